From an optimization exercise on the open Yosys and OpenROAD flow, aimed at small area, a short achievable clock period and few clock cycles; shortcuts taken in it are not production practice.
RTL that was checked went through simulation tests only; none was proved equivalent to the original.
The runs stand in the order in which they began. Some may have run side by side, so a run need not build on the results above it, and the first need not be the original design.
The series may have gaps, and a smaller design here may also do less where the tests do not look.
For runs 3, 4 and 7 to 12, only the layout was checked, not whether the RTL still works.

$ cat flow/run.sh
#!/bin/bash
# synth_recipe.tcl (not shown) runs the flow's synth.tcl, then flattens the netlist and writes it again
# the make line also repeats each setting of config.mk as NAME=value (left out here)
make -C /OpenROAD-flow-scripts/flow DESIGN_CONFIG=/design/flow/config.mk WORK_HOME=/design/flow/orfs CLKGATE_MAP_FILE= SYNTH_SCRIPT=/design/flow/synth_recipe.tcl finish
$ cat flow/config.mk
export PLATFORM = sky130hd
export DESIGN_NAME = SimpleCPU
export DESIGN_NICKNAME = SimpleCPU
export VERILOG_FILES = /design/flow/design.v
export SDC_FILE = /design/flow/constraint.sdc
export NUM_CORES = 4
export LEC_CHECK = 0
export CAP_MARGIN = 20
export CORE_MARGIN = 2
export CORE_UTILIZATION = 40
export PLACE_DENSITY = 0.6
export SLEW_MARGIN = 20
$ cat flow/constraint.sdc
create_clock -name core_clock -period 10.0 [get_ports {clk}]
set_input_delay 2.0000 -clock core_clock [delete_from_list [all_inputs] [get_ports {clk}]]
set_output_delay 2.0000 -clock core_clock [all_outputs]
set_load 0.01 [all_outputs]
$ cat flow/design.v
module SimpleCPU(clk,rst,wrEn,data_fromRAM,addr_toRAM,data_toRAM,pCounter);
parameter SIZE = 13;
input clk,rst;
input wire [15:0] data_fromRAM;
output reg wrEn;
output reg [15:0] data_toRAM;
output reg [SIZE-1:0] addr_toRAM;
output reg [SIZE-1:0] pCounter;
reg [1:0] state,stateNxt;
reg [2:0] opcode,opcodeNxt;
reg [12:0] arg,argNxt;
reg [15:0] starArg,starArgNxt;
reg [SIZE-1:0] pCounterNxt;
reg [15:0] W,WNxt;
always @(posedge clk) begin
    state <= stateNxt;
    pCounter <= pCounterNxt;
    opcode <= opcodeNxt;
    arg <= argNxt;
    starArg <= starArgNxt;
    W <= WNxt;
end
always @(*) begin
    stateNxt = state+1;
    pCounterNxt = pCounter;
    opcodeNxt = opcode;
    argNxt = arg;
    starArgNxt = starArg;
    WNxt = W;
    wrEn = 0;
    addr_toRAM = 13'bx;
    data_toRAM = 16'bx;
    if(rst)begin
        stateNxt = 0;
        opcodeNxt = 0;
        argNxt = 0;
        starArgNxt = 0;
        WNxt = 0;
        data_toRAM = 0;
        pCounterNxt = 0;
        addr_toRAM = 0;
        wrEn = 0;
    end else begin
        case(state)
            0:begin
                {opcodeNxt,argNxt} = data_fromRAM;
                if(argNxt == 0)
                    addr_toRAM = 4;
                else
                    addr_toRAM = argNxt;
            end
            1:begin
                starArgNxt = data_fromRAM;  
					 addr_toRAM = arg;
                if(arg == 0)
                    addr_toRAM = starArgNxt;  
            end
            2:begin
						  starArgNxt = data_fromRAM;
                wrEn = (opcode == 3'b110) ? 1 : 0;
                addr_toRAM = (arg == 0) ? starArg : arg;  
                pCounterNxt = pCounter +1;
                case(opcode)
                    3'b000: WNxt = W + starArgNxt;
                    3'b001: WNxt = ~(W & starArgNxt);
                    3'b010: WNxt = (starArgNxt <= 16) ? (W >> starArgNxt) : (W << (starArgNxt - 16));
                    3'b011: WNxt = (W < starArgNxt);
                    3'b101: WNxt = starArgNxt;
                    3'b110: data_toRAM = W;
                    3'b111: WNxt = starArgNxt * W;
                    3'b100: pCounterNxt = (W == 0) ? starArgNxt : pCounter+1;
                endcase
            end
            3:begin addr_toRAM = pCounter;stateNxt = 0;end
            default:begin 
                  stateNxt = 0;
                  opcodeNxt = 0;
                  argNxt = 0;
                  starArgNxt = 0;
                  WNxt = 0;
                  data_toRAM = 0;
                  pCounterNxt = 0;
                  addr_toRAM = 0;
                  wrEn = 0;
                end
        endcase
    end
end
endmodule
==> results of run 1 <==
==> final timing paths <==
path / startpoint / slack, ps / depth (start not counted) / endpoint
max: data_fromRAM[5] / 2180 / 19 / W[14]
min: state[0] / 490 / 1 / state[0]
max reg2reg: W[1] / 3840 / 20 / W[15]
min reg2reg: state[0] / 490 / 1 / state[0]
==> flip-flops by register name, indices dropped and copies added (netlist names) <==
name / count
W: 16
pCounter: 13
starArg: 13
state: 2
arg: 13
opcode: 3
==> through the flow <==
step | hold WS (ps) | util (%)
after floorplan | 448 | -
after global placement | 470 | 43.8
after detailed placement | 477 | 43.8
after CTS | 484 | 45.1
after global routing | 500 | 45.1
final | 486 | 45.1
==> per-layer routing <==
| layer | track usage (%) | vias to the layer above | routed length (um) |
|---|---|---|---|
| met5 | 0 | - | 0 |
| met4 | 9.37 | 0 | 1230 |
| met3 | 3.36 | 79 | 2630 |
| met2 | 46.9 | 448 | 17100 |
| met1 | 36.6 | 4727 | 15400 |
| li1 | - | 4507 | - |
==> area by class of cell <==
cell class                 count  area (sq um)
inverter                     158           593
multi-input combinational   1027          7880
clock inverter                 4          47.5
sequential                    60          1200
timing repair buffer          93           828
clock buffer                  12           256
fill                        2552         13700
tap                          330           413
==> cells by family after synthesis <==
kind of cell	share of synthesized area, %
compound gates	17.8
simple gates	21.1
xor+xnor	4.45
fa+ha+maj	27.3
flops	12.0
mux	7.66
buf+inv	9.64
==> worst max-delay path, stage by stage <==
cell and delay, ps:
clkdlybuf4s50_1 810, ha_1 490, fa_1 510, inv_1 50
fa_1 390, fa_1 520, fa_1 540, inv_1 50
fa_1 470, inv_1 60, fa_1 480, inv_1 40
ha_1 340, and3_1 170, a211oi_1 370, a21oi_1 140
xor2_1 170, a221o_1 350, o21a_1 110
==> cell usage in the layout (no fill, tap or decap), types with 10 or more instances in the layout <==
cell and n:
a211oi_1 11, a21oi_1 78, a22oi_1 16, a31oi_1 11
and2_1 49, buf_4 33, clkdlybuf4s50_1 56, dfxtp_1 60
fa_1 81, ha_1 90, inv_1 157, mux2i_1 51
mux4_2 10, nand2_1 153, nand2b_1 18, nand3_1 15
nor2_1 123, nor2b_1 20, nor3_1 23, o21ai_0 90
o22ai_1 16, xnor2_1 38, xor2_1 13
==> impl_metrics.tcl, run 1 <==
set metrics [dict create \
    avgSynthCellArea_sq_um 7.49 \
    cts.sinks 60 \
    vias_per_cell 5.80 \
    clk_path_buf_depth 2 \
    start_util_pct 40.4 \
    yosysMostFrequentCell "inv_1" \
    post_cts_resized 0 \
    fin_tns_setup_ps 0 \
    finalNonFillerCells 1684 \
    cts_made_buffers 9 \
    clk_pin_slew_worst_paths_ps 50 \
    synth_top_cells_by_count "inv_1 (157), nand2_1 (153), nor2_1 (123)" \
    ant_nets 0 \
    max_freq_ghz 0.128 \
    hold_buffers 0 \
    yosysSeqAreaShare_pct 12.0 \
    wire_per_inst_um 21.6 \
    h-tree-depth 3 \
    wl_mm 36.4 \
    drtPass1Iterations 5 \
    period_minus_slack_ps 7820 \
    place_congestion 0.999 \
    yosysTopAreaCell "fa_1" \
    antenna_found_initial 0 \
    portBuffers 60 \
    drive_above_1_share_pct 5.24 \
    synth_top_cell_area_share_pct 16.1 \
    dp_hpwl_mm 26.7 \
    grt_first_pass_wirelength_mm 55.9 \
    rows 58 \
    outcome "no timing/DRC/antenna violations" \
    vias 9761 \
    clock-root-buffer "clkbuf_16" \
    dp.cells 1668 \
    synth-seq-cells 60 \
    synthToLayoutAreaGrowth_pct 11.6 \
    drv_cap 0 \
    diodes 0 \
    cp_data_arrival_time_ps 8060 \
    route.detailed.drc 0 \
    setup_viol 0 \
    post_cts_buffers 0 \
    holdCritPathClass "reg2reg" \
    dieArea_sq_um 26400 \
    synth_area_leaders "fa_1 (16%), dfxtp_1 (12%), ha_1 (11%)" \
    worst_pin_slew_ps 1070 \
    period_share_pct 78.2 \
    clk_latency_ps 350 \
    synth_flop_cell "dfxtp_1" \
    grt_start_max_net_pins 56 \
    worst_slack_ps 2180 \
    die_w_um 162 \
    core_sq_um 24900 \
    slew_violations 0 \
    synthArstFlopShare_pct 0 \
    grt-ovfl-total 0 \
    rsz0062_at_grt "false" \
    placed_area_sq_um 10900 \
    design_area_sq_um 11200 \
    yosys_warnings 1 \
    synth_cell_type_count 63 \
    dp_slack_ps 1880 \
    dr.first_iter.drc_count 889 \
    crit_path_end_kind "register" \
    start_kind "primary input" \
    io_pins 61 \
    synth_cells 1342 \
    crit_required_ps 10240 \
    slew_headroom_pct 28.7 \
    grt.total_usage_pct 27.7 \
    final_nets 1538 \
    finalHoldViolCount 0 \
    fin_skew_ps 8.36 \
    chipHeight_um 162 \
    synth_nets 1531 \
    critPathKind "in2reg" \
    cts_tree "done" \
    grt_pass1_vias 9600 \
    synth_edf_count 0 \
    syn_area_sq_um 10000 \
    worstPathMaxFanout 17 \
]
Testbench counts, summed over its fixed seeds: cycles 942,824.
Power of run 1 is not shown: the default activity estimate is doubtful for this run.
==> inputs of run 2 (changes only) <==
==> flow/design.v (replaced) <==
module SimpleCPU(clk,rst,wrEn,data_fromRAM,addr_toRAM,data_toRAM,pCounter);
parameter SIZE = 13;
input clk,rst;
input wire [15:0] data_fromRAM;
output reg wrEn;
output reg [15:0] data_toRAM;
output reg [SIZE-1:0] addr_toRAM;
output reg [SIZE-1:0] pCounter;
localparam OP_ADD = 3'd0, OP_NAND = 3'd1, OP_SRL = 3'd2, OP_LT = 3'd3,
           OP_BZ = 3'd4, OP_CP2W = 3'd5, OP_CPFW = 3'd6, OP_MUL = 3'd7;
localparam S_F = 3'd0, S_I = 3'd1, S_E = 3'd2, S_D = 3'd3, S_M = 3'd4;
reg [2:0] state, stateNxt;
reg [2:0] op, opNxt;
reg [15:0] W, WNxt;
reg [15:0] opnd;
reg [12:0] pcNxt;
wire [15:0] d = data_fromRAM;
wire [2:0] dOp = d[15:13];
wire dZero = ~|d[12:0];
wire wNZ = |W;
wire [12:0] pcInc = pCounter + 13'd1;
wire isLT = (op == OP_LT);
wire [16:0] sum = {1'b0, W} + {1'b0, d ^ {16{isLT}}} + {16'd0, isLT};
wire [3:0] sh = d[3:0];
wire shLeft = d[4];
wire shZero = (|d[15:5]) | (shLeft & ~|sh);
wire [15:0] shIn, shOut, shRes;
genvar k;
generate for (k = 0; k < 16; k = k + 1) begin : rev
    assign shIn[k] = shLeft ? W[15-k] : W[k];
    assign shRes[k] = shLeft ? shOut[15-k] : shOut[k];
end endgenerate
assign shOut = shIn >> sh;
reg [15:0] alu;
always @(*) begin
    case (op)
        OP_ADD:  alu = sum[15:0];
        OP_NAND: alu = ~(W & d);
        OP_SRL:  alu = shZero ? 16'd0 : shRes;
        OP_LT:   alu = {15'd0, ~sum[16]};
        default: alu = d;
    endcase
end
always @(*) begin
    stateNxt = state;
    opNxt = op;
    WNxt = W;
    pcNxt = pCounter;
    wrEn = 1'b0;
    data_toRAM = W;
    addr_toRAM = pcInc;
    if (rst) begin
        stateNxt = S_F;
        WNxt = 16'd0;
        pcNxt = 13'd0;
        addr_toRAM = 13'd0;
    end else begin
        case (state)
            S_F: begin
                opNxt = dOp;
                if (dOp == OP_BZ && wNZ) begin
                    pcNxt = pcInc;
                end else begin
                    addr_toRAM = {d[12:3], d[2] | dZero, d[1:0]};
                    if (dZero)
                        stateNxt = S_I;
                    else if (dOp == OP_CPFW) begin
                        wrEn = 1'b1;
                        stateNxt = S_D;
                    end else
                        stateNxt = S_E;
                end
            end
            S_I: begin
                addr_toRAM = d[12:0];
                if (op == OP_CPFW) begin
                    wrEn = 1'b1;
                    stateNxt = S_D;
                end else
                    stateNxt = S_E;
            end
            S_E: begin
                if (op == OP_BZ) begin
                    addr_toRAM = d[12:0];
                    pcNxt = d[12:0];
                    stateNxt = S_F;
                end else if (op == OP_MUL) begin
                    addr_toRAM = pCounter;
                    stateNxt = S_M;
                end else begin
                    WNxt = alu;
                    pcNxt = pcInc;
                    stateNxt = S_F;
                end
            end
            S_M: begin
                WNxt = W * opnd;
                pcNxt = pcInc;
                stateNxt = S_F;
            end
            default: begin  
                pcNxt = pcInc;
                stateNxt = S_F;
            end
        endcase
    end
end
always @(posedge clk) begin
    state <= stateNxt;
    op <= opNxt;
    W <= WNxt;
    pCounter <= pcNxt;
    opnd <= d;
end
endmodule
==> run 2 against run 1 <==
Still clean on timing, DRC and antenna. Setup slack improved by 1100 ps. Register-to-register slack worse by 50 ps. Core utilization is 0.43 points lower. Synthesized cell count down 13%.
==> impl_metrics.tcl, run 2 <==
set metrics [dict create \
    finalHoldViolCount 0 \
    setup_viol 0 \
    synth_cells 1173 \
    slew_headroom_pct 34.2 \
    holdCritPathClass "reg2reg" \
    yosys_warnings 1 \
    max_freq_ghz 0.149 \
    vias_per_cell 5.83 \
    synth_flop_cell "dfxtp_1" \
    dr.first_iter.drc_count 709 \
    final_nets 1341 \
    dp_hpwl_mm 22.0 \
    portBuffers 60 \
    final_common_cell "nand2_1" \
    fin_skew_ps 12.5 \
    grt.total_usage_pct 25.4 \
    min_from "pCounter[1]" \
    cts_tree "done" \
    synth_top_cells_by_count "nand2_1 (133), inv_1 (118), fa_1 (81)" \
    reg2reg_from "W[3]" \
    fin_tns_setup_ps 0 \
    synth-seq-cells 51 \
    wl_mm 30.3 \
    clock-root-buffer "clkbuf_16" \
    place_congestion 0.965 \
    start_util_pct 40.4 \
    final_cell_mix "nand2_1 (133), inv_1 (118), fa_1 (81), and2_1 (76), nor2_1 (75)" \
    grt_first_pass_wirelength_mm 48.8 \
    clk_path_buf_depth 2 \
    h-tree-depth 2 \
    crit_path_end_kind "output pin" \
    cp-startpoint "data_fromRAM[14]" \
    io_pins 61 \
    die_w_um 157 \
    synth_top_cell_area_share_pct 17.2 \
    clk_pin_slew_worst_paths_ps 80 \
    dieArea_sq_um 24700 \
    synthArstFlopShare_pct 0 \
    post_cts_buffers 0 \
    core_sq_um 23300 \
    diodes 0 \
    synth_nets 1338 \
    cp_data_arrival_time_ps 4720 \
    antenna_found_initial 0 \
    hold_depth 2 \
    ant_nets 0 \
    clk_latency_ps 310 \
    synth_edf_count 3 \
    post_cts_resized 0 \
    rows 56 \
    fillCellCount 2344 \
    final-seq-area_sq_um 1050 \
    cts_made_buffers 5 \
    worst_pin_slew_ps 984 \
    start_kind "primary input" \
    yosysTopAreaCell "fa_1" \
    vias 8726 \
    rr_worst_depth 20 \
    drv_cap 0 \
    yosysMostFrequentCell "nand2_1" \
    slew_violations 0 \
    crit_required_ps 8000 \
    grt_pass1_vias 8691 \
    synth_cell_type_count 71 \
    hold_buffers 0 \
    multi_input_area_sq_um 7510 \
    synth_area_leaders "fa_1 (17%), dfxtp_1 (10%), ha_1 (8.8%)" \
    wire_per_inst_um 20.3 \
    dp.cells 1488 \
    worstPathMaxFanout 23 \
    chipHeight_um 157 \
    avgSynthCellArea_sq_um 8.01 \
    outcome "no timing/DRC/antenna violations" \
    yosysSeqAreaShare_pct 11.2 \
    critPathKind "in2out" \
    synthToLayoutAreaGrowth_pct 10.4 \
    period_minus_slack_ps 6720 \
    period_share_pct 67.2 \
    drive_above_1_share_pct 6.54 \
    rsz0062_at_grt "false" \
    finalNonFillerCells 1496 \
    drtPass1Iterations 6 \
    route.detailed.drc 0 \
    top_regs "W x16, opnd x16, pCounter x13" \
    grt_start_max_net_pins 45 \
    syn_area_sq_um 9400 \
    grt-ovfl-total 0 \
    cts.sinks 51 \
    rrSetupSlack_ps 3790 \
]
[run 2: cell types whose count changed after synthesis, moves of 20 or more]
cell     before  now
nor2_1      123   75
o21ai_0      90   45
inv_1       157  118
mux2i_1      51   21
and2_1       49   76
ha_1         90   66
xnor2_1      38   59
nand2_1     153  133
[run 2: metal layers]
layer | vias to the layer above | routed length (um) | GRT usage (%)
met5 | - | 0 | 0
met4 | 0 | 753 | 7.23
met3 | 66 | 2720 | 4.63
met2 | 432 | 13600 | 39.8
met1 | 4222 | 13300 | 35.8
li1 | 4006 | - | -
[run 2: kinds of logic after synthesis]
family | Yosys count | synth area share, %
muxes | 52 | 8.42
AOI/OAI and AO/OA | 240 | 17.2
DFF | 51 | 11.2
buffers and inverters | 210 | 9.01
xor gates and xnor gates | 86 | 8.16
and+or+nand+nor | 387 | 20.0
adders and majority gates | 147 | 26.0
[run 2: metrics by stage]
step                      instance area, sq um  util [%]  worst slack [ps]  hold WS [ps]
after floorplan                           9400         -              4300           516
after global placement                   10200      43.8              3360           510
after detailed placement                 10200      43.8              3330           518
after CTS                                10400      44.6              3310           532
after global routing                     10400      44.6              3060           565
final                                    10400      44.6              3280           536
[run 2: final cells by class]
cell class | count | share of cell area (%)
Multi-Input combinational cell | 912 | 72.3
Clock inverter | 2 | 0.578
Tap cell | 319 | 3.84
Inverter | 119 | 4.30
Clock buffer | 6 | 1.24
Sequential cell | 51 | 10.1
Timing Repair Buffer | 87 | 7.59
[run 2: worst paths after layout]
| path | end |
|---|---|
| min | pCounter[1] |
| max reg2reg | W[14] |
| min reg2reg | pCounter[1] |
| max | addr_toRAM[2] |
[run 2: critical path, stage by stage]
cell and delay (ps):
clkdlybuf4s50_1 700, nand3b_1 230, o21a_1 690, o21ai_0 230, a31oi_1 280, clkdlybuf4s50_1 580
Testbench counts for the RTL of run 2, summed over its fixed seeds: cycles 477,662.
Power of run 2 is not shown: the default activity estimate is doubtful for this run.
==> inputs of run 3 (changes only) <==
--- a/flow/design.v
+++ b/flow/design.v
@@ -12,7 +12,8 @@
 reg [2:0] state, stateNxt;
 reg [2:0] op, opNxt;
 reg [15:0] W, WNxt;
-reg [15:0] opnd;
+reg [15:0] opnd, acc;
+localparam MR = 2;
 reg [12:0] pcNxt;
 wire [15:0] d = data_fromRAM;
 wire [2:0] dOp = d[15:13];
@@ -31,6 +32,19 @@
     assign shRes[k] = shLeft ? shOut[15-k] : shOut[k];
 end endgenerate
 assign shOut = shIn >> sh;
+wire inE = (state == S_E);
+wire [15:0] mB = inE ? d : opnd;
+wire [15:0] mAcc = inE ? 16'd0 : acc;
+reg [15:0] mSum;
+integer j;
+always @(*) begin
+    mSum = mAcc;
+    for (j = 0; j < MR; j = j + 1)
+        mSum = mSum + ((W << j) & {16{mB[j]}});
+end
+wire [15:0] mBRest = mB >> MR;
+wire [15:0] mWRest = W << MR;
+wire mDone = ~|mBRest | ~|mWRest;
 reg [15:0] alu;
 always @(*) begin
     case (op)
@@ -38,6 +52,7 @@
         OP_NAND: alu = ~(W & d);
         OP_SRL:  alu = shZero ? 16'd0 : shRes;
         OP_LT:   alu = {15'd0, ~sum[16]};
+        OP_MUL:  alu = mSum;
         default: alu = d;
     endcase
 end
@@ -84,8 +99,9 @@
                     addr_toRAM = d[12:0];
                     pcNxt = d[12:0];
                     stateNxt = S_F;
-                end else if (op == OP_MUL) begin
+                end else if (op == OP_MUL && !mDone) begin
                     addr_toRAM = pCounter;
+                    WNxt = mWRest;
                     stateNxt = S_M;
                 end else begin
                     WNxt = alu;
@@ -94,9 +110,14 @@
                 end
             end
             S_M: begin
-                WNxt = W * opnd;
-                pcNxt = pcInc;
-                stateNxt = S_F;
+                if (mDone) begin
+                    WNxt = mSum;
+                    pcNxt = pcInc;
+                    stateNxt = S_F;
+                end else begin
+                    addr_toRAM = pCounter;
+                    WNxt = mWRest;
+                end
             end
             default: begin  
                 pcNxt = pcInc;
@@ -110,6 +131,7 @@
     op <= opNxt;
     W <= WNxt;
     pCounter <= pcNxt;
-    opnd <= d;
+    opnd <= mBRest;
+    acc <= mSum;
 end
 endmodule
--- a/flow/config.mk
+++ b/flow/config.mk
@@ -9,4 +9,5 @@
 export CORE_MARGIN = 2
 export CORE_UTILIZATION = 40
 export PLACE_DENSITY = 0.6
+export SETUP_SLACK_MARGIN = 4
 export SLEW_MARGIN = 20
==> run 3 against run 2 <==
Core utilization grew 5.1 points. Clock skew grew 4.3 ps. Worst hold slack got worse by 90 ps. Die area fell by 18%. Sequential share of layout area increased by 4.1 points. Global-route usage increased by 5.9 points. Critical path type unchanged. Critical endpoint is now wrEn. Largest cell class unchanged.
==> impl_metrics.tcl, run 3 <==
set metrics [dict create \
    worst_pin_slew_ps 866 \
    fin_tns_setup_ps 0 \
    holdCritPathClass "reg2reg" \
    chipHeight_um 143 \
    grt_pass1_vias 8164 \
    final-seq-area_sq_um 1330 \
    synth_flop_cell "dfxtp_1" \
    synth-seq-cells 65 \
    critPathKind "in2out" \
    grt-ovfl-total 0 \
    synth_nets 1102 \
    cts.sinks 65 \
    start_util_pct 40.9 \
    yosysSeqAreaShare_pct 17.3 \
    ant_nets 0 \
    io_pins 61 \
    max_freq_ghz 0.168 \
    rows 50 \
    portBuffers 60 \
    antenna_found_initial 0 \
    clock-root-buffer "clkbuf_16" \
    setup_viol 0 \
    dp_hpwl_mm 21.8 \
    rsz0062_at_grt "true" \
    synth_top_cell_area_share_pct 16.1 \
    wl_mm 32.2 \
    drive_above_1_share_pct 16.4 \
    period_minus_slack_ps 5970 \
    critPathBufInv 3 \
    finalNonFillerCells 1356 \
    top_regs "W x16, acc x16, opnd x14" \
    vias_per_cell 6.53 \
    die_w_um 143 \
    slew_violations 0 \
    finalHoldViolCount 0 \
    fin_skew_ps 16.8 \
    yosysTopAreaCell "dfxtp_1" \
    period_share_pct 59.7 \
    synth_cell_type_count 87 \
    synth_area_leaders "dfxtp_1 (16%), nand2_1 (6.9%), ha_1 (5.2%)" \
    worstPathMaxFanout 25 \
    yosys_warnings 1 \
    vias 8852 \
    h-tree-depth 3 \
    synth_cells 1036 \
    worst_slack_ps 4030 \
    final_nets 1157 \
    route.detailed.drc 0 \
    synth_edf_count 3 \
    synthToLayoutAreaGrowth_pct 21.4 \
    clk_latency_ps 360 \
    cp_data_arrival_time_ps 3970 \
    cts_tree "done" \
    dr.first_iter.drc_count 1162 \
    grt.total_usage_pct 31.3 \
    multi_input_area_sq_um 6000 \
    critical_path.cell_chain "clkdlybuf4s50_1 -> buf_6 -> nor2_1 -> nand3_1 -> a21oi_1 -> nor3_1 -> clkdlybuf4s50_1" \
    yosysMostFrequentCell "nand2_1" \
    syn_area_sq_um 7710 \
    slew_headroom_pct 42.1 \
    synthArstFlopShare_pct 0 \
    drv_cap 0 \
    clk_path_buf_depth 2 \
    dp.cells 1300 \
    dieArea_sq_um 20400 \
    outcome "no timing/DRC/antenna violations" \
    final_cell_mix "nand2_1 (140), nor2_1 (87), dfxtp_1 (62), a21oi_1 (62), buf_4 (60)" \
    slowest_stage "clkdlybuf4s50_1" \
    start_kind "primary input" \
    final_common_cell "nand2_1" \
    dp_slack_ps 2680 \
    drtPass1Iterations 6 \
    clk_pin_slew_worst_paths_ps 60 \
    wire_per_inst_um 23.8 \
    grt_start_max_net_pins 53 \
    avgSynthCellArea_sq_um 7.44 \
    grt_first_pass_wirelength_mm 48.3 \
    cp_top_family "buffers and inverters" \
    crit_path_end_kind "output pin" \
    diodes 0 \
    cpMostUsedCell "clkdlybuf4s50_1" \
    cpPeakStageDelay_ps 510 \
    place_congestion 0.982 \
    cts_made_buffers 9 \
    core_sq_um 18800 \
    synth_top_cells_by_count "nand2_1 (141), nor2_1 (88), o21ai_0 (65)" \
    fillCellCount 1885 \
    crit_required_ps 8000 \
]
-- run 3: logic make-up (layout without fill, tap and decap cells) --
| logic type | after synthesis | count (layout) | share of synthesized area, % |
|---|---|---|---|
| muxes | 45 | 45 | 8.44 |
| DFF | 65 | 65 | 17.3 |
| adders and majority gates | 48 | 48 | 9.35 |
| and+or+nand+nor | 363 | 364 | 22.2 |
| buffers and inverters | 135 | 194 | 7.37 |
| AOI/OAI and AO/OA | 335 | 335 | 30.1 |
| xor gates and xnor gates | 45 | 45 | 5.29 |
-- run 3: per-layer routing --
metal / vias to the layer above / routed length [um] / global-route usage, %
met5: - / 0 / 0
met3: 128 / 3670 / 8.12
li1: 3946 / - / -
met4: 0 / 1500 / 14.2
met2: 589 / 13600 / 45.1
met1: 4189 / 13400 / 43.5
-- run 3: layout make-up --
| type | instances | area share (%) |
|---|---|---|
| clock buffers | 10 | 2.67 |
| clock inverters | 6 | 0.695 |
| inverters | 45 | 1.80 |
| flip-flops and latches | 65 | 14.2 |
| well taps | 260 | 3.48 |
| multi-input cells | 837 | 64.1 |
| repair buffers | 133 | 13.0 |
-- run 3: worst register-to-register path, cell delays in order (launching register included) --
cell and delay (ps):
edfxtp_1 780, and2_1 410, nand2b_1 250, buf_4 280, xnor2_1 320, ha_1 350
and3_1 250, a221oi_1 520, o221ai_1 390, xnor2_1 430, o21ai_0 130, o221a_2 280
o31a_1 270
-- run 3: stage by stage --
stage / utilization, % / instance area (sq um) / hold slack, ps
after global routing: 49.7 / 9360 / 466
after detailed placement: 45.1 / 8500 / 433
after CTS: 48.7 / 9170 / 442
after global placement: 45.1 / 8500 / 430
after floorplan: - / 7710 / 422
final: 49.7 / 9360 / 446
-- run 3: worst paths after layout --
check                       start  endpoint  slack (ps)  cells after the start
setup / recovery  data_fromRAM[0]      wrEn        4030                      7
hold reg to reg           opnd[4]   opnd[2]         450                      2
hold / removal            opnd[4]   opnd[2]         450                      2
setup reg to reg            op[1]     W[10]        5230                     12
-- run 3: repair_timing --
action,in CTS,in global routing
pin swaps,25,19
gates resized for setup,121,56
hold buffers,0,0
gates cloned,4,1
setup buffers,19,15
endpoints found under the setup margin,26,19
Power of run 3 is not shown: the default activity estimate is doubtful for this run.
==> inputs of run 4 (changes only) <==
--- a/flow/config.mk
+++ b/flow/config.mk
@@ -9,5 +9,5 @@
 export CORE_MARGIN = 2
 export CORE_UTILIZATION = 40
 export PLACE_DENSITY = 0.6
-export SETUP_SLACK_MARGIN = 4
+export SETUP_SLACK_MARGIN = 5
 export SLEW_MARGIN = 20
==> run 4 against run 3 <==
Setup slack better by 44 ps. Routed wire length is 8.0% higher. Critical path type unchanged. Critical path depth is 3 higher. Critical endpoint is now addr_toRAM[11]. Core utilization is 5.9 points higher. Worst hold slack better by 1.5 ps. Still clean. Register-to-register slack better by 30 ps.
==> impl_metrics.tcl, run 4 <==
set metrics [dict create \
    final_cell_mix "nand2_1 (136), buf_4 (91), nor2_1 (85), dfxtp_1 (62), o21ai_0 (48)" \
    final_nets 1200 \
    synth_edf_count 3 \
    setup_viol 0 \
    start_util_pct 40.9 \
    reg2reg_from "op[0]" \
    synth-seq-cells 65 \
    dr.first_iter.drc_count 934 \
    h-tree-depth 3 \
    dieArea_sq_um 20400 \
    io_pins 61 \
    clk_pin_slew_worst_paths_ps 60 \
    yosysMostFrequentCell "nand2_1" \
    grt-ovfl-total 0 \
    place_congestion 1.02 \
    crit_path_end_kind "output pin" \
    fin_skew_ps 10.5 \
    reg2reg_to "W[9]" \
    rows 50 \
    outcome "no timing/DRC/antenna violations" \
    rrSetupSlack_ps 5260 \
    cp_data_arrival_time_ps 3920 \
    holdCritPathClass "reg2reg" \
    cts.sinks 65 \
    dp_slack_ps 2680 \
    drv_cap 0 \
    synth_top_cell_area_share_pct 16.1 \
    yosys_warnings 1 \
    cp-startpoint "data_fromRAM[13]" \
    rsz0062_at_grt "true" \
    top_regs "W x16, acc x16, opnd x14" \
    rr_worst_depth 12 \
    antenna_found_initial 0 \
    cp-endpoint "addr_toRAM[11]" \
    final_common_cell "nand2_1" \
    synth_cells 1036 \
    dp_hpwl_mm 22.1 \
    ant_nets 0 \
    dp.cells 1295 \
    worst_slack_ps 4080 \
    synth_cell_type_count 87 \
    start_kind "primary input" \
    grt.total_usage_pct 33.8 \
    wire_per_inst_um 24.9 \
    finalHoldViolCount 0 \
    worst_pin_slew_ps 1020 \
    drive_above_1_share_pct 27.6 \
    slew_violations 0 \
    crit_required_ps 8000 \
    vias_per_cell 6.57 \
    synth_flop_cell "dfxtp_1" \
    synthToLayoutAreaGrowth_pct 35.8 \
    critPathKind "in2out" \
    synth_top_cells_by_count "nand2_1 (141), nor2_1 (88), o21ai_0 (65)" \
    synth_area_leaders "dfxtp_1 (16%), nand2_1 (6.9%), ha_1 (5.2%)" \
    grt_pass1_vias 8544 \
    worstPathMaxFanout 8 \
    period_minus_slack_ps 5920 \
    hold_buffers 0 \
    whs_ps 447 \
    cts_tree "done" \
    avgSynthCellArea_sq_um 7.44 \
    wl_mm 34.8 \
    max_freq_ghz 0.169 \
    grt_first_pass_wirelength_mm 52.3 \
    vias 9198 \
    drtPass1Iterations 6 \
    die_w_um 143 \
    period_share_pct 59.2 \
    core_sq_um 18800 \
    syn_area_sq_um 7710 \
    fin_tns_setup_ps 0 \
    clk_path_buf_depth 2 \
    cts_made_buffers 9 \
    synthArstFlopShare_pct 0 \
    portBuffers 60 \
    synth_nets 1102 \
    yosysTopAreaCell "dfxtp_1" \
    finalNonFillerCells 1399 \
    grt_start_max_net_pins 53 \
    slew_headroom_pct 32.1 \
    clock-root-buffer "clkbuf_16" \
    diodes 0 \
    yosysSeqAreaShare_pct 17.3 \
    clk_latency_ps 340 \
    route.detailed.drc 0 \
    chipHeight_um 143 \
]
## run 4: worst min-delay path by stage
| stage | from | end | cells past startpoint |
|---|---|---|---|
| floorplan | opnd[12] | opnd[10] | 2 |
| global placement | opnd[6] | opnd[4] | 2 |
| finish | opnd[11] | opnd[9] | 2 |
| global route | opnd[5] | opnd[3] | 2 |
| CTS | opnd[11] | opnd[9] | 2 |
| detailed placement | opnd[6] | opnd[4] | 2 |
## run 4: cells by family after synthesis
family | share of synthesized area [%]
adder cells (fa/ha/maj) | 9.35
multiplexers | 8.44
AND/OR/NAND/NOR | 22.2
flip-flops | 17.3
XOR/XNOR | 5.29
buffers and inverters | 7.37
AO/OA/AOI/OAI | 30.1
## run 4: cell type report
type	instances	area (sq um)
clock inverters	6	130
multi-input cells	836	6520
well taps	260	325
fillers	1760	8360
flip-flops and latches	65	1330
clock buffers	10	229
inverters	45	185
repair buffers	177	1750
## run 4: timing repair
item	in CTS	in global routing
gates resized for setup	234	45
cloned	8	0
hold endpoints to repair	0	0
setup buffers	62	18
setup endpoints to repair	40	25
pin swaps	53	37
## run 4: worst max-delay path, cell delays in order
cell and delay [ps]:
clkdlybuf4s15_2 320, nor3_2 270, and4_4 340, nor3_4 80, buf_12 180, buf_16 120
a2bb2o_4 190, a22oi_2 160, a21oi_2 80, buf_2 170
## run 4: stage by stage
step | instance area, sq um | util [%]
final | 10500 | 55.6
after global routing | 10500 | 55.6
after CTS | 10100 | 53.7
after detailed placement | 8680 | 46.1
after global placement | 8680 | 46.1
after floorplan | 8020 | -
## run 4: layer usage
layer,global-route usage [%],up-vias,share of wire [%]
met5,0,-,0
li1,-,4036,-
met2,49.4,593,42
met3,7.21,153,11
met1,46.9,4416,41
met4,16.8,0,5.5
Power of run 4 is not shown: the default activity estimate is doubtful for this run.
==> inputs of run 5 (changes only) <==
==> flow/design.v (replaced) <==
module SimpleCPU(clk,rst,wrEn,data_fromRAM,addr_toRAM,data_toRAM,pCounter);
parameter SIZE = 13;
input clk,rst;
input wire [15:0] data_fromRAM;
output reg wrEn;
output reg [15:0] data_toRAM;
output reg [SIZE-1:0] addr_toRAM;
output reg [SIZE-1:0] pCounter;
localparam OP_ADD = 3'd0, OP_NAND = 3'd1, OP_SRL = 3'd2, OP_LT = 3'd3,
           OP_BZ = 3'd4, OP_CP2W = 3'd5, OP_CPFW = 3'd6, OP_MUL = 3'd7;
localparam S_F = 3'd0, S_I = 3'd1, S_E = 3'd2, S_D = 3'd3, S_M = 3'd4;
localparam MR = 2;
reg [2:0] state, stateNxt;
reg [2:0] op, opNxt;
reg [15:0] W, WNxt;
reg [15:0] opnd, acc;
reg [12:0] pcNxt;
wire [15:0] d = data_fromRAM;
wire [2:0] dOp = d[15:13];
wire dZero = ~|d[12:0];
wire wNZ = |W;
wire [12:0] pcInc = pCounter + 13'd1;
wire isLT = (op == OP_LT);
wire [16:0] sum = {1'b0, W} + {1'b0, d ^ {16{isLT}}} + {16'd0, isLT};
wire [3:0] sh = d[3:0];
wire shLeft = d[4];
wire shZero = (|d[15:5]) | (shLeft & ~|sh);
wire [15:0] shIn, shOut, shRes;
genvar k;
generate for (k = 0; k < 16; k = k + 1) begin : rev
    assign shIn[k] = shLeft ? W[15-k] : W[k];
    assign shRes[k] = shLeft ? shOut[15-k] : shOut[k];
end endgenerate
assign shOut = shIn >> sh;
wire inE = (state == S_E);
wire [15:0] mB = inE ? d : opnd;
wire [15:0] mAcc = inE ? 16'd0 : acc;
reg [15:0] mSum;
integer j;
always @(*) begin
    mSum = mAcc;
    for (j = 0; j < MR; j = j + 1)
        mSum = mSum + ((W << j) & {16{mB[j]}});
end
wire [15:0] mBRest = mB >> MR;
wire [15:0] mWRest = W << MR;
wire mDone = ~|mBRest | ~|mWRest;
reg [15:0] alu;
always @(*) begin
    case (op)
        OP_ADD:  alu = sum[15:0];
        OP_NAND: alu = ~(W & d);
        OP_SRL:  alu = shZero ? 16'd0 : shRes;
        OP_LT:   alu = {15'd0, ~sum[16]};
        OP_MUL:  alu = mSum;
        default: alu = d;
    endcase
end
always @(*) begin
    stateNxt = state;
    opNxt = op;
    WNxt = W;
    pcNxt = pCounter;
    wrEn = 1'b0;
    data_toRAM = W;
    addr_toRAM = pcInc;
    case (state)
        S_F: begin
            opNxt = dOp;
            if (dOp == OP_BZ && wNZ) begin
                pcNxt = pcInc;
            end else begin
                addr_toRAM = {d[12:3], d[2] | dZero, d[1:0]};
                if (dZero)
                    stateNxt = S_I;
                else if (dOp == OP_CPFW) begin
                    wrEn = 1'b1;
                    pcNxt = pcInc;
                    stateNxt = S_D;
                end else
                    stateNxt = S_E;
            end
        end
        S_I: begin
            addr_toRAM = d[12:0];
            if (op == OP_CPFW) begin
                wrEn = 1'b1;
                pcNxt = pcInc;
                stateNxt = S_D;
            end else
                stateNxt = S_E;
        end
        S_E: begin
            if (op == OP_BZ) begin
                addr_toRAM = d[12:0];
                pcNxt = d[12:0];
                stateNxt = S_F;
            end else if (op == OP_MUL && !mDone) begin
                WNxt = mWRest;
                stateNxt = S_M;
            end else begin
                WNxt = alu;
                pcNxt = pcInc;
                stateNxt = S_F;
            end
        end
        S_M: begin
            if (mDone) begin
                WNxt = mSum;
                pcNxt = pcInc;
                stateNxt = S_F;
            end else
                WNxt = mWRest;
        end
        default: begin  
            addr_toRAM = pCounter;
            stateNxt = S_F;
        end
    endcase
    if (rst) begin
        stateNxt = S_D;
        WNxt = 16'd0;
        pcNxt = 13'd0;
    end
end
always @(posedge clk) begin
    state <= stateNxt;
    op <= opNxt;
    W <= WNxt;
    pCounter <= pcNxt;
    opnd <= mBRest;
    acc <= mSum;
end
endmodule
==> flow/flow/run.sh (new file) <==
#!/bin/bash
# The standard layout (standard.sh, standard synthesis unchanged), with
# buf_2 cells instead of the default port buffers; make's output goes to
# standard.log and each ORFS step logs under orfs/logs/.
export BUFFER_PORTS_ARGS="-buffer_cell sky130_fd_sc_hd__buf_2"
bash standard.sh > standard.log 2>&1
==> flow/standard.sh (new file) <==
#!/bin/bash
# synth_recipe.tcl (not shown) runs the flow's synth.tcl, then flattens the netlist and writes it again
# the make line also repeats each setting of config.mk as NAME=value (left out here)
make -C /OpenROAD-flow-scripts/flow DESIGN_CONFIG=/design/flow/config.mk WORK_HOME=/design/flow/orfs CLKGATE_MAP_FILE= SYNTH_SCRIPT=/design/flow/synth_recipe.tcl "${@:-finish}"
--- a/flow/config.mk
+++ b/flow/config.mk
@@ -9,5 +9,5 @@
 export CORE_MARGIN = 2
 export CORE_UTILIZATION = 40
 export PLACE_DENSITY = 0.6
-export SETUP_SLACK_MARGIN = 5
+export SETUP_SLACK_MARGIN = 4.5
 export SLEW_MARGIN = 20
removed: flow/run.sh
==> run 5 against run 4 <==
Setup slack better by 400 ps. Die area fell by 0.74%. Core utilization shrank 10 points. Worst hold slack worse by 7.4 ps. Sequential share of layout area grew 2.8 points. Critical path depth is 2 lower. Clock skew decreased by 4.2 ps. Non-clock buffer count shrank 84. Final area shrank 18%. Cell count down 8.7%.
==> impl_metrics.tcl, run 5 <==
set metrics [dict create \
    synth_nets 1085 \
    worstPathMaxFanout 8 \
    yosys_warnings 1 \
    hold_buffers 0 \
    synth_top_cells_by_count "nand2_1 (148), nor2_1 (97), a21oi_1 (72)" \
    rr_worst_depth 13 \
    dp_hpwl_mm 20.5 \
    dieArea_sq_um 20300 \
    synthToLayoutAreaGrowth_pct 11.9 \
    vias_per_cell 6.44 \
    period_minus_slack_ps 5520 \
    io_pins 61 \
    clk_pin_slew_worst_paths_ps 60 \
    min_from "opnd[12]" \
    synth_cells 1019 \
    holdCritPathClass "reg2reg" \
    synth_edf_count 3 \
    portBuffers 60 \
    dr.first_iter.drc_count 987 \
    final_common_cell "nand2_1" \
    diodes 0 \
    cts_made_buffers 9 \
    clk_latency_ps 340 \
    start_kind "primary input" \
    syn_area_sq_um 7650 \
    die_w_um 142 \
    setup_viol 0 \
    slew_headroom_pct 29.9 \
    final_nets 1104 \
    core_sq_um 18800 \
    finalHoldViolCount 0 \
    h-tree-depth 3 \
    route.detailed.drc 0 \
    grt.total_usage_pct 28.9 \
    crit_path_end_kind "output pin" \
    avgSynthCellArea_sq_um 7.51 \
    hold_depth 2 \
    reg2reg_from "op[2]" \
    final_cell_mix "nand2_1 (147), nor2_1 (95), a21oi_1 (72), dfxtp_1 (62), buf_2 (55)" \
    rsz0062_at_grt "true" \
    synth_cell_type_count 87 \
    ant_nets 0 \
    place_congestion 1.00 \
    synthArstFlopShare_pct 0 \
    drive_above_1_share_pct 16.3 \
    drtPass1Iterations 7 \
    fillCellCount 1920 \
    worst_pin_slew_ps 1050 \
    wire_per_inst_um 23.2 \
    antenna_found_initial 0 \
    start_util_pct 40.8 \
    rrSetupSlack_ps 5300 \
    grt-ovfl-total 0 \
    grt_start_max_net_pins 42 \
    cp_data_arrival_time_ps 3520 \
    vias 8227 \
    slew_violations 0 \
    yosysMostFrequentCell "nand2_1" \
    chipHeight_um 142 \
    synth_area_leaders "dfxtp_1 (16%), nand2_1 (7.3%), ha_1 (5.2%)" \
    cts_tree "done" \
    reg2reg_to "W[5]" \
    clk_path_buf_depth 2 \
    drv_cap 0 \
    outcome "no timing/DRC/antenna violations" \
    max_freq_ghz 0.181 \
    synth_flop_cell "dfxtp_1" \
    fin_skew_ps 6.28 \
    period_share_pct 55.2 \
    rows 50 \
    yosysTopAreaCell "dfxtp_1" \
    yosysSeqAreaShare_pct 17.4 \
    grt_first_pass_wirelength_mm 44.8 \
    grt_pass1_vias 7620 \
    synth-seq-cells 65 \
    synth_top_cell_area_share_pct 16.2 \
    top_regs "W x16, acc x16, opnd x14" \
    crit_required_ps 8000 \
    cts.sinks 65 \
    critPathKind "in2out" \
    min_to "opnd[10]" \
    wl_mm 29.7 \
    clock-root-buffer "clkbuf_16" \
    fin_tns_setup_ps 0 \
]
run 5: changes by cell type after synthesis, sizes merged, moves of 7 or more:
cell,change
a211oi,-8
a21oi,+8
a221o,+8
a22oi,-32
mux2i,+16
nand2,+8
nand4,+9
nor2,+9
o21ai,-12
o221ai,-8
o2bb2ai,-7
xnor2,-9
xor2,+8
run 5: worst max-delay path by stage:
stage                     from             to  slack, ps  cells past startpoint
2_1_floorplan  data_fromRAM[2]  addr_toRAM[2]       4540                      8
3_3_place_gp   data_fromRAM[3]  addr_toRAM[2]       4080                      8
3_5_place_dp   data_fromRAM[3]  addr_toRAM[2]       4070                      8
4_1_cts        data_fromRAM[2]  addr_toRAM[2]       4420                      8
5_1_grt        data_fromRAM[3]  addr_toRAM[2]       4360                      8
6_report       data_fromRAM[3]  addr_toRAM[2]       4480                      8
run 5: logic make-up after synthesis:
logic type	share of synthesized area (%)
simple gates	23.5
fa+ha+maj	9.42
compound gates	25.6
buf+inv	7.42
flops	17.4
xor+xnor	5.22
mux	11.4
run 5: layout make-up:
class | instances | area, sq um | share of cell area, %
Tap cell | 234 | 293 | 3.42
Inverter | 47 | 178 | 2.08
Clock inverter | 7 | 71.3 | 0.833
Multi-Input combinational cell | 822 | 5830 | 68.1
Timing Repair Buffer | 93 | 631 | 7.37
Clock buffer | 9 | 225 | 2.63
Sequential cell | 65 | 1330 | 15.5
run 5: through the flow:
step / cells / setup WS, ps / util [%] / instance area, sq um / hold slack [ps]
finish: 1277 / 4480 / 45.6 / 8560 / 440
CTS: 1271 / 4420 / 44.8 / 8420 / 442
global route: 1277 / 4360 / 45.6 / 8560 / 461
floorplan: 1019 / 4540 / - / 7660 / 422
global placement: 1250 / 4080 / 42.8 / 8040 / 433
detailed placement: 1250 / 4070 / 42.9 / 8040 / 431
run 5: repair_timing:
| item | 4_1_cts | 5_1_grt |
|---|---|---|
| cloned | 1 | 1 |
| endpoints found under the setup margin | 19 | 23 |
| buffers inserted | 4 | 5 |
| pin swaps | 4 | 6 |
| resized for setup | 13 | 23 |
run 5: layer usage:
layer / vias to the layer above / routed length (um) / GRT usage, %
li1: 3746 / - / -
met5: - / 0 / 0
met3: 125 / 3050 / 6.63
met2: 531 / 12900 / 45.1
met4: 0 / 1610 / 13.4
met1: 3825 / 12100 / 37.9
run 5: critical path, cell delays in order:
cell and delay, ps:
buf_16 120, or2_4 270, nor3_4 260, nand4_1 240
mux2i_1 190, nand2_1 70, a32oi_1 200, buf_2 160
Testbench counts for the RTL of run 5, summed over its fixed seeds: cycles 500,458.
Power of run 5 is not shown: the default activity estimate is doubtful for this run.
==> inputs of run 6 (changes only) <==
--- a/flow/config.mk
+++ b/flow/config.mk
@@ -5,9 +5,10 @@
 export SDC_FILE = /design/flow/constraint.sdc
 export NUM_CORES = 4
 export LEC_CHECK = 0
+export ABC_CLOCK_PERIOD_IN_PS = 2000
 export CAP_MARGIN = 20
 export CORE_MARGIN = 2
 export CORE_UTILIZATION = 40
 export PLACE_DENSITY = 0.6
-export SETUP_SLACK_MARGIN = 4.5
+export SETUP_SLACK_MARGIN = 5
 export SLEW_MARGIN = 20
==> run 6 against run 5 <==
Still clean. Critical path depth did not move. Core utilization rose by 1.5 points. First-iteration DRC count fell by 8.7%. Synthesized cell count did not move. Clock-buffer cell count did not move. Non-clock buffer count rose by 5. Die area did not move. Cell count rose by 0.47%. Maximum frequency rose by 1.9%. Via count fell by 0.13%. Critical path type unchanged. Critical endpoint unchanged. Highest routed layer unchanged.
==> impl_metrics.tcl, run 6 <==
set metrics [dict create \
    worstPathMaxFanout 4 \
    dp_slack_ps 4090 \
    portBuffers 60 \
    clk_latency_ps 360 \
    synth_cell_type_count 87 \
    vias_per_cell 6.40 \
    wl_mm 29.9 \
    grt_pass1_vias 7623 \
    clk_pin_slew_worst_paths_ps 50 \
    rows 50 \
    start_util_pct 40.8 \
    grt_start_max_net_pins 42 \
    reg2reg_to "W[5]" \
    yosys_warnings 1 \
    diodes 0 \
    fillCellCount 1893 \
    chipHeight_um 142 \
    final_nets 1110 \
    yosysSeqAreaShare_pct 17.4 \
    synth_area_leaders "dfxtp_1 (16%), nand2_1 (7.3%), ha_1 (5.2%)" \
    synth_top_cell_area_share_pct 16.2 \
    syn_area_sq_um 7650 \
    start_kind "primary input" \
    period_share_pct 54.2 \
    yosysTopAreaCell "dfxtp_1" \
    drv_cap 0 \
    yosysMostFrequentCell "nand2_1" \
    crit_required_ps 8000 \
    cp_data_arrival_time_ps 3420 \
    synth_flop_cell "dfxtp_1" \
    dieArea_sq_um 20300 \
    top_regs "W x16, acc x16, opnd x14" \
    period_minus_slack_ps 5420 \
    ant_nets 0 \
    synthToLayoutAreaGrowth_pct 15.5 \
    vias 8216 \
    fin_skew_ps 9.51 \
    synth-seq-cells 65 \
    critical_path.cell_chain "buf_16 -> or2_4 -> nor3_4 -> nand4_1 -> mux2i_1 -> nand2_1 -> a32oi_2 -> buf_2" \
    core_sq_um 18800 \
    synth_cells 1019 \
    grt.total_usage_pct 29.9 \
    slowest_stage "or2_4" \
    io_pins 61 \
    cts_made_buffers 9 \
    min_from "opnd[12]" \
    clock-root-buffer "clkbuf_16" \
    crit_path_end_kind "output pin" \
    place_congestion 0.973 \
    die_w_um 142 \
    clk_path_buf_depth 2 \
    holdCritPathClass "reg2reg" \
    cts.sinks 65 \
    slew_headroom_pct 37.7 \
    final_common_cell "nand2_1" \
    rsz0062_at_grt "true" \
    outcome "no timing/DRC/antenna violations" \
    hold_depth 2 \
    min_to "opnd[10]" \
    setup_viol 0 \
    synth_top_cells_by_count "nand2_1 (148), nor2_1 (97), a21oi_1 (72)" \
    dp_hpwl_mm 20.4 \
    finalHoldViolCount 0 \
    h-tree-depth 3 \
    synth_nets 1085 \
    wire_per_inst_um 23.3 \
    slew_violations 0 \
    drtPass1Iterations 6 \
    cpPeakStageDelay_ps 270 \
    drive_above_1_share_pct 18.7 \
    dr.first_iter.drc_count 901 \
    synth_edf_count 3 \
    grt-ovfl-total 0 \
    grt_first_pass_wirelength_mm 45.9 \
    worst_pin_slew_ps 928 \
    antenna_found_initial 0 \
    max_freq_ghz 0.185 \
    avgSynthCellArea_sq_um 7.51 \
    hold_buffers 0 \
    rr_worst_depth 12 \
    rrSetupSlack_ps 5280 \
    fin_tns_setup_ps 0 \
    route.detailed.drc 0 \
    cts_tree "done" \
    critPathKind "in2out" \
    final_cell_mix "nand2_1 (144), nor2_1 (95), a21oi_1 (70), dfxtp_1 (62), buf_2 (54)" \
    reg2reg_from "op[2]" \
    worst_slack_ps 4580 \
    synthArstFlopShare_pct 0 \
]
-- run 6: cell types whose count changed in the layout (fill, tap and decap cells not counted), sizes merged --
cell / before / now
buf: 91 / 97
bufbuf: 0 / 1
inv: 45 / 46
mux2: 11 / 12
clkinvlp: 3 / 1
clkbuf: 11 / 9
bufinv: 1 / 2
-- run 6: cells by family after synthesis --
logic type,after synthesis,share of synthesized area [%]
AND/OR/NAND/NOR,378,23.5
AO/OA/AOI/OAI,285,25.6
adder cells (fa/ha/maj),48,9.42
multiplexers,66,11.4
buffers and inverters,133,7.42
XOR/XNOR,44,5.22
flip-flops,65,17.4
-- run 6: repair_timing --
action / in CTS / in global routing
pin swaps: 9 / 11
cloned: 2 / 1
resized for setup: 34 / 15
setup endpoints to repair: 36 / 24
setup buffers: 11 / 6
-- run 6: area by class of cell --
type                       count  area [sq um]  share of cell area (%)
multi-input combinational    823          5990                    67.8
sequential                    65          1330                    15.1
timing repair buffer          98           732                    8.28
tap                          234           293                    3.31
clock buffer                   9           225                    2.55
inverter                      47           179                    2.02
clock inverter                 7          85.1                   0.963
-- run 6: through the flow --
step / hold slack (ps) / utilization (%) / instance area (sq um) / std cells
finish: 440 / 47.1 / 8840 / 1283
global route: 461 / 47.1 / 8840 / 1283
CTS: 441 / 46.3 / 8700 / 1276
detailed placement: 434 / 43.4 / 8140 / 1247
global placement: 433 / 43.4 / 8140 / 1247
floorplan: 422 / - / 7900 / 1019
-- run 6: per-layer routing --
metal  routed length, um  part of all wire, %  GRT usage [%]  vias to the layer above
met2               13100                   44           45.8                      477
met1               12600                   42           41.5                     3909
met4                1150                  3.8           11.2                        0
met3                3010                   10           6.12                       87
met5                   0                    0              0                        -
li1                    -                    -              -                     3743
-- run 6: worst max-delay path by stage --
stage / from / endpoint / cells past startpoint
after floorplan: data_fromRAM[2] / addr_toRAM[2] / 8
after global placement: data_fromRAM[4] / wrEn / 7
after detailed placement: data_fromRAM[4] / wrEn / 7
after CTS: data_fromRAM[2] / addr_toRAM[2] / 8
after global routing: data_fromRAM[3] / addr_toRAM[2] / 8
final: data_fromRAM[3] / addr_toRAM[2] / 8
-- run 6: critical path, delay by kind of cell --
family / cells / cell delay (ps)
and+or+nand+nor: 4 / 790
buffers and inverters: 2 / 270
muxes: 1 / 210
AOI/OAI and AO/OA: 1 / 160
Power of run 6 is not shown: the default activity estimate is doubtful for this run.
==> inputs of run 7 (changes only) <==
--- a/flow/design.v
+++ b/flow/design.v
@@ -32,9 +32,9 @@
     assign shRes[k] = shLeft ? shOut[15-k] : shOut[k];
 end endgenerate
 assign shOut = shIn >> sh;
-wire inE = (state == S_E);
-wire [15:0] mB = inE ? d : opnd;
-wire [15:0] mAcc = inE ? 16'd0 : acc;
+wire inM = (state == S_M);
+wire [15:0] mB = opnd;
+wire [15:0] mAcc = acc;
 reg [15:0] mSum;
 integer j;
 always @(*) begin
@@ -52,7 +52,6 @@
         OP_NAND: alu = ~(W & d);
         OP_SRL:  alu = shZero ? 16'd0 : shRes;
         OP_LT:   alu = {15'd0, ~sum[16]};
-        OP_MUL:  alu = mSum;
         default: alu = d;
     endcase
 end
@@ -95,8 +94,7 @@
                 addr_toRAM = d[12:0];
                 pcNxt = d[12:0];
                 stateNxt = S_F;
-            end else if (op == OP_MUL && !mDone) begin
-                WNxt = mWRest;
+            end else if (op == OP_MUL) begin
                 stateNxt = S_M;
             end else begin
                 WNxt = alu;
@@ -128,7 +126,7 @@
     op <= opNxt;
     W <= WNxt;
     pCounter <= pcNxt;
-    opnd <= mBRest;
-    acc <= mSum;
+    opnd <= inM ? mBRest : d;
+    acc <= inM ? mSum : 16'd0;
 end
 endmodule
==> flow/config.mk (replaced) <==
export PLATFORM = sky130hd
export DESIGN_NAME = SimpleCPU
export DESIGN_NICKNAME = SimpleCPU
export VERILOG_FILES = /design/flow/design.v
export SDC_FILE = /design/flow/constraint.sdc
export NUM_CORES = 4
export LEC_CHECK = 0
export ABC_AREA = 1
export CAP_MARGIN = 20
export CORE_MARGIN = 2
export CORE_UTILIZATION = 40
export PLACE_DENSITY = 0.6
export SETUP_SLACK_MARGIN = 4.5
export SLEW_MARGIN = 20
==> run 7 against run 6 <==
Still clean. Setup slack got worse by 3.2 ps. Critical path depth rose by 1. Die area fell by 3.8%. Clock-buffer cell count rose by 1. Clock skew rose by 5.9 ps. Final area fell by 8.7%. Synthesized area fell by 3.9%. Critical path type unchanged. Largest cell class unchanged.
==> impl_metrics.tcl, run 7 <==
set metrics [dict create \
    grt_first_pass_wirelength_mm 42.3 \
    vias 8423 \
    grt-ovfl-total 0 \
    cts_made_buffers 9 \
    yosysMostFrequentCell "nand2_1" \
    rows 49 \
    chipHeight_um 140 \
    worstPathMaxFanout 38 \
    synth_compound_area_share_pct 19.8 \
    setup_viol 0 \
    synth_edf_count 3 \
    crit_required_ps 8000 \
    final_nets 1321 \
    syn_area_sq_um 7350 \
    worst_pin_slew_ps 988 \
    synth_top_cell_area_share_pct 17.4 \
    dr.first_iter.drc_count 914 \
    wire_per_inst_um 18.0 \
    top_regs "W x16, acc x16, opnd x16" \
    route.detailed.drc 0 \
    synth_nets 1293 \
    grt_start_max_net_pins 45 \
    slew_headroom_pct 34.1 \
    crit_path_end_kind "output pin" \
    final_cell_mix "nand2_1 (305), nand3_1 (150), inv_1 (132), a21oi_1 (128), o21ai_0 (97)" \
    synth_top_cells_by_count "nand2_1 (305), nand3_1 (150), inv_1 (132)" \
    critPathKind "in2out" \
    highest_layer "met4" \
    synthSimpleGateAreaFrac_pct 36.4 \
    finalHoldViolCount 0 \
    diodes 0 \
    place_congestion 0.967 \
    wl_met2_mm 12.2 \
    fin_skew_ps 15.5 \
    synth_area_leaders "dfxtp_1 (17%), nand2_1 (16%), nand3_1 (10%)" \
    vias_per_cell 5.67 \
    portBuffers 60 \
    clk_latency_ps 350 \
    synthArstFlopShare_pct 0 \
    period_minus_slack_ps 5420 \
    fillCellCount 1986 \
    synthToLayoutAreaGrowth_pct 9.74 \
    synth_top_family_by_area "simple AND/OR/NAND/NOR gates" \
    synthMuxAreaShare_pct 0 \
    io_pins 61 \
    synth_cells 1224 \
    synth-seq-cells 67 \
    cts.sinks 67 \
    cp_data_arrival_time_ps 3420 \
    synth_cell_type_count 58 \
    fin_tns_setup_ps 0 \
    cts_tree "done" \
    dieArea_sq_um 19500 \
    h-tree-depth 3 \
    start_util_pct 40.8 \
    grt.total_usage_pct 27.1 \
    wl_mm 26.7 \
    clock-root-buffer "clkbuf_16" \
    drv_cap 0 \
    start_kind "primary input" \
    antenna_found_initial 0 \
    rsz0062_at_grt "true" \
    slew_violations 0 \
    routed-wl-met3_mm 1.90 \
    period_share_pct 54.2 \
    final-seq-area_sq_um 1370 \
    clk_path_buf_depth 2 \
    core_sq_um 18000 \
    drtPass1Iterations 6 \
    multi_input_area_sq_um 5150 \
    dp_hpwl_mm 20.3 \
    yosysTopAreaCell "dfxtp_1" \
    clk_pin_slew_worst_paths_ps 60 \
    yosysSeqAreaShare_pct 18.7 \
    max_freq_ghz 0.184 \
    outcome "no timing/DRC/antenna violations" \
    synth_flop_cell "dfxtp_1" \
    synth_xor_area_share_pct 3.34 \
    die_w_um 140 \
    synthAdderAreaFrac_pct 10.3 \
    ant_nets 0 \
    avgSynthCellArea_sq_um 6.00 \
    drive_above_1_share_pct 10.3 \
    grt_pass1_vias 7830 \
    yosys_warnings 1 \
    final_common_cell "nand2_1" \
    holdCritPathClass "reg2reg" \
    wl_met1_mm 11.6 \
]
-- run 7: layer usage --
| layer | up-vias | global-route usage, % |
|---|---|---|
| li1 | 4125 | - |
| met1 | 3864 | 35.8 |
| met2 | 366 | 44.3 |
| met3 | 68 | 3.65 |
| met4 | 0 | 11.7 |
| met5 | - | 0 |
-- run 7: final cells by class --
cell class | instances | share of cell area [%]
flip-flops and latches | 67 | 17.0
multi-input cells | 953 | 63.9
clock buffers | 10 | 2.84
inverters | 148 | 7.14
repair buffers | 73 | 5.06
well taps | 229 | 3.55
clock inverters | 6 | 0.512
-- run 7: timing repair --
item | CTS | global route
hold buffers | 0 | 0
resized for setup | 2 | 11
endpoints found under the setup margin | 2 | 10
endpoints found under the hold margin | 0 | 0
buffers inserted | 0 | 8
-- run 7: through the flow --
step                utilization (%)  hold slack (ps)  worst slack [ps]  cells  area, sq um
floorplan                         -              429              4820   1224         7350
global route                   44.7              497              4440   1486         8070
detailed placement             42.7              450              4420   1462         7690
global placement               42.7              454              4410   1462         7690
CTS                            44.2              461              4520   1478         7970
finish                         44.7              464              4580   1486         8070
-- run 7: cells by family after synthesis --
kind of cell             Yosys count
buffers and inverters            204
AO/OA/AOI/OAI                    270
AND/OR/NAND/NOR                  604
XOR/XNOR                          28
adder cells (fa/ha/maj)           51
flip-flops                        67
-- run 7: path summary, 6_finish.rpt --
kind / startpoint / end / slack [ps] / cells past startpoint
hold reg to reg: opnd[5] / opnd[3] / 460 / 2
hold / removal: opnd[5] / opnd[3] / 460 / 2
setup / recovery: data_fromRAM[4] / addr_toRAM[4] / 4580 / 9
setup reg to reg: opnd[0] / W[7] / 6620 / 15
-- run 7: worst max-delay path, stage by stage --
cell       delay [ps]
buf_4             230
clkinv_1           90
buf_6             250
nor2_1             80
inv_1              70
o21ai_0            80
a221oi_1          230
o2111ai_1         190
buf_2             180
Power of run 7 is not shown: the default activity estimate is doubtful for this run.
==> inputs of run 8 (changes only) <==
--- a/flow/config.mk
+++ b/flow/config.mk
@@ -10,5 +10,5 @@
 export CORE_MARGIN = 2
 export CORE_UTILIZATION = 40
 export PLACE_DENSITY = 0.6
-export SETUP_SLACK_MARGIN = 4.5
+export SETUP_SLACK_MARGIN = 5
 export SLEW_MARGIN = 20
==> run 8 against run 7 <==
Setup slack improved by 240 ps. Worst hold slack about the same. Core utilization increased by 3.6 points. Global-route usage increased by 1.1 points. Sequential share of layout area decreased by 1.3 points. Die area unchanged.
==> impl_metrics.tcl, run 8 <==
set metrics [dict create \
    outcome "no timing/DRC/antenna violations" \
    h-tree-depth 3 \
    crit_path_end_kind "output pin" \
    wl_mm 28.5 \
    worstPathMaxFanout 8 \
    synth_flop_cell "dfxtp_1" \
    route.detailed.drc 0 \
    clk_pin_slew_worst_paths_ps 60 \
    io_pins 61 \
    yosysTopAreaCell "dfxtp_1" \
    antenna_found_initial 0 \
    synth_cells 1224 \
    drive_above_1_share_pct 15.7 \
    dp_hpwl_mm 20.6 \
    synth-seq-cells 67 \
    yosys_warnings 1 \
    cts.sinks 67 \
    grt-ovfl-total 0 \
    grt_start_max_net_pins 45 \
    period_share_pct 51.8 \
    synth_top_cells_by_count "nand2_1 (305), nand3_1 (150), inv_1 (132)" \
    syn_area_sq_um 7350 \
    slew_violations 0 \
    dp_slack_ps 4360 \
    critical_path.cell_chain "buf_12 -> nor2_4 -> nand3_4 -> nand2_4 -> nand2_2 -> a21oi_1 -> a22oi_1 -> buf_2" \
    cp-startpoint "data_fromRAM[13]" \
    start_kind "primary input" \
    slowest_stage "a21oi_1" \
    diodes 0 \
    avgSynthCellArea_sq_um 6.00 \
    drtPass1Iterations 5 \
    start_util_pct 40.8 \
    top_regs "W x16, acc x16, opnd x16" \
    final_nets 1353 \
    chipHeight_um 140 \
    clk_latency_ps 350 \
    slew_headroom_pct 25.4 \
    cts_tree "done" \
    period_minus_slack_ps 5180 \
    cpPeakStageDelay_ps 230 \
    whs_ps 464 \
    dr.first_iter.drc_count 860 \
    critPathBufInv 2 \
    wire_per_inst_um 18.8 \
    yosysMostFrequentCell "nand2_1" \
    dieArea_sq_um 19500 \
    grt_first_pass_wirelength_mm 43.3 \
    rsz0062_at_grt "true" \
    reg2reg_from "opnd[0]" \
    fin_tns_setup_ps 0 \
    holdCritPathClass "reg2reg" \
    final_common_cell "nand2_1" \
    clock-root-buffer "clkbuf_16" \
    finalHoldViolCount 0 \
    cp_data_arrival_time_ps 3180 \
    min_from "opnd[4]" \
    core_sq_um 18000 \
    synth_edf_count 3 \
    yosysSeqAreaShare_pct 18.7 \
    hold_buffers 0 \
    cts_made_buffers 9 \
    portBuffers 60 \
    fillCellCount 1957 \
    ant_nets 0 \
    clk_path_buf_depth 2 \
    worst_slack_ps 4820 \
    vias_per_cell 5.76 \
    final_cell_mix "nand2_1 (299), nand3_1 (149), inv_1 (126), a21oi_1 (121), o21ai_0 (89)" \
    grt.total_usage_pct 28.2 \
    setup_viol 0 \
    synthToLayoutAreaGrowth_pct 18.6 \
    synth_nets 1293 \
    rows 49 \
    max_freq_ghz 0.193 \
    synthArstFlopShare_pct 0 \
    drv_cap 0 \
    cp_top_family "simple AND/OR/NAND/NOR gates" \
    synth_area_leaders "dfxtp_1 (17%), nand2_1 (16%), nand3_1 (10%)" \
    vias 8736 \
    worst_pin_slew_ps 1120 \
    synth_top_cell_area_share_pct 17.4 \
    critPathKind "in2out" \
    synth_cell_type_count 58 \
    die_w_um 140 \
    fin_skew_ps 14.4 \
    crit_required_ps 8000 \
    grt_pass1_vias 7854 \
    place_congestion 0.930 \
]
==> run 8: cell count changes in the layout (fill, tap and decap cells not counted), sizes merged <==
cell,before,now
buf,73,102
bufbuf,0,1
clkinvlp,1,0
inv,148,149
==> run 8: logic make-up (layout without fill, tap and decap cells) <==
kind of cell,Yosys count,after routing,share of synthesized area (%)
xor gates and xnor gates,28,28,3.34
adders and majority gates,51,51,10.3
buffers and inverters,204,267,11.4
DFF,67,67,18.7
and+or+nand+nor,604,604,36.4
AOI/OAI and AO/OA,270,270,19.8
==> run 8: metrics by stage <==
step                      std cells  utilization [%]  area [sq um]
after CTS                      1499             46.4          8370
after global routing           1516             48.3          8710
after detailed placement       1463             42.8          7720
final                          1516             48.3          8710
after floorplan                1224                -          7400
after global placement         1463             42.8          7720
==> run 8: worst reg2reg max path, delay by kind of cell, from the launching register on <==
family | cells | cell delay (ps)
buffers and inverters | 2 | 90
DFF | 1 | 750
and+or+nand+nor | 6 | 770
adders and majority gates | 3 | 1220
AOI/OAI and AO/OA | 3 | 530
==> run 8: repair_timing <==
item,CTS,global route
setup endpoints to repair,14,14
gates cloned,3,0
gates resized for setup,63,61
buffers inserted,19,17
pin swaps,15,21
==> run 8: path summary, 6_finish.rpt <==
kind / endpoint / slack, ps / depth (start not counted)
setup reg to reg: W[9] / 6570 / 14
hold reg to reg: opnd[2] / 460 / 2
hold / removal: opnd[2] / 460 / 2
setup / recovery: addr_toRAM[8] / 4820 / 8
==> run 8: area by class of cell <==
type / count / area [sq um] / area share, %
timing repair inverter: 2 / 15.0 / 0.172
tap: 229 / 287 / 3.29
sequential: 67 / 1370 / 15.7
clock inverter: 4 / 26.3 / 0.302
inverter: 148 / 623 / 7.15
timing repair buffer: 103 / 805 / 9.23
clock buffer: 10 / 239 / 2.74
multi-input combinational: 953 / 5350 / 61.4
==> run 8: routing by layer <==
| metal | up-vias | track usage (%) | share of wire, % |
|---|---|---|---|
| met2 | 400 | 45.3 | 46 |
| met4 | 0 | 11.3 | 3.7 |
| met5 | - | 0 | 0 |
| met1 | 4057 | 38.3 | 43 |
| met3 | 86 | 3.82 | 7.4 |
| li1 | 4193 | - | - |
Power of run 8 is not shown: the default activity estimate is doubtful for this run.
==> inputs of run 9 (changes only) <==
--- a/flow/config.mk
+++ b/flow/config.mk
@@ -8,7 +8,7 @@
 export ABC_AREA = 1
 export CAP_MARGIN = 20
 export CORE_MARGIN = 2
-export CORE_UTILIZATION = 40
-export PLACE_DENSITY = 0.6
-export SETUP_SLACK_MARGIN = 5
+export CORE_UTILIZATION = 60
+export PLACE_DENSITY = 0.75
+export SETUP_SLACK_MARGIN = 4.5
 export SLEW_MARGIN = 20
==> run 9 against run 8 <==
Core utilization is 18 points higher. Routed wire length is 9.9% lower. Sequential share of layout area is 1.5 points higher. Cell count is 7.7% lower. Via count is 2.3% lower. Highest routed layer is now met5. Die area is 32% lower. Register-to-register slack worse by 20 ps.
==> impl_metrics.tcl, run 9 <==
set metrics [dict create \
    outcome "no timing/DRC/antenna violations" \
    synthArstFlopShare_pct 0 \
    vias_per_cell 6.10 \
    h-tree-depth 3 \
    grt_pass1_vias 7509 \
    cpPeakStageDelay_ps 230 \
    start_kind "primary input" \
    place_congestion 0.986 \
    synth_nets 1293 \
    top_regs "W x16, acc x16, opnd x16" \
    wl_mm 25.7 \
    synthAdderAreaFrac_pct 10.3 \
    fin_tns_setup_ps 0 \
    period_share_pct 54.9 \
    slew_violations 0 \
    finalHoldViolCount 0 \
    route.detailed.drc 0 \
    drive_above_1_share_pct 9.99 \
    synthSimpleGateAreaFrac_pct 36.4 \
    crit_required_ps 8000 \
    clock-root-buffer "clkbuf_16" \
    cp_data_arrival_time_ps 3490 \
    rows 40 \
    synth_flop_cell "dfxtp_1" \
    ant_nets 0 \
    final-seq-area_sq_um 1370 \
    synth_top_cell_area_share_pct 17.4 \
    fin_skew_ps 6.60 \
    crit_path_end_kind "output pin" \
    holdCritPathClass "reg2reg" \
    synth_top_family_by_area "simple AND/OR/NAND/NOR gates" \
    synth_cells 1224 \
    critPathKind "in2out" \
    grt_start_max_net_pins 45 \
    critical_path.cell_chain "buf_2 -> inv_8 -> nand2_4 -> nor2_4 -> nand2_1 -> inv_2 -> nand2_1 -> nor2_1 -> nor2_1 -> o2111ai_1 -> buf_2" \
    io_pins 61 \
    yosysSeqAreaShare_pct 18.7 \
    period_minus_slack_ps 5490 \
    synth_cell_type_count 58 \
    dr.first_iter.drc_count 1264 \
    core_sq_um 12000 \
    final_cell_mix "nand2_1 (304), nand3_1 (150), inv_1 (131), a21oi_1 (128), o21ai_0 (97)" \
    synth_edf_count 3 \
    cts.sinks 67 \
    synth_area_leaders "dfxtp_1 (17%), nand2_1 (16%), nand3_1 (10%)" \
    die_w_um 115 \
    synth-seq-cells 67 \
    multi_input_area_sq_um 5140 \
    yosysTopAreaCell "dfxtp_1" \
    cts_tree "done" \
    yosysMostFrequentCell "nand2_1" \
    whs_ps 459 \
    dieArea_sq_um 13200 \
    cts_made_buffers 9 \
    setup_viol 0 \
    avgSynthCellArea_sq_um 6.00 \
    worst_slack_ps 4510 \
    fillCellCount 1171 \
    start_util_pct 61.4 \
    synthMuxAreaShare_pct 0 \
    synth_compound_area_share_pct 19.8 \
    clk_path_buf_depth 2 \
    worstPathMaxFanout 17 \
    synth_top_cells_by_count "nand2_1 (305), nand3_1 (150), inv_1 (132)" \
    portBuffers 60 \
    yosys_warnings 1 \
    final_common_cell "nand2_1" \
    clk_pin_slew_worst_paths_ps 60 \
    drtPass1Iterations 12 \
    vias 8536 \
    slowest_stage "o2111ai_1" \
    slew_headroom_pct 33.2 \
    wire_per_inst_um 18.4 \
    drv_cap 0 \
    grt.total_usage_pct 39.6 \
    clk_latency_ps 350 \
    grt_first_pass_wirelength_mm 40.1 \
    dp_hpwl_mm 19.2 \
    final_nets 1315 \
    worst_pin_slew_ps 1000 \
    rsz0062_at_grt "true" \
    syn_area_sq_um 7350 \
    grt-ovfl-total 0 \
    synth_xor_area_share_pct 3.34 \
    synthToLayoutAreaGrowth_pct 8.05 \
    design_area_sq_um 7940 \
    chipHeight_um 115 \
    max_freq_ghz 0.182 \
    antenna_found_initial 2 \
    dp_slack_ps 4310 \
    placed_area_sq_um 7580 \
]
## run 9: logic make-up after synthesis
kind of cell    count (synthesis)
fa+ha+maj                      51
compound gates                270
xor+xnor                       28
buf+inv                       204
flops                          67
simple gates                  604
## run 9: layer usage
layer  wire [um]  GRT usage [%]  part of all wire (%)
met5          13              0                 0.051
met3        2770           9.05                    11
met4         719           14.6                   2.8
met2       11500           60.5                    45
met1       10800           54.4                    42
## run 9: critical path: cells and delay by family
| family | cells | cell delay [ps] |
|---|---|---|
| buf+inv | 4 | 640 |
| simple gates | 6 | 610 |
| compound gates | 1 | 230 |
## run 9: final cells by class
type	count	area share, %
Tap cell	147	2.32
Timing Repair inverter	1	0.0630
Multi-Input combinational cell	953	64.8
Sequential cell	67	17.3
Antenna cell	1	0.0315
Inverter	148	7.26
Clock buffer	11	3.06
Clock inverter	5	0.788
Timing Repair Buffer	66	4.43
## run 9: path summary, 6_finish.rpt
| kind | depth (start not counted) | slack [ps] | end | from |
|---|---|---|---|---|
| hold / removal | 2 | 460 | opnd[9] | opnd[11] |
| hold reg to reg | 2 | 460 | opnd[9] | opnd[11] |
| setup reg to reg | 14 | 6550 | W[9] | opnd[0] |
| setup / recovery | 11 | 4510 | addr_toRAM[2] | data_fromRAM[2] |
## run 9: stage by stage
step / util (%) / cells
after global placement: 63.3 / 1378
after floorplan: - / 1224
after detailed placement: 63.3 / 1378
final: 66.4 / 1399
after CTS: 66.0 / 1395
after global routing: 66.4 / 1398
## run 9: what timing repair did
action                                 in CTS  in global routing
buffers inserted                            0                  3
endpoints found under the hold margin       0                  0
cloned                                      1                  0
setup endpoints to repair                   4                  9
hold buffers                                0                  0
gates resized for setup                     3                  7
Power of run 9 is not shown: the default activity estimate is doubtful for this run.
==> inputs of run 10 (changes only) <==
--- a/flow/config.mk
+++ b/flow/config.mk
@@ -8,7 +8,7 @@
 export ABC_AREA = 1
 export CAP_MARGIN = 20
 export CORE_MARGIN = 2
-export CORE_UTILIZATION = 60
-export PLACE_DENSITY = 0.75
-export SETUP_SLACK_MARGIN = 4.5
+export CORE_UTILIZATION = 40
+export PLACE_DENSITY = 0.6
+export SETUP_SLACK_MARGIN = 4.75
 export SLEW_MARGIN = 20
==> run 10 against run 9 <==
Global-route usage fell by 12 points. Non-clock buffer count rose by 14. Sequential share of layout area fell by 0.74 points. Core utilization fell by 20 points. Die area rose by 48%. Clock-buffer cell count fell by 1. Setup slack improved by 280 ps. Maximum frequency rose by 5.4%. Still clean.
==> impl_metrics.tcl, run 10 <==
set metrics [dict create \
    worst_pin_slew_ps 1010 \
    antenna_found_initial 0 \
    rows 49 \
    final_common_cell "nand2_1" \
    dr.first_iter.drc_count 912 \
    cts_tree "done" \
    cts_made_buffers 9 \
    synth_top_cells_by_count "nand2_1 (305), nand3_1 (150), inv_1 (132)" \
    max_freq_ghz 0.192 \
    worstPathMaxFanout 4 \
    start_kind "primary input" \
    fin_skew_ps 15.2 \
    dieArea_sq_um 19500 \
    clk_path_buf_depth 2 \
    yosysTopAreaCell "dfxtp_1" \
    holdCritPathClass "reg2reg" \
    io_pins 61 \
    cp-startpoint "data_fromRAM[10]" \
    core_sq_um 18000 \
    clk_latency_ps 350 \
    outcome "no timing/DRC/antenna violations" \
    synth_nets 1293 \
    critPathBufInv 4 \
    start_util_pct 40.8 \
    fillCellCount 1970 \
    hold_buffers 0 \
    wl_mm 27.2 \
    yosysSeqAreaShare_pct 18.7 \
    final_nets 1328 \
    cp_data_arrival_time_ps 3200 \
    place_congestion 0.967 \
    synth_edf_count 3 \
    multi_input_area_sq_um 5190 \
    final_cell_mix "nand2_1 (303), nand3_1 (150), inv_1 (130), a21oi_1 (128), o21ai_0 (96)" \
    rsz0062_at_grt "true" \
    cpPeakStageDelay_ps 390 \
    ant_nets 0 \
    grt_start_max_net_pins 45 \
    min_from "opnd[5]" \
    synthArstFlopShare_pct 0 \
    period_share_pct 52.0 \
    synth_flop_cell "dfxtp_1" \
    crit_required_ps 8000 \
    die_w_um 140 \
    portBuffers 60 \
    grt-ovfl-total 0 \
    wire_per_inst_um 18.2 \
    final-seq-area_sq_um 1370 \
    slew_headroom_pct 32.5 \
    synth-seq-cells 67 \
    reg2reg_from "opnd[0]" \
    synth_cell_type_count 58 \
    cts.sinks 67 \
    h-tree-depth 3 \
    synth_top_cell_area_share_pct 17.4 \
    diodes 0 \
    synth_area_leaders "dfxtp_1 (17%), nand2_1 (16%), nand3_1 (10%)" \
    dp_slack_ps 4420 \
    synth_cells 1224 \
    clk_pin_slew_worst_paths_ps 60 \
    route.detailed.drc 0 \
    cp_top_family "simple AND/OR/NAND/NOR gates" \
    worst_slack_ps 4800 \
    drive_above_1_share_pct 11.4 \
    slew_violations 0 \
    syn_area_sq_um 7350 \
    vias 8500 \
    vias_per_cell 5.69 \
    dp_hpwl_mm 20.3 \
    drv_cap 0 \
    synthToLayoutAreaGrowth_pct 12.9 \
    setup_viol 0 \
    top_regs "W x16, acc x16, opnd x16" \
    grt_pass1_vias 7854 \
    clock-root-buffer "clkbuf_16" \
    yosys_warnings 1 \
    drtPass1Iterations 5 \
    chipHeight_um 140 \
    finalHoldViolCount 0 \
    slowest_stage "nor4_4" \
    critical_path.cell_chain "buf_12 -> clkinv_8 -> nand2_4 -> nor4_4 -> inv_2 -> nor2_4 -> nor2_1 -> o2111ai_1 -> buf_2" \
    avgSynthCellArea_sq_um 6.00 \
    critPathKind "in2out" \
    period_minus_slack_ps 5200 \
    grt.total_usage_pct 27.4 \
    grt_first_pass_wirelength_mm 42.7 \
    yosysMostFrequentCell "nand2_1" \
    fin_tns_setup_ps 0 \
    crit_path_end_kind "output pin" \
]
[run 10: cell counts after synthesis]
Identical to the previous run, type by type.
[run 10: area by class of cell]
class                      instances  share of cell area (%)
multi-input combinational        953                    62.5
sequential                        67                    16.5
inverter                         148                    7.33
timing repair buffer              80                    6.89
tap                              229                    3.45
clock buffer                      10                    2.76
clock inverter                     6                   0.498
[run 10: worst paths after layout]
check	end	slack, ps	cells after the start
max reg2reg	W[13]	6580	15
min	opnd[3]	470	2
max	addr_toRAM[2]	4800	9
min reg2reg	opnd[3]	470	2
[run 10: per-layer routing]
layer  wire (um)  track usage [%]
met1       11600             35.9
met2       12500             45.0
met3        2230             4.20
met4         889             11.2
met5           0                0
[run 10: worst register-to-register path, stage by stage, from the launching register on]
cell,delay (ps)
dfxtp_1,730
nand2_1,170
fa_1,530
inv_1,40
ha_1,250
fa_1,460
nand3_1,100
nand3_1,170
nand3_1,170
nand3_1,90
nand2_1,60
a21oi_1,100
o21bai_1,180
nand2_1,90
a21oi_1,160
nor2_1,50
[run 10: logic make-up after synthesis]
kind of cell	share of synthesized area, %
XOR/XNOR	3.34
flip-flops	18.7
buffers and inverters	11.4
adder cells (fa/ha/maj)	10.3
AO/OA/AOI/OAI	19.8
AND/OR/NAND/NOR	36.4
[run 10: timing repair]
| item | CTS | global route |
|---|---|---|
| pin swaps | 1 | 10 |
| buffers inserted | 5 | 8 |
| setup endpoints to repair | 14 | 13 |
| cloned | 1 | 1 |
| gates resized for setup | 18 | 41 |
[run 10: metrics by stage]
stage                     utilization (%)  hold slack, ps  cells  cell area (sq um)
after global placement               42.7             454   1462               7690
after global routing                 46.0             497   1493               8300
after CTS                            44.9             461   1484               8090
final                                46.0             466   1493               8300
after floorplan                         -             429   1224               7350
after detailed placement             42.7             450   1462               7690
Power of run 10 is not shown: the default activity estimate is doubtful for this run.
==> inputs of run 11 (changes only) <==
--- a/flow/design.v
+++ b/flow/design.v
@@ -8,7 +8,8 @@
 output reg [SIZE-1:0] pCounter;
 localparam OP_ADD = 3'd0, OP_NAND = 3'd1, OP_SRL = 3'd2, OP_LT = 3'd3,
            OP_BZ = 3'd4, OP_CP2W = 3'd5, OP_CPFW = 3'd6, OP_MUL = 3'd7;
-localparam S_F = 3'd0, S_I = 3'd1, S_E = 3'd2, S_D = 3'd3, S_M = 3'd4;
+localparam S_F = 3'd0, S_I = 3'd1, S_E = 3'd2, S_D = 3'd3, S_M = 3'd4,
+           S_S = 3'd5;
 localparam MR = 2;
 reg [2:0] state, stateNxt;
 reg [2:0] op, opNxt;
@@ -22,9 +23,9 @@
 wire [12:0] pcInc = pCounter + 13'd1;
 wire isLT = (op == OP_LT);
 wire [16:0] sum = {1'b0, W} + {1'b0, d ^ {16{isLT}}} + {16'd0, isLT};
-wire [3:0] sh = d[3:0];
-wire shLeft = d[4];
-wire shZero = (|d[15:5]) | (shLeft & ~|sh);
+wire [3:0] sh = opnd[3:0];
+wire shLeft = opnd[4];
+wire shZero = (|opnd[15:5]) | (shLeft & ~|sh);
 wire [15:0] shIn, shOut, shRes;
 genvar k;
 generate for (k = 0; k < 16; k = k + 1) begin : rev
@@ -50,7 +51,6 @@
     case (op)
         OP_ADD:  alu = sum[15:0];
         OP_NAND: alu = ~(W & d);
-        OP_SRL:  alu = shZero ? 16'd0 : shRes;
         OP_LT:   alu = {15'd0, ~sum[16]};
         default: alu = d;
     endcase
@@ -96,6 +96,8 @@
                 stateNxt = S_F;
             end else if (op == OP_MUL) begin
                 stateNxt = S_M;
+            end else if (op == OP_SRL) begin
+                stateNxt = S_S;
             end else begin
                 WNxt = alu;
                 pcNxt = pcInc;
@@ -109,6 +111,11 @@
                 stateNxt = S_F;
             end else
                 WNxt = mWRest;
+        end
+        S_S: begin
+            WNxt = shZero ? 16'd0 : shRes;
+            pcNxt = pcInc;
+            stateNxt = S_F;
         end
         default: begin  
             addr_toRAM = pCounter;
==> run 11 against run 10 <==
Core utilization decreased by 0.44 points. Sequential share of layout area increased by 0.10 points. Maximum frequency decreased by 0.45%. Flip-flop and latch count unchanged. Highest routed layer unchanged.
==> impl_metrics.tcl, run 11 <==
set metrics [dict create \
    outcome "no timing/DRC/antenna violations" \
    die_w_um 140 \
    final_common_cell "nand2_1" \
    wire_per_inst_um 17.7 \
    final_nets 1369 \
    slowest_stage "buf_2" \
    cts.sinks 67 \
    cts_tree "done" \
    critPathKind "in2out" \
    cp-startpoint "data_fromRAM[6]" \
    wl_mm 27.2 \
    min_from "opnd[7]" \
    crit_required_ps 8000 \
    start_kind "primary input" \
    synth_top_cell_area_share_pct 17.4 \
    clk_path_buf_depth 2 \
    clk_pin_slew_worst_paths_ps 50 \
    grt_pass1_vias 7720 \
    vias 8564 \
    hold_buffers 0 \
    chipHeight_um 140 \
    hold_depth 2 \
    place_congestion 0.949 \
    portBuffers 60 \
    max_freq_ghz 0.191 \
    synthArstFlopShare_pct 0 \
    final_core_util_pct 45.6 \
    clk_latency_ps 360 \
    holdCritPathClass "reg2reg" \
    core_sq_um 18100 \
    slew_headroom_pct 33.2 \
    rr_worst_depth 10 \
    dp_hpwl_mm 20.8 \
    rows 49 \
    synth_nets 1333 \
    avgSynthCellArea_sq_um 5.85 \
    min_to "opnd[5]" \
    final_cell_mix "nand2_1 (341), inv_1 (139), nand3_1 (137), nor2_1 (106), o21ai_0 (103)" \
    route.detailed.drc 0 \
    finalHoldViolCount 0 \
    period_share_pct 52.3 \
    drv_cap 0 \
    synth_flop_cell "dfxtp_1" \
    rsz0062_at_grt "true" \
    grt-ovfl-total 0 \
    yosys_warnings 1 \
    antenna_found_initial 1 \
    critical_path.cell_chain "buf_2 -> inv_2 -> nand4_1 -> nor2_2 -> nand2_2 -> nand3_1 -> o211ai_1 -> o21ai_0 -> nor2_1 -> o21ai_0 -> buf_2" \
    h-tree-depth 3 \
    worst_pin_slew_ps 999 \
    reg2reg_to "W[8]" \
    start_util_pct 41.0 \
    synth-seq-cells 67 \
    synthToLayoutAreaGrowth_pct 11.3 \
    ant_nets 0 \
    slew_violations 0 \
    yosysMostFrequentCell "nand2_1" \
    dieArea_sq_um 19600 \
    fin_tns_setup_ps 0 \
    synth_area_leaders "nand2_1 (17%), dfxtp_1 (17%), nand3_1 (9.3%)" \
    synth_top_cells_by_count "nand2_1 (344), inv_1 (152), nand3_1 (137)" \
    dr.first_iter.drc_count 911 \
    worst_slack_ps 4770 \
    drtPass1Iterations 18 \
    grt_first_pass_wirelength_mm 42.2 \
    dp_slack_ps 4550 \
    synth_edf_count 3 \
    synth_cells 1267 \
    vias_per_cell 5.57 \
    diodes 0 \
    cp_data_arrival_time_ps 3230 \
    synth_cell_type_count 46 \
    rrSetupSlack_ps 6580 \
    reg2reg_from "state[0]" \
    grt_start_max_net_pins 42 \
    io_pins 61 \
    yosysSeqAreaShare_pct 18.5 \
    worstPathMaxFanout 6 \
    clock-root-buffer "clkbuf_16" \
    fin_skew_ps 13.4 \
    fillCellCount 1991 \
    top_regs "W x16, acc x16, opnd x16" \
    grt.total_usage_pct 27.4 \
    yosysTopAreaCell "nand2_1" \
    crit_path_end_kind "output pin" \
    syn_area_sq_um 7410 \
    setup_viol 0 \
    cpPeakStageDelay_ps 160 \
    cts_made_buffers 9 \
    period_minus_slack_ps 5230 \
    drive_above_1_share_pct 10.6 \
]
## run 11: cell types whose count changed after synthesis, sizes merged, moves of 10 or more
| cell | before | now |
|---|---|---|
| nand2 | 310 | 347 |
| a21oi | 128 | 92 |
| nor2 | 95 | 117 |
| inv | 147 | 167 |
| nand3 | 153 | 140 |
| o211ai | 2 | 14 |
| buf | 37 | 26 |
| o21ai | 103 | 114 |
| nand4 | 16 | 26 |
## run 11: routing by layer
layer	global-route usage, %	wire length [um]	vias to the layer above
li1	-	-	4241
met1	37.9	12100	3906
met2	43.2	12100	365
met3	5.30	2370	52
met4	9.04	711	0
met5	0	0	-
## run 11: cells by family (layout without fill, tap and decap cells)
logic type                 count (synthesis)  after routing  synth area share, %
and+or+nand+nor                          658            658                 38.5
AOI/OAI and AO/OA                        252            252                 18.4
buffers and inverters                    212            253                 11.3
DFF                                       67             67                 18.5
adders and majority gates                 48             48                 9.72
xor gates and xnor gates                  30             30                 3.55
## run 11: through the flow
stage	hold slack [ps]	instance area [sq um]	std cells
CTS	491	8210	1536
floorplan	451	7410	1267
global route	529	8250	1537
detailed placement	486	7850	1519
global placement	485	7850	1519
finish	490	8250	1537
## run 11: repair_timing
action,in CTS,in global routing
hold endpoints to repair,0,0
endpoints found under the setup margin,7,8
resized for setup,4,22
pin swaps,1,4
setup buffers,1,1
## run 11: critical path, delay by kind of cell
kind                   cells  cell delay (ps)
and+or+nand+nor            5              570
buffers and inverters      3              390
AOI/OAI and AO/OA          3              260
## run 11: worst max path at each step
stage                         end  slack [ps]  depth (start not counted)
global placement    addr_toRAM[6]        4590                         10
detailed placement  addr_toRAM[6]        4550                         10
floorplan           addr_toRAM[4]        4960                          8
finish              addr_toRAM[2]        4770                         11
global route        addr_toRAM[7]        4740                          9
CTS                 addr_toRAM[6]        4740                         10
## run 11: cell type report
| class | instances | area [sq um] | share of cell area [%] |
|---|---|---|---|
| Clock buffer | 9 | 225 | 2.73 |
| Sequential cell | 67 | 1370 | 16.6 |
| Inverter | 168 | 646 | 7.83 |
| Multi-Input combinational cell | 988 | 5230 | 63.5 |
| Clock inverter | 7 | 116 | 1.41 |
| Tap cell | 229 | 287 | 3.47 |
| Timing Repair Buffer | 69 | 368 | 4.46 |
Power of run 11 is not shown: the default activity estimate is doubtful for this run.
==> inputs of run 12 (changes only) <==
--- a/flow/design.v
+++ b/flow/design.v
@@ -8,8 +8,7 @@
 output reg [SIZE-1:0] pCounter;
 localparam OP_ADD = 3'd0, OP_NAND = 3'd1, OP_SRL = 3'd2, OP_LT = 3'd3,
            OP_BZ = 3'd4, OP_CP2W = 3'd5, OP_CPFW = 3'd6, OP_MUL = 3'd7;
-localparam S_F = 3'd0, S_I = 3'd1, S_E = 3'd2, S_D = 3'd3, S_M = 3'd4,
-           S_S = 3'd5;
+localparam S_F = 3'd0, S_I = 3'd1, S_E = 3'd2, S_D = 3'd3, S_M = 3'd4;
 localparam MR = 2;
 reg [2:0] state, stateNxt;
 reg [2:0] op, opNxt;
@@ -23,9 +22,9 @@
 wire [12:0] pcInc = pCounter + 13'd1;
 wire isLT = (op == OP_LT);
 wire [16:0] sum = {1'b0, W} + {1'b0, d ^ {16{isLT}}} + {16'd0, isLT};
-wire [3:0] sh = opnd[3:0];
-wire shLeft = opnd[4];
-wire shZero = (|opnd[15:5]) | (shLeft & ~|sh);
+wire [3:0] sh = d[3:0];
+wire shLeft = d[4];
+wire shZero = (|d[15:5]) | (shLeft & ~|sh);
 wire [15:0] shIn, shOut, shRes;
 genvar k;
 generate for (k = 0; k < 16; k = k + 1) begin : rev
@@ -51,6 +50,7 @@
     case (op)
         OP_ADD:  alu = sum[15:0];
         OP_NAND: alu = ~(W & d);
+        OP_SRL:  alu = shZero ? 16'd0 : shRes;
         OP_LT:   alu = {15'd0, ~sum[16]};
         default: alu = d;
     endcase
@@ -96,8 +96,6 @@
                 stateNxt = S_F;
             end else if (op == OP_MUL) begin
                 stateNxt = S_M;
-            end else if (op == OP_SRL) begin
-                stateNxt = S_S;
             end else begin
                 WNxt = alu;
                 pcNxt = pcInc;
@@ -111,11 +109,6 @@
                 stateNxt = S_F;
             end else
                 WNxt = mWRest;
-        end
-        S_S: begin
-            WNxt = shZero ? 16'd0 : shRes;
-            pcNxt = pcInc;
-            stateNxt = S_F;
         end
         default: begin  
             addr_toRAM = pCounter;
--- a/flow/config.mk
+++ b/flow/config.mk
@@ -5,7 +5,6 @@
 export SDC_FILE = /design/flow/constraint.sdc
 export NUM_CORES = 4
 export LEC_CHECK = 0
-export ABC_AREA = 1
 export CAP_MARGIN = 20
 export CORE_MARGIN = 2
 export CORE_UTILIZATION = 40
==> run 12 against run 11 <==
Flip-flop and latch count did not move. Maximum frequency decreased by 5.7%. Critical path depth fell by 4. Critical path type unchanged. Core utilization is 2.1 points higher.
==> impl_metrics.tcl, run 12 <==
set metrics [dict create \
    route.detailed.drc 0 \
    setup_viol 0 \
    clk_path_buf_depth 2 \
    avgSynthCellArea_sq_um 7.81 \
    slew_headroom_pct 30.3 \
    yosysMostFrequentCell "nand2_1" \
    vias 7788 \
    yosysTopAreaCell "dfxtp_1" \
    fillCellCount 1790 \
    period_share_pct 55.4 \
    synth_edf_count 3 \
    synth_top_cells_by_count "nand2_1 (101), nor2_1 (78), o21ai_0 (65)" \
    fin_skew_ps 6.87 \
    h-tree-depth 3 \
    clk_latency_ps 340 \
    wl_mm 26.9 \
    start_kind "primary input" \
    synth_flop_cell "dfxtp_1" \
    worst_slack_ps 4460 \
    hold_depth 2 \
    ant_nets 0 \
    fin_tns_setup_ps 0 \
    io_pins 61 \
    synthToLayoutAreaGrowth_pct 16.7 \
    synth_top_cell_area_share_pct 17.4 \
    min_to "opnd[9]" \
    max_freq_ghz 0.180 \
    final_common_cell "nand2_1" \
    worstPathMaxFanout 5 \
    grt_pass1_vias 7405 \
    grt_start_max_net_pins 37 \
    cp_data_arrival_time_ps 3540 \
    dr.first_iter.drc_count 637 \
    holdCritPathClass "reg2reg" \
    clock-root-buffer "clkbuf_16" \
    hold_buffers 0 \
    wire_per_inst_um 22.3 \
    chipHeight_um 140 \
    final_nets 1042 \
    grt-ovfl-total 0 \
    portBuffers 60 \
    critPathKind "in2out" \
    synth_cell_type_count 79 \
    diodes 0 \
    syn_area_sq_um 7350 \
    crit_required_ps 8000 \
    synth_area_leaders "dfxtp_1 (17%), ha_1 (6.0%), nand2_1 (5.2%)" \
    worst_pin_slew_ps 1050 \
    final_core_util_pct 47.7 \
    antenna_found_initial 0 \
    grt_first_pass_wirelength_mm 41.4 \
    period_minus_slack_ps 5540 \
    crit_path_end_kind "output pin" \
    clk_pin_slew_worst_paths_ps 60 \
    drv_cap 0 \
    synthArstFlopShare_pct 0 \
    die_w_um 140 \
    reg2reg_from "W[1]" \
    rrSetupSlack_ps 6050 \
    yosysSeqAreaShare_pct 18.7 \
    rsz0062_at_grt "true" \
    rows 49 \
    drtPass1Iterations 5 \
    rr_worst_depth 12 \
    cpPeakStageDelay_ps 510 \
    final_cell_mix "nand2_1 (97), nor2_1 (78), dfxtp_1 (64), o21ai_0 (60), a21oi_1 (57)" \
    drive_above_1_share_pct 17.6 \
    synth_cells 941 \
    outcome "no timing/DRC/antenna violations" \
    critical_path.cell_chain "buf_12 -> a2111o_1 -> o41a_4 -> o21ai_2 -> nand2_2 -> o311ai_4 -> buf_2" \
    vias_per_cell 6.45 \
    min_from "opnd[11]" \
    reg2reg_to "W[9]" \
    grt.total_usage_pct 26.8 \
    synth_nets 1010 \
    synth-seq-cells 67 \
    cts_tree "done" \
    slowest_stage "a2111o_1" \
    place_congestion 0.963 \
    cts_made_buffers 9 \
    dieArea_sq_um 19500 \
    slew_violations 0 \
    dp_hpwl_mm 18.5 \
    start_util_pct 40.9 \
    cts.sinks 67 \
    yosys_warnings 1 \
    core_sq_um 18000 \
    finalHoldViolCount 0 \
    dp_slack_ps 4020 \
    top_regs "W x16, acc x16, opnd x16" \
]
## run 12: final cells by class
type | instances | area (sq um) | share of cell area, %
repair buffers | 103 | 762 | 8.89
flip-flops and latches | 67 | 1370 | 16.0
inverters | 22 | 88.8 | 1.04
clock buffers | 11 | 264 | 3.08
clock inverters | 5 | 81.3 | 0.949
multi-input cells | 770 | 5720 | 66.7
well taps | 229 | 287 | 3.34
## run 12: critical path: cells and delay by family
family | cells | cell delay [ps]
and+or+nand+nor | 1 | 80
buffers and inverters | 2 | 280
AOI/OAI and AO/OA | 4 | 1170
## run 12: kinds of logic (layout without fill, tap and decap cells)
logic type / Yosys count / after routing / synth area share, %
xor+xnor: 41 / 41 / 5.08
buf+inv: 107 / 141 / 6.03
flops: 67 / 67 / 18.7
fa+ha+maj: 51 / 51 / 10.3
mux: 43 / 43 / 10.6
simple gates: 348 / 349 / 23.0
compound gates: 284 / 286 / 26.4
## run 12: per-layer routing
layer  track usage (%)  share of wire, %  vias to the layer above
met2              44.5                46                      394
met1              34.6                41                     3727
li1                  -                 -                     3582
met3              4.65               8.8                       85
met4              10.9               4.3                        0
met5                 0                 0                        -
## run 12: worst max path at each step
stage,from,to,slack [ps],cells after the start
floorplan,data_fromRAM[13],addr_toRAM[3],4500,7
global placement,data_fromRAM[14],addr_toRAM[7],4070,7
global route,data_fromRAM[13],addr_toRAM[7],4400,7
detailed placement,data_fromRAM[14],addr_toRAM[7],4020,7
CTS,data_fromRAM[15],addr_toRAM[7],4430,8
finish,data_fromRAM[13],addr_toRAM[7],4460,7
## run 12: metrics by stage
step / hold slack [ps] / cells / cell area, sq um
global route: 466 / 1207 / 8570
floorplan: 416 / 941 / 7410
finish: 438 / 1207 / 8570
global placement: 428 / 1165 / 7770
CTS: 439 / 1192 / 8330
detailed placement: 429 / 1165 / 7770
## run 12: repair_timing
item | 4_1_cts | 5_1_grt
endpoints found under the setup margin | 14 | 14
gates resized for setup | 30 | 39
cloned | 3 | 1
pin swaps | 11 | 12
setup buffers | 8 | 14
hold endpoints to repair | 0 | 0
Power of run 12 is not shown: the default activity estimate is doubtful for this run.
==> inputs of run 13 (changes only) <==
--- a/flow/design.v
+++ b/flow/design.v
@@ -9,7 +9,7 @@
 localparam OP_ADD = 3'd0, OP_NAND = 3'd1, OP_SRL = 3'd2, OP_LT = 3'd3,
            OP_BZ = 3'd4, OP_CP2W = 3'd5, OP_CPFW = 3'd6, OP_MUL = 3'd7;
 localparam S_F = 3'd0, S_I = 3'd1, S_E = 3'd2, S_D = 3'd3, S_M = 3'd4;
-localparam MR = 2;
+localparam MR = 2;  
 reg [2:0] state, stateNxt;
 reg [2:0] op, opNxt;
 reg [15:0] W, WNxt;
@@ -21,7 +21,9 @@
 wire wNZ = |W;
 wire [12:0] pcInc = pCounter + 13'd1;
 wire isLT = (op == OP_LT);
-wire [16:0] sum = {1'b0, W} + {1'b0, d ^ {16{isLT}}} + {16'd0, isLT};
+wire [15:0] addA, addB;
+wire addC;
+wire [16:0] sum = {1'b0, addA} + {1'b0, addB} + {16'd0, addC};
 wire [3:0] sh = d[3:0];
 wire shLeft = d[4];
 wire shZero = (|d[15:5]) | (shLeft & ~|sh);
@@ -35,13 +37,14 @@
 wire inM = (state == S_M);
 wire [15:0] mB = opnd;
 wire [15:0] mAcc = acc;
-reg [15:0] mSum;
-integer j;
-always @(*) begin
-    mSum = mAcc;
-    for (j = 0; j < MR; j = j + 1)
-        mSum = mSum + ((W << j) & {16{mB[j]}});
-end
+wire [15:0] pp0 = W & {16{mB[0]}};
+wire [15:0] pp1 = {W[14:0], 1'b0} & {16{mB[1]}};
+wire [15:0] csS = mAcc ^ pp0 ^ pp1;
+wire [15:0] csC = (mAcc & pp0) | (mAcc & pp1) | (pp0 & pp1);
+assign addA = inM ? csS : W;
+assign addB = inM ? {csC[14:0], 1'b0} : d ^ {16{isLT}};
+assign addC = ~inM & isLT;
+wire [15:0] mSum = sum[15:0];
 wire [15:0] mBRest = mB >> MR;
 wire [15:0] mWRest = W << MR;
 wire mDone = ~|mBRest | ~|mWRest;
--- a/flow/config.mk
+++ b/flow/config.mk
@@ -5,6 +5,7 @@
 export SDC_FILE = /design/flow/constraint.sdc
 export NUM_CORES = 4
 export LEC_CHECK = 0
+export ABC_AREA = 1
 export CAP_MARGIN = 20
 export CORE_MARGIN = 2
 export CORE_UTILIZATION = 40
==> run 13 against run 12 <==
Non-clock buffer count decreased by 26. Synthesized cell count increased by 22%. Flip-flop and latch count unchanged. Critical path depth increased by 2. Cell count increased by 16%. Setup slack improved by 270 ps. First-iteration DRC count increased by 57%. Clock skew about the same. Die area decreased by 6.7%. Register-to-register slack got worse by 380 ps. Critical endpoint is now addr_toRAM[2]. Highest routed layer unchanged.
==> impl_metrics.tcl, run 13 <==
set metrics [dict create \
    cts_tree "done" \
    cpPeakStageDelay_ps 210 \
    synth_nets 1201 \
    chipHeight_um 135 \
    critical_path.cell_chain "buf_2 -> inv_2 -> nand2_1 -> nor4_4 -> nand4_1 -> o211ai_1 -> a21oi_1 -> a21oi_1 -> buf_2" \
    synth_flop_cell "dfxtp_1" \
    grt_start_max_net_pins 71 \
    core_sq_um 16600 \
    avgSynthCellArea_sq_um 5.94 \
    synth_cells 1150 \
    yosys_warnings 1 \
    rr_worst_depth 26 \
    syn_area_sq_um 6840 \
    cts.sinks 67 \
    period_share_pct 52.7 \
    synth_top_family_by_area "simple AND/OR/NAND/NOR gates" \
    grt_pass1_vias 7164 \
    synthToLayoutAreaGrowth_pct 12.3 \
    final_cell_mix "nand2_1 (323), nand3_1 (127), a21oi_1 (123), inv_1 (98), nor2_1 (97)" \
    crit_required_ps 8000 \
    crit_path_end_kind "output pin" \
    vias 7873 \
    synth_edf_count 3 \
    outcome "no timing/DRC/antenna violations" \
    wire_per_inst_um 17.7 \
    slew_headroom_pct 32.1 \
    final_nets 1224 \
    holdCritPathClass "reg2reg" \
    io_pins 61 \
    dieArea_sq_um 18200 \
    drive_above_1_share_pct 12.4 \
    worst_pin_slew_ps 1020 \
    antenna_found_initial 0 \
    synth_compound_area_share_pct 20.6 \
    critPathKind "in2out" \
    cts_made_buffers 9 \
    h-tree-depth 3 \
    fin_tns_setup_ps 0 \
    drv_cap 0 \
    synth_top_cell_area_share_pct 18.7 \
    route.detailed.drc 0 \
    rows 47 \
    vias_per_cell 5.63 \
    top_regs "W x16, acc x16, opnd x16" \
    slowest_stage "o211ai_1" \
    dp_hpwl_mm 18.3 \
    rsz0062_at_grt "true" \
    diodes 0 \
    yosysTopAreaCell "dfxtp_1" \
    slew_violations 0 \
    grt.total_usage_pct 27.6 \
    critPathBufInv 3 \
    cp_data_arrival_time_ps 3270 \
    setup_viol 0 \
    worstPathMaxFanout 5 \
    synthAdderAreaFrac_pct 7.80 \
    hold_buffers 0 \
    synthMuxAreaShare_pct 0 \
    grt_first_pass_wirelength_mm 39.1 \
    clk_path_buf_depth 2 \
    yosysSeqAreaShare_pct 20.1 \
    place_congestion 0.926 \
    ant_nets 0 \
    clk_pin_slew_worst_paths_ps 60 \
    start_util_pct 41.1 \
    finalHoldViolCount 0 \
    period_minus_slack_ps 5270 \
    crit_cells 9 \
    synthSimpleGateAreaFrac_pct 38.1 \
    grt-ovfl-total 0 \
    hold_depth 2 \
    synth_xor_area_share_pct 2.31 \
    wl_mm 24.7 \
    synth_top_cells_by_count "nand2_1 (326), nand3_1 (127), a21oi_1 (123)" \
    fin_skew_ps 6.65 \
    synth_area_leaders "dfxtp_1 (19%), nand2_1 (18%), nand3_1 (9.3%)" \
    synth-seq-cells 67 \
    synthArstFlopShare_pct 0 \
    clk_latency_ps 350 \
    max_freq_ghz 0.190 \
    portBuffers 60 \
    final_common_cell "nand2_1" \
    synth_cell_type_count 48 \
    yosysMostFrequentCell "nand2_1" \
    die_w_um 135 \
    dr.first_iter.drc_count 1002 \
    start_kind "primary input" \
    clock-root-buffer "clkbuf_16" \
    cp_top_family "simple AND/OR/NAND/NOR gates" \
    drtPass1Iterations 6 \
]
-- run 13: per-stage QoR --
| step | hold slack (ps) | worst slack [ps] | area [sq um] | util, % | instances |
|---|---|---|---|---|---|
| floorplan | 426 | 4960 | 6840 | - | 1150 |
| global placement | 442 | 4220 | 7130 | 42.8 | 1369 |
| detailed placement | 452 | 4230 | 7130 | 42.8 | 1369 |
| CTS | 459 | 4690 | 7560 | 45.4 | 1394 |
| global route | 472 | 4630 | 7680 | 46.1 | 1398 |
| finish | 459 | 4730 | 7680 | 46.1 | 1398 |
-- run 13: worst reg2reg max path: cells and delay by family, from the launching register on --
kind | cells | cell delay [ps]
buffers and inverters | 6 | 1450
adders and majority gates | 2 | 650
and+or+nand+nor | 16 | 1560
DFF | 1 | 400
AOI/OAI and AO/OA | 2 | 180
-- run 13: metal layers --
layer  up-vias  routed length [um]  global-route usage (%)
met5         -                   0                       0
met4         0                 643                    8.30
met3        51                1980                    4.92
met2       360               11100                    42.7
met1      3593               11000                    39.2
li1       3869                   -                       -
-- run 13: cells by family after synthesis --
logic type,after synthesis
AO/OA/AOI/OAI,252
AND/OR/NAND/NOR,599
buffers and inverters,181
adder cells (fa/ha/maj),33
XOR/XNOR,18
flip-flops,67
-- run 13: path summary, 6_finish.rpt --
kind / start / to / slack (ps)
worst max register to register: state[1] / W[0] / 5670
worst min-delay path: opnd[14] / opnd[12] / 460
worst max-delay path: data_fromRAM[10] / addr_toRAM[2] / 4730
worst min register to register: opnd[14] / opnd[12] / 460
-- run 13: what timing repair did --
item                       4_1_cts  5_1_grt
gates cloned                     3        0
setup buffers                    6        4
pin swaps                        3        5
resized for setup               17       27
setup endpoints to repair       14       14
-- run 13: cell type report --
cell class	count	area [sq um]
clock buffer	9	225
clock inverter	7	83.8
fill	1806	8960
inverter	113	460
multi-input combinational	902	4770
sequential	67	1370
tap	220	275
timing repair buffer	77	474
timing repair inverter	3	20.0
Testbench counts for the RTL of run 13, summed over its fixed seeds: cycles 510,758.
Power of run 13 is not shown: the default activity estimate is doubtful for this run.
==> inputs of run 14 (changes only) <==
--- a/flow/config.mk
+++ b/flow/config.mk
@@ -9,6 +9,7 @@
 export CAP_MARGIN = 20
 export CORE_MARGIN = 2
 export CORE_UTILIZATION = 40
+export CTS_BUF_LIST = sky130_fd_sc_hd__clkbuf_8
 export PLACE_DENSITY = 0.6
-export SETUP_SLACK_MARGIN = 4.75
+export SETUP_SLACK_MARGIN = 4.5
 export SLEW_MARGIN = 20
==> run 14 against run 13 <==
Still clean on timing, DRC and antenna. Via count shrank 1.1%. First-iteration DRC count is 1.4% lower. Setup slack got worse by 110 ps. Cell count shrank 0.36%. Critical path depth down 1. Clock skew increased by 5.3 ps. Synthesized area stayed put. Die area is the same. Critical path type unchanged.
==> impl_metrics.tcl, run 14 <==
set metrics [dict create \
    rr_worst_depth 26 \
    grt_start_max_net_pins 71 \
    dr.first_iter.drc_count 988 \
    synth_top_cell_area_share_pct 18.7 \
    synth-seq-cells 67 \
    final_cell_mix "nand2_1 (324), nand3_1 (127), a21oi_1 (123), inv_1 (101), nor2_1 (97)" \
    hold_depth 2 \
    finalHoldViolCount 0 \
    cp_top_family "buffers and inverters" \
    synth_flop_cell "dfxtp_1" \
    clock-root-buffer "clkbuf_8" \
    synthSimpleGateAreaFrac_pct 38.1 \
    synth_cell_type_count 48 \
    diodes 0 \
    crit_cells 8 \
    portBuffers 60 \
    synth_area_leaders "dfxtp_1 (19%), nand2_1 (18%), nand3_1 (9.3%)" \
    critPathKind "in2out" \
    top_regs "W x16, acc x16, opnd x16" \
    yosysTopAreaCell "dfxtp_1" \
    wl_mm 24.5 \
    rrSetupSlack_ps 5530 \
    cts_tree "done" \
    vias_per_cell 5.59 \
    holdCritPathClass "reg2reg" \
    crit_required_ps 8000 \
    core_sq_um 16600 \
    avgSynthCellArea_sq_um 5.94 \
    synth_edf_count 3 \
    crit_path_end_kind "output pin" \
    chipHeight_um 135 \
    rows 47 \
    clk_latency_ps 380 \
    cpPeakStageDelay_ps 250 \
    cp_data_arrival_time_ps 3390 \
    outcome "no timing/DRC/antenna violations" \
    cts.sinks 67 \
    reg2reg_from "state[1]" \
    synthMuxAreaShare_pct 0 \
    worstPathMaxFanout 37 \
    synth_compound_area_share_pct 20.6 \
    worst_pin_slew_ps 1000 \
    synthToLayoutAreaGrowth_pct 8.53 \
    slew_headroom_pct 33.2 \
    start_util_pct 41.1 \
    cts_made_buffers 9 \
    critical_path.cell_chain "buf_2 -> buf_4 -> inv_8 -> nand4_1 -> o211ai_1 -> a21oi_1 -> a21oi_1 -> buf_2" \
    slew_violations 0 \
    start_kind "primary input" \
    vias 7789 \
    clk_pin_slew_worst_paths_ps 80 \
    synth_cells 1150 \
    finalNonFillerCells 1393 \
    io_pins 61 \
    rsz0062_at_grt "false" \
    drive_above_1_share_pct 11.3 \
    synth_xor_area_share_pct 2.31 \
    grt_pass1_vias 7044 \
    final_core_util_pct 44.6 \
    max_freq_ghz 0.186 \
    ant_nets 0 \
    place_congestion 0.926 \
    synth_top_cells_by_count "nand2_1 (326), nand3_1 (127), a21oi_1 (123)" \
    drv_cap 0 \
    h-tree-depth 3 \
    yosysMostFrequentCell "nand2_1" \
    clk_path_buf_depth 2 \
    synthAdderAreaFrac_pct 7.80 \
    final_common_cell "nand2_1" \
    wire_per_inst_um 17.6 \
    fin_skew_ps 12.0 \
    die_w_um 135 \
    min_to "opnd[12]" \
    reg2reg_to "W[0]" \
    grt-ovfl-total 0 \
    dp.cells 1369 \
    critPathBufInv 4 \
    grt.total_usage_pct 27.3 \
    antenna_found_initial 0 \
    yosysSeqAreaShare_pct 20.1 \
    drtPass1Iterations 8 \
    setup_viol 0 \
    synthArstFlopShare_pct 0 \
    grt_first_pass_wirelength_mm 38.7 \
    yosys_warnings 1 \
    route.detailed.drc 0 \
    min_from "opnd[14]" \
    synth_top_family_by_area "simple AND/OR/NAND/NOR gates" \
    hold_buffers 0 \
    fin_tns_setup_ps 0 \
    dieArea_sq_um 18200 \
    period_share_pct 53.9 \
    period_minus_slack_ps 5390 \
    final_nets 1219 \
    slowest_stage "buf_4" \
    syn_area_sq_um 6840 \
    dp_hpwl_mm 18.3 \
    synth_nets 1201 \
]
[run 14: cell families (layout without fill, tap and decap cells)]
kind of cell / after synthesis / after routing
buffers and inverters: 181 / 204
and+or+nand+nor: 599 / 599
adders and majority gates: 33 / 33
xor gates and xnor gates: 18 / 18
DFF: 67 / 67
AOI/OAI and AO/OA: 252 / 252
[run 14: worst max-delay path by stage]
| stage | from | slack, ps | endpoint |
|---|---|---|---|
| floorplan | data_fromRAM[4] | 4960 | addr_toRAM[4] |
| global placement | data_fromRAM[3] | 4220 | addr_toRAM[2] |
| detailed placement | data_fromRAM[3] | 4230 | addr_toRAM[2] |
| CTS | data_fromRAM[4] | 4470 | addr_toRAM[2] |
| global route | data_fromRAM[14] | 4510 | addr_toRAM[12] |
| finish | data_fromRAM[4] | 4610 | addr_toRAM[2] |
[run 14: timing repair]
action | in CTS | in global routing
hold endpoints to repair | 0 | 0
setup buffers | 0 | 6
endpoints found under the setup margin | 8 | 13
cloned | 1 | 0
resized for setup | 4 | 5
pin swaps | 0 | 3
[run 14: through the flow]
stage | area [sq um] | setup slack [ps] | hold slack [ps]
after floorplan | 6840 | 4960 | 426
after global placement | 7130 | 4220 | 442
after detailed placement | 7130 | 4230 | 452
after CTS | 7350 | 4470 | 462
after global routing | 7420 | 4510 | 476
final | 7420 | 4610 | 462
[run 14: per-layer routing]
layer	track usage [%]	part of all wire, %	routed length, um
met1	38.6	45	11000
met2	42.2	45	11000
met3	5.33	8.0	1960
met4	7.60	2.1	525
met5	0	0	0
[run 14: layout make-up]
class	instances	area [sq um]
Timing Repair inverter	1	5.00
Fill cell	1831	9220
Timing Repair Buffer	74	403
Multi-Input combinational cell	902	4710
Sequential cell	67	1370
Clock inverter	7	83.8
Clock buffer	9	124
Inverter	113	443
Tap cell	220	275
[run 14: worst reg2reg max path: stages, from the launching register on]
cell and delay [ps]:
dfxtp_1 350, nor2_1 130, inv_2 80, nor2_8 70, buf_4 630, inv_2 70, buf_4 350, nand2_1 160
buf_4 340, nand2_1 110, o21ai_0 120, fa_1 240, inv_1 80, fa_1 460, nand3_1 110, nand2_1 120
nand2_1 80, nand2_1 80, nand2_1 110, nand2_1 90, nand2_1 70, nand2_1 120, nand2_1 100, nor2_1 40
nand3_1 100, nand2_1 70, a21oi_1 120
Power of run 14 is not shown: the default activity estimate is doubtful for this run.
==> inputs of run 15 (changes only) <==
--- a/flow/config.mk
+++ b/flow/config.mk
@@ -11,5 +11,5 @@
 export CORE_UTILIZATION = 40
 export CTS_BUF_LIST = sky130_fd_sc_hd__clkbuf_8
 export PLACE_DENSITY = 0.6
-export SETUP_SLACK_MARGIN = 4.5
+export SETUP_SLACK_MARGIN = 5
 export SLEW_MARGIN = 20
==> run 15 against run 14 <==
Still clean on timing, DRC and antenna. Routed wire length increased by 3.7%. First-iteration DRC count is 0.20% higher. Synthesized area unchanged. Clock-buffer cell count unchanged. Sequential share of layout area is 1.4 points lower. Clock skew is 2.1 ps lower. Critical path type unchanged.
==> impl_metrics.tcl, run 15 <==
set metrics [dict create \
    cts.sinks 67 \
    yosysMostFrequentCell "nand2_1" \
    syn_area_sq_um 6840 \
    place_congestion 0.943 \
    drive_above_1_share_pct 18.1 \
    synth_nets 1201 \
    outcome "no timing/DRC/antenna violations" \
    dp_hpwl_mm 18.2 \
    synth_top_cell_area_share_pct 18.7 \
    fin_skew_ps 9.81 \
    h-tree-depth 3 \
    cts_made_buffers 9 \
    wire_per_inst_um 17.8 \
    antenna_found_initial 1 \
    clk_latency_ps 380 \
    grt-ovfl-total 0 \
    crit_required_ps 8000 \
    portBuffers 60 \
    slew_violations 0 \
    clock-root-buffer "clkbuf_8" \
    synth_cell_type_count 48 \
    dr.first_iter.drc_count 990 \
    start_kind "primary input" \
    final_nets 1247 \
    grt_pass1_vias 7125 \
    setup_viol 0 \
    finalHoldViolCount 0 \
    rows 47 \
    synth_top_cells_by_count "nand2_1 (326), nand3_1 (127), a21oi_1 (123)" \
    yosysSeqAreaShare_pct 20.1 \
    drv_cap 0 \
    cp-startpoint "data_fromRAM[10]" \
    grt_start_max_net_pins 71 \
    rsz0062_at_grt "true" \
    period_minus_slack_ps 5200 \
    die_w_um 135 \
    drtPass1Iterations 6 \
    diodes 0 \
    grt.total_usage_pct 27.6 \
    clk_pin_slew_worst_paths_ps 80 \
    cp_data_arrival_time_ps 3200 \
    route.detailed.drc 0 \
    top_regs "W x16, acc x16, opnd x16" \
    worst_pin_slew_ps 1050 \
    wl_mm 25.3 \
    io_pins 61 \
    core_sq_um 16600 \
    dieArea_sq_um 18200 \
    synth_area_leaders "dfxtp_1 (19%), nand2_1 (18%), nand3_1 (9.3%)" \
    worstPathMaxFanout 2 \
    yosys_warnings 1 \
    max_freq_ghz 0.192 \
    vias 8021 \
    yosysTopAreaCell "dfxtp_1" \
    synth_edf_count 3 \
    chipHeight_um 135 \
    synthArstFlopShare_pct 0 \
    final_common_cell "nand2_1" \
    holdCritPathClass "reg2reg" \
    cts_tree "done" \
    fillCellCount 1772 \
    critPathKind "in2out" \
    synth-seq-cells 67 \
    reg2reg_from "state[1]" \
    clk_path_buf_depth 2 \
    min_from "opnd[2]" \
    synth_cells 1150 \
    slew_headroom_pct 30.1 \
    vias_per_cell 5.64 \
    crit_path_end_kind "output pin" \
    start_util_pct 41.1 \
    final_cell_mix "nand2_1 (308), nand3_1 (119), a21oi_1 (118), inv_1 (96), nor2_1 (92)" \
    synthToLayoutAreaGrowth_pct 17.4 \
    ant_nets 0 \
    synth_flop_cell "dfxtp_1" \
    grt_first_pass_wirelength_mm 39.4 \
    period_share_pct 52.0 \
    fin_tns_setup_ps 0 \
    avgSynthCellArea_sq_um 5.94 \
]
==> run 15: cell counts after synthesis <==
Identical to the previous run, type by type.
==> run 15: final timing paths <==
path / to / cells after the start / slack, ps
worst max-delay path: addr_toRAM[2] / 9 / 4800
worst min-delay path: opnd[0] / 2 / 450
worst max register to register: W[10] / 23 / 5670
worst min register to register: opnd[0] / 2 / 450
==> run 15: cell families after synthesis <==
kind of cell | Yosys count | synth area share [%]
adder cells (fa/ha/maj) | 33 | 7.80
flip-flops | 67 | 20.1
AND/OR/NAND/NOR | 599 | 38.1
AO/OA/AOI/OAI | 252 | 20.6
buffers and inverters | 181 | 11.1
XOR/XNOR | 18 | 2.31
==> run 15: layout make-up <==
cell class	instances	area, sq um	area share [%]
Inverter	113	460	5.74
Multi-Input combinational cell	902	5030	62.7
Clock inverter	7	52.6	0.655
Clock buffer	9	124	1.54
Sequential cell	67	1370	17.1
Timing Repair inverter	1	5.00	0.0623
Tap cell	220	275	3.43
Timing Repair Buffer	102	707	8.81
==> run 15: repair_timing <==
item | CTS | global route
cloned | 1 | 0
hold buffers | 0 | 0
resized for setup | 55 | 65
pin swaps | 15 | 32
setup buffers | 29 | 7
setup endpoints to repair | 14 | 26
==> run 15: critical path: stages <==
cell      delay (ps)
buf_8            110
inv_4             50
nand2_4           40
nor4_4           270
nand4_1          180
o211ai_1         190
a21oi_1           70
a21oi_2          140
buf_2            150
==> run 15: metal layers <==
layer	vias up	GRT usage, %	wire (um)
met2	345	43.9	11600
met5	-	0	13
met3	41	4.39	1970
met1	3719	39.2	11300
met4	2	6.96	437
li1	3914	-	-
==> run 15: through the flow <==
step	setup slack (ps)	hold slack, ps	cells	area, sq um	utilization, %
finish	4800	453	1421	8030	48.2
global route	4730	487	1421	8030	48.2
CTS	4780	455	1414	7720	46.4
detailed placement	4250	443	1368	7140	42.9
global placement	4270	442	1368	7140	42.9
floorplan	5000	426	1150	6860	-
Power of run 15 is not shown: the default activity estimate is doubtful for this run.
==> inputs of run 16 (changes only) <==
--- a/flow/config.mk
+++ b/flow/config.mk
@@ -11,5 +11,5 @@
 export CORE_UTILIZATION = 40
 export CTS_BUF_LIST = sky130_fd_sc_hd__clkbuf_8
 export PLACE_DENSITY = 0.6
-export SETUP_SLACK_MARGIN = 5
+export SETUP_SLACK_MARGIN = 4.75
 export SLEW_MARGIN = 20
==> run 16 against run 15 <==
Critical path depth unchanged. Sequential share of layout area rose by 1.0 points. Worst hold slack improved by 9.9 ps.
==> impl_metrics.tcl, run 16 <==
set metrics [dict create \
    syn_area_sq_um 6840 \
    fin_skew_ps 12.0 \
    period_minus_slack_ps 5270 \
    worst_pin_slew_ps 998 \
    grt.total_usage_pct 27.5 \
    rr_worst_depth 26 \
    route.detailed.drc 0 \
    synth_nets 1201 \
    min_from "opnd[15]" \
    yosysSeqAreaShare_pct 20.1 \
    fin_tns_setup_ps 0 \
    rsz0062_at_grt "true" \
    synth_compound_area_share_pct 20.6 \
    cpPeakStageDelay_ps 210 \
    setup_viol 0 \
    final_common_cell "nand2_1" \
    yosysMostFrequentCell "nand2_1" \
    synth_area_leaders "dfxtp_1 (19%), nand2_1 (18%), nand3_1 (9.3%)" \
    chipHeight_um 135 \
    period_share_pct 52.7 \
    grt-ovfl-total 0 \
    synthToLayoutAreaGrowth_pct 10.7 \
    worstPathMaxFanout 5 \
    finalHoldViolCount 0 \
    vias_per_cell 5.59 \
    min_to "opnd[13]" \
    start_kind "primary input" \
    grt_start_max_net_pins 71 \
    reg2reg_from "state[1]" \
    drv_cap 0 \
    dp_hpwl_mm 18.3 \
    crit_required_ps 8000 \
    yosys_warnings 1 \
    dr.first_iter.drc_count 862 \
    fillCellCount 1827 \
    clk_latency_ps 380 \
    placed_area_sq_um 7130 \
    cts_tree "done" \
    finalNonFillerCells 1399 \
    avgSynthCellArea_sq_um 5.94 \
    synth_cells 1150 \
    io_pins 61 \
    multi_input_area_sq_um 4760 \
    synthArstFlopShare_pct 0 \
    synth_xor_area_share_pct 2.31 \
    synthSimpleGateAreaFrac_pct 38.1 \
    antenna_found_initial 0 \
    h-tree-depth 3 \
    critical_path.cell_chain "buf_2 -> inv_2 -> nand2_1 -> nor4_4 -> nand4_1 -> o211ai_1 -> a21oi_1 -> a21oi_1 -> buf_2" \
    core_sq_um 16600 \
    synth_flop_cell "dfxtp_1" \
    synthMuxAreaShare_pct 0 \
    place_congestion 0.926 \
    start_util_pct 41.1 \
    rows 47 \
    wl_mm 24.7 \
    dp.cells 1369 \
    synthAdderAreaFrac_pct 7.80 \
    top_regs "W x16, acc x16, opnd x16" \
    clk_pin_slew_worst_paths_ps 80 \
    clk_path_buf_depth 2 \
    slew_violations 0 \
    design_area_sq_um 7570 \
    vias 7819 \
    grt_pass1_vias 7163 \
    portBuffers 60 \
    drtPass1Iterations 8 \
    slew_headroom_pct 33.4 \
    final_cell_mix "nand2_1 (323), nand3_1 (127), a21oi_1 (123), inv_1 (98), nor2_1 (97)" \
    crit_path_end_kind "output pin" \
    ant_nets 0 \
    synth_edf_count 3 \
    cts.sinks 67 \
    dieArea_sq_um 18200 \
    rrSetupSlack_ps 5660 \
    outcome "no timing/DRC/antenna violations" \
    synth_top_family_by_area "simple AND/OR/NAND/NOR gates" \
    slowest_stage "o211ai_1" \
    whs_ps 463 \
    synth_cell_type_count 48 \
    holdCritPathClass "reg2reg" \
    cp_data_arrival_time_ps 3270 \
    critPathKind "in2out" \
    cts_made_buffers 9 \
    synth_top_cell_area_share_pct 18.7 \
    wire_per_inst_um 17.6 \
    synth-seq-cells 67 \
    grt_first_pass_wirelength_mm 39.0 \
    drive_above_1_share_pct 12.3 \
    yosysTopAreaCell "dfxtp_1" \
    max_freq_ghz 0.190 \
    die_w_um 135 \
    hold_depth 2 \
    final_nets 1225 \
    final-seq-area_sq_um 1370 \
    diodes 0 \
    clock-root-buffer "clkbuf_8" \
    hold_buffers 0 \
    reg2reg_to "W[0]" \
    synth_top_cells_by_count "nand2_1 (326), nand3_1 (127), a21oi_1 (123)" \
]
-- run 16: cell types whose count changed in the layout (fill, tap and decap cells not counted), moves of 4 or more --
cell     change
a21oi_1      +5
a21oi_2      -4
buf_2        +6
buf_4       -24
buf_6        -4
buf_8        -4
nand2_1     +15
nand2_2     -11
nand3_1      +8
nand3_2      -8
nor2_1       +5
nor2_4       -4
o22ai_1      +4
-- run 16: repair_timing --
action	in CTS	in global routing
endpoints found under the hold margin	0	0
gates cloned	3	0
endpoints found under the setup margin	14	14
pin swaps	3	5
setup buffers	6	4
gates resized for setup	17	25
-- run 16: logic make-up (layout without fill, tap and decap cells) --
group                    after synthesis  count (layout)
XOR/XNOR                              18              18
AND/OR/NAND/NOR                      599             599
buffers and inverters                181             210
flip-flops                            67              67
adder cells (fa/ha/maj)               33              33
AO/OA/AOI/OAI                        252             252
-- run 16: how the worst max path moves through the flow --
stage	start	cells past startpoint	endpoint	slack, ps
after floorplan	data_fromRAM[4]	7	addr_toRAM[4]	4960
after global placement	data_fromRAM[3]	9	addr_toRAM[2]	4220
after detailed placement	data_fromRAM[3]	9	addr_toRAM[2]	4230
after CTS	data_fromRAM[11]	9	addr_toRAM[2]	4690
after global routing	data_fromRAM[11]	9	addr_toRAM[2]	4630
final	data_fromRAM[10]	9	addr_toRAM[2]	4730
-- run 16: per-layer routing --
layer / routed length [um] / track usage, % / vias up / share of wire (%)
met1: 10800 / 38.3 / 3545 / 44
met5: 0 / 0 / - / 0
met4: 577 / 8.42 / 0 / 2.3
li1: - / - / 3863 / -
met3: 2170 / 6.04 / 45 / 8.8
met2: 11100 / 42.6 / 366 / 45
-- run 16: cell type report --
class	count	area share (%)
clock buffer	9	1.64
multi-input combinational	902	62.9
clock inverter	7	1.11
tap	220	3.64
timing repair buffer	78	6.33
timing repair inverter	3	0.264
sequential	67	18.1
inverter	113	6.05
-- run 16: critical path: cells and delay by family --
kind | cells | cell delay, ps
buf+inv | 3 | 370
compound gates | 3 | 440
simple gates | 3 | 460
-- run 16: metrics by stage --
step,util (%),setup WS [ps]
after CTS,44.8,4690
after detailed placement,42.8,4230
after floorplan,-,4960
final,45.5,4730
after global routing,45.5,4630
after global placement,42.8,4220
Power of run 16 is not shown: the default activity estimate is doubtful for this run.
==> inputs of run 17 (changes only) <==
==> flow/design.v (replaced) <==
module SimpleCPU(clk,rst,wrEn,data_fromRAM,addr_toRAM,data_toRAM,pCounter);
parameter SIZE = 13;
input clk,rst;
input wire [15:0] data_fromRAM;
output reg wrEn;
output reg [15:0] data_toRAM;
output reg [SIZE-1:0] addr_toRAM;
output reg [SIZE-1:0] pCounter;
localparam OP_ADD = 3'd0, OP_NAND = 3'd1, OP_SRL = 3'd2, OP_LT = 3'd3,
           OP_BZ = 3'd4, OP_CP2W = 3'd5, OP_CPFW = 3'd6, OP_MUL = 3'd7;
localparam S_P0 = 3'd0, S_P1 = 3'd1, S_P2 = 3'd2, S_P3 = 3'd3,
           S_I1 = 3'd4, S_I2 = 3'd5, S_BT = 3'd6, S_MW = 3'd7;
reg [2:0] state, stateNxt;
reg [2:0] op1, op1Nxt, op2, op2Nxt;
reg ind1, ind1Nxt;
reg [12:0] arNxt, pcNxt;
reg weNxt;
reg [15:0] W, WNxt;
reg [15:0] opnd, acc;
reg aV, aVNxt, dV, xV;
reg [2:0] aOp, aOpNxt, dOpT, xOp;
reg mBusy;
wire [15:0] d = data_fromRAM;
wire [2:0] dOp = d[15:13];
wire dZero = ~|d[12:0];
wire wZ = ~|W;
wire [12:0] pcInc = pCounter + 13'd1;
function isALU;
    input [2:0] o;
    isALU = (o != OP_BZ) && (o != OP_CPFW);
endfunction
reg xMul, xLT;
reg [3:0] xSel;    
wire mFirst = xMul;
wire inMul = mFirst | mBusy;
wire [15:0] mAcc = mFirst ? 16'd0 : acc;
wire [15:0] pp0 = W & {16{opnd[0]}};
wire [15:0] pp1 = {W[14:0], 1'b0} & {16{opnd[1]}};
wire [15:0] csS = mAcc ^ pp0 ^ pp1;
wire [15:0] csC = (mAcc & pp0) | (mAcc & pp1) | (pp0 & pp1);
wire [15:0] mBRest = opnd >> 2;
wire [15:0] mWRest = W << 2;
wire mDone = ~|mBRest | ~|mWRest;
wire isLT = xLT;
wire [15:0] addA = inMul ? csS : W;
wire [15:0] addB = inMul ? {csC[14:0], 1'b0} : opnd ^ {16{isLT}};
wire addC = ~inMul & isLT;
wire [16:0] sum = {1'b0, addA} + {1'b0, addB} + {16'd0, addC};
wire [3:0] sh = opnd[3:0];
wire shLeft = opnd[4];
wire shZero = (|opnd[15:5]) | (shLeft & ~|sh);
wire [15:0] shIn, shOut, shRes;
genvar k;
generate for (k = 0; k < 16; k = k + 1) begin : rev
    assign shIn[k] = shLeft ? W[15-k] : W[k];
    assign shRes[k] = shLeft ? shOut[15-k] : shOut[k];
end endgenerate
assign shOut = shIn >> sh;
wire [15:0] addRes = xLT ? {15'd0, ~sum[16]} : sum[15:0];
wire mulEnd = inMul & mDone;
always @(*) begin
    WNxt = ({16{xSel[0] | mulEnd}} & addRes)
         | ({16{xSel[1]}} & ~(W & opnd))
         | ({16{xSel[2] & ~shZero}} & shRes)
         | ({16{xSel[3]}} & opnd)
         | ({16{inMul & ~mDone}} & mWRest)
         | ({16{~inMul & ~|xSel}} & W);
    if (rst)
        WNxt = 16'd0;
end
reg wOK;    
always @(*) begin
    stateNxt = state;
    arNxt = addr_toRAM;
    pcNxt = pCounter;
    weNxt = 1'b0;
    aVNxt = 1'b0;
    aOpNxt = (state == S_I1) ? op1 : dOp;
    op1Nxt = op1;
    op2Nxt = op2;
    ind1Nxt = ind1;
    wOK = 1'b0;
    case (state)
        S_P0: begin
            arNxt = pcInc;
            stateNxt = S_P1;
        end
        S_P1: begin
            op1Nxt = dOp;
            ind1Nxt = dZero;
            arNxt = {d[12:3], d[2] | dZero, d[1:0]};
            weNxt = (dOp == OP_CPFW) & ~dZero;
            aVNxt = ~dZero & isALU(dOp);
            stateNxt = S_P2;
        end
        S_P2: begin
            op2Nxt = dOp;
            if (op1 == OP_BZ && wZ)
                stateNxt = ind1 ? S_I1 : S_BT;
            else if (ind1 && op1 != OP_BZ)
                stateNxt = S_I1;
            else if (op1 == OP_CPFW && addr_toRAM == pcInc) begin
                arNxt = pcInc;
                pcNxt = pcInc;
                stateNxt = S_P0;
            end else if (op1 == OP_MUL) begin
                arNxt = pcInc;
                pcNxt = pcInc;
                stateNxt = S_MW;
            end else begin
                wOK = (op1 == OP_CPFW) || (op1 == OP_BZ);
                pcNxt = pcInc;
                if (dZero || dOp == OP_MUL ||
                    ((dOp == OP_BZ || dOp == OP_CPFW) && !wOK)) begin
                    arNxt = pcInc;
                    stateNxt = S_P0;
                end else begin
                    arNxt = d[12:0];
                    weNxt = (dOp == OP_CPFW);
                    aVNxt = isALU(dOp);
                    stateNxt = S_P3;
                end
            end
        end
        S_P3: begin
            if (op2 == OP_BZ && wZ)
                stateNxt = S_BT;
            else begin
                arNxt = pcInc;
                pcNxt = pcInc;
                stateNxt = S_P0;
            end
        end
        S_I1: begin
            arNxt = d[12:0];
            weNxt = (op1 == OP_CPFW);
            aVNxt = isALU(op1);
            stateNxt = S_I2;
        end
        S_I2: begin
            if (op1 == OP_BZ)
                stateNxt = S_BT;
            else begin
                arNxt = pcInc;
                pcNxt = pcInc;
                stateNxt = (op1 == OP_MUL) ? S_MW : S_P0;
            end
        end
        S_BT: begin
            arNxt = d[12:0];
            pcNxt = d[12:0];
            stateNxt = S_P0;
        end
        default: begin  
            if (inMul && mDone) begin
                arNxt = pcInc;
                stateNxt = S_P1;
            end
        end
    endcase
    if (rst) begin
        stateNxt = S_P0;
        arNxt = 13'd0;
        pcNxt = 13'd0;
        weNxt = 1'b0;
        aVNxt = 1'b0;
    end
end
always @(*) data_toRAM = W;
wire inP1 = (state == S_P1), inP2 = (state == S_P2), inI1 = (state == S_I1),
     inBT = (state == S_BT), inMW = (state == S_MW);
wire p2First = (op1 == OP_BZ && wZ) || (ind1 && op1 != OP_BZ) ||
               (op1 == OP_CPFW && addr_toRAM == pcInc) || (op1 == OP_MUL);
wire p2OK = (op1 == OP_CPFW) || (op1 == OP_BZ);
wire sq2 = dZero || dOp == OP_MUL || ((dOp == OP_BZ || dOp == OP_CPFW) && !p2OK);
wire selD = inP1 | inI1 | inBT | (inP2 & ~p2First & ~sq2);
wire [12:0] regSrc = (inMW & ~(inMul & mDone)) ? pCounter : pcInc;
wire [12:0] arD = {d[12:3], d[2] | (inP1 & dZero), d[1:0]};
wire [12:0] arNew = rst ? 13'd0 : selD ? arD : regSrc;
always @(posedge clk) begin
    state <= stateNxt;
    addr_toRAM <= arNew;
    wrEn <= weNxt;
    pCounter <= pcNxt;
    op1 <= op1Nxt;
    op2 <= op2Nxt;
    ind1 <= ind1Nxt;
    aV <= aVNxt;
    aOp <= aOpNxt;
    dV <= aV & ~rst;
    dOpT <= aOp;
    xV <= dV & ~rst;
    xOp <= dOpT;
    xMul <= dV & ~rst & (dOpT == OP_MUL);
    xLT <= dV & ~rst & (dOpT == OP_LT);
    xSel <= {4{dV & ~rst}} & {dOpT == OP_CP2W, dOpT == OP_SRL, dOpT == OP_NAND,
                              dOpT == OP_ADD || dOpT == OP_LT};
    mBusy <= ~rst & inMul & ~mDone;
    W <= WNxt;
    opnd <= inMul ? mBRest : d;
    acc <= sum[15:0];
end
endmodule
--- a/flow/config.mk
+++ b/flow/config.mk
@@ -11,5 +11,5 @@
 export CORE_UTILIZATION = 40
 export CTS_BUF_LIST = sky130_fd_sc_hd__clkbuf_8
 export PLACE_DENSITY = 0.6
-export SETUP_SLACK_MARGIN = 4.75
+export SETUP_SLACK_MARGIN = 5
 export SLEW_MARGIN = 20
==> run 17 against run 16 <==
Global-route usage fell by 1.8 points. Synthesized area is 13% higher. Critical path depth up 4. Highest routed layer unchanged. Synthesized cell count rose by 7.7%. Sequential share of layout area rose by 6.5 points. Via count up 3.2%. Still clean.
==> impl_metrics.tcl, run 17 <==
set metrics [dict create \
    outcome "no timing/DRC/antenna violations" \
    synth_top_cell_area_share_pct 24.1 \
    slew_violations 0 \
    cp_data_arrival_time_ps 4530 \
    grt.total_usage_pct 25.7 \
    min_to "dOpT[1]" \
    start_kind "register" \
    drive_above_1_share_pct 8.25 \
    dp_hpwl_mm 19.1 \
    worst_slack_ps 5820 \
    synthToLayoutAreaGrowth_pct 9.28 \
    hold_buffers 0 \
    portBuffers 60 \
    crit_required_ps 10350 \
    rrSetupSlack_ps 5820 \
    cts_made_buffers 9 \
    synth-seq-cells 100 \
    setup_viol 0 \
    synth_cell_type_count 46 \
    fin_tns_setup_ps 0 \
    yosysMostFrequentCell "nand2_1" \
    dp_slack_ps 5970 \
    max_freq_ghz 0.239 \
    die_w_um 143 \
    cpMostUsedCell "inv_1" \
    final_common_cell "nand2_1" \
    synth_area_leaders "dfxtp_1 (24%), nand2_1 (16%), inv_1 (8.9%)" \
    cpPeakStageDelay_ps 1050 \
    synth_edf_count 7 \
    min_from "aOp[1]" \
    grt_util_met3_pct 4.12 \
    clk_path_buf_depth 2 \
    h-tree-depth 3 \
    start_util_pct 40.9 \
    final_cell_mix "nand2_1 (327), inv_1 (183), o21ai_0 (122), nor2_1 (104), dfxtp_1 (93)" \
    reg2reg_from "opnd[0]" \
    chipHeight_um 143 \
    post_cts_buffers 0 \
    critPathBufInv 4 \
    synth_flop_cell "dfxtp_1" \
    cp_top_family "flip-flops" \
    grt_start_max_net_pins 65 \
    rr_worst_depth 13 \
    diodes 0 \
    dieArea_sq_um 20400 \
    grt_first_pass_wirelength_mm 40.7 \
    final_nets 1319 \
    period_share_pct 41.8 \
    hold_depth 0 \
    critPathKind "reg2reg" \
    rsz0062_at_grt "false" \
    period_minus_slack_ps 4180 \
    vias_per_cell 5.26 \
    clk_pin_slew_worst_paths_ps 110 \
    holdCritPathClass "reg2reg" \
    place_congestion 0.948 \
    wl_mm 25.6 \
    cts.sinks 100 \
    wire_per_inst_um 16.7 \
    rows 50 \
    critical_path.cell_chain "clkinv_1 -> a21oi_1 -> fa_1 -> inv_1 -> fa_1 -> inv_1 -> a21oi_1 -> o21ai_0 -> xor2_1 -> nand2_1 -> nand4_1 -> nand2_1 -> inv_1" \
    top_regs "W x16, acc x16, opnd x16" \
    ant_nets 0 \
    core_sq_um 18800 \
    worst_pin_slew_ps 1150 \
    grt_pass1_vias 7476 \
    worstPathMaxFanout 27 \
    fin_skew_ps 18.7 \
    clock-root-buffer "clkbuf_8" \
    dr.first_iter.drc_count 835 \
    route.detailed.drc 0 \
    busiest_layer "met2" \
    cts_tree "done" \
    antenna_found_initial 0 \
    io_pins 61 \
    drtPass1Iterations 5 \
    vias 8069 \
    drv_cap 0 \
    clk_latency_ps 410 \
    grt_util_met1_pct 35.0 \
    synth_nets 1290 \
    slowest_stage "dfxtp_1" \
    synthArstFlopShare_pct 0 \
    fillCellCount 2065 \
    syn_area_sq_um 7710 \
    yosys_warnings 1 \
    crit_path_end_kind "register" \
    finalHoldViolCount 0 \
    reg2reg_to "W[14]" \
    yosysTopAreaCell "dfxtp_1" \
    synth_top_cells_by_count "nand2_1 (327), inv_1 (183), o21ai_0 (122)" \
    synth_cells 1239 \
    post_cts_resized 0 \
    grt-ovfl-total 0 \
    slew_headroom_pct 23.5 \
    met2_usage_pct 41.2 \
    yosysSeqAreaShare_pct 26.9 \
    avgSynthCellArea_sq_um 6.22 \
]
-- run 17: cells by family after synthesis --
group           Yosys count  synth area share (%)
mux                       7                 0.909
flops                   100                  26.9
fa+ha+maj                33                  6.91
simple gates            574                  31.7
buf+inv                 239                  12.2
xor+xnor                 31                  3.52
compound gates          255                  18.0
-- run 17: per-stage QoR --
stage / utilization, % / area [sq um] / hold WS [ps] / std cells
floorplan: - / 7710 / 310 / 1239
CTS: 44.7 / 8430 / 339 / 1533
finish: 44.7 / 8430 / 338 / 1533
detailed placement: 43.5 / 8190 / 312 / 1517
global placement: 43.5 / 8190 / 312 / 1517
global route: 44.7 / 8430 / 348 / 1533
-- run 17: worst max-delay path by stage --
stage | start | endpoint | slack [ps] | cells after the start
6_report | opnd[0] | W[14] | 5820 | 13
5_1_grt | opnd[0] | W[14] | 5490 | 13
4_1_cts | opnd[0] | W[14] | 5930 | 13
3_5_place_dp | opnd[0] | W[14] | 5970 | 14
3_3_place_gp | opnd[0] | W[14] | 6060 | 14
2_1_floorplan | data_fromRAM[8] | addr_toRAM[10] | 6860 | 11
-- run 17: cell type report --
class	instances	area (sq um)	area share, %
Multi-Input combinational cell	900	4710	55.9
Sequential cell	100	2070	24.6
Inverter	187	702	8.33
Timing Repair Buffer	70	375	4.46
Tap cell	260	325	3.86
Clock buffer	9	124	1.47
Clock inverter	7	116	1.38
-- run 17: metal layers --
layer,part of all wire (%),routed length (um)
met5,0,0
met4,3.2,817
met3,7.1,1810
met2,46,11700
met1,44,11300
Testbench counts for the RTL of run 17, summed over its fixed seeds: cycles 671,040.
Power of run 17 is not shown: the default activity estimate is doubtful for this run.
==> inputs of run 18 (changes only) <==
==> flow/flow/run.sh (replaced) <==
#!/bin/bash
# The standard layout (standard.sh, standard synthesis unchanged), with
# buf_2 cells instead of the default port buffers and timing repair aimed at a
# setup slack of 7 ns; make's output goes to standard.log and each ORFS step
# logs under orfs/logs/.
export BUFFER_PORTS_ARGS="-buffer_cell sky130_fd_sc_hd__buf_2"
bash standard.sh SETUP_SLACK_MARGIN=7 finish > standard.log 2>&1
==> run 18 against run 17 <==
Core utilization rose by 5.4 points. Critical path depth rose by 2. Flip-flop and latch count did not move. Via count grew 5.7%. Synthesized area unchanged. Die area unchanged. Worst hold slack got worse by 8.0 ps. Global-route usage up 1.0 points. Cell count up 3.1%. Still clean on timing, DRC and antenna. Maximum frequency up 38%. Highest routed layer unchanged. Critical endpoint is now W[4]. Non-clock buffer count up 44. First-iteration DRC count fell by 19%.
==> impl_metrics.tcl, run 18 <==
set metrics [dict create \
    grt_util_met1_pct 34.1 \
    met2_usage_pct 45.3 \
    final_nets 1366 \
    ant_nets 0 \
    cts_made_buffers 9 \
    cp_data_arrival_time_ps 3320 \
    yosysMostFrequentCell "nand2_1" \
    multi_input_area_sq_um 5070 \
    reg2reg_from "xMul" \
    syn_area_sq_um 7710 \
    period_minus_slack_ps 3040 \
    final-seq-area_sq_um 2160 \
    drive_above_1_share_pct 19.6 \
    max_freq_ghz 0.329 \
    fin_tns_setup_ps 0 \
    busiest_layer "met2" \
    grt_pass1_vias 7917 \
    crit_required_ps 10280 \
    rr_worst_depth 15 \
    critPathBufInv 7 \
    rsz0062_at_grt "true" \
    fillCellCount 1902 \
    yosys_warnings 1 \
    slew_headroom_pct 41.8 \
    synth_cell_type_count 46 \
    synth_edf_count 7 \
    crit_path_end_kind "register" \
    io_pins 61 \
    grt_util_met3_pct 4.73 \
    cts.sinks 100 \
    drtPass1Iterations 5 \
    fin_skew_ps 16.3 \
    reg2reg_to "W[4]" \
    whs_ps 330 \
    top_regs "W x16, acc x16, opnd x16" \
    vias_per_cell 5.40 \
    chipHeight_um 143 \
    grt-ovfl-total 0 \
    synth_cells 1239 \
    synth_flop_cell "dfxtp_1" \
    cts_tree "done" \
    wire_per_inst_um 17.4 \
    critical_path.cell_chain "buf_12 -> nor2_4 -> buf_12 -> clkinvlp_4 -> buf_12 -> o21ai_2 -> fa_2 -> inv_2 -> fa_2 -> buf_4 -> o31ai_2 -> xor2_1 -> inv_1 -> a21oi_1 -> a21oi_1" \
    diodes 0 \
    cpMostUsedCell "buf_12" \
    rows 50 \
    min_from "aOp[1]" \
    h-tree-depth 3 \
    grt_first_pass_wirelength_mm 42.1 \
    slew_violations 0 \
    rrSetupSlack_ps 6960 \
    portBuffers 60 \
    grt.total_usage_pct 26.7 \
    hold_depth 0 \
    final_cell_mix "nand2_1 (318), inv_1 (174), o21ai_0 (108), nor2_1 (98), nand3_1 (70)" \
    antenna_found_initial 0 \
    wl_mm 27.5 \
    clock-root-buffer "clkbuf_8" \
    dieArea_sq_um 20400 \
    clk_latency_ps 400 \
    min_to "dOpT[1]" \
    worstPathMaxFanout 17 \
    start_util_pct 40.9 \
    cpPeakStageDelay_ps 420 \
    clk_path_buf_depth 2 \
    die_w_um 143 \
    slowest_stage "fa_2" \
    route.detailed.drc 0 \
    cp_top_family "buffers and inverters" \
    yosysTopAreaCell "dfxtp_1" \
    vias 8526 \
    final_common_cell "nand2_1" \
    holdCritPathClass "reg2reg" \
    place_congestion 0.956 \
    synthArstFlopShare_pct 0 \
    synth_top_cell_area_share_pct 24.1 \
    finalHoldViolCount 0 \
    synth-seq-cells 100 \
    worst_pin_slew_ps 866 \
    synthToLayoutAreaGrowth_pct 22.5 \
    synth_area_leaders "dfxtp_1 (24%), nand2_1 (16%), inv_1 (8.9%)" \
    clk_pin_slew_worst_paths_ps 110 \
    dp_hpwl_mm 18.7 \
    outcome "no timing/DRC/antenna violations" \
    core_sq_um 18800 \
    setup_viol 0 \
    drv_cap 0 \
    dp_slack_ps 6320 \
    synth_nets 1290 \
    yosysSeqAreaShare_pct 26.9 \
    avgSynthCellArea_sq_um 6.22 \
    grt_start_max_net_pins 52 \
    start_kind "register" \
    critPathKind "reg2reg" \
    dr.first_iter.drc_count 676 \
    period_share_pct 30.4 \
    synth_top_cells_by_count "nand2_1 (327), inv_1 (183), o21ai_0 (122)" \
    worst_slack_ps 6960 \
]
==> run 18: cell types whose count changed in the layout (fill, tap and decap cells not counted), sizes merged <==
cell      before  now
bufbuf         0    4
clkinv         5    4
clkbuf         9   12
clkinvlp       0    3
bufinv         2    0
nand4         23   26
buf           70  107
==> run 18: cell families after synthesis <==
kind of cell               count (synthesis)  share of synthesized area, %
adders and majority gates                 33                          6.91
AOI/OAI and AO/OA                        255                          18.0
buffers and inverters                    239                          12.2
DFF                                      100                          26.9
xor gates and xnor gates                  31                          3.52
muxes                                      7                         0.909
and+or+nand+nor                          574                          31.7
==> run 18: layout make-up <==
type,instances,share of cell area (%)
Clock buffer,9,1.31
Multi-Input combinational cell,903,53.7
Timing Repair Buffer,114,10.4
Inverter,187,7.61
Sequential cell,100,22.8
Tap cell,260,3.45
Clock inverter,7,0.689
==> run 18: what timing repair did <==
item	CTS	global route
resized for setup	91	78
endpoints found under the hold margin	0	0
setup endpoints to repair	83	55
hold buffers	0	0
buffers inserted	14	19
pin swaps	17	29
cloned	8	3
==> run 18: worst max path at each step <==
stage	startpoint	to	slack, ps	depth (start not counted)
6_report	xMul	W[4]	6960	15
3_5_place_dp	data_fromRAM[8]	addr_toRAM[9]	6320	11
4_1_cts	data_fromRAM[8]	addr_toRAM[2]	7000	11
3_3_place_gp	data_fromRAM[8]	addr_toRAM[7]	6390	11
5_1_grt	opnd[1]	W[6]	6810	15
2_1_floorplan	data_fromRAM[8]	addr_toRAM[10]	6900	11
==> run 18: routing by layer <==
layer	vias up	wire, um
met1	3924	11800
met3	72	1940
li1	4177	-
met2	353	12900
met5	-	0
met4	0	961
==> run 18: through the flow <==
stage | cell area [sq um] | cells | utilization [%]
6_report | 9440 | 1580 | 50.1
3_3_place_gp | 8230 | 1520 | 43.7
2_1_floorplan | 7730 | 1239 | -
3_5_place_dp | 8230 | 1520 | 43.7
4_1_cts | 8960 | 1558 | 47.6
5_1_grt | 9440 | 1580 | 50.1
Power of run 18 is not shown: the default activity estimate is doubtful for this run.
==> inputs of run 19 (changes only) <==
==> flow/flow/run.sh (replaced) <==
#!/bin/bash
# The standard layout (standard.sh, standard synthesis unchanged), with
# buf_2 cells instead of the default port buffers and timing repair aimed at a
# setup slack of 6.5 ns; make's output goes to standard.log and each ORFS step
# logs under orfs/logs/.
export BUFFER_PORTS_ARGS="-buffer_cell sky130_fd_sc_hd__buf_2"
bash standard.sh SETUP_SLACK_MARGIN=6.5 finish > standard.log 2>&1
==> run 19 against run 18 <==
Worst hold slack improved by 8.0 ps. Clock skew increased by 0.86 ps. Setup slack worse by 330 ps. Synthesized area did not move. Critical path depth fell by 4. Clock-buffer cell count stayed put. Sequential share of layout area up 1.8 points. Global-route usage down 1.0 points. Highest routed layer unchanged. Still clean.
==> impl_metrics.tcl, run 19 <==
set metrics [dict create \
    grt.total_usage_pct 25.7 \
    vias_per_cell 5.28 \
    place_congestion 0.948 \
    synthToLayoutAreaGrowth_pct 9.66 \
    h-tree-depth 3 \
    grt-ovfl-total 0 \
    fin_tns_setup_ps 0 \
    drive_above_1_share_pct 8.56 \
    post_cts_buffers 0 \
    min_from "aOp[1]" \
    whs_ps 338 \
    dp_hpwl_mm 19.1 \
    rsz0062_at_grt "true" \
    wire_per_inst_um 16.7 \
    vias 8094 \
    final_nets 1319 \
    grt_pass1_vias 7476 \
    dp_slack_ps 5970 \
    rrSetupSlack_ps 6730 \
    clk_latency_ps 410 \
    wl_mm 25.6 \
    synth_cell_type_count 46 \
    cp_data_arrival_time_ps 3670 \
    synth_edf_count 7 \
    yosysMostFrequentCell "nand2_1" \
    setup_viol 0 \
    synth_flop_cell "dfxtp_1" \
    dieArea_sq_um 20400 \
    yosys_warnings 1 \
    grt_first_pass_wirelength_mm 40.7 \
    clock-root-buffer "clkbuf_8" \
    grt_start_max_net_pins 65 \
    final_cell_mix "nand2_1 (327), inv_1 (183), o21ai_0 (121), nor2_1 (104), dfxtp_1 (90)" \
    clk_pin_slew_worst_paths_ps 110 \
    slew_headroom_pct 32.4 \
    dr.first_iter.drc_count 769 \
    cts_made_buffers 9 \
    start_kind "primary input" \
    synth-seq-cells 100 \
    avgSynthCellArea_sq_um 6.22 \
    reg2reg_to "W[14]" \
    finalHoldViolCount 0 \
    route.detailed.drc 0 \
    cp-startpoint "data_fromRAM[8]" \
    reg2reg_from "xMul" \
    core_sq_um 18800 \
    synthArstFlopShare_pct 0 \
    cts.sinks 100 \
    worst_slack_ps 6630 \
    drv_cap 0 \
    rows 50 \
    crit_path_end_kind "register" \
    fin_skew_ps 17.2 \
    antenna_found_initial 0 \
    die_w_um 143 \
    start_util_pct 40.9 \
    period_minus_slack_ps 3370 \
    ant_nets 0 \
    synth_area_leaders "dfxtp_1 (24%), nand2_1 (16%), inv_1 (8.9%)" \
    worstPathMaxFanout 27 \
    synth_nets 1290 \
    clk_path_buf_depth 2 \
    top_regs "W x16, acc x16, opnd x16" \
    portBuffers 60 \
    syn_area_sq_um 7710 \
    max_freq_ghz 0.297 \
    synth_top_cell_area_share_pct 24.1 \
    final_common_cell "nand2_1" \
    cts_tree "done" \
    cp-endpoint "addr_toRAM[1]" \
    slowest_stage "nand4_4" \
    synth_cells 1239 \
    yosysTopAreaCell "dfxtp_1" \
    rr_worst_depth 16 \
    crit_required_ps 10310 \
    yosysSeqAreaShare_pct 26.9 \
    chipHeight_um 143 \
    critPathKind "in2reg" \
    period_share_pct 33.7 \
    critical_path.cell_chain "buf_2 -> nor2_1 -> nand2_1 -> nor4_1 -> nand4_1 -> nand2_1 -> nor2_1 -> nand4_4 -> nand3_1 -> nand2_1 -> nor2_1" \
    cpPeakStageDelay_ps 330 \
    slew_violations 0 \
    synth_top_cells_by_count "nand2_1 (327), inv_1 (183), o21ai_0 (122)" \
    io_pins 61 \
    diodes 0 \
    outcome "no timing/DRC/antenna violations" \
    holdCritPathClass "reg2reg" \
    worst_pin_slew_ps 1010 \
    drtPass1Iterations 5 \
]
## run 19: cell count changes in the layout (fill, tap and decap cells not counted), moves of 15 or more
cell | before | now
dfxtp_1 | 61 | 90
buf_4 | 40 | 8
a21oi_2 | 15 | 0
a21oi_1 | 69 | 86
dfxtp_4 | 18 | 2
## run 19: cell families after synthesis
kind of cell / synth area share, %
buffers and inverters: 12.2
flip-flops: 26.9
adder cells (fa/ha/maj): 6.91
AO/OA/AOI/OAI: 18.0
XOR/XNOR: 3.52
AND/OR/NAND/NOR: 31.7
multiplexers: 0.909
## run 19: layout make-up
cell class                      instances  area (sq um)
Fill cell                            2063         10400
Multi-Input combinational cell        900          4710
Sequential cell                       100          2080
Inverter                              187           703
Timing Repair Buffer                   70           394
Tap cell                              260           325
Clock buffer                            9           124
Clock inverter                          7           116
## run 19: what timing repair did
item / 4_1_cts / 5_1_grt
cloned: 0 / 0
hold buffers: 0 / 0
endpoints found under the hold margin: 0 / 0
endpoints found under the setup margin: 23 / 11
resized for setup: 6 / 6
## run 19: layer usage
layer  GRT usage, %  up-vias  part of all wire [%]
met1           35.0     3650                    44
met4           9.33        0                   3.3
li1               -     4068                     -
met3           4.12       53                   6.4
met2           41.2      323                    46
met5              0        -                     0
## run 19: critical path, delay by kind of cell
kind                   cells  cell delay (ps)
AND/OR/NAND/NOR           10             1550
buffers and inverters      1              130
## run 19: how the worst min path moves through the flow
stage	to	slack [ps]	depth (start not counted)
finish	dOpT[1]	340	0
global route	dOpT[1]	350	0
CTS	dOpT[1]	340	0
detailed placement	dOpT[1]	310	0
global placement	dOpT[1]	310	0
floorplan	dOpT[0]	310	0
## run 19: stage by stage
stage | cell area, sq um | cells | utilization (%)
3_5_place_dp | 8190 | 1517 | 43.5
2_1_floorplan | 7710 | 1239 | -
5_1_grt | 8450 | 1533 | 44.9
3_3_place_gp | 8190 | 1517 | 43.5
4_1_cts | 8440 | 1533 | 44.8
6_report | 8450 | 1533 | 44.9
Power of run 19 is not shown: the default activity estimate is doubtful for this run.
==> inputs of run 20 (changes only) <==
==> flow/flow/run.sh (replaced) <==
#!/bin/bash
# The standard layout (standard.sh, standard synthesis unchanged), with
# buf_2 cells instead of the default port buffers and timing repair aimed at a
# setup slack of 6.8 ns; make's output goes to standard.log and each ORFS step
# logs under orfs/logs/.
export BUFFER_PORTS_ARGS="-buffer_cell sky130_fd_sc_hd__buf_2"
bash standard.sh SETUP_SLACK_MARGIN=6.8 finish > standard.log 2>&1
==> run 20 against run 19 <==
Largest cell class unchanged. Clock skew rose by 1.8 ps. Critical path type unchanged. Cell count rose by 1.0%. Critical path depth rose by 1. Via count rose by 1.3%. Worst hold slack barely moved. Clock-buffer cell count did not move. Non-clock buffer count rose by 15. Routed wire length rose by 4.0%. Die area did not move.
==> impl_metrics.tcl, run 20 <==
set metrics [dict create \
    vias 8202 \
    synth_area_leaders "dfxtp_1 (24%), nand2_1 (16%), inv_1 (8.9%)" \
    start_util_pct 40.9 \
    antenna_found_initial 0 \
    synth_flop_cell "dfxtp_1" \
    h-tree-depth 3 \
    critPathKind "in2reg" \
    fillCellCount 2033 \
    synth_cell_type_count 46 \
    drive_above_1_share_pct 11.5 \
    fin_skew_ps 19.0 \
    drv_cap 0 \
    start_kind "primary input" \
    crit_required_ps 10310 \
    ant_nets 0 \
    diodes 0 \
    dr.first_iter.drc_count 768 \
    dieArea_sq_um 20400 \
    slew_headroom_pct 33.8 \
    clk_path_buf_depth 2 \
    period_minus_slack_ps 3210 \
    drtPass1Iterations 6 \
    syn_area_sq_um 7710 \
    clk_pin_slew_worst_paths_ps 110 \
    slew_violations 0 \
    crit_path_end_kind "register" \
    grt_first_pass_wirelength_mm 41.2 \
    yosysMostFrequentCell "nand2_1" \
    synth_nets 1290 \
    setup_viol 0 \
    dp_hpwl_mm 19.1 \
    top_regs "W x16, acc x16, opnd x16" \
    grt-ovfl-total 0 \
    period_share_pct 32.1 \
    cp_data_arrival_time_ps 3510 \
    place_congestion 0.948 \
    avgSynthCellArea_sq_um 6.22 \
    fin_tns_setup_ps 0 \
    grt_start_max_net_pins 65 \
    hold_buffers 0 \
    cts_tree "done" \
    cts.sinks 100 \
    final_common_cell "nand2_1" \
    grt.total_usage_pct 26.1 \
    wl_mm 26.6 \
    worst_pin_slew_ps 985 \
    rows 50 \
    yosysSeqAreaShare_pct 26.9 \
    max_freq_ghz 0.312 \
    synth_top_cell_area_share_pct 24.1 \
    holdCritPathClass "reg2reg" \
    final_nets 1335 \
    synthArstFlopShare_pct 0 \
    synth_cells 1239 \
    chipHeight_um 143 \
    clock-root-buffer "clkbuf_8" \
    core_sq_um 18800 \
    synth_top_cells_by_count "nand2_1 (327), inv_1 (183), o21ai_0 (122)" \
    wire_per_inst_um 17.2 \
    rsz0062_at_grt "true" \
    grt_pass1_vias 7550 \
    outcome "no timing/DRC/antenna violations" \
    synth_edf_count 7 \
    synth-seq-cells 100 \
    cts_made_buffers 9 \
    portBuffers 60 \
    final_cell_mix "nand2_1 (323), inv_1 (181), o21ai_0 (116), nor2_1 (101), dfxtp_1 (86)" \
    yosys_warnings 1 \
    die_w_um 143 \
    finalHoldViolCount 0 \
    clk_latency_ps 410 \
    synthToLayoutAreaGrowth_pct 13.6 \
    yosysTopAreaCell "dfxtp_1" \
    worstPathMaxFanout 7 \
    io_pins 61 \
    vias_per_cell 5.30 \
    route.detailed.drc 0 \
]
run 20: worst max-delay path, stage by stage:
cell	delay [ps]
buf_4	140
nor2_4	110
nand2_2	70
nor4_4	190
nand4_1	250
nand2_2	160
nor2_4	70
nand4_4	160
buf_12	140
nand3_1	80
nand2_1	100
nor2_1	40
run 20: cell type report:
type	count	area (sq um)	share of cell area, %
multi-input combinational	901	4810	54.9
sequential	100	2090	23.9
inverter	187	703	8.03
timing repair buffer	85	588	6.71
tap	260	325	3.71
clock buffer	9	124	1.41
clock inverter	7	116	1.33
run 20: final timing paths:
kind / from / end / slack (ps) / cells past startpoint
hold reg to reg: aOp[1] / dOpT[1] / 340 / 0
setup / recovery: data_fromRAM[8] / addr_toRAM[1] / 6790 / 12
hold / removal: aOp[1] / dOpT[1] / 340 / 0
setup reg to reg: xMul / W[12] / 6980 / 17
run 20: routing by layer:
layer | track usage, % | routed length [um] | share of wire (%)
met5 | 0 | 0 | 0
met4 | 9.64 | 890 | 3.3
met3 | 4.12 | 1980 | 7.4
met2 | 42.0 | 12200 | 46
met1 | 35.3 | 11600 | 44
run 20: what timing repair did:
item | CTS | global route
hold endpoints to repair | 0 | 0
pin swaps | 2 | 7
endpoints found under the setup margin | 44 | 33
gates resized for setup | 15 | 36
cloned | 1 | 3
buffers inserted | 0 | 12
run 20: cells by family (layout without fill, tap and decap cells):
logic type                 after synthesis  count (layout)  share of synthesized area, %
and+or+nand+nor                        574             575                          31.7
AOI/OAI and AO/OA                      255             255                          18.0
buffers and inverters                  239             288                          12.2
DFF                                    100             100                          26.9
adders and majority gates               33              33                          6.91
xor gates and xnor gates                31              31                          3.52
muxes                                    7               7                         0.909
run 20: metrics by stage:
step	instance area (sq um)	utilization, %	std cells	setup slack, ps	hold WS, ps
floorplan	7710	-	1239	6860	310
CTS	8480	45.0	1534	6790	339
global route	8760	46.5	1549	6720	348
finish	8760	46.5	1549	6790	338
global placement	8190	43.5	1517	6060	312
detailed placement	8190	43.5	1517	5970	312
Power of run 20 is not shown: the default activity estimate is doubtful for this run.
==> inputs of run 21 (changes only) <==
--- a/flow/config.mk
+++ b/flow/config.mk
@@ -8,8 +8,8 @@
 export ABC_AREA = 1
 export CAP_MARGIN = 20
 export CORE_MARGIN = 2
-export CORE_UTILIZATION = 40
+export CORE_UTILIZATION = 55
 export CTS_BUF_LIST = sky130_fd_sc_hd__clkbuf_8
-export PLACE_DENSITY = 0.6
+export PLACE_DENSITY = 0.7
 export SETUP_SLACK_MARGIN = 5
 export SLEW_MARGIN = 20
==> run 21 against run 20 <==
Via count increased by 2.8%. Clock skew is 8.3 ps lower. Register-to-register slack lost 100 ps. Still clean on timing, DRC and antenna. Critical path depth shrank 11. Maximum frequency increased by 1.9%. Critical path type is now reg2out. Synthesized area unchanged. Die area shrank 27%. Routed wire length shrank 2.6%. First-iteration DRC count shrank 9.6%. Worst hold slack barely moved. Clock-buffer cell count unchanged. Synthesized cell count stayed put.
==> impl_metrics.tcl, run 21 <==
set metrics [dict create \
    outcome "no timing/DRC/antenna violations" \
    synth_top_cells_by_count "nand2_1 (327), inv_1 (183), o21ai_0 (122)" \
    synth_flop_cell "dfxtp_1" \
    worst_pin_slew_ps 1100 \
    drtPass1Iterations 6 \
    avgSynthCellArea_sq_um 6.22 \
    ant_nets 0 \
    yosysSeqAreaShare_pct 26.9 \
    slew_headroom_pct 26.3 \
    period_minus_slack_ps 3150 \
    fin_skew_ps 10.8 \
    cts.sinks 100 \
    grt_start_max_net_pins 52 \
    cp_top_family "flip-flops" \
    worstPathMaxFanout 7 \
    chipHeight_um 122 \
    worst_slack_ps 6850 \
    antenna_found_initial 0 \
    h-tree-depth 3 \
    setup_viol 0 \
    slowest_stage "dfxtp_1" \
    finalHoldViolCount 0 \
    vias_per_cell 5.74 \
    synth_top_cell_area_share_pct 24.1 \
    critPathKind "reg2out" \
    rsz0062_at_grt "true" \
    core_sq_um 13800 \
    start_kind "register" \
    fin_tns_setup_ps 0 \
    final_nets 1335 \
    drive_above_1_share_pct 11.5 \
    dp_hpwl_mm 18.2 \
    cts_tree "done" \
    portBuffers 60 \
    grt-ovfl-total 0 \
    clk_pin_slew_worst_paths_ps 110 \
    yosysTopAreaCell "dfxtp_1" \
    clock-root-buffer "clkbuf_8" \
    drv_cap 0 \
    wire_per_inst_um 17.7 \
    final_cell_mix "nand2_1 (326), inv_1 (183), o21ai_0 (114), nor2_1 (102), dfxtp_1 (86)" \
    die_w_um 122 \
    dieArea_sq_um 15000 \
    reg2reg_from "opnd[1]" \
    hold_buffers 0 \
    grt_pass1_vias 7545 \
    synthArstFlopShare_pct 0 \
    io_pins 61 \
    synthToLayoutAreaGrowth_pct 12.7 \
    min_from "aOp[2]" \
    synth_cells 1239 \
    start_util_pct 56.0 \
    grt_first_pass_wirelength_mm 39.2 \
    final_common_cell "nand2_1" \
    vias 8428 \
    slew_violations 0 \
    cts_made_buffers 9 \
    dr.first_iter.drc_count 694 \
    critical_path.cell_chain "buf_2" \
    synth_edf_count 7 \
    rows 43 \
    max_freq_ghz 0.318 \
    yosys_warnings 1 \
    cp-startpoint "W[10]" \
    route.detailed.drc 0 \
    period_share_pct 31.5 \
    top_regs "W x16, acc x16, opnd x16" \
    wl_mm 25.9 \
    clk_path_buf_depth 2 \
    holdCritPathClass "reg2reg" \
    synth_nets 1290 \
    grt.total_usage_pct 34.1 \
    clk_latency_ps 400 \
    critPathBufInv 1 \
    crit_required_ps 8000 \
    cp_data_arrival_time_ps 1150 \
    design_area_sq_um 8690 \
    dp_slack_ps 6160 \
    crit_path_end_kind "output pin" \
    syn_area_sq_um 7710 \
    cpPeakStageDelay_ps 540 \
    synth_area_leaders "dfxtp_1 (24%), nand2_1 (16%), inv_1 (8.9%)" \
    placed_area_sq_um 8080 \
    synth_cell_type_count 46 \
    diodes 0 \
    synth-seq-cells 100 \
    place_congestion 0.999 \
    yosysMostFrequentCell "nand2_1" \
]
==> run 21: worst paths after layout <==
| check | cells past startpoint | to | slack [ps] |
|---|---|---|---|
| worst max-delay path | 1 | data_toRAM[10] | 6850 |
| worst min-delay path | 0 | dOpT[2] | 340 |
| worst max register to register | 18 | W[15] | 6880 |
| worst min register to register | 0 | dOpT[2] | 340 |
==> run 21: timing repair <==
| item | CTS | global route |
|---|---|---|
| cloned | 2 | 5 |
| pin swaps | 2 | 16 |
| endpoints found under the setup margin | 46 | 33 |
| gates resized for setup | 15 | 38 |
| setup buffers | 1 | 9 |
==> run 21: cell type report <==
| type | count | area, sq um |
|---|---|---|
| Fill cell | 1403 | 5080 |
| Clock buffer | 9 | 124 |
| Sequential cell | 100 | 2090 |
| Inverter | 187 | 707 |
| Timing Repair Buffer | 83 | 608 |
| Tap cell | 180 | 225 |
| Clock inverter | 7 | 71.3 |
| Multi-Input combinational cell | 903 | 4870 |
==> run 21: cells by family (layout without fill, tap and decap cells) <==
group	after synthesis	after routing	synth area share (%)
fa+ha+maj	33	33	6.91
mux	7	7	0.909
buf+inv	239	286	12.2
xor+xnor	31	31	3.52
simple gates	574	577	31.7
compound gates	255	255	18.0
flops	100	100	26.9
==> run 21: per-stage QoR <==
stage                     instances  util, %  hold slack (ps)
after floorplan                1239        -              310
after global placement         1436     58.6              311
after detailed placement       1436     58.6              313
after CTS                      1455     60.9              339
after global routing           1469     63.1              347
final                          1469     63.1              337
==> run 21: routing by layer <==
metal | wire, um | global-route usage [%]
met5 | 0 | 0
met4 | 1490 | 18.4
met3 | 2130 | 5.67
met2 | 12200 | 56.8
met1 | 10100 | 42.0
Power of run 21 is not shown: the default activity estimate is doubtful for this run.
==> inputs of run 22 (changes only) <==
==> flow/config.mk (replaced) <==
export PLATFORM = sky130hd
export DESIGN_NAME = SimpleCPU
export DESIGN_NICKNAME = SimpleCPU
export VERILOG_FILES = /design/flow/design.v
export SDC_FILE = /design/flow/constraint.sdc
export NUM_CORES = 4
export LEC_CHECK = 0
export CAP_MARGIN = 20
export CORE_MARGIN = 2
export CORE_UTILIZATION = 40
export CTS_BUF_LIST = sky130_fd_sc_hd__clkbuf_8
export PLACE_DENSITY = 0.6
export SETUP_SLACK_MARGIN = 5
export SLEW_MARGIN = 20
==> run 22 against run 21 <==
Via count decreased by 13%. Flip-flop and latch count stayed put. Synthesized cell count fell by 25%. Final area increased by 6.5%. First-iteration DRC count decreased by 10%. Cell count shrank 16%. Synthesized area increased by 1.8%.
==> impl_metrics.tcl, run 22 <==
set metrics [dict create \
    outcome "no timing/DRC/antenna violations" \
    vias 7319 \
    ant_nets 0 \
    synth_area_leaders "dfxtp_1 (24%), mux2_2 (6.7%), a21oi_1 (5.2%)" \
    synth-seq-cells 100 \
    reg2reg_to "addr_toRAM[6]" \
    avgSynthCellArea_sq_um 8.42 \
    synth_top_cells_by_count "dfxtp_1 (93), a21oi_1 (82), nor2_1 (82)" \
    grt.total_usage_pct 25.2 \
    core_sq_um 19300 \
    start_kind "primary input" \
    chipHeight_um 144 \
    start_util_pct 40.6 \
    cpPeakStageDelay_ps 450 \
    rrSetupSlack_ps 6580 \
    wire_per_inst_um 21.0 \
    rr_worst_depth 8 \
    io_pins 61 \
    hold_depth 0 \
    final_cell_mix "nor2_1 (81), a21oi_1 (72), dfxtp_1 (69), buf_2 (56), nand2_1 (49)" \
    rsz0062_at_grt "true" \
    grt_first_pass_wirelength_mm 40.0 \
    slowest_stage "a211o_2" \
    fin_tns_setup_ps 0 \
    yosysSeqAreaShare_pct 26.4 \
    syn_area_sq_um 7850 \
    slew_violations 0 \
    fin_skew_ps 7.55 \
    clk_path_buf_depth 2 \
    worstPathMaxFanout 6 \
    drtPass1Iterations 5 \
    cp_data_arrival_time_ps 3890 \
    place_congestion 0.936 \
    rows 51 \
    vias_per_cell 5.94 \
    synth_cell_type_count 68 \
    fillCellCount 1863 \
    grt_start_max_net_pins 74 \
    drive_above_1_share_pct 29.4 \
    final_common_cell "nor2_1" \
    reg2reg_from "pCounter[1]" \
    yosysMostFrequentCell "dfxtp_1" \
    cts_tree "done" \
    max_freq_ghz 0.278 \
    cts.sinks 100 \
    dieArea_sq_um 20800 \
    top_regs "W x16, acc x16, opnd x16" \
    synth_nets 983 \
    synth_top_cell_area_share_pct 23.7 \
    synth_edf_count 7 \
    portBuffers 60 \
    dp_hpwl_mm 17.1 \
    synthArstFlopShare_pct 0 \
    finalHoldViolCount 0 \
    critical_path.cell_chain "buf_8 -> nor4_4 -> nand4_1 -> inv_2 -> a21oi_2 -> and2_4 -> nor4bb_4 -> a211o_2 -> mux2_4" \
    holdCritPathClass "reg2reg" \
    synth_cells 932 \
    crit_path_end_kind "register" \
    yosys_warnings 1 \
    crit_required_ps 10290 \
    dr.first_iter.drc_count 623 \
    period_minus_slack_ps 3600 \
    wl_mm 25.9 \
    drv_cap 0 \
    clk_latency_ps 390 \
    clk_pin_slew_worst_paths_ps 100 \
    h-tree-depth 3 \
    hold_buffers 0 \
    min_to "dOpT[2]" \
    route.detailed.drc 0 \
    critPathKind "in2reg" \
    worst_pin_slew_ps 842 \
    die_w_um 144 \
    final_nets 1012 \
    clock-root-buffer "clkbuf_8" \
    synthToLayoutAreaGrowth_pct 17.9 \
    slew_headroom_pct 43.8 \
    min_from "aOp[2]" \
    grt_pass1_vias 6846 \
    synth_flop_cell "dfxtp_1" \
    antenna_found_initial 0 \
    period_share_pct 36.0 \
    cts_made_buffers 9 \
    yosysTopAreaCell "dfxtp_1" \
    grt-ovfl-total 0 \
    setup_viol 0 \
]
==> run 22: cell types whose count changed after synthesis, sizes merged, moves of 12 or more <==
cell	change
a22oi	+12
and2	+37
clkbuf	+35
inv	-160
mux2	+57
mux4	+16
nand2	-280
nand3	-65
nand4	-14
nor2	-26
nor2b	+42
o21ai	-82
xnor2	+16
==> run 22: routing by layer <==
layer | part of all wire (%) | vias up | GRT usage, %
met3 | 8.3 | 42 | 5.96
met4 | 1.9 | 0 | 6.45
li1 | - | 3422 | -
met1 | 45 | 3554 | 36.1
met5 | 0 | - | 0
met2 | 45 | 301 | 38.1
==> run 22: worst max-delay path by stage <==
stage	start	to	slack, ps	cells past startpoint
floorplan	data_fromRAM[6]	addr_toRAM[10]	6290	9
detailed placement	data_fromRAM[0]	addr_toRAM[4]	5640	9
global route	data_fromRAM[0]	addr_toRAM[12]	6350	9
global placement	data_fromRAM[0]	addr_toRAM[6]	5660	9
CTS	data_fromRAM[3]	addr_toRAM[12]	6310	9
finish	data_fromRAM[0]	addr_toRAM[6]	6400	9
==> run 22: area by class of cell <==
class / instances / area, sq um / share of cell area (%)
antenna: 1 / 2.50 / 0.0270
clock buffer: 9 / 124 / 1.34
clock inverter: 7 / 65.1 / 0.703
inverter: 26 / 97.6 / 1.05
multi-input combinational: 729 / 5790 / 62.6
sequential: 100 / 2110 / 22.8
tap: 265 / 332 / 3.58
timing repair buffer: 95 / 731 / 7.90
==> run 22: repair_timing <==
action,4_1_cts,5_1_grt
gates cloned,4,1
buffers inserted,14,5
gates resized for setup,56,48
endpoints found under the setup margin,65,51
pin swaps,15,19
==> run 22: logic make-up after synthesis <==
kind of cell	Yosys count	share of synthesized area, %
and+or+nand+nor	317	21.0
AOI/OAI and AO/OA	235	19.4
buffers and inverters	104	5.15
DFF	100	26.4
muxes	86	14.9
xor gates and xnor gates	57	6.36
adders and majority gates	33	6.79
==> run 22: critical path: cells and delay by family <==
kind,cells,cell delay [ps]
AOI/OAI and AO/OA,2,500
buffers and inverters,2,230
muxes,1,320
and+or+nand+nor,4,840
==> run 22: stage by stage <==
| stage | std cells | hold slack (ps) | setup WS, ps | utilization [%] | cell area (sq um) |
|---|---|---|---|---|---|
| after floorplan | 932 | 310 | 6290 | - | 8010 |
| after global placement | 1191 | 312 | 5660 | 43.4 | 8380 |
| after detailed placement | 1191 | 312 | 5640 | 43.4 | 8380 |
| after CTS | 1225 | 335 | 6310 | 46.5 | 8980 |
| after global routing | 1231 | 348 | 6350 | 47.8 | 9250 |
| final | 1232 | 334 | 6400 | 47.8 | 9250 |
Power of run 22 is not shown: the default activity estimate is doubtful for this run.
==> inputs of run 23 (changes only) <==
==> flow/flow/run.sh (replaced) <==
#!/bin/bash
# The standard layout (standard.sh, standard synthesis unchanged), with
# buf_2 cells instead of the default port buffers and timing repair aimed at a
# setup slack of 6.9 ns; make's output goes to standard.log and each ORFS step
# logs under orfs/logs/.
export BUFFER_PORTS_ARGS="-buffer_cell sky130_fd_sc_hd__buf_2"
bash standard.sh SETUP_SLACK_MARGIN=6.9 finish > standard.log 2>&1
--- a/flow/config.mk
+++ b/flow/config.mk
@@ -5,10 +5,11 @@
 export SDC_FILE = /design/flow/constraint.sdc
 export NUM_CORES = 4
 export LEC_CHECK = 0
+export ABC_AREA = 1
 export CAP_MARGIN = 20
 export CORE_MARGIN = 2
-export CORE_UTILIZATION = 40
+export CORE_UTILIZATION = 55
 export CTS_BUF_LIST = sky130_fd_sc_hd__clkbuf_8
-export PLACE_DENSITY = 0.6
+export PLACE_DENSITY = 0.7
 export SETUP_SLACK_MARGIN = 5
 export SLEW_MARGIN = 20
==> run 23 against run 22 <==
Synthesized cell count is 33% higher. First-iteration DRC count increased by 20%. Global-route usage up 9.9 points. Routed wire length is 4.2% higher. Non-clock buffer count up 4. Clock-buffer cell count stayed put. Die area fell by 28%. Critical path depth shrank 8. Final area is 2.2% lower.
==> impl_metrics.tcl, run 23 <==
set metrics [dict create \
    cts_tree "done" \
    slew_headroom_pct 29.2 \
    holdCritPathClass "reg2reg" \
    final_common_cell "nand2_1" \
    wire_per_inst_um 18.2 \
    clk_pin_slew_worst_paths_ps 120 \
    antenna_found_initial 0 \
    ant_nets 0 \
    max_freq_ghz 0.324 \
    fin_tns_setup_ps 0 \
    reg2reg_from "opnd[1]" \
    chipHeight_um 122 \
    clk_path_buf_depth 2 \
    syn_area_sq_um 7710 \
    cp_top_family "flip-flops" \
    worst_pin_slew_ps 1060 \
    route.detailed.drc 0 \
    synth_area_leaders "dfxtp_1 (24%), nand2_1 (16%), inv_1 (8.9%)" \
    synth_cell_type_count 46 \
    slew_violations 0 \
    placed_area_sq_um 8070 \
    place_congestion 1.01 \
    grt.total_usage_pct 35.1 \
    dp_hpwl_mm 18.3 \
    cp-startpoint "W[15]" \
    vias_per_cell 5.81 \
    dr.first_iter.drc_count 746 \
    synth_flop_cell "dfxtp_1" \
    dp_slack_ps 6270 \
    synthArstFlopShare_pct 0 \
    outcome "no timing/DRC/antenna violations" \
    drtPass1Iterations 7 \
    multi_input_area_sq_um 4980 \
    finalHoldViolCount 0 \
    rsz0062_at_grt "true" \
    yosys_warnings 1 \
    worstPathMaxFanout 5 \
    h-tree-depth 3 \
    synthToLayoutAreaGrowth_pct 17.3 \
    dieArea_sq_um 15000 \
    final-seq-area_sq_um 2110 \
    wl_mm 27.0 \
    min_from "aOp[2]" \
    design_area_sq_um 9050 \
    cts_made_buffers 9 \
    period_share_pct 30.9 \
    crit_path_end_kind "output pin" \
    start_kind "register" \
    final_nets 1351 \
    grt_pass1_vias 7872 \
    worst_slack_ps 6910 \
    synth_edf_count 7 \
    synth_top_cell_area_share_pct 24.1 \
    critPathKind "reg2out" \
    cp_data_arrival_time_ps 1090 \
    synth_top_cells_by_count "nand2_1 (327), inv_1 (183), o21ai_0 (122)" \
    synth_nets 1290 \
    io_pins 61 \
    core_sq_um 13800 \
    final_cell_mix "nand2_1 (319), inv_1 (178), o21ai_0 (111), nor2_1 (98), nand3_1 (73)" \
    yosysTopAreaCell "dfxtp_1" \
    grt_first_pass_wirelength_mm 40.4 \
    grt_start_max_net_pins 52 \
    slowest_stage "dfxtp_1" \
    grt-ovfl-total 0 \
    clock-root-buffer "clkbuf_8" \
    synth-seq-cells 100 \
    period_minus_slack_ps 3090 \
    synth_cells 1239 \
    rows 43 \
    fillCellCount 1355 \
    drv_cap 0 \
    start_util_pct 56.0 \
    avgSynthCellArea_sq_um 6.22 \
    crit_required_ps 8000 \
    cpPeakStageDelay_ps 480 \
    diodes 0 \
    clk_latency_ps 420 \
    cts.sinks 100 \
    setup_viol 0 \
    critPathBufInv 1 \
    critical_path.cell_chain "buf_2" \
    top_regs "W x16, acc x16, opnd x16" \
    fin_skew_ps 13.7 \
    drive_above_1_share_pct 16.9 \
    die_w_um 122 \
    yosysMostFrequentCell "nand2_1" \
    vias 8631 \
    portBuffers 60 \
    yosysSeqAreaShare_pct 26.9 \
]
run 23: cell count changes after synthesis, sizes merged, moves of 35 or more:
cell	previous run	this run
mux2	57	0
o21ai	44	126
nand3	17	82
nor2b	42	0
and2	37	0
clkbuf	67	32
inv	24	184
nand2	49	329
run 23: final timing paths:
| path | end | slack (ps) | cells after the start |
|---|---|---|---|
| max | data_toRAM[15] | 6910 | 1 |
| min | dOpT[2] | 340 | 0 |
| max reg2reg | W[11] | 7010 | 21 |
| min reg2reg | dOpT[2] | 340 | 0 |
run 23: per-stage QoR:
step                      util, %  cells  hold WS, ps
after global routing         65.7   1485          347
after global placement       58.6   1434          310
after CTS                    61.5   1457          343
after detailed placement     58.6   1434          316
after floorplan                 -   1239          310
final                        65.7   1485          339
run 23: cells by family (layout without fill, tap and decap cells):
family                   count (synthesis)  after routing  synth area share, %
buffers and inverters                  239            303                 12.2
adder cells (fa/ha/maj)                 33             33                 6.91
XOR/XNOR                                31             31                 3.52
multiplexers                             7              7                0.909
AND/OR/NAND/NOR                        574            576                 31.7
AO/OA/AOI/OAI                          255            255                 18.0
flip-flops                             100            100                 26.9
run 23: metal layers:
metal | part of all wire [%] | track usage, %
met5 | 0 | 0
met4 | 5.8 | 20.0
met3 | 8.8 | 6.32
met2 | 47 | 58.0
met1 | 39 | 43.0
run 23: what timing repair did:
action,in CTS,in global routing
pin swaps,1,40
endpoints found under the setup margin,56,38
gates cloned,4,5
hold buffers,0,0
gates resized for setup,36,91
buffers inserted,3,23
run 23: final cells by class:
type	instances	area share, %
Timing Repair inverter	1	0.0830
Inverter	187	7.90
Clock buffer	9	1.37
Tap cell	180	2.49
Timing Repair Buffer	99	8.98
Clock inverter	7	0.844
Multi-Input combinational cell	902	55.0
Sequential cell	100	23.3
Power of run 23 is not shown: the default activity estimate is doubtful for this run.
==> inputs of run 24 (changes only) <==
==> flow/flow/run.sh (replaced) <==
#!/bin/bash
# The standard layout (standard.sh, standard synthesis unchanged), with
# buf_2 cells instead of the default port buffers and timing repair aimed at a
# setup slack of 6.7 ns; make's output goes to standard.log and each ORFS step
# logs under orfs/logs/.
export BUFFER_PORTS_ARGS="-buffer_cell sky130_fd_sc_hd__buf_2"
bash standard.sh SETUP_SLACK_MARGIN=6.7 finish > standard.log 2>&1
==> run 24 against run 23 <==
Still clean on timing, DRC and antenna. Die area unchanged. Global-route usage fell by 1.4 points. Register-to-register slack worse by 160 ps. Via count fell by 2.8%. Sequential share of layout area up 1.2 points. Critical path depth stayed put. Flip-flop and latch count unchanged. Worst hold slack got worse by 2.0 ps.
==> impl_metrics.tcl, run 24 <==
set metrics [dict create \
    outcome "no timing/DRC/antenna violations" \
    diodes 0 \
    clock-root-buffer "clkbuf_8" \
    yosys_warnings 1 \
    synth_area_leaders "dfxtp_1 (24%), nand2_1 (16%), inv_1 (8.9%)" \
    top_regs "W x16, acc x16, opnd x16" \
    finalHoldViolCount 0 \
    worstPathMaxFanout 8 \
    synth_nets 1290 \
    ant_nets 0 \
    fin_tns_setup_ps 0 \
    synthArstFlopShare_pct 0 \
    core_sq_um 13800 \
    final_common_cell "nand2_1" \
    critPathKind "reg2out" \
    crit_path_end_kind "output pin" \
    max_freq_ghz 0.309 \
    portBuffers 60 \
    slew_violations 0 \
    rows 43 \
    synth_cells 1239 \
    clk_path_buf_depth 2 \
    cp-endpoint "data_toRAM[9]" \
    period_share_pct 32.4 \
    vias 8390 \
    rr_worst_depth 19 \
    antenna_found_initial 0 \
    clk_latency_ps 410 \
    crit_cells 1 \
    drv_cap 0 \
    grt-ovfl-total 0 \
    chipHeight_um 122 \
    synth_flop_cell "dfxtp_1" \
    cts_tree "done" \
    synthToLayoutAreaGrowth_pct 10.0 \
    io_pins 61 \
    cts.sinks 100 \
    drtPass1Iterations 8 \
    slowest_stage "dfxtp_1" \
    cts_made_buffers 9 \
    cp_top_family "flip-flops" \
    hold_buffers 0 \
    vias_per_cell 5.75 \
    dr.first_iter.drc_count 731 \
    yosysTopAreaCell "dfxtp_1" \
    clk_pin_slew_worst_paths_ps 110 \
    drive_above_1_share_pct 9.69 \
    rsz0062_at_grt "true" \
    fillCellCount 1424 \
    crit_required_ps 8000 \
    synth_edf_count 7 \
    h-tree-depth 3 \
    place_congestion 0.999 \
    wl_mm 25.3 \
    final_nets 1326 \
    rrSetupSlack_ps 6850 \
    cpPeakStageDelay_ps 610 \
    final_cell_mix "nand2_1 (327), inv_1 (183), o21ai_0 (115), nor2_1 (103), dfxtp_1 (91)" \
    start_util_pct 56.0 \
    dp_hpwl_mm 18.2 \
    grt.total_usage_pct 33.8 \
    period_minus_slack_ps 3240 \
    yosysSeqAreaShare_pct 26.9 \
    avgSynthCellArea_sq_um 6.22 \
    setup_viol 0 \
    yosysMostFrequentCell "nand2_1" \
    route.detailed.drc 0 \
    grt_start_max_net_pins 65 \
    fin_skew_ps 10.7 \
    grt_pass1_vias 7495 \
    slew_headroom_pct 33.0 \
    critPathBufInv 1 \
    synth_cell_type_count 46 \
    start_kind "register" \
    reg2reg_to "W[15]" \
    cp_data_arrival_time_ps 1240 \
    synth_top_cell_area_share_pct 24.1 \
    reg2reg_from "opnd[1]" \
    die_w_um 122 \
    grt_first_pass_wirelength_mm 38.9 \
    whs_ps 337 \
    synth_top_cells_by_count "nand2_1 (327), inv_1 (183), o21ai_0 (122)" \
    synth-seq-cells 100 \
    holdCritPathClass "reg2reg" \
    syn_area_sq_um 7710 \
    dieArea_sq_um 15000 \
    cp-startpoint "W[9]" \
    critical_path.cell_chain "buf_2" \
    worst_pin_slew_ps 1000 \
    wire_per_inst_um 17.4 \
]
run 24: cell counts after synthesis:
No cell type changed its count.
run 24: area by class of cell:
cell class / instances / area [sq um] / area share (%)
inverters: 187 / 707 / 8.33
clock buffers: 9 / 124 / 1.46
clock inverters: 7 / 71.3 / 0.841
multi-input cells: 901 / 4760 / 56.2
repair buffers: 76 / 514 / 6.06
flip-flops and latches: 100 / 2080 / 24.5
well taps: 180 / 225 / 2.65
run 24: metrics by stage:
| step | setup slack (ps) | utilization [%] | cells | instance area [sq um] |
|---|---|---|---|---|
| finish | 6760 | 61.6 | 1460 | 8480 |
| detailed placement | 6160 | 58.6 | 1436 | 8080 |
| global route | 6680 | 61.6 | 1460 | 8480 |
| global placement | 6160 | 58.6 | 1436 | 8080 |
| floorplan | 6860 | - | 1239 | 7710 |
| CTS | 6730 | 60.3 | 1452 | 8300 |
run 24: cells by family after synthesis:
logic type / Yosys count / share of synthesized area (%)
AND/OR/NAND/NOR: 574 / 31.7
AO/OA/AOI/OAI: 255 / 18.0
buffers and inverters: 239 / 12.2
flip-flops: 100 / 26.9
adder cells (fa/ha/maj): 33 / 6.91
XOR/XNOR: 31 / 3.52
multiplexers: 7 / 0.909
run 24: worst reg2reg max path, cell delays in order (launching register included):
cell     delay, ps
dfxtp_2        380
buf_12         160
nand2_1         80
inv_1           70
fa_1           550
nand2_1         50
o21ai_1        140
ha_1           320
a21oi_1        170
o21ai_0        110
a21oi_2        180
o21ai_1        120
nand2_1        110
nand2_1         60
nand2_1         70
nand2_1        110
nand2_1        100
nand4_1        120
nand2_1         90
inv_1           50
run 24: layer usage:
metal / vias up / global-route usage [%] / wire [um]
li1: 4088 / - / -
met1: 3786 / 41.5 / 9950
met2: 427 / 56.2 / 12000
met3: 89 / 5.81 / 2110
met4: 0 / 18.6 / 1270
met5: - / 0 / 0
run 24: worst min-delay path by stage:
| stage | startpoint | to | slack [ps] | cells past startpoint |
|---|---|---|---|---|
| after floorplan | aOp[0] | dOpT[0] | 310 | 0 |
| after global placement | aOp[2] | dOpT[2] | 310 | 0 |
| after detailed placement | aOp[2] | dOpT[2] | 310 | 0 |
| after CTS | aOp[2] | dOpT[2] | 340 | 0 |
| after global routing | aOp[1] | dOpT[1] | 350 | 0 |
| final | aOp[2] | dOpT[2] | 340 | 0 |
run 24: timing repair:
action,4_1_cts,5_1_grt
gates cloned,0,4
pin swaps,0,4
buffers inserted,0,4
gates resized for setup,11,19
endpoints found under the setup margin,41,28
Power of run 24 is not shown: the default activity estimate is doubtful for this run.
==> inputs of run 25 (changes only) <==
--- a/flow/design.v
+++ b/flow/design.v
@@ -11,14 +11,15 @@
 localparam S_P0 = 3'd0, S_P1 = 3'd1, S_P2 = 3'd2, S_P3 = 3'd3,
            S_I1 = 3'd4, S_I2 = 3'd5, S_BT = 3'd6, S_MW = 3'd7;
 reg [2:0] state, stateNxt;
-reg [2:0] op1, op1Nxt, op2, op2Nxt;
+reg [2:0] op1, op1Nxt;
+reg bz2, bz2Nxt;    
 reg ind1, ind1Nxt;
-reg [12:0] arNxt, pcNxt;
+reg [12:0] pcNxt;
 reg weNxt;
 reg [15:0] W, WNxt;
 reg [15:0] opnd, acc;
-reg aV, aVNxt, dV, xV;
-reg [2:0] aOp, aOpNxt, dOpT, xOp;
+reg aV, aVNxt, dV;
+reg [2:0] aOp, aOpNxt, dOpT;
 reg mBusy;
 wire [15:0] d = data_fromRAM;
 wire [2:0] dOp = d[15:13];
@@ -71,40 +72,35 @@
 reg wOK;    
 always @(*) begin
     stateNxt = state;
-    arNxt = addr_toRAM;
     pcNxt = pCounter;
     weNxt = 1'b0;
     aVNxt = 1'b0;
     aOpNxt = (state == S_I1) ? op1 : dOp;
     op1Nxt = op1;
-    op2Nxt = op2;
+    bz2Nxt = bz2;
     ind1Nxt = ind1;
     wOK = 1'b0;
     case (state)
         S_P0: begin
-            arNxt = pcInc;
             stateNxt = S_P1;
         end
         S_P1: begin
             op1Nxt = dOp;
             ind1Nxt = dZero;
-            arNxt = {d[12:3], d[2] | dZero, d[1:0]};
             weNxt = (dOp == OP_CPFW) & ~dZero;
             aVNxt = ~dZero & isALU(dOp);
             stateNxt = S_P2;
         end
         S_P2: begin
-            op2Nxt = dOp;
+            bz2Nxt = (dOp == OP_BZ);
             if (op1 == OP_BZ && wZ)
                 stateNxt = ind1 ? S_I1 : S_BT;
             else if (ind1 && op1 != OP_BZ)
                 stateNxt = S_I1;
             else if (op1 == OP_CPFW && addr_toRAM == pcInc) begin
-                arNxt = pcInc;
                 pcNxt = pcInc;
                 stateNxt = S_P0;
             end else if (op1 == OP_MUL) begin
-                arNxt = pcInc;
                 pcNxt = pcInc;
                 stateNxt = S_MW;
             end else begin
@@ -112,10 +108,8 @@
                 pcNxt = pcInc;
                 if (dZero || dOp == OP_MUL ||
                     ((dOp == OP_BZ || dOp == OP_CPFW) && !wOK)) begin
-                    arNxt = pcInc;
                     stateNxt = S_P0;
                 end else begin
-                    arNxt = d[12:0];
                     weNxt = (dOp == OP_CPFW);
                     aVNxt = isALU(dOp);
                     stateNxt = S_P3;
@@ -123,16 +117,14 @@
             end
         end
         S_P3: begin
-            if (op2 == OP_BZ && wZ)
+            if (bz2 && wZ)
                 stateNxt = S_BT;
             else begin
-                arNxt = pcInc;
                 pcNxt = pcInc;
                 stateNxt = S_P0;
             end
         end
         S_I1: begin
-            arNxt = d[12:0];
             weNxt = (op1 == OP_CPFW);
             aVNxt = isALU(op1);
             stateNxt = S_I2;
@@ -141,26 +133,22 @@
             if (op1 == OP_BZ)
                 stateNxt = S_BT;
             else begin
-                arNxt = pcInc;
                 pcNxt = pcInc;
                 stateNxt = (op1 == OP_MUL) ? S_MW : S_P0;
             end
         end
         S_BT: begin
-            arNxt = d[12:0];
             pcNxt = d[12:0];
             stateNxt = S_P0;
         end
         default: begin  
             if (inMul && mDone) begin
-                arNxt = pcInc;
                 stateNxt = S_P1;
             end
         end
     endcase
     if (rst) begin
         stateNxt = S_P0;
-        arNxt = 13'd0;
         pcNxt = 13'd0;
         weNxt = 1'b0;
         aVNxt = 1'b0;
@@ -183,14 +171,12 @@
     wrEn <= weNxt;
     pCounter <= pcNxt;
     op1 <= op1Nxt;
-    op2 <= op2Nxt;
+    bz2 <= bz2Nxt;
     ind1 <= ind1Nxt;
     aV <= aVNxt;
     aOp <= aOpNxt;
     dV <= aV & ~rst;
     dOpT <= aOp;
-    xV <= dV & ~rst;
-    xOp <= dOpT;
     xMul <= dV & ~rst & (dOpT == OP_MUL);
     xLT <= dV & ~rst & (dOpT == OP_LT);
     xSel <= {4{dV & ~rst}} & {dOpT == OP_CP2W, dOpT == OP_SRL, dOpT == OP_NAND,
==> run 25 against run 24 <==
Clock skew grew 2.5 ps. Sequential share of layout area down 0.41 points. Synthesized cell count down 2.1%. Global-route usage grew 0.75 points. Routed wire length shrank 1.7%. Non-clock buffer count fell by 1. Cell count decreased by 1.9%. Final area fell by 0.86%. Flip-flop and latch count fell by 2. Maximum frequency rose by 2.0%. Critical path type unchanged. Largest cell class unchanged.
==> impl_metrics.tcl, run 25 <==
set metrics [dict create \
    die_w_um 121 \
    critPathBufInv 1 \
    dp_hpwl_mm 17.8 \
    drtPass1Iterations 6 \
    clk_path_buf_depth 2 \
    rr_worst_depth 18 \
    cpPeakStageDelay_ps 570 \
    wire_per_inst_um 17.4 \
    clk_pin_slew_worst_paths_ps 100 \
    place_congestion 0.978 \
    rsz0062_at_grt "true" \
    yosys_warnings 1 \
    cts_made_buffers 9 \
    synthArstFlopShare_pct 0 \
    cp_data_arrival_time_ps 1180 \
    synth_nets 1264 \
    dr.first_iter.drc_count 697 \
    fin_skew_ps 13.2 \
    synth_top_family_by_area "simple AND/OR/NAND/NOR gates" \
    syn_area_sq_um 7530 \
    yosysMostFrequentCell "nand2_1" \
    period_minus_slack_ps 3180 \
    slew_violations 0 \
    final_cell_mix "nand2_1 (315), inv_1 (161), nor2_1 (134), o21ai_0 (124), a21oi_1 (88)" \
    ant_nets 0 \
    synth_area_leaders "dfxtp_1 (25%), nand2_1 (16%), o21ai_0 (8.6%)" \
    io_pins 61 \
    core_sq_um 13300 \
    dieArea_sq_um 14600 \
    synth_flop_cell "dfxtp_1" \
    holdCritPathClass "reg2reg" \
    fillCellCount 1339 \
    setup_viol 0 \
    synthToLayoutAreaGrowth_pct 11.8 \
    critPathKind "reg2out" \
    worstPathMaxFanout 7 \
    synth_top_cell_area_share_pct 24.7 \
    yosysTopAreaCell "dfxtp_1" \
    wl_met2_mm 11.2 \
    route.detailed.drc 0 \
    grt_start_max_net_pins 53 \
    crit_cells 1 \
    grt-ovfl-total 0 \
    chipHeight_um 121 \
    highest_layer "met4" \
    crit_path_end_kind "output pin" \
    clk_latency_ps 400 \
    finalHoldViolCount 0 \
    synthSimpleGateAreaFrac_pct 32.0 \
    cts_tree "done" \
    worst_pin_slew_ps 973 \
    vias 8138 \
    synth_top_cells_by_count "nand2_1 (315), inv_1 (161), nor2_1 (135)" \
    grt_pass1_vias 7364 \
    slowest_stage "dfxtp_1" \
    yosysSeqAreaShare_pct 26.7 \
    diodes 0 \
    fin_tns_setup_ps 0 \
    top_regs "W x16, acc x16, opnd x16" \
    clock-root-buffer "clkbuf_8" \
    cts.sinks 98 \
    max_freq_ghz 0.315 \
    wl_met1_mm 10.2 \
    synth_xor_area_share_pct 4.37 \
    synth_edf_count 5 \
    grt.total_usage_pct 34.5 \
    final_common_cell "nand2_1" \
    vias_per_cell 5.68 \
    rows 42 \
    grt_first_pass_wirelength_mm 39.0 \
    antenna_found_initial 0 \
    avgSynthCellArea_sq_um 6.20 \
    routed-wl-met3_mm 2.27 \
    h-tree-depth 3 \
    synthMuxAreaShare_pct 1.06 \
    synth_compound_area_share_pct 17.8 \
    synth_cell_type_count 48 \
    drv_cap 0 \
    slew_headroom_pct 35.2 \
    critical_path.cell_chain "buf_2" \
    synthAdderAreaFrac_pct 7.08 \
    cp_top_family "flip-flops" \
    portBuffers 60 \
    start_kind "register" \
    crit_required_ps 8000 \
    hold_depth 0 \
    final_core_util_pct 63.3 \
    final_nets 1302 \
    drive_above_1_share_pct 10.2 \
    outcome "no timing/DRC/antenna violations" \
    period_share_pct 31.8 \
    synth-seq-cells 98 \
    start_util_pct 56.6 \
    wl_mm 24.9 \
    synth_cells 1213 \
]
==> run 25: changes by cell type after synthesis, sizes merged, moves of 7 or more <==
cell / delta
inv: -22
a31oi: -14
o21ai: +7
nand2: -10
nor2: +30
nand3: -11
==> run 25: layout make-up <==
type | count | area, sq um | share of cell area [%]
Clock buffer | 9 | 124 | 1.47
Clock inverter | 7 | 109 | 1.29
Inverter | 165 | 624 | 7.42
Multi-Input combinational cell | 902 | 4750 | 56.5
Sequential cell | 98 | 2020 | 24.1
Tap cell | 176 | 220 | 2.62
Timing Repair Buffer | 75 | 558 | 6.63
==> run 25: stage by stage <==
step / hold WS (ps) / setup slack [ps] / std cells / instance area (sq um)
2_1_floorplan: 310 / 6710 / 1213 / 7530
5_1_grt: 345 / 6630 / 1432 / 8410
6_report: 336 / 6820 / 1432 / 8410
4_1_cts: 336 / 6690 / 1429 / 8300
3_5_place_dp: 312 / 6270 / 1409 / 7920
3_3_place_gp: 311 / 6380 / 1409 / 7920
==> run 25: worst reg2reg max path, stage by stage, from the launching register on <==
cell and delay, ps:
dfxtp_2 420, buf_12 190, nand2_1 100, inv_1 100, fa_1 400, nand2_1 80, o21ai_0 90, ha_1 330
inv_1 90, o21bai_1 230, a21oi_4 80, o21ai_2 200, nand3_1 130, o21ai_1 170, xor2_1 220, nand2_1 70
nand3_1 90, nand2_1 60, inv_1 60
==> run 25: layer usage <==
layer	track usage, %	vias to the layer above
met5	0	-
met4	19.3	0
met3	5.03	70
met2	54.5	426
met1	45.2	3673
li1	-	3969
==> run 25: worst paths after layout <==
check             slack, ps  startpoint             end
hold / removal          340      aOp[1]         dOpT[1]
setup reg to reg       6840     opnd[1]           W[11]
setup / recovery       6820       W[13]  data_toRAM[13]
hold reg to reg         340      aOp[1]         dOpT[1]
==> run 25: logic make-up after synthesis <==
group           Yosys count
compound gates          251
xor+xnor                 36
fa+ha+maj                33
buf+inv                 213
flops                    98
mux                       8
simple gates            574
==> run 25: what timing repair did <==
item	CTS	global route
pin swaps	1	5
resized for setup	17	22
endpoints found under the setup margin	16	22
hold buffers	0	0
cloned	3	1
setup buffers	1	2
Testbench counts for the RTL of run 25, summed over its fixed seeds: cycles 671,040.
Power of run 25 is not shown: the default activity estimate is doubtful for this run.
==> inputs of run 26 (changes only) <==
--- a/flow/config.mk
+++ b/flow/config.mk
@@ -8,8 +8,8 @@
 export ABC_AREA = 1
 export CAP_MARGIN = 20
 export CORE_MARGIN = 2
-export CORE_UTILIZATION = 55
+export CORE_UTILIZATION = 60
 export CTS_BUF_LIST = sky130_fd_sc_hd__clkbuf_8
-export PLACE_DENSITY = 0.7
+export PLACE_DENSITY = 0.75
 export SETUP_SLACK_MARGIN = 5
 export SLEW_MARGIN = 20
==> run 26 against run 25 <==
Still clean on timing, DRC and antenna. Synthesized cell count unchanged. Routed wire length shrank 0.87%. First-iteration DRC count is 14% higher. Register-to-register slack better by 80 ps. Final area rose by 0.83%. Core utilization grew 6.8 points. Maximum frequency decreased by 1.1%. Global-route usage up 3.0 points. Synthesized area is the same.
==> impl_metrics.tcl, run 26 <==
set metrics [dict create \
    critPathBufInv 1 \
    slew_violations 0 \
    synth_compound_area_share_pct 17.8 \
    synth-seq-cells 98 \
    place_congestion 0.994 \
    vias 8192 \
    chipHeight_um 116 \
    crit_cells 1 \
    final_cell_mix "nand2_1 (314), inv_1 (160), nor2_1 (132), o21ai_0 (124), dfxtp_1 (90)" \
    synthAdderAreaFrac_pct 7.08 \
    ant_nets 0 \
    cts_made_buffers 9 \
    synth_edf_count 5 \
    dp_hpwl_mm 17.3 \
    die_w_um 116 \
    yosysTopAreaCell "dfxtp_1" \
    max_freq_ghz 0.312 \
    grt.total_usage_pct 37.5 \
    grt_start_max_net_pins 53 \
    finalHoldViolCount 0 \
    synth_flop_cell "dfxtp_1" \
    drv_cap 0 \
    final_common_cell "nand2_1" \
    dieArea_sq_um 13500 \
    synthArstFlopShare_pct 0 \
    dr.first_iter.drc_count 797 \
    h-tree-depth 3 \
    rr_worst_depth 18 \
    worstPathMaxFanout 7 \
    io_pins 61 \
    clk_path_buf_depth 2 \
    period_minus_slack_ps 3210 \
    synthToLayoutAreaGrowth_pct 12.7 \
    drive_above_1_share_pct 11.1 \
    reg2reg_from "opnd[1]" \
    period_share_pct 32.1 \
    synth_area_leaders "dfxtp_1 (25%), nand2_1 (16%), o21ai_0 (8.6%)" \
    clock-root-buffer "clkbuf_8" \
    synthMuxAreaShare_pct 1.06 \
    rsz0062_at_grt "true" \
    fin_skew_ps 13.3 \
    yosys_warnings 1 \
    cp_data_arrival_time_ps 1210 \
    diodes 0 \
    cpPeakStageDelay_ps 590 \
    cp-startpoint "W[9]" \
    antenna_found_initial 0 \
    grt_first_pass_wirelength_mm 38.9 \
    synthSimpleGateAreaFrac_pct 32.0 \
    holdCritPathClass "reg2reg" \
    crit_path_end_kind "output pin" \
    yosysMostFrequentCell "nand2_1" \
    reg2reg_to "W[11]" \
    portBuffers 60 \
    slowest_stage "dfxtp_1" \
    synth_nets 1264 \
    rows 40 \
    grt_pass1_vias 7618 \
    syn_area_sq_um 7530 \
    synth_top_cell_area_share_pct 24.7 \
    rrSetupSlack_ps 6920 \
    grt-ovfl-total 0 \
    start_kind "register" \
    clk_latency_ps 400 \
    outcome "no timing/DRC/antenna violations" \
    worst_pin_slew_ps 1330 \
    wire_per_inst_um 17.2 \
    synth_cell_type_count 48 \
    wl_mm 24.7 \
    critical_path.cell_chain "buf_2" \
    core_sq_um 12100 \
    crit_required_ps 8000 \
    synth_top_cells_by_count "nand2_1 (315), inv_1 (161), nor2_1 (135)" \
    synth_top_family_by_area "simple AND/OR/NAND/NOR gates" \
    clk_pin_slew_worst_paths_ps 110 \
    synth_cells 1213 \
    critPathKind "reg2out" \
    avgSynthCellArea_sq_um 6.20 \
    top_regs "W x16, acc x16, opnd x16" \
    cp_top_family "flip-flops" \
    final_nets 1313 \
    setup_viol 0 \
    cp-endpoint "data_toRAM[9]" \
    cts.sinks 98 \
    start_util_pct 62.1 \
    vias_per_cell 5.71 \
    fin_tns_setup_ps 0 \
    route.detailed.drc 0 \
    yosysSeqAreaShare_pct 26.7 \
    synth_xor_area_share_pct 4.37 \
    drtPass1Iterations 5 \
    slew_headroom_pct 10.3 \
    cts_tree "done" \
]
run 26: logic make-up after synthesis:
kind of cell / after synthesis
and+or+nand+nor: 574
buffers and inverters: 213
xor gates and xnor gates: 36
adders and majority gates: 33
DFF: 98
muxes: 8
AOI/OAI and AO/OA: 251
run 26: final cells by class:
class                      count  area [sq um]
multi-input combinational    903          4790
sequential                    98          2020
timing repair buffer          85           631
clock inverter                 7          77.6
fill                        1159          3630
inverter                     165           632
tap                          168           210
clock buffer                   9           124
run 26: stage by stage:
stage / util [%] / hold slack [ps] / std cells / setup slack (ps) / cell area [sq um]
after CTS: 68.0 / 337 / 1423 / 6600 / 8230
after floorplan: - / 310 / 1213 / 6710 / 7530
after detailed placement: 65.3 / 313 / 1401 / 5990 / 7910
after global placement: 65.3 / 312 / 1401 / 6110 / 7910
after global routing: 70.0 / 346 / 1435 / 6640 / 8480
final: 70.0 / 337 / 1435 / 6790 / 8480
run 26: worst min path at each step:
stage,startpoint,end,slack (ps),cells after the start
3_3_place_gp,aOp[1],dOpT[1],310,0
4_1_cts,aOp[0],dOpT[0],340,0
5_1_grt,aOp[0],dOpT[0],350,0
2_1_floorplan,aOp[0],dOpT[0],310,0
3_5_place_dp,aOp[0],dOpT[0],310,0
6_report,aOp[0],dOpT[0],340,0
run 26: layer usage:
metal	up-vias	share of wire (%)	track usage (%)
li1	4006	-	-
met1	3695	41	48.0
met2	409	44	59.8
met3	82	9.3	5.75
met4	0	6.0	22.7
met5	-	0	0
run 26: what timing repair did:
action | in CTS | in global routing
setup endpoints to repair | 36 | 24
pin swaps | 2 | 10
cloned | 2 | 3
resized for setup | 12 | 31
buffers inserted | 4 | 9
hold buffers | 0 | 0
Power of run 26 is not shown: the default activity estimate is doubtful for this run.
==> inputs of run 27 (changes only) <==
--- a/flow/config.mk
+++ b/flow/config.mk
@@ -8,8 +8,8 @@
 export ABC_AREA = 1
 export CAP_MARGIN = 20
 export CORE_MARGIN = 2
-export CORE_UTILIZATION = 60
+export CORE_UTILIZATION = 50
 export CTS_BUF_LIST = sky130_fd_sc_hd__clkbuf_8
-export PLACE_DENSITY = 0.75
+export PLACE_DENSITY = 0.65
 export SETUP_SLACK_MARGIN = 5
 export SLEW_MARGIN = 20
==> run 27 against run 26 <==
Cell count grew 0.84%. Critical endpoint unchanged. Final area shrank 0.15%. Non-clock buffer count shrank 4. Die area grew 19%. Critical path depth is the same. Synthesized cell count is the same. Core utilization shrank 12 points. Synthesized area is the same. Still clean on timing, DRC and antenna. Flip-flop and latch count is the same.
==> impl_metrics.tcl, run 27 <==
set metrics [dict create \
    outcome "no timing/DRC/antenna violations" \
    setup_viol 0 \
    die_w_um 127 \
    max_freq_ghz 0.314 \
    synth_nets 1264 \
    cts.sinks 98 \
    yosysMostFrequentCell "nand2_1" \
    finalHoldViolCount 0 \
    yosys_warnings 1 \
    place_congestion 0.965 \
    synth-seq-cells 98 \
    worst_pin_slew_ps 985 \
    synth_flop_cell "dfxtp_1" \
    io_pins 61 \
    dr.first_iter.drc_count 656 \
    period_minus_slack_ps 3190 \
    grt_first_pass_wirelength_mm 39.8 \
    final_nets 1309 \
    cp_top_family "flip-flops" \
    crit_required_ps 8000 \
    synth_cells 1213 \
    route.detailed.drc 0 \
    yosysTopAreaCell "dfxtp_1" \
    vias_per_cell 5.57 \
    final-seq-area_sq_um 2020 \
    grt_pass1_vias 7364 \
    synth_edf_count 5 \
    yosysSeqAreaShare_pct 26.7 \
    final_cell_mix "nand2_1 (315), inv_1 (160), nor2_1 (132), o21ai_0 (124), dfxtp_1 (91)" \
    cts_tree "done" \
    fillCellCount 1525 \
    crit_path_end_kind "output pin" \
    rows 44 \
    vias 8053 \
    synthToLayoutAreaGrowth_pct 12.5 \
    synth_area_leaders "dfxtp_1 (25%), nand2_1 (16%), o21ai_0 (8.6%)" \
    avgSynthCellArea_sq_um 6.20 \
    start_util_pct 51.4 \
    worstPathMaxFanout 7 \
    drv_cap 0 \
    cp_data_arrival_time_ps 1190 \
    core_sq_um 14600 \
    ant_nets 0 \
    cts_made_buffers 9 \
    period_share_pct 31.9 \
    synthArstFlopShare_pct 0 \
    critPathKind "reg2out" \
    critical_path.cell_chain "buf_2" \
    drive_above_1_share_pct 11.0 \
    top_regs "W x16, acc x16, opnd x16" \
    start_kind "register" \
    syn_area_sq_um 7530 \
    synth_cell_type_count 48 \
    rsz0062_at_grt "false" \
    clk_path_buf_depth 2 \
    fin_skew_ps 9.10 \
    antenna_found_initial 0 \
    final_common_cell "nand2_1" \
    multi_input_area_sq_um 4780 \
    diodes 0 \
    fin_tns_setup_ps 0 \
    cpPeakStageDelay_ps 580 \
    clk_pin_slew_worst_paths_ps 110 \
    chipHeight_um 127 \
    dieArea_sq_um 16000 \
    drtPass1Iterations 6 \
    wire_per_inst_um 17.6 \
    slew_violations 0 \
    portBuffers 60 \
    synth_top_cells_by_count "nand2_1 (315), inv_1 (161), nor2_1 (135)" \
    grt_start_max_net_pins 53 \
    clk_latency_ps 400 \
    clock-root-buffer "clkbuf_8" \
    slowest_stage "dfxtp_1" \
    grt-ovfl-total 0 \
    h-tree-depth 3 \
    synth_top_cell_area_share_pct 24.7 \
    holdCritPathClass "reg2reg" \
    wl_mm 25.4 \
    dp_hpwl_mm 17.9 \
    critPathBufInv 1 \
    grt.total_usage_pct 31.9 \
    slew_headroom_pct 34.3 \
]
[run 27: cell counts after synthesis]
Identical to the previous run, type by type.
[run 27: kinds of logic (layout without fill, tap and decap cells)]
group | Yosys count | in the layout | share of synthesized area (%)
simple gates | 574 | 574 | 32.0
compound gates | 251 | 251 | 17.8
buf+inv | 213 | 263 | 10.9
flops | 98 | 98 | 26.7
xor+xnor | 36 | 36 | 4.37
fa+ha+maj | 33 | 33 | 7.08
mux | 8 | 8 | 1.06
[run 27: routing by layer]
layer / vias to the layer above / track usage [%] / share of wire, %
met3: 64 / 4.51 / 7.7
met5: - / 0 / 0
met2: 360 / 52.4 / 46
met1: 3638 / 41.9 / 42
li1: 3991 / - / -
met4: 0 / 14.4 / 4.4
[run 27: path summary, 6_finish.rpt]
kind,cells past startpoint,slack (ps),to,startpoint
hold / removal,0,340,dOpT[1],aOp[1]
hold reg to reg,0,340,dOpT[1],aOp[1]
setup reg to reg,20,6860,W[10],opnd[0]
setup / recovery,1,6810,data_toRAM[9],W[9]
[run 27: layout make-up]
cell class,count,area share [%]
well taps,184,2.72
clock inverters,7,1.00
inverters,165,7.42
repair buffers,81,7.03
clock buffers,9,1.46
flip-flops and latches,98,23.8
multi-input cells,902,56.4
repair inverters,1,0.0887
[run 27: what timing repair did]
action,in CTS,in global routing
buffers inserted,6,3
pin swaps,2,9
hold buffers,0,0
gates cloned,3,2
setup endpoints to repair,37,21
resized for setup,19,25
[run 27: worst reg2reg max path: stages (launching register included)]
cell and delay, ps:
dfxtp_4 380, buf_12 160, nand2_1 90, inv_1 50
ha_1 280, nand2_1 60, o21ai_1 80, fa_2 430
fa_2 380, nand3_1 110, nand3_2 110, nand2_1 80
nand2_1 70, o21ai_2 80, nor2_1 70, o21ai_1 170
xor2_1 200, nand2_1 70, nand4_1 130, nand2_1 50
inv_1 60
[run 27: stage by stage]
stage,hold WS [ps],cell area [sq um],worst slack (ps),instances,util [%]
3_3_place_gp,311,7930,5810,1417,54.1
4_1_cts,340,8310,6680,1442,56.7
5_1_grt,349,8470,6690,1447,57.8
3_5_place_dp,314,7930,5740,1417,54.1
2_1_floorplan,310,7530,6710,1213,-
6_report,336,8470,6810,1447,57.8
Power of run 27 is not shown: the default activity estimate is doubtful for this run.
==> inputs of run 28 (changes only) <==
--- a/flow/config.mk
+++ b/flow/config.mk
@@ -8,8 +8,7 @@
 export ABC_AREA = 1
 export CAP_MARGIN = 20
 export CORE_MARGIN = 2
-export CORE_UTILIZATION = 50
-export CTS_BUF_LIST = sky130_fd_sc_hd__clkbuf_8
-export PLACE_DENSITY = 0.65
+export CORE_UTILIZATION = 55
+export PLACE_DENSITY = 0.7
 export SETUP_SLACK_MARGIN = 5
 export SLEW_MARGIN = 20
==> run 28 against run 27 <==
Sequential share of layout area decreased by 0.075 points. Register-to-register slack is essentially flat. Critical endpoint is now addr_toRAM[7]. Die area fell by 8.8%. Routed wire length decreased by 1.7%. Synthesized area stayed put.
==> impl_metrics.tcl, run 28 <==
set metrics [dict create \
    grt_pass1_vias 7400 \
    yosysMostFrequentCell "nand2_1" \
    vias 8134 \
    hold_buffers 0 \
    crit_required_ps 10300 \
    syn_area_sq_um 7530 \
    clk_path_buf_depth 2 \
    dieArea_sq_um 14600 \
    fin_skew_ps 7.72 \
    yosysSeqAreaShare_pct 26.7 \
    vias_per_cell 5.68 \
    route.detailed.drc 0 \
    start_kind "primary input" \
    synth_flop_cell "dfxtp_1" \
    final_nets 1302 \
    wire_per_inst_um 17.4 \
    finalNonFillerCells 1432 \
    synth_top_cell_area_share_pct 24.7 \
    worstPathMaxFanout 22 \
    wl_mm 25.0 \
    cts.sinks 98 \
    crit_path_end_kind "register" \
    slew_violations 0 \
    critPathKind "in2reg" \
    rrSetupSlack_ps 6860 \
    die_w_um 121 \
    core_sq_um 13300 \
    place_congestion 0.978 \
    drive_above_1_share_pct 10.1 \
    antenna_found_initial 0 \
    synth_cells 1213 \
    diodes 0 \
    rows 42 \
    synth-seq-cells 98 \
    min_from "aOp[1]" \
    synth_edf_count 5 \
    holdCritPathClass "reg2reg" \
    outcome "no timing/DRC/antenna violations" \
    slew_headroom_pct 34.4 \
    cp_data_arrival_time_ps 3490 \
    period_minus_slack_ps 3190 \
    h-tree-depth 3 \
    synthToLayoutAreaGrowth_pct 13.1 \
    grt_first_pass_wirelength_mm 39.0 \
    yosys_warnings 1 \
    chipHeight_um 121 \
    max_freq_ghz 0.314 \
    fin_tns_setup_ps 0 \
    cts_made_buffers 9 \
    drtPass1Iterations 7 \
    io_pins 61 \
    finalHoldViolCount 0 \
    clk_pin_slew_worst_paths_ps 70 \
    portBuffers 60 \
    synth_area_leaders "dfxtp_1 (25%), nand2_1 (16%), o21ai_0 (8.6%)" \
    setup_viol 0 \
    period_share_pct 31.9 \
    reg2reg_from "opnd[1]" \
    synthArstFlopShare_pct 0 \
    grt-ovfl-total 0 \
    clock-root-buffer "clkbuf_16" \
    rsz0062_at_grt "true" \
    yosysTopAreaCell "dfxtp_1" \
    synth_nets 1264 \
    start_util_pct 56.6 \
    dr.first_iter.drc_count 807 \
    cp-startpoint "data_fromRAM[12]" \
    grt.total_usage_pct 34.5 \
    final_common_cell "nand2_1" \
    cts_tree "done" \
    ant_nets 0 \
    drv_cap 0 \
    synth_top_cells_by_count "nand2_1 (315), inv_1 (161), nor2_1 (135)" \
    avgSynthCellArea_sq_um 6.20 \
    synth_cell_type_count 48 \
    top_regs "W x16, acc x16, opnd x16" \
    fillCellCount 1326 \
    final_cell_mix "nand2_1 (315), inv_1 (161), nor2_1 (134), o21ai_0 (124)" \
    clk_latency_ps 360 \
    grt_start_max_net_pins 53 \
    dp_hpwl_mm 17.8 \
    worst_pin_slew_ps 985 \
    dp.cells 1409 \
]
-- run 28: cell types whose count changed in the layout (fill, tap and decap cells not counted), sizes merged --
cell	change
clkbuf	-1
bufinv	+1
bufbuf	+1
buf	-6
clkinv	-1
clkinvlp	-2
inv	+1
-- run 28: worst paths after layout --
kind / end / depth (start not counted)
worst max-delay path: addr_toRAM[7] / 12
worst min-delay path: dOpT[1] / 0
worst max register to register: W[11] / 18
worst min register to register: dOpT[1] / 0
-- run 28: stage by stage --
stage | util, % | cell area, sq um | worst slack [ps] | hold WS [ps]
3_3_place_gp | 59.5 | 7920 | 6380 | 311
2_1_floorplan | - | 7530 | 6710 | 310
3_5_place_dp | 59.5 | 7920 | 6270 | 312
4_1_cts | 63.3 | 8410 | 6690 | 330
5_1_grt | 64.0 | 8510 | 6640 | 335
6_report | 64.0 | 8510 | 6810 | 328
-- run 28: logic make-up (layout without fill, tap and decap cells) --
logic type / Yosys count / after routing / share of synthesized area (%)
AND/OR/NAND/NOR: 574 / 574 / 32.0
AO/OA/AOI/OAI: 251 / 251 / 17.8
multiplexers: 8 / 8 / 1.06
adder cells (fa/ha/maj): 33 / 33 / 7.08
flip-flops: 98 / 98 / 26.7
XOR/XNOR: 36 / 36 / 4.37
buffers and inverters: 213 / 256 / 10.9
-- run 28: critical path, stage by stage --
cell     delay [ps]
buf_2           110
inv_1           120
nand3_1         100
nor2_1          160
nand4_1         210
nand3_2         140
inv_1            70
nand4_4         150
nand2_8         140
nand2_1         120
nand2_1          60
nor2_1          100
-- run 28: timing repair --
item / CTS / global route
pin swaps: 2 / 4
resized for setup: 16 / 22
setup buffers: 2 / 1
setup endpoints to repair: 26 / 20
gates cloned: 3 / 1
-- run 28: cell type report --
cell class / instances / area, sq um / area share (%)
Timing Repair Buffer: 75 / 558 / 6.56
Multi-Input combinational cell: 902 / 4750 / 55.8
Inverter: 165 / 624 / 7.34
Tap cell: 176 / 220 / 2.59
Sequential cell: 98 / 2020 / 23.8
Clock buffer: 9 / 225 / 2.65
Clock inverter: 7 / 109 / 1.28
-- run 28: layer usage --
metal / global-route usage, % / vias to the layer above / part of all wire, %
met1: 45.7 / 3653 / 41
met3: 4.51 / 80 / 9.2
met4: 17.2 / 0 / 4.7
li1: - / 3979 / -
met5: 0 / - / 0
met2: 55.3 / 422 / 45
Power of run 28 is not shown: the default activity estimate is doubtful for this run.
==> inputs of run 29 (changes only) <==
--- a/flow/config.mk
+++ b/flow/config.mk
@@ -9,6 +9,8 @@
 export CAP_MARGIN = 20
 export CORE_MARGIN = 2
 export CORE_UTILIZATION = 55
+export CTS_BUF_LIST = sky130_fd_sc_hd__clkbuf_8
 export PLACE_DENSITY = 0.7
 export SETUP_SLACK_MARGIN = 5
 export SLEW_MARGIN = 20
+export TNS_END_PERCENT = 50
==> run 29 against run 28 <==
Still clean on timing, DRC and antenna. Die area is the same. Synthesized cell count unchanged. Setup slack improved by 11 ps. Flip-flop and latch count is the same. Via count hardly changed. Global-route usage hardly changed. Worst hold slack gained 7.1 ps. Critical path depth shrank 11. Highest routed layer unchanged.
==> impl_metrics.tcl, run 29 <==
set metrics [dict create \
    clk_latency_ps 400 \
    cpPeakStageDelay_ps 570 \
    synth_cells 1213 \
    rrSetupSlack_ps 6840 \
    synth_top_cells_by_count "nand2_1 (315), inv_1 (161), nor2_1 (135)" \
    rr_worst_depth 18 \
    vias 8138 \
    crit_required_ps 8000 \
    yosysTopAreaCell "dfxtp_1" \
    finalHoldViolCount 0 \
    critical_path.cell_chain "buf_2" \
    core_sq_um 13300 \
    synth_nets 1264 \
    grt.total_usage_pct 34.5 \
    critPathBufInv 1 \
    crit_cells 1 \
    drive_above_1_share_pct 10.2 \
    worst_pin_slew_ps 973 \
    grt_pass1_vias 7364 \
    start_kind "register" \
    slew_headroom_pct 35.2 \
    max_freq_ghz 0.315 \
    avgSynthCellArea_sq_um 6.20 \
    synth_cell_type_count 48 \
    final_common_cell "nand2_1" \
    cp_data_arrival_time_ps 1180 \
    cts_made_buffers 9 \
    holdCritPathClass "reg2reg" \
    cp-startpoint "W[13]" \
    io_pins 61 \
    wl_mm 24.9 \
    portBuffers 60 \
    outcome "no timing/DRC/antenna violations" \
    slew_violations 0 \
    min_from "aOp[1]" \
    clk_pin_slew_worst_paths_ps 100 \
    worstPathMaxFanout 7 \
    critPathKind "reg2out" \
    synth_flop_cell "dfxtp_1" \
    grt_first_pass_wirelength_mm 39.0 \
    dp_hpwl_mm 17.8 \
    reg2reg_from "opnd[1]" \
    ant_nets 0 \
    period_minus_slack_ps 3180 \
    setup_viol 0 \
    synth_area_leaders "dfxtp_1 (25%), nand2_1 (16%), o21ai_0 (8.6%)" \
    reg2reg_to "W[11]" \
    cp_top_family "flip-flops" \
    synth-seq-cells 98 \
    synthToLayoutAreaGrowth_pct 11.8 \
    clock-root-buffer "clkbuf_8" \
    crit_path_end_kind "output pin" \
    min_to "dOpT[1]" \
    synth_top_cell_area_share_pct 24.7 \
    final_cell_mix "nand2_1 (315), inv_1 (161), nor2_1 (134), o21ai_0 (124), a21oi_1 (88)" \
    h-tree-depth 3 \
    cts_tree "done" \
    yosysMostFrequentCell "nand2_1" \
    place_congestion 0.978 \
    cts.sinks 98 \
    drv_cap 0 \
    chipHeight_um 121 \
    syn_area_sq_um 7530 \
    slowest_stage "dfxtp_1" \
    wire_per_inst_um 17.4 \
    top_regs "W x16, acc x16, opnd x16" \
    grt-ovfl-total 0 \
    dr.first_iter.drc_count 697 \
    rsz0062_at_grt "true" \
    synth_edf_count 5 \
    dieArea_sq_um 14600 \
    grt_start_max_net_pins 53 \
    drtPass1Iterations 6 \
    hold_buffers 0 \
    rows 42 \
    hold_depth 0 \
    route.detailed.drc 0 \
    fin_skew_ps 13.2 \
    synthArstFlopShare_pct 0 \
    fin_tns_setup_ps 0 \
    period_share_pct 31.8 \
    final_nets 1302 \
    fillCellCount 1339 \
    diodes 0 \
    yosys_warnings 1 \
    start_util_pct 56.6 \
    yosysSeqAreaShare_pct 26.7 \
    die_w_um 121 \
    clk_path_buf_depth 2 \
    vias_per_cell 5.68 \
    antenna_found_initial 0 \
]
[run 29: cell counts after synthesis]
Identical to the previous run, type by type.
[run 29: kinds of logic (layout without fill, tap and decap cells)]
group | Yosys count | after routing | synth area share, %
XOR/XNOR | 36 | 36 | 4.37
AO/OA/AOI/OAI | 251 | 251 | 17.8
flip-flops | 98 | 98 | 26.7
AND/OR/NAND/NOR | 574 | 574 | 32.0
adder cells (fa/ha/maj) | 33 | 33 | 7.08
buffers and inverters | 213 | 256 | 10.9
multiplexers | 8 | 8 | 1.06
[run 29: through the flow]
step,worst slack [ps],cells,cell area (sq um),utilization [%],hold slack (ps)
2_1_floorplan,6710,1213,7530,-,310
3_3_place_gp,6380,1409,7920,59.5,311
3_5_place_dp,6270,1409,7920,59.5,312
4_1_cts,6690,1429,8300,62.5,336
5_1_grt,6630,1432,8410,63.3,345
6_report,6820,1432,8410,63.3,336
[run 29: how the worst max path moves through the flow]
stage	endpoint	slack, ps
finish	data_toRAM[13]	6820
global route	W[11]	6630
CTS	W[10]	6690
detailed placement	W[10]	6270
global placement	addr_toRAM[6]	6380
floorplan	W[11]	6710
[run 29: layout make-up]
class / count / area, sq um / share of cell area [%]
Multi-Input combinational cell: 902 / 4750 / 56.5
Sequential cell: 98 / 2020 / 24.1
Inverter: 165 / 624 / 7.42
Timing Repair Buffer: 75 / 558 / 6.63
Tap cell: 176 / 220 / 2.62
Clock buffer: 9 / 124 / 1.47
Clock inverter: 7 / 109 / 1.29
[run 29: routing by layer]
layer / global-route usage [%] / share of wire [%] / vias to the layer above / wire (um)
met5: 0 / 0 / - / 0
met4: 19.3 / 4.9 / 0 / 1210
met3: 5.03 / 9.1 / 70 / 2270
met2: 54.5 / 45 / 426 / 11200
met1: 45.2 / 41 / 3673 / 10200
li1: - / - / 3969 / -
[run 29: what timing repair did]
item                                    4_1_cts  5_1_grt
gates resized for setup                      17       22
pin swaps                                     1        5
cloned                                        3        1
buffers inserted                              1        2
endpoints found under the setup margin       16       22
Power of run 29 is not shown: the default activity estimate is doubtful for this run.
==> inputs of run 30 (changes only) <==
--- a/flow/config.mk
+++ b/flow/config.mk
@@ -10,7 +10,7 @@
 export CORE_MARGIN = 2
 export CORE_UTILIZATION = 55
 export CTS_BUF_LIST = sky130_fd_sc_hd__clkbuf_8
+export GPL_ROUTABILITY_DRIVEN = 0
 export PLACE_DENSITY = 0.7
 export SETUP_SLACK_MARGIN = 5
 export SLEW_MARGIN = 20
-export TNS_END_PERCENT = 50
==> run 30 against run 29 <==
Setup slack got worse by 52 ps. Die area did not move. Routed wire length decreased by 0.88%. Critical path depth is 11 higher. Critical path type is now in2reg. Critical endpoint is now addr_toRAM[6].
==> impl_metrics.tcl, run 30 <==
set metrics [dict create \
    synthMuxAreaShare_pct 1.06 \
    holdCritPathClass "reg2reg" \
    synthAdderAreaFrac_pct 7.08 \
    reg2reg_to "W[11]" \
    max_freq_ghz 0.310 \
    h-tree-depth 3 \
    drv_cap 0 \
    cts_made_buffers 9 \
    cp_top_family "simple AND/OR/NAND/NOR gates" \
    start_util_pct 56.6 \
    syn_area_sq_um 7530 \
    cts_tree "done" \
    slew_headroom_pct 8.42 \
    vias 8211 \
    yosysSeqAreaShare_pct 26.7 \
    fin_tns_setup_ps 0 \
    synth_cells 1213 \
    final_cell_mix "nand2_1 (315), inv_1 (160), nor2_1 (132), o21ai_0 (124), a21oi_1 (88)" \
    synthSimpleGateAreaFrac_pct 32.0 \
    rrSetupSlack_ps 6820 \
    wl_mm 24.7 \
    cpPeakStageDelay_ps 240 \
    clk_path_buf_depth 2 \
    fillCellCount 1306 \
    die_w_um 121 \
    drive_above_1_share_pct 11.2 \
    diodes 0 \
    chipHeight_um 121 \
    io_pins 61 \
    ant_nets 0 \
    hold_buffers 0 \
    outcome "no timing/DRC/antenna violations" \
    start_kind "primary input" \
    finalHoldViolCount 0 \
    yosys_warnings 1 \
    route.detailed.drc 0 \
    final_nets 1310 \
    grt_first_pass_wirelength_mm 38.5 \
    clock-root-buffer "clkbuf_8" \
    synth_flop_cell "dfxtp_1" \
    cp-startpoint "data_fromRAM[10]" \
    synth_xor_area_share_pct 4.37 \
    whs_ps 338 \
    core_sq_um 13300 \
    worstPathMaxFanout 11 \
    yosysMostFrequentCell "nand2_1" \
    setup_viol 0 \
    synth-seq-cells 98 \
    vias_per_cell 5.70 \
    top_regs "W x16, acc x16, opnd x16" \
    fin_skew_ps 12.4 \
    dp_hpwl_mm 17.5 \
    final-seq-area_sq_um 2030 \
    cp-endpoint "addr_toRAM[6]" \
    antenna_found_initial 0 \
    synthToLayoutAreaGrowth_pct 12.0 \
    drtPass1Iterations 8 \
    wire_per_inst_um 17.2 \
    synth_top_cell_area_share_pct 24.7 \
    worst_pin_slew_ps 1360 \
    yosysTopAreaCell "dfxtp_1" \
    avgSynthCellArea_sq_um 6.20 \
    clk_pin_slew_worst_paths_ps 110 \
    grt_pass1_vias 7408 \
    rows 42 \
    cp_data_arrival_time_ps 3570 \
    grt_start_max_net_pins 53 \
    synth_edf_count 5 \
    synthArstFlopShare_pct 0 \
    crit_cells 12 \
    period_minus_slack_ps 3230 \
    rr_worst_depth 18 \
    slew_violations 0 \
    multi_input_area_sq_um 4780 \
    slowest_stage "nand4_1" \
    synth_top_family_by_area "simple AND/OR/NAND/NOR gates" \
    critPathBufInv 3 \
    clk_latency_ps 400 \
    critical_path.cell_chain "buf_2 -> inv_1 -> nand3_1 -> nor2_2 -> nand4_1 -> nand3_2 -> inv_1 -> nand4_4 -> nand2_4 -> nand2_1 -> nand2_1 -> nor2_1" \
    grt.total_usage_pct 33.8 \
    reg2reg_from "opnd[1]" \
    final_common_cell "nand2_1" \
    synth_area_leaders "dfxtp_1 (25%), nand2_1 (16%), o21ai_0 (8.6%)" \
    dr.first_iter.drc_count 771 \
    crit_path_end_kind "register" \
    synth_nets 1264 \
    portBuffers 60 \
    dieArea_sq_um 14600 \
    critPathKind "in2reg" \
    cts.sinks 98 \
    crit_required_ps 10340 \
    period_share_pct 32.3 \
    grt-ovfl-total 0 \
    rsz0062_at_grt "true" \
    synth_cell_type_count 48 \
    synth_compound_area_share_pct 17.8 \
    synth_top_cells_by_count "nand2_1 (315), inv_1 (161), nor2_1 (135)" \
]
==> run 30: cell counts after synthesis <==
Identical to the previous run, type by type.
==> run 30: repair_timing <==
item                                    CTS  global route
resized for setup                        19            25
endpoints found under the setup margin   25            21
pin swaps                                 1             9
gates cloned                              2             3
buffers inserted                          3             8
==> run 30: worst min path at each step <==
stage	from	endpoint	depth (start not counted)
after global placement	aOp[1]	dOpT[1]	0
after CTS	aOp[0]	dOpT[0]	0
final	aOp[2]	dOpT[2]	0
after detailed placement	aOp[0]	dOpT[0]	0
after floorplan	aOp[0]	dOpT[0]	0
after global routing	aOp[2]	dOpT[2]	0
==> run 30: cell families (layout without fill, tap and decap cells) <==
logic type	Yosys count	count (layout)
AND/OR/NAND/NOR	574	575
buffers and inverters	213	263
adder cells (fa/ha/maj)	33	33
flip-flops	98	98
XOR/XNOR	36	36
AO/OA/AOI/OAI	251	251
multiplexers	8	8
==> run 30: layout make-up <==
class	count	area share, %
clock inverters	7	0.772
well taps	176	2.61
multi-input cells	903	56.6
flip-flops and latches	98	24.1
inverters	165	7.40
repair buffers	82	7.02
clock buffers	9	1.47
==> run 30: per-stage QoR <==
stage | std cells | utilization [%] | instance area (sq um) | setup slack [ps]
after floorplan | 1213 | - | 7530 | 6710
after global placement | 1408 | 59.5 | 7910 | 6130
after detailed placement | 1408 | 59.5 | 7910 | 6040
after CTS | 1429 | 62.0 | 8240 | 6710
after global routing | 1440 | 63.4 | 8430 | 6670
final | 1440 | 63.4 | 8430 | 6770
==> run 30: routing by layer <==
layer	GRT usage, %	wire length (um)
met2	53.7	11100
met5	0	0
met1	43.7	9960
met3	5.31	2260
met4	19.4	1390
Power of run 30 is not shown: the default activity estimate is doubtful for this run.

-- separate check: timing with driven ports --
In the flow no input, the clock included, has a driving cell. The finished layouts below were timed again as built, in two steps.
Step 1 (the two cells are an assumption about what drives the block):
set clk [get_ports {clk}]
set_driving_cell -lib_cell sky130_fd_sc_hd__clkbuf_16 $clk
set_driving_cell -lib_cell sky130_fd_sc_hd__buf_2 [delete_from_list [all_inputs] $clk]
Step 2, shift: input delay + t, output delay - t, t = (earliest + latest rising clock arrival at the registers) / 2. This alone moves slack from input paths to output paths.
a / b / c = ideal ports / drivers / drivers and shift; a / b = the first two.
run | t (ns) | setup WS [ns] | worst data-port slew with drivers (ns)
run 1 | 0.391 | 2.180 / 2.194 / 1.803 | 0.06
run 2 | 0.350 | 3.283 / 3.261 / 3.261 | 0.03
run 3 | 0.396 | 4.034 / 4.010 / 3.793 | 0.05
run 4 | 0.378 | 4.078 / 4.054 / 4.054 | 0.06
run 5 | 0.375 | 4.481 / 4.357 / 4.255 | 0.19
run 6 | 0.398 | 4.582 / 4.492 / 4.492 | 0.13
run 7 | 0.385 | 4.579 / 4.545 / 4.545 | 0.04
run 8 | 0.391 | 4.821 / 4.775 / 4.775 | 0.08
run 9 | 0.393 | 4.512 / 4.492 / 4.492 | 0.07
run 10 | 0.389 | 4.795 / 4.749 / 4.749 | 0.07
run 11 | 0.394 | 4.772 / 4.745 / 4.745 | 0.05
run 12 | 0.385 | 4.456 / 4.402 / 4.402 | 0.08
run 13 | 0.394 | 4.725 / 4.703 / 4.703 | 0.04
run 14 | 0.419 | 4.611 / 4.592 / 4.592 | 0.03
run 15 | 0.416 | 4.796 / 4.755 / 4.506 | 0.06
run 16 | 0.419 | 4.732 / 4.710 / 4.710 | 0.04
run 17 | 0.441 | 5.821 / 5.821 / 5.821 | 0.05
run 18 | 0.435 | 6.963 / 6.963 / 6.554 | 0.05
run 19 | 0.438 | 6.634 / 6.654 / 6.216 | 0.05
run 20 | 0.440 | 6.794 / 6.776 / 6.373 | 0.05
run 21 | 0.440 | 6.853 / 6.812 / 6.451 | 0.03
run 22 | 0.431 | 6.401 / 6.405 / 5.974 | 0.05
run 23 | 0.451 | 6.912 / 6.873 / 6.487 | 0.05
run 24 | 0.443 | 6.761 / 6.720 / 6.459 | 0.03
run 25 | 0.439 | 6.825 / 6.783 / 6.423 | 0.03
run 26 | 0.431 | 6.790 / 6.752 / 6.379 | 0.04
run 27 | 0.434 | 6.814 / 6.772 / 6.413 | 0.03
run 28 | 0.403 | 6.814 / 6.841 / 6.438 | 0.04
run 29 | 0.439 | 6.825 / 6.783 / 6.423 | 0.03
run 30 | 0.432 | 6.773 / 6.795 / 6.363 | 0.03
After both steps setup and hold are still met in every run listed. For run 22, which loses most, drivers alone change the setup slack by +0.004 ns; drivers and shift together by -0.427 ns.
